This is an optimization exercise on Yosys and OpenROAD, whose aim is small area, a short achievable clock period and few clock cycles per item, not a production implementation.
Where RTL was checked, it was by simulation tests only, not by an equivalence proof against the original.
The runs stand in the order in which they began. Some may have run side by side, so a run need not build on the results above it, and the first need not be the original design.
The series may have gaps, and a smaller design here may also do less where the tests do not look.
No functional check of the RTL was part of runs 1 to 3, 7 and 13.
No activity file was given, so power comes from the tool's default toggle rates.

==> design/flow/design.v <==
`timescale 1 ns / 1 ps
module sfa_5to1_mux
(
  output  reg              s1_tready  ,
  input   wire             s1_tvalid  ,
  input   wire  [31 : 0]   s1_tdata   ,
  output  reg              s2_tready  ,
  input   wire             s2_tvalid  ,
  input   wire  [31 : 0]   s2_tdata   ,
  output  reg              s3_tready  ,
  input   wire             s3_tvalid  ,
  input   wire  [31 : 0]   s3_tdata   ,
  output  reg              s4_tready  ,
  input   wire             s4_tvalid  ,
  input   wire  [31 : 0]   s4_tdata   ,
  output  reg              s5_tready  ,
  input   wire             s5_tvalid  ,
  input   wire  [31 : 0]   s5_tdata   ,
  input   wire             mO_tready ,
  output  reg              mO_tvalid ,
  output  reg   [31 : 0]   mO_tdata  ,
  input   wire  [ 3 : 0]   CONF
);
always @(*)
begin
  case (CONF)
    4'd0: begin
      mO_tvalid =  1'b0     ;
      mO_tdata  = 32'd0     ;
      s1_tready =  1'b0     ;
      s2_tready =  1'b0     ;
      s3_tready =  1'b0     ;
      s4_tready =  1'b0     ;
      s5_tready =  1'b0     ;
    end
    4'd1: begin
      mO_tvalid = s1_tvalid ;
      mO_tdata  = s1_tdata  ;
      s1_tready = mO_tready ;
      s2_tready = 1'b0      ;
      s3_tready = 1'b0      ;
      s4_tready = 1'b0      ;
      s5_tready = 1'b0      ;
    end
    4'd2: begin
      mO_tvalid = s2_tvalid ;
      mO_tdata  = s2_tdata  ;
      s1_tready = 1'b0      ;
      s2_tready = mO_tready ;
      s3_tready = 1'b0      ;
      s4_tready = 1'b0      ;
      s5_tready = 1'b0      ;
    end
    4'd3: begin
      mO_tvalid = s3_tvalid ;
      mO_tdata  = s3_tdata  ;
      s1_tready = 1'b0      ;
      s2_tready = 1'b0      ;
      s3_tready = mO_tready ;
      s4_tready = 1'b0      ;
      s5_tready = 1'b0      ;
    end
    4'd4: begin
      mO_tvalid = s4_tvalid ;
      mO_tdata  = s4_tdata  ;
      s1_tready = 1'b0      ;
      s2_tready = 1'b0      ;
      s3_tready = 1'b0      ;
      s4_tready = mO_tready ;
      s5_tready = 1'b0      ;
    end
    4'd5: begin
      mO_tvalid = s5_tvalid ;
      mO_tdata  = s5_tdata  ;
      s1_tready = 1'b0      ;
      s2_tready = 1'b0      ;
      s3_tready = 1'b0      ;
      s4_tready = 1'b0      ;
      s5_tready = mO_tready ;
    end
    default: begin
      mO_tvalid =  1'b0     ;
      mO_tdata  = 32'd0     ;
      s1_tready =  1'b0     ;
      s2_tready =  1'b0     ;
      s3_tready =  1'b0     ;
      s4_tready =  1'b0     ;
      s5_tready =  1'b0     ;
    end
  endcase
end
endmodule
`timescale 1 ns / 1 ps
module sfa_interconnect(
  output  wire            sn_tready     ,
  input   wire            sn_tvalid     ,
  input   wire  [31 : 0]  sn_tdata      ,
  output  wire            se_tready     ,
  input   wire            se_tvalid     ,
  input   wire  [31 : 0]  se_tdata      ,
  output  wire            ss_tready     ,
  input   wire            ss_tvalid     ,
  input   wire  [31 : 0]  ss_tdata      ,
  output  wire            sw_tready     ,
  input   wire            sw_tvalid     ,
  input   wire  [31 : 0]  sw_tdata      ,
  input   wire            mn_tready     ,
  output  wire            mn_tvalid     ,
  output  wire  [31 : 0]  mn_tdata      ,
  input   wire            me_tready     ,
  output  wire            me_tvalid     ,
  output  wire  [31 : 0]  me_tdata      ,
  input   wire            ms_tready     ,
  output  wire            ms_tvalid     ,
  output  wire  [31 : 0]  ms_tdata      ,
  input   wire            mw_tready     ,
  output  wire            mw_tvalid     ,
  output  wire  [31 : 0]  mw_tdata      ,
  input   wire            macc1_tready  ,
  output  wire            macc1_tvalid  ,
  output  wire  [31 : 0]  macc1_tdata   ,
  input   wire            macc2_tready  ,
  output  wire            macc2_tvalid  ,
  output  wire  [31 : 0]  macc2_tdata   ,
  output  wire            sacc_tready   ,
  input   wire            sacc_tvalid   ,
  input   wire  [31 : 0]  sacc_tdata    ,
  input   wire  [ 3 : 0]  IN1_CONF      ,
  input   wire  [ 3 : 0]  IN2_CONF      ,
  input   wire  [ 3 : 0]  N_CONF        ,
  input   wire  [ 3 : 0]  E_CONF        ,
  input   wire  [ 3 : 0]  S_CONF        ,
  input   wire  [ 3 : 0]  W_CONF        ,
  input   wire            ACLK          ,
  input   wire            ARESETN
);
wire en_tmp_tready;
wire sn_tmp_tready;
wire wn_tmp_tready;
wire ne_tmp_tready;
wire se_tmp_tready;
wire we_tmp_tready;
wire ns_tmp_tready;
wire es_tmp_tready;
wire ws_tmp_tready;
wire nw_tmp_tready;
wire ew_tmp_tready;
wire sw_tmp_tready;
wire nout_tmp_tready;
wire eout_tmp_tready;
wire sout_tmp_tready;
wire wout_tmp_tready;
wire nacc1_tmp_tready;
wire eacc1_tmp_tready;
wire sacc1_tmp_tready;
wire wacc1_tmp_tready;
wire nacc2_tmp_tready;
wire eacc2_tmp_tready;
wire sacc2_tmp_tready;
wire wacc2_tmp_tready;
assign sn_tready    = en_tmp_tready   | sn_tmp_tready   | wn_tmp_tready   | nacc1_tmp_tready | nacc2_tmp_tready;
assign se_tready    = ne_tmp_tready   | se_tmp_tready   | we_tmp_tready   | eacc1_tmp_tready | eacc2_tmp_tready;
assign ss_tready    = ns_tmp_tready   | es_tmp_tready   | ws_tmp_tready   | sacc1_tmp_tready | sacc2_tmp_tready;
assign sw_tready    = nw_tmp_tready   | ew_tmp_tready   | sw_tmp_tready   | wacc1_tmp_tready | wacc2_tmp_tready;
assign sacc_tready  = nout_tmp_tready | eout_tmp_tready | sout_tmp_tready | wout_tmp_tready;
sfa_5to1_mux N_OUT_MUX (
  .s1_tready () ,
  .s1_tvalid (1'b0 ) ,
  .s1_tdata  (32'b0) ,
  .s2_tready (ne_tmp_tready) ,
  .s2_tvalid (se_tvalid) ,
  .s2_tdata  (se_tdata ) ,
  .s3_tready (ns_tmp_tready) ,
  .s3_tvalid (ss_tvalid) ,
  .s3_tdata  (ss_tdata ) ,
  .s4_tready (nw_tmp_tready) ,
  .s4_tvalid (sw_tvalid) ,
  .s4_tdata  (sw_tdata ) ,
  .s5_tready (nout_tmp_tready) ,
  .s5_tvalid (sacc_tvalid) ,
  .s5_tdata  (sacc_tdata ) ,
  .mO_tready (mn_tready) ,
  .mO_tvalid (mn_tvalid) ,
  .mO_tdata  (mn_tdata ) ,
  .CONF      (N_CONF    )
);
sfa_5to1_mux E_OUT_MUX (
  .s1_tready (en_tmp_tready) ,
  .s1_tvalid (sn_tvalid) ,
  .s1_tdata  (sn_tdata ) ,
  .s2_tready () ,
  .s2_tvalid (1'b0 ) ,
  .s2_tdata  (32'b0) ,
  .s3_tready (es_tmp_tready) ,
  .s3_tvalid (ss_tvalid) ,
  .s3_tdata  (ss_tdata ) ,
  .s4_tready (ew_tmp_tready) ,
  .s4_tvalid (sw_tvalid) ,
  .s4_tdata  (sw_tdata ) ,
  .s5_tready (eout_tmp_tready) ,
  .s5_tvalid (sacc_tvalid) ,
  .s5_tdata  (sacc_tdata ) ,
  .mO_tready (me_tready) ,
  .mO_tvalid (me_tvalid) ,
  .mO_tdata  (me_tdata ) ,
  .CONF      (E_CONF    )
);
sfa_5to1_mux S_OUT_MUX (
  .s1_tready (sn_tmp_tready) ,
  .s1_tvalid (sn_tvalid) ,
  .s1_tdata  (sn_tdata ) ,
  .s2_tready (se_tmp_tready) ,
  .s2_tvalid (se_tvalid) ,
  .s2_tdata  (se_tdata ) ,
  .s3_tready () ,
  .s3_tvalid (1'b0 ) ,
  .s3_tdata  (32'b0) ,
  .s4_tready (sw_tmp_tready) ,
  .s4_tvalid (sw_tvalid) ,
  .s4_tdata  (sw_tdata ) ,
  .s5_tready (sout_tmp_tready) ,
  .s5_tvalid (sacc_tvalid) ,
  .s5_tdata  (sacc_tdata ) ,
  .mO_tready (ms_tready) ,
  .mO_tvalid (ms_tvalid) ,
  .mO_tdata  (ms_tdata ) ,
  .CONF      (S_CONF    )
);
sfa_5to1_mux W_OUT_MUX (
  .s1_tready (wn_tmp_tready) ,
  .s1_tvalid (sn_tvalid) ,
  .s1_tdata  (sn_tdata ) ,
  .s2_tready (we_tmp_tready) ,
  .s2_tvalid (se_tvalid) ,
  .s2_tdata  (se_tdata ) ,
  .s3_tready (ws_tmp_tready) ,
  .s3_tvalid (ss_tvalid) ,
  .s3_tdata  (ss_tdata ) ,
  .s4_tready () ,
  .s4_tvalid (1'b0 ) ,
  .s4_tdata  (32'b0) ,
  .s5_tready (wout_tmp_tready) ,
  .s5_tvalid (sacc_tvalid) ,
  .s5_tdata  (sacc_tdata ) ,
  .mO_tready (mw_tready) ,
  .mO_tvalid (mw_tvalid) ,
  .mO_tdata  (mw_tdata ) ,
  .CONF      (W_CONF    )
);
sfa_5to1_mux ACC_IN1_MUX (
  .s1_tready (nacc1_tmp_tready) ,
  .s1_tvalid (sn_tvalid) ,
  .s1_tdata  (sn_tdata ) ,
  .s2_tready (eacc1_tmp_tready) ,
  .s2_tvalid (se_tvalid) ,
  .s2_tdata  (se_tdata ) ,
  .s3_tready (sacc1_tmp_tready) ,
  .s3_tvalid (ss_tvalid) ,
  .s3_tdata  (ss_tdata ) ,
  .s4_tready (wacc1_tmp_tready) ,
  .s4_tvalid (sw_tvalid) ,
  .s4_tdata  (sw_tdata ) ,
  .s5_tready () ,
  .s5_tvalid (1'b0 ) ,
  .s5_tdata  (32'b0) ,
  .mO_tready (macc1_tready) ,
  .mO_tvalid (macc1_tvalid) ,
  .mO_tdata  (macc1_tdata ) ,
  .CONF      (IN1_CONF )
);
sfa_5to1_mux ACC_IN2_MUX (
  .s1_tready (nacc2_tmp_tready) ,
  .s1_tvalid (sn_tvalid) ,
  .s1_tdata  (sn_tdata ) ,
  .s2_tready (eacc2_tmp_tready) ,
  .s2_tvalid (se_tvalid) ,
  .s2_tdata  (se_tdata ) ,
  .s3_tready (sacc2_tmp_tready) ,
  .s3_tvalid (ss_tvalid) ,
  .s3_tdata  (ss_tdata ) ,
  .s4_tready (wacc2_tmp_tready) ,
  .s4_tvalid (sw_tvalid) ,
  .s4_tdata  (sw_tdata ) ,
  .s5_tready () ,
  .s5_tvalid (1'b0 ) ,
  .s5_tdata  (32'b0) ,
  .mO_tready (macc2_tready) ,
  .mO_tvalid (macc2_tvalid) ,
  .mO_tdata  (macc2_tdata ) ,
  .CONF      (IN2_CONF )
);
endmodule
`timescale 1ns / 1ps
module sfa_control (
  output  wire             sCMD_tready   ,
  input   wire             sCMD_tvalid   ,
  input   wire  [31 : 0]   sCMD_tdata    ,
  input   wire             mRet_tready   ,
  output  wire             mRet_tvalid   ,
  output  wire  [31 : 0]   mRet_tdata    ,
  output  wire             BC1_ap_start  ,
  input   wire             BC1_ap_done   ,
  input   wire             BC1_ap_idle   ,
  input   wire             BC1_ap_ready  ,
  output  wire             BC1_MODE      ,
  output  wire  [23 : 0]   BC1_INDEX     ,
  output  wire  [23 : 0]   BC1_SIZE      ,
  output  wire  [23 : 0]   BC1_STRIDE    ,
  output  wire             BC2_ap_start  ,
  input   wire             BC2_ap_done   ,
  input   wire             BC2_ap_idle   ,
  input   wire             BC2_ap_ready  ,
  output  wire             BC2_MODE      ,
  output  wire  [23 : 0]   BC2_INDEX     ,
  output  wire  [23 : 0]   BC2_SIZE      ,
  output  wire  [23 : 0]   BC2_STRIDE    ,
  output  wire  [ 3 : 0]   IN1_CONF      ,
  output  wire  [ 3 : 0]   IN2_CONF      ,
  output  wire  [ 3 : 0]   N_CONF        ,
  output  wire  [ 3 : 0]   E_CONF        ,
  output  wire  [ 3 : 0]   S_CONF        ,
  output  wire  [ 3 : 0]   W_CONF        ,
  input   wire             ACLK          ,
  input   wire             ARESETN
);
  localparam Fetch           = 6'd1;
  localparam Decode          = 6'd2;
  localparam VAMSET          = 6'd3;
  localparam VAMSTART        = 6'd4;
  localparam VAMDONE         = 6'd5;
  localparam VAMDONE_PLUS    = 6'd6;
  localparam WRITE_BACK      = 6'd7;
  localparam VSET          = 8'h1;
  localparam VSTART        = 8'hA;
  localparam VBC1_MODE     = 8'h11;
  localparam VBC1_INDEX    = 8'h12;
  localparam VBC1_SIZE     = 8'h13;
  localparam VBC1_STRIDE   = 8'h14;
  localparam VBC2_MODE     = 8'h21;
  localparam VBC2_INDEX    = 8'h22;
  localparam VBC2_SIZE     = 8'h23;
  localparam VBC2_STRIDE   = 8'h24;
  wire       condition_done;
  reg [ 5:0] state       ;
  reg [31:0] instruction ;
  reg [31:0] ret         ;
  reg [31:0] rPRSTART    ;
  reg [31:0] rPRDONE     ;
  reg        rDone1      ;
  reg        rDone2      ;
  wire       wDone1      ;
  wire       wDone2      ;
  assign sCMD_tready   = (state == Fetch);
  assign mRet_tvalid   = (state == WRITE_BACK);
  assign mRet_tdata   = ret;
  reg        rBC1_ap_start;
  reg        rBC2_ap_start;
  reg [3:0]  rIN1_CONF;
  reg [3:0]  rIN2_CONF;
  reg [3:0]  rN_CONF;
  reg [3:0]  rE_CONF;
  reg [3:0]  rS_CONF;
  reg [3:0]  rW_CONF;
  reg [23:0] rBC1_INDEX  ;
  reg [23:0] rBC1_SIZE   ;
  reg [23:0] rBC1_STRIDE ;
  reg        rBC1_MODE   ;
  reg [23:0] rBC2_INDEX  ;
  reg [23:0] rBC2_SIZE   ;
  reg [23:0] rBC2_STRIDE ;
  reg        rBC2_MODE   ;
  assign condition_done = BC1_ap_done & BC2_ap_done;
  assign wDone1 = rDone1 | BC1_ap_done;
  assign wDone2 = rDone2 | BC2_ap_done;
  assign IN1_CONF    = rIN1_CONF ;
  assign IN2_CONF    = rIN2_CONF ;
  assign N_CONF     = rN_CONF  ;
  assign E_CONF     = rE_CONF  ;
  assign S_CONF     = rS_CONF  ;
  assign W_CONF     = rW_CONF  ;
  assign BC1_ap_start = rBC1_ap_start ;
  assign BC1_INDEX    = rBC1_INDEX    ;
  assign BC1_SIZE     = rBC1_SIZE     ;
  assign BC1_STRIDE   = rBC1_STRIDE   ;
  assign BC1_MODE     = rBC1_MODE     ;
  assign BC2_ap_start = rBC2_ap_start ;
  assign BC2_INDEX    = rBC2_INDEX    ;
  assign BC2_SIZE     = rBC2_SIZE     ;
  assign BC2_STRIDE   = rBC2_STRIDE   ;
  assign BC2_MODE     = rBC2_MODE     ;
  always @(posedge ACLK)
  begin
    if(!ARESETN) begin
      state <= Fetch;
      rBC1_ap_start <= 1'd0;
      rBC2_ap_start <= 1'd0;
      rBC1_MODE    <=  1'd0;
      rBC1_INDEX   <= 24'd0;
      rBC1_SIZE    <= 24'd0;
      rBC1_STRIDE  <= 24'd0;
      rBC2_MODE    <=  1'd0;
      rBC2_INDEX   <= 24'd0;
      rBC2_SIZE    <= 24'd0;
      rBC2_STRIDE  <= 24'd0;
      instruction  <= 32'd0;
      ret          <= 32'd0;
      rDone1       <= 1'd0;
      rDone2       <= 1'd0;
    end
    else begin
      case (state)
        Fetch: begin
          if (sCMD_tvalid == 1) begin
            instruction  <= sCMD_tdata;
            state        <= Decode;
          end
          else begin
            state        <= Fetch;
          end
        end
        Decode: begin
          case (instruction[31 : 24])
            VSET        : state <= VAMSET;
            VSTART      : begin
              state <= VAMSTART;
            end
            VBC1_INDEX  : begin
              rBC1_INDEX  <= instruction[23 : 0];
              state       <= Fetch;
            end
            VBC1_SIZE   : begin
              rBC1_SIZE   <= instruction[23 : 0];
              state       <= Fetch;
            end
            VBC1_STRIDE : begin
              rBC1_STRIDE <= instruction[23 : 0];
              state       <= Fetch;
            end
            VBC1_MODE : begin
              rBC1_MODE   <= instruction[0];
              state       <= Fetch;
            end
            VBC2_INDEX  : begin
              rBC2_INDEX  <= instruction[23 : 0];
              state       <= Fetch;
            end
            VBC2_SIZE   : begin
              rBC2_SIZE   <= instruction[23 : 0];
              state       <= Fetch;
            end
            VBC2_STRIDE : begin
              rBC2_STRIDE <= instruction[23 : 0];
              state       <= Fetch;
            end
            VBC2_MODE : begin
              rBC2_MODE   <= instruction[0];
              state       <= Fetch;
            end
            default: begin
              state       <= Fetch;
            end
          endcase
        end
        VAMSET: begin
          rIN1_CONF  <= instruction[23 : 20];
          rIN2_CONF  <= instruction[19 : 16];
          rN_CONF   <= instruction[15 : 12];
          rE_CONF   <= instruction[11 :  8];
          rS_CONF   <= instruction[ 7 :  4];
          rW_CONF   <= instruction[ 3 :  0];
          state <=  Fetch;
        end
        VAMSTART: begin
          if (BC1_ap_idle == 1 & BC2_ap_idle == 1) begin
            rBC1_ap_start <= 1;
            rBC2_ap_start <= 1;
            rDone1 <= 0;
            rDone2 <= 0;
            state <= VAMDONE;
          end
          else begin
            state <= VAMSTART;
          end
        end
        VAMDONE: begin
          rBC1_ap_start <= 0;
          rBC2_ap_start <= 0;
          rDone1 <= wDone1;
          rDone2 <= wDone2;
          if (wDone1 == 1 & wDone2 == 1) begin
            ret   <= 32'hFFFF   ;
            state <= WRITE_BACK ;
          end
          else begin
            state <= VAMDONE;
          end
        end
        WRITE_BACK: begin
          if (mRet_tready == 1) begin
            state        <= Fetch;
          end
          else begin
            state        <= WRITE_BACK;
          end
        end
      endcase
    end
  end
endmodule
`timescale 1 ns / 1 ps
module sfa_bif(
  output reg              bram_en       ,
  output reg   [ 3 : 0]   bram_we       ,
  output wire  [31 : 0]   bram_addr     ,
  output wire  [31 : 0]   bram_din      ,
  input  wire  [31 : 0]   bram_dout     ,
  output wire             sBIF_tready   ,
  input  wire             sBIF_tvalid   ,
  input  wire  [31 : 0]   sBIF_tdata    ,
  input  wire             mBIF_tready   ,
  output wire             mBIF_tvalid   ,
  output wire  [31 : 0]   mBIF_tdata    ,
  input  wire             ap_start      ,
  output reg              ap_done       ,
  output reg              ap_idle       ,
  input  wire             MODE          ,
  input  wire  [23 : 0]   INDEX         ,
  input  wire  [23 : 0]   SIZE          ,
  input  wire  [23 : 0]   STRIDE        ,
  input  wire             ACLK          ,
  input  wire             ARESETN
);
localparam IDEL            = 5'b10000;  
localparam BRAM_READ       = 5'b01000;  
localparam AXIs_SEND       = 5'b00100;  
localparam BRAM_WRITE      = 5'b00010;  
localparam AXIs_Receive    = 5'b00001;  
reg   [ 4 : 0]   state          ;
reg   [15 : 0]   i_reg          ;
wire             condition      ;
wire   [23 : 0]  wINDEX         ;
wire   [23 : 0]  wSIZE          ;
wire   [23 : 0]  wbound         ;
assign wINDEX = $signed(INDEX);
assign wSIZE  = $signed(SIZE);
assign wbound = wINDEX + wSIZE;
assign condition = (i_reg == wbound ? 1'b1 : 1'b0);
assign bram_din            = sBIF_tdata ;
assign mBIF_tdata          = bram_dout  ;
assign bram_addr           = i_reg << 32'd2;
assign mBIF_tvalid         = (state == AXIs_SEND) ;
assign sBIF_tready         = (state == AXIs_Receive);
always @(posedge ACLK) begin
  if ((state == IDEL) & (ap_start == 0)) begin
    i_reg <= wINDEX;
  end
  else if ((state == BRAM_READ | state == BRAM_WRITE) & (condition != 1)) begin
    i_reg <= i_reg + 1;
  end
end
always @(*) begin
  if ((ap_start != 1) & (state == IDEL)) begin
    ap_idle = 1;
  end
  else begin
    ap_idle = 0;
  end
end
always @(*) begin
  if (ap_start == 1 & SIZE == 24'd0) begin
    ap_done  = 1;
  end
  else if ((state == BRAM_READ | state == AXIs_Receive) & (condition == 1)) begin
    ap_done = 1;
  end
  else begin
    ap_done = 0;
  end
end
always @(*) begin
  if ((state == BRAM_READ | state == AXIs_Receive) & (ap_done != 1)) begin
    bram_en = 1;
  end
  else begin
    bram_en = 0;
  end
end
always @(*) begin
  if (state == AXIs_Receive & ap_done != 1) begin
    bram_we = 4'hF;
  end
  else begin
    bram_we = 4'h0;
  end
end
always @(posedge ACLK) begin
  if (!ARESETN) begin
    state <= IDEL;
  end
  else begin
    case (state)
      IDEL: begin
        if (ap_start) begin
          if (!MODE) begin
            state <= BRAM_READ;
          end
          else begin
            state <= AXIs_Receive;
          end
        end
      end
      BRAM_READ: begin
        if (condition != 1) begin
          state <= AXIs_SEND;
        end
        else begin
          state <= IDEL;
        end
      end
      AXIs_SEND: begin
        if (mBIF_tready == 1) begin
          state <= BRAM_READ;
        end
        else begin
          state <= AXIs_SEND;
        end
      end
      AXIs_Receive: begin
        if (condition != 1) begin
          if (sBIF_tvalid == 1) begin
            state     <= BRAM_WRITE;
          end
          else begin
            state <= AXIs_Receive;
          end
        end
        else begin
          state <= IDEL;
        end
      end
      BRAM_WRITE: begin
        state <= AXIs_Receive;
      end
    endcase
  end
end
endmodule
`timescale 1 ns / 1 ps
module sfa_switch(
  output  wire            sn_tready     ,
  input   wire            sn_tvalid     ,
  input   wire  [31 : 0]  sn_tdata      ,
  output  wire            se_tready     ,
  input   wire            se_tvalid     ,
  input   wire  [31 : 0]  se_tdata      ,
  output  wire            ss_tready     ,
  input   wire            ss_tvalid     ,
  input   wire  [31 : 0]  ss_tdata      ,
  output  wire            sw_tready     ,
  input   wire            sw_tvalid     ,
  input   wire  [31 : 0]  sw_tdata      ,
  input   wire            mn_tready     ,
  output  wire            mn_tvalid     ,
  output  wire  [31 : 0]  mn_tdata      ,
  input   wire            me_tready     ,
  output  wire            me_tvalid     ,
  output  wire  [31 : 0]  me_tdata      ,
  input   wire            ms_tready     ,
  output  wire            ms_tvalid     ,
  output  wire  [31 : 0]  ms_tdata      ,
  input   wire            mw_tready     ,
  output  wire            mw_tvalid     ,
  output  wire  [31 : 0]  mw_tdata      ,
  input   wire            macc1_tready  ,
  output  wire            macc1_tvalid  ,
  output  wire  [31 : 0]  macc1_tdata   ,
  input   wire            macc2_tready  ,
  output  wire            macc2_tvalid  ,
  output  wire  [31 : 0]  macc2_tdata   ,
  output  wire            sacc_tready   ,
  input   wire            sacc_tvalid   ,
  input   wire  [31 : 0]  sacc_tdata    ,
  output  wire            sCMD_tready   ,
  input   wire            sCMD_tvalid   ,
  input   wire  [31 : 0]  sCMD_tdata    ,
  input   wire            mRet_tready   ,
  output  wire            mRet_tvalid   ,
  output  wire  [31 : 0]  mRet_tdata    ,
  output  wire            BC1_ap_start  ,
  input   wire            BC1_ap_done   ,
  input   wire            BC1_ap_idle   ,
  input   wire            BC1_ap_ready  ,
  output  wire            BC1_MODE      ,
  output  wire  [23 : 0]  BC1_INDEX     ,
  output  wire  [23 : 0]  BC1_SIZE      ,
  output  wire  [23 : 0]  BC1_STRIDE    ,
  output  wire            BC2_ap_start  ,
  input   wire            BC2_ap_done   ,
  input   wire            BC2_ap_idle   ,
  input   wire            BC2_ap_ready  ,
  output  wire            BC2_MODE      ,
  output  wire  [23 : 0]  BC2_INDEX     ,
  output  wire  [23 : 0]  BC2_SIZE      ,
  output  wire  [23 : 0]  BC2_STRIDE    ,
  input   wire            ACLK          ,
  input   wire            ARESETN
);
wire  [ 3 : 0]  IN1_CONF;
wire  [ 3 : 0]  IN2_CONF;
wire  [ 3 : 0]  N_CONF  ;
wire  [ 3 : 0]  E_CONF  ;
wire  [ 3 : 0]  S_CONF  ;
wire  [ 3 : 0]  W_CONF  ;
sfa_interconnect u_interconnect(
  .sn_tready      (sn_tready      ) ,
  .sn_tvalid      (sn_tvalid      ) ,
  .sn_tdata       (sn_tdata       ) ,
  .se_tready      (se_tready      ) ,
  .se_tvalid      (se_tvalid      ) ,
  .se_tdata       (se_tdata       ) ,
  .ss_tready      (ss_tready      ) ,
  .ss_tvalid      (ss_tvalid      ) ,
  .ss_tdata       (ss_tdata       ) ,
  .sw_tready      (sw_tready      ) ,
  .sw_tvalid      (sw_tvalid      ) ,
  .sw_tdata       (sw_tdata       ) ,
  .mn_tready      (mn_tready      ) ,
  .mn_tvalid      (mn_tvalid      ) ,
  .mn_tdata       (mn_tdata       ) ,
  .me_tready      (me_tready      ) ,
  .me_tvalid      (me_tvalid      ) ,
  .me_tdata       (me_tdata       ) ,
  .ms_tready      (ms_tready      ) ,
  .ms_tvalid      (ms_tvalid      ) ,
  .ms_tdata       (ms_tdata       ) ,
  .mw_tready      (mw_tready      ) ,
  .mw_tvalid      (mw_tvalid      ) ,
  .mw_tdata       (mw_tdata       ) ,
  .macc1_tready   (macc1_tready   ) ,
  .macc1_tvalid   (macc1_tvalid   ) ,
  .macc1_tdata    (macc1_tdata    ) ,
  .macc2_tready   (macc2_tready   ) ,
  .macc2_tvalid   (macc2_tvalid   ) ,
  .macc2_tdata    (macc2_tdata    ) ,
  .sacc_tready    (sacc_tready    ) ,
  .sacc_tvalid    (sacc_tvalid    ) ,
  .sacc_tdata     (sacc_tdata     ) ,
  .N_CONF         (N_CONF         ) ,
  .E_CONF         (E_CONF         ) ,
  .S_CONF         (S_CONF         ) ,
  .W_CONF         (W_CONF         ) ,
  .IN1_CONF       (IN1_CONF       ) ,
  .IN2_CONF       (IN2_CONF       ) ,
  .ACLK           (ACLK           ) ,
  .ARESETN        (ARESETN        )
);
sfa_control u_control(
  .sCMD_tready    (sCMD_tready    ) ,
  .sCMD_tvalid    (sCMD_tvalid    ) ,
  .sCMD_tdata     (sCMD_tdata     ) ,
  .mRet_tready    (mRet_tready    ) ,
  .mRet_tvalid    (mRet_tvalid    ) ,
  .mRet_tdata     (mRet_tdata     ) ,
  .BC1_ap_start   (BC1_ap_start   ) ,
  .BC1_ap_done    (BC1_ap_done    ) ,
  .BC1_ap_idle    (BC1_ap_idle    ) ,
  .BC1_ap_ready   (BC1_ap_ready   ) ,
  .BC1_MODE       (BC1_MODE       ) ,
  .BC1_INDEX      (BC1_INDEX      ) ,
  .BC1_SIZE       (BC1_SIZE       ) ,
  .BC1_STRIDE     (BC1_STRIDE     ) ,
  .BC2_ap_start   (BC2_ap_start   ) ,
  .BC2_ap_done    (BC2_ap_done    ) ,
  .BC2_ap_idle    (BC2_ap_idle    ) ,
  .BC2_ap_ready   (BC2_ap_ready   ) ,
  .BC2_MODE       (BC2_MODE       ) ,
  .BC2_INDEX      (BC2_INDEX      ) ,
  .BC2_SIZE       (BC2_SIZE       ) ,
  .BC2_STRIDE     (BC2_STRIDE     ) ,
  .IN1_CONF       (IN1_CONF       ) ,
  .IN2_CONF       (IN2_CONF       ) ,
  .N_CONF         (N_CONF         ) ,
  .E_CONF         (E_CONF         ) ,
  .S_CONF         (S_CONF         ) ,
  .W_CONF         (W_CONF         ) ,
  .ACLK           (ACLK           ) ,
  .ARESETN        (ARESETN        )
);
endmodule
`timescale 1 ns / 1 ps
module sfa_link(
  output  wire            s_tready      ,
  input   wire            s_tvalid      ,
  input   wire  [31 : 0]  s_tdata       ,
  input   wire            m_tready      ,
  output  wire            m_tvalid      ,
  output  wire  [31 : 0]  m_tdata       ,
  input   wire            ACLK          ,
  input   wire            ARESETN
);
reg             out_valid ;
reg   [31 : 0]  out_data  ;
reg             skid_valid;
reg   [31 : 0]  skid_data ;
assign s_tready = ~skid_valid;
assign m_tvalid = out_valid;
assign m_tdata  = out_data;
always @(posedge ACLK) begin
  if (!ARESETN) begin
    out_valid  <= 1'b0;
    skid_valid <= 1'b0;
  end
  else begin
    if (~out_valid | m_tready) begin
      if (skid_valid) begin
        out_valid  <= 1'b1;
        out_data   <= skid_data;
        skid_valid <= 1'b0;
      end
      else begin
        out_valid  <= s_tvalid;
        out_data   <= s_tdata;
      end
    end
    else if (s_tvalid & ~skid_valid) begin
      skid_valid <= 1'b1;
      skid_data  <= s_tdata;
    end
  end
end
endmodule
`timescale 1 ns / 1 ps
module sfa_2x2(
  input   wire            u_switch_00_macc1_tready,
  output  wire            u_switch_00_macc1_tvalid,
  output  wire  [31 : 0]  u_switch_00_macc1_tdata ,
  input   wire            u_switch_00_macc2_tready,
  output  wire            u_switch_00_macc2_tvalid,
  output  wire  [31 : 0]  u_switch_00_macc2_tdata ,
  output  wire            u_switch_00_sacc_tready ,
  input   wire            u_switch_00_sacc_tvalid ,
  input   wire  [31 : 0]  u_switch_00_sacc_tdata  ,
  output  wire            u_switch_00_sCMD_tready ,
  input   wire            u_switch_00_sCMD_tvalid ,
  input   wire  [31 : 0]  u_switch_00_sCMD_tdata  ,
  input   wire            u_switch_00_mRet_tready ,
  output  wire            u_switch_00_mRet_tvalid ,
  output  wire  [31 : 0]  u_switch_00_mRet_tdata  ,
  input   wire            u_switch_01_macc1_tready,
  output  wire            u_switch_01_macc1_tvalid,
  output  wire  [31 : 0]  u_switch_01_macc1_tdata ,
  input   wire            u_switch_01_macc2_tready,
  output  wire            u_switch_01_macc2_tvalid,
  output  wire  [31 : 0]  u_switch_01_macc2_tdata ,
  output  wire            u_switch_01_sacc_tready ,
  input   wire            u_switch_01_sacc_tvalid ,
  input   wire  [31 : 0]  u_switch_01_sacc_tdata  ,
  output  wire            u_switch_01_sCMD_tready ,
  input   wire            u_switch_01_sCMD_tvalid ,
  input   wire  [31 : 0]  u_switch_01_sCMD_tdata  ,
  input   wire            u_switch_01_mRet_tready ,
  output  wire            u_switch_01_mRet_tvalid ,
  output  wire  [31 : 0]  u_switch_01_mRet_tdata  ,
  input   wire            u_switch_10_macc1_tready,
  output  wire            u_switch_10_macc1_tvalid,
  output  wire  [31 : 0]  u_switch_10_macc1_tdata ,
  input   wire            u_switch_10_macc2_tready,
  output  wire            u_switch_10_macc2_tvalid,
  output  wire  [31 : 0]  u_switch_10_macc2_tdata ,
  output  wire            u_switch_10_sacc_tready ,
  input   wire            u_switch_10_sacc_tvalid ,
  input   wire  [31 : 0]  u_switch_10_sacc_tdata  ,
  output  wire            u_switch_10_sCMD_tready ,
  input   wire            u_switch_10_sCMD_tvalid ,
  input   wire  [31 : 0]  u_switch_10_sCMD_tdata  ,
  input   wire            u_switch_10_mRet_tready ,
  output  wire            u_switch_10_mRet_tvalid ,
  output  wire  [31 : 0]  u_switch_10_mRet_tdata  ,
  input   wire            u_switch_11_macc1_tready,
  output  wire            u_switch_11_macc1_tvalid,
  output  wire  [31 : 0]  u_switch_11_macc1_tdata ,
  input   wire            u_switch_11_macc2_tready,
  output  wire            u_switch_11_macc2_tvalid,
  output  wire  [31 : 0]  u_switch_11_macc2_tdata ,
  output  wire            u_switch_11_sacc_tready ,
  input   wire            u_switch_11_sacc_tvalid ,
  input   wire  [31 : 0]  u_switch_11_sacc_tdata  ,
  output  wire            u_switch_11_sCMD_tready ,
  input   wire            u_switch_11_sCMD_tvalid ,
  input   wire  [31 : 0]  u_switch_11_sCMD_tdata  ,
  input   wire            u_switch_11_mRet_tready ,
  output  wire            u_switch_11_mRet_tvalid ,
  output  wire  [31 : 0]  u_switch_11_mRet_tdata  ,
  output  wire            u_bif_00_1_bram_en     ,
  output  wire  [ 3 : 0]  u_bif_00_1_bram_we     ,
  output  wire  [31 : 0]  u_bif_00_1_bram_addr   ,
  output  wire  [31 : 0]  u_bif_00_1_bram_din    ,
  input   wire  [31 : 0]  u_bif_00_1_bram_dout   ,
  output  wire            u_bif_00_2_bram_en     ,
  output  wire  [ 3 : 0]  u_bif_00_2_bram_we     ,
  output  wire  [31 : 0]  u_bif_00_2_bram_addr   ,
  output  wire  [31 : 0]  u_bif_00_2_bram_din    ,
  input   wire  [31 : 0]  u_bif_00_2_bram_dout   ,
  output  wire            u_bif_01_1_bram_en     ,
  output  wire  [ 3 : 0]  u_bif_01_1_bram_we     ,
  output  wire  [31 : 0]  u_bif_01_1_bram_addr   ,
  output  wire  [31 : 0]  u_bif_01_1_bram_din    ,
  input   wire  [31 : 0]  u_bif_01_1_bram_dout   ,
  output  wire            u_bif_01_2_bram_en     ,
  output  wire  [ 3 : 0]  u_bif_01_2_bram_we     ,
  output  wire  [31 : 0]  u_bif_01_2_bram_addr   ,
  output  wire  [31 : 0]  u_bif_01_2_bram_din    ,
  input   wire  [31 : 0]  u_bif_01_2_bram_dout   ,
  output  wire            u_bif_10_1_bram_en     ,
  output  wire  [ 3 : 0]  u_bif_10_1_bram_we     ,
  output  wire  [31 : 0]  u_bif_10_1_bram_addr   ,
  output  wire  [31 : 0]  u_bif_10_1_bram_din    ,
  input   wire  [31 : 0]  u_bif_10_1_bram_dout   ,
  output  wire            u_bif_10_2_bram_en     ,
  output  wire  [ 3 : 0]  u_bif_10_2_bram_we     ,
  output  wire  [31 : 0]  u_bif_10_2_bram_addr   ,
  output  wire  [31 : 0]  u_bif_10_2_bram_din    ,
  input   wire  [31 : 0]  u_bif_10_2_bram_dout   ,
  output  wire            u_bif_11_1_bram_en     ,
  output  wire  [ 3 : 0]  u_bif_11_1_bram_we     ,
  output  wire  [31 : 0]  u_bif_11_1_bram_addr   ,
  output  wire  [31 : 0]  u_bif_11_1_bram_din    ,
  input   wire  [31 : 0]  u_bif_11_1_bram_dout   ,
  output  wire            u_bif_11_2_bram_en     ,
  output  wire  [ 3 : 0]  u_bif_11_2_bram_we     ,
  output  wire  [31 : 0]  u_bif_11_2_bram_addr   ,
  output  wire  [31 : 0]  u_bif_11_2_bram_din    ,
  input   wire  [31 : 0]  u_bif_11_2_bram_dout   ,
  input   wire            ACLK,
  input   wire            ARESETN
);
  wire            mn_u_bif_00_1_tready;
  wire            mn_u_bif_00_1_tvalid;
  wire  [31 : 0]  mn_u_bif_00_1_tdata;
  wire            me_00_sw_01_tready;
  wire            me_00_sw_01_tvalid;
  wire  [31 : 0]  me_00_sw_01_tdata;
  wire            ms_00_sn_10_tready;
  wire            ms_00_sn_10_tvalid;
  wire  [31 : 0]  ms_00_sn_10_tdata;
  wire            mw_u_bif_00_2_tready;
  wire            mw_u_bif_00_2_tvalid;
  wire  [31 : 0]  mw_u_bif_00_2_tdata;
  wire            BC1_u_bif_00_1_ap_start;
  wire            BC1_u_bif_00_1_ap_done ;
  wire            BC1_u_bif_00_1_ap_idle ;
  wire            BC1_u_bif_00_1_ap_ready;
  wire            BC1_u_bif_00_1_MODE    ;
  wire  [23 : 0]  BC1_u_bif_00_1_INDEX   ;
  wire  [23 : 0]  BC1_u_bif_00_1_SIZE    ;
  wire  [23 : 0]  BC1_u_bif_00_1_STRIDE  ;
  wire            BC2_u_bif_00_2_ap_start;
  wire            BC2_u_bif_00_2_ap_done ;
  wire            BC2_u_bif_00_2_ap_idle ;
  wire            BC2_u_bif_00_2_ap_ready;
  wire            BC2_u_bif_00_2_MODE    ;
  wire  [23 : 0]  BC2_u_bif_00_2_INDEX   ;
  wire  [23 : 0]  BC2_u_bif_00_2_SIZE    ;
  wire  [23 : 0]  BC2_u_bif_00_2_STRIDE  ;
  wire            mn_u_bif_01_1_tready;
  wire            mn_u_bif_01_1_tvalid;
  wire  [31 : 0]  mn_u_bif_01_1_tdata;
  wire            me_u_bif_01_2_tready;
  wire            me_u_bif_01_2_tvalid;
  wire  [31 : 0]  me_u_bif_01_2_tdata;
  wire            ms_01_sn_11_tready;
  wire            ms_01_sn_11_tvalid;
  wire  [31 : 0]  ms_01_sn_11_tdata;
  wire            mw_01_se_00_tready;
  wire            mw_01_se_00_tvalid;
  wire  [31 : 0]  mw_01_se_00_tdata;
  wire            BC1_u_bif_01_1_ap_start;
  wire            BC1_u_bif_01_1_ap_done ;
  wire            BC1_u_bif_01_1_ap_idle ;
  wire            BC1_u_bif_01_1_ap_ready;
  wire            BC1_u_bif_01_1_MODE    ;
  wire  [23 : 0]  BC1_u_bif_01_1_INDEX   ;
  wire  [23 : 0]  BC1_u_bif_01_1_SIZE    ;
  wire  [23 : 0]  BC1_u_bif_01_1_STRIDE  ;
  wire            BC2_u_bif_01_2_ap_start;
  wire            BC2_u_bif_01_2_ap_done ;
  wire            BC2_u_bif_01_2_ap_idle ;
  wire            BC2_u_bif_01_2_ap_ready;
  wire            BC2_u_bif_01_2_MODE    ;
  wire  [23 : 0]  BC2_u_bif_01_2_INDEX   ;
  wire  [23 : 0]  BC2_u_bif_01_2_SIZE    ;
  wire  [23 : 0]  BC2_u_bif_01_2_STRIDE  ;
  wire            mn_10_ss_00_tready;
  wire            mn_10_ss_00_tvalid;
  wire  [31 : 0]  mn_10_ss_00_tdata;
  wire            me_10_sw_11_tready;
  wire            me_10_sw_11_tvalid;
  wire  [31 : 0]  me_10_sw_11_tdata;
  wire            ms_u_bif_10_1_tready;
  wire            ms_u_bif_10_1_tvalid;
  wire  [31 : 0]  ms_u_bif_10_1_tdata;
  wire            mw_u_bif_10_2_tready;
  wire            mw_u_bif_10_2_tvalid;
  wire  [31 : 0]  mw_u_bif_10_2_tdata;
  wire            BC1_u_bif_10_1_ap_start;
  wire            BC1_u_bif_10_1_ap_done ;
  wire            BC1_u_bif_10_1_ap_idle ;
  wire            BC1_u_bif_10_1_ap_ready;
  wire            BC1_u_bif_10_1_MODE    ;
  wire  [23 : 0]  BC1_u_bif_10_1_INDEX   ;
  wire  [23 : 0]  BC1_u_bif_10_1_SIZE    ;
  wire  [23 : 0]  BC1_u_bif_10_1_STRIDE  ;
  wire            BC2_u_bif_10_2_ap_start;
  wire            BC2_u_bif_10_2_ap_done ;
  wire            BC2_u_bif_10_2_ap_idle ;
  wire            BC2_u_bif_10_2_ap_ready;
  wire            BC2_u_bif_10_2_MODE    ;
  wire  [23 : 0]  BC2_u_bif_10_2_INDEX   ;
  wire  [23 : 0]  BC2_u_bif_10_2_SIZE    ;
  wire  [23 : 0]  BC2_u_bif_10_2_STRIDE  ;
  wire            mn_11_ss_01_tready;
  wire            mn_11_ss_01_tvalid;
  wire  [31 : 0]  mn_11_ss_01_tdata;
  wire            me_u_bif_11_2_tready;
  wire            me_u_bif_11_2_tvalid;
  wire  [31 : 0]  me_u_bif_11_2_tdata;
  wire            ms_u_bif_11_1_tready;
  wire            ms_u_bif_11_1_tvalid;
  wire  [31 : 0]  ms_u_bif_11_1_tdata;
  wire            mw_11_se_10_tready;
  wire            mw_11_se_10_tvalid;
  wire  [31 : 0]  mw_11_se_10_tdata;
  wire            BC1_u_bif_11_1_ap_start;
  wire            BC1_u_bif_11_1_ap_done ;
  wire            BC1_u_bif_11_1_ap_idle ;
  wire            BC1_u_bif_11_1_ap_ready;
  wire            BC1_u_bif_11_1_MODE    ;
  wire  [23 : 0]  BC1_u_bif_11_1_INDEX   ;
  wire  [23 : 0]  BC1_u_bif_11_1_SIZE    ;
  wire  [23 : 0]  BC1_u_bif_11_1_STRIDE  ;
  wire            BC2_u_bif_11_2_ap_start;
  wire            BC2_u_bif_11_2_ap_done ;
  wire            BC2_u_bif_11_2_ap_idle ;
  wire            BC2_u_bif_11_2_ap_ready;
  wire            BC2_u_bif_11_2_MODE    ;
  wire  [23 : 0]  BC2_u_bif_11_2_INDEX   ;
  wire  [23 : 0]  BC2_u_bif_11_2_SIZE    ;
  wire  [23 : 0]  BC2_u_bif_11_2_STRIDE  ;
  wire            sn_u_bif_00_1_tready     ;
  wire            sn_u_bif_00_1_tvalid     ;
  wire  [31 : 0]  sn_u_bif_00_1_tdata      ;
  wire            sw_u_bif_00_2_tready     ;
  wire            sw_u_bif_00_2_tvalid     ;
  wire  [31 : 0]  sw_u_bif_00_2_tdata      ;
  wire            sn_u_bif_01_1_tready     ;
  wire            sn_u_bif_01_1_tvalid     ;
  wire  [31 : 0]  sn_u_bif_01_1_tdata      ;
  wire            se_u_bif_01_2_tready     ;
  wire            se_u_bif_01_2_tvalid     ;
  wire  [31 : 0]  se_u_bif_01_2_tdata      ;
  wire            ss_u_bif_10_1_tready     ;
  wire            ss_u_bif_10_1_tvalid     ;
  wire  [31 : 0]  ss_u_bif_10_1_tdata      ;
  wire            sw_u_bif_10_2_tready     ;
  wire            sw_u_bif_10_2_tvalid     ;
  wire  [31 : 0]  sw_u_bif_10_2_tdata      ;
  wire            ss_u_bif_11_1_tready     ;
  wire            ss_u_bif_11_1_tvalid     ;
  wire  [31 : 0]  ss_u_bif_11_1_tdata      ;
  wire            se_u_bif_11_2_tready     ;
  wire            se_u_bif_11_2_tvalid     ;
  wire  [31 : 0]  se_u_bif_11_2_tdata      ;
  wire            me_00_sw_01_q_tready;
  wire            me_00_sw_01_q_tvalid;
  wire  [31 : 0]  me_00_sw_01_q_tdata;
  wire            mw_01_se_00_q_tready;
  wire            mw_01_se_00_q_tvalid;
  wire  [31 : 0]  mw_01_se_00_q_tdata;
  wire            ms_00_sn_10_q_tready;
  wire            ms_00_sn_10_q_tvalid;
  wire  [31 : 0]  ms_00_sn_10_q_tdata;
  wire            mn_10_ss_00_q_tready;
  wire            mn_10_ss_00_q_tvalid;
  wire  [31 : 0]  mn_10_ss_00_q_tdata;
  wire            ms_01_sn_11_q_tready;
  wire            ms_01_sn_11_q_tvalid;
  wire  [31 : 0]  ms_01_sn_11_q_tdata;
  wire            mn_11_ss_01_q_tready;
  wire            mn_11_ss_01_q_tvalid;
  wire  [31 : 0]  mn_11_ss_01_q_tdata;
  wire            me_10_sw_11_q_tready;
  wire            me_10_sw_11_q_tvalid;
  wire  [31 : 0]  me_10_sw_11_q_tdata;
  wire            mw_11_se_10_q_tready;
  wire            mw_11_se_10_q_tvalid;
  wire  [31 : 0]  mw_11_se_10_q_tdata;
sfa_link u_link_me_00_sw_01(
  .s_tready      (me_00_sw_01_tready),
  .s_tvalid      (me_00_sw_01_tvalid),
  .s_tdata       (me_00_sw_01_tdata ),
  .m_tready      (me_00_sw_01_q_tready),
  .m_tvalid      (me_00_sw_01_q_tvalid),
  .m_tdata       (me_00_sw_01_q_tdata ),
  .ACLK          (ACLK),
  .ARESETN       (ARESETN)
);
sfa_link u_link_mw_01_se_00(
  .s_tready      (mw_01_se_00_tready),
  .s_tvalid      (mw_01_se_00_tvalid),
  .s_tdata       (mw_01_se_00_tdata ),
  .m_tready      (mw_01_se_00_q_tready),
  .m_tvalid      (mw_01_se_00_q_tvalid),
  .m_tdata       (mw_01_se_00_q_tdata ),
  .ACLK          (ACLK),
  .ARESETN       (ARESETN)
);
sfa_link u_link_ms_00_sn_10(
  .s_tready      (ms_00_sn_10_tready),
  .s_tvalid      (ms_00_sn_10_tvalid),
  .s_tdata       (ms_00_sn_10_tdata ),
  .m_tready      (ms_00_sn_10_q_tready),
  .m_tvalid      (ms_00_sn_10_q_tvalid),
  .m_tdata       (ms_00_sn_10_q_tdata ),
  .ACLK          (ACLK),
  .ARESETN       (ARESETN)
);
sfa_link u_link_mn_10_ss_00(
  .s_tready      (mn_10_ss_00_tready),
  .s_tvalid      (mn_10_ss_00_tvalid),
  .s_tdata       (mn_10_ss_00_tdata ),
  .m_tready      (mn_10_ss_00_q_tready),
  .m_tvalid      (mn_10_ss_00_q_tvalid),
  .m_tdata       (mn_10_ss_00_q_tdata ),
  .ACLK          (ACLK),
  .ARESETN       (ARESETN)
);
sfa_link u_link_ms_01_sn_11(
  .s_tready      (ms_01_sn_11_tready),
  .s_tvalid      (ms_01_sn_11_tvalid),
  .s_tdata       (ms_01_sn_11_tdata ),
  .m_tready      (ms_01_sn_11_q_tready),
  .m_tvalid      (ms_01_sn_11_q_tvalid),
  .m_tdata       (ms_01_sn_11_q_tdata ),
  .ACLK          (ACLK),
  .ARESETN       (ARESETN)
);
sfa_link u_link_mn_11_ss_01(
  .s_tready      (mn_11_ss_01_tready),
  .s_tvalid      (mn_11_ss_01_tvalid),
  .s_tdata       (mn_11_ss_01_tdata ),
  .m_tready      (mn_11_ss_01_q_tready),
  .m_tvalid      (mn_11_ss_01_q_tvalid),
  .m_tdata       (mn_11_ss_01_q_tdata ),
  .ACLK          (ACLK),
  .ARESETN       (ARESETN)
);
sfa_link u_link_me_10_sw_11(
  .s_tready      (me_10_sw_11_tready),
  .s_tvalid      (me_10_sw_11_tvalid),
  .s_tdata       (me_10_sw_11_tdata ),
  .m_tready      (me_10_sw_11_q_tready),
  .m_tvalid      (me_10_sw_11_q_tvalid),
  .m_tdata       (me_10_sw_11_q_tdata ),
  .ACLK          (ACLK),
  .ARESETN       (ARESETN)
);
sfa_link u_link_mw_11_se_10(
  .s_tready      (mw_11_se_10_tready),
  .s_tvalid      (mw_11_se_10_tvalid),
  .s_tdata       (mw_11_se_10_tdata ),
  .m_tready      (mw_11_se_10_q_tready),
  .m_tvalid      (mw_11_se_10_q_tvalid),
  .m_tdata       (mw_11_se_10_q_tdata ),
  .ACLK          (ACLK),
  .ARESETN       (ARESETN)
);
sfa_switch u_switch_00(
  .sn_tready     (sn_u_bif_00_1_tready),
  .sn_tvalid     (sn_u_bif_00_1_tvalid),
  .sn_tdata      (sn_u_bif_00_1_tdata),
  .mn_tready     (mn_u_bif_00_1_tready),
  .mn_tvalid     (mn_u_bif_00_1_tvalid),
  .mn_tdata      (mn_u_bif_00_1_tdata),
  .se_tready     (mw_01_se_00_q_tready),
  .se_tvalid     (mw_01_se_00_q_tvalid),
  .se_tdata      (mw_01_se_00_q_tdata),
  .me_tready     (me_00_sw_01_tready),
  .me_tvalid     (me_00_sw_01_tvalid),
  .me_tdata      (me_00_sw_01_tdata),
  .ss_tready     (mn_10_ss_00_q_tready),
  .ss_tvalid     (mn_10_ss_00_q_tvalid),
  .ss_tdata      (mn_10_ss_00_q_tdata),
  .ms_tready     (ms_00_sn_10_tready),
  .ms_tvalid     (ms_00_sn_10_tvalid),
  .ms_tdata      (ms_00_sn_10_tdata),
  .sw_tready     (sw_u_bif_00_2_tready),
  .sw_tvalid     (sw_u_bif_00_2_tvalid),
  .sw_tdata      (sw_u_bif_00_2_tdata),
  .mw_tready     (mw_u_bif_00_2_tready),
  .mw_tvalid     (mw_u_bif_00_2_tvalid),
  .mw_tdata      (mw_u_bif_00_2_tdata),
  .macc1_tready  (u_switch_00_macc1_tready),
  .macc1_tvalid  (u_switch_00_macc1_tvalid),
  .macc1_tdata   (u_switch_00_macc1_tdata ),
  .macc2_tready  (u_switch_00_macc2_tready),
  .macc2_tvalid  (u_switch_00_macc2_tvalid),
  .macc2_tdata   (u_switch_00_macc2_tdata),
  .sacc_tready   (u_switch_00_sacc_tready),
  .sacc_tvalid   (u_switch_00_sacc_tvalid),
  .sacc_tdata    (u_switch_00_sacc_tdata ),
  .sCMD_tready   (u_switch_00_sCMD_tready),
  .sCMD_tvalid   (u_switch_00_sCMD_tvalid),
  .sCMD_tdata    (u_switch_00_sCMD_tdata ),
  .mRet_tready   (u_switch_00_mRet_tready),
  .mRet_tvalid   (u_switch_00_mRet_tvalid),
  .mRet_tdata    (u_switch_00_mRet_tdata ),
  .BC1_ap_start  (BC1_u_bif_00_1_ap_start),
  .BC1_ap_done   (BC1_u_bif_00_1_ap_done ),
  .BC1_ap_idle   (BC1_u_bif_00_1_ap_idle ),
  .BC1_ap_ready  (BC1_u_bif_00_1_ap_ready),
  .BC1_MODE      (BC1_u_bif_00_1_MODE    ),
  .BC1_INDEX     (BC1_u_bif_00_1_INDEX   ),
  .BC1_SIZE      (BC1_u_bif_00_1_SIZE    ),
  .BC1_STRIDE    (BC1_u_bif_00_1_STRIDE  ),
  .BC2_ap_start  (BC2_u_bif_00_2_ap_start),
  .BC2_ap_done   (BC2_u_bif_00_2_ap_done ),
  .BC2_ap_idle   (BC2_u_bif_00_2_ap_idle ),
  .BC2_ap_ready  (BC2_u_bif_00_2_ap_ready),
  .BC2_MODE      (BC2_u_bif_00_2_MODE    ),
  .BC2_INDEX     (BC2_u_bif_00_2_INDEX   ),
  .BC2_SIZE      (BC2_u_bif_00_2_SIZE    ),
  .BC2_STRIDE    (BC2_u_bif_00_2_STRIDE  ),
  .ACLK          (ACLK),
  .ARESETN       (ARESETN)
);
sfa_switch u_switch_01(
  .sn_tready     (sn_u_bif_01_1_tready),
  .sn_tvalid     (sn_u_bif_01_1_tvalid),
  .sn_tdata      (sn_u_bif_01_1_tdata),
  .mn_tready     (mn_u_bif_01_1_tready),
  .mn_tvalid     (mn_u_bif_01_1_tvalid),
  .mn_tdata      (mn_u_bif_01_1_tdata),
  .se_tready     (se_u_bif_01_2_tready),
  .se_tvalid     (se_u_bif_01_2_tvalid),
  .se_tdata      (se_u_bif_01_2_tdata),
  .me_tready     (me_u_bif_01_2_tready),
  .me_tvalid     (me_u_bif_01_2_tvalid),
  .me_tdata      (me_u_bif_01_2_tdata),
  .ss_tready     (mn_11_ss_01_q_tready),
  .ss_tvalid     (mn_11_ss_01_q_tvalid),
  .ss_tdata      (mn_11_ss_01_q_tdata),
  .ms_tready     (ms_01_sn_11_tready),
  .ms_tvalid     (ms_01_sn_11_tvalid),
  .ms_tdata      (ms_01_sn_11_tdata),
  .sw_tready     (me_00_sw_01_q_tready),
  .sw_tvalid     (me_00_sw_01_q_tvalid),
  .sw_tdata      (me_00_sw_01_q_tdata),
  .mw_tready     (mw_01_se_00_tready),
  .mw_tvalid     (mw_01_se_00_tvalid),
  .mw_tdata      (mw_01_se_00_tdata),
  .macc1_tready  (u_switch_01_macc1_tready),
  .macc1_tvalid  (u_switch_01_macc1_tvalid),
  .macc1_tdata   (u_switch_01_macc1_tdata ),
  .macc2_tready  (u_switch_01_macc2_tready),
  .macc2_tvalid  (u_switch_01_macc2_tvalid),
  .macc2_tdata   (u_switch_01_macc2_tdata),
  .sacc_tready   (u_switch_01_sacc_tready),
  .sacc_tvalid   (u_switch_01_sacc_tvalid),
  .sacc_tdata    (u_switch_01_sacc_tdata ),
  .sCMD_tready   (u_switch_01_sCMD_tready),
  .sCMD_tvalid   (u_switch_01_sCMD_tvalid),
  .sCMD_tdata    (u_switch_01_sCMD_tdata ),
  .mRet_tready   (u_switch_01_mRet_tready),
  .mRet_tvalid   (u_switch_01_mRet_tvalid),
  .mRet_tdata    (u_switch_01_mRet_tdata ),
  .BC1_ap_start  (BC1_u_bif_01_1_ap_start),
  .BC1_ap_done   (BC1_u_bif_01_1_ap_done ),
  .BC1_ap_idle   (BC1_u_bif_01_1_ap_idle ),
  .BC1_ap_ready  (BC1_u_bif_01_1_ap_ready),
  .BC1_MODE      (BC1_u_bif_01_1_MODE    ),
  .BC1_INDEX     (BC1_u_bif_01_1_INDEX   ),
  .BC1_SIZE      (BC1_u_bif_01_1_SIZE    ),
  .BC1_STRIDE    (BC1_u_bif_01_1_STRIDE  ),
  .BC2_ap_start  (BC2_u_bif_01_2_ap_start),
  .BC2_ap_done   (BC2_u_bif_01_2_ap_done ),
  .BC2_ap_idle   (BC2_u_bif_01_2_ap_idle ),
  .BC2_ap_ready  (BC2_u_bif_01_2_ap_ready),
  .BC2_MODE      (BC2_u_bif_01_2_MODE    ),
  .BC2_INDEX     (BC2_u_bif_01_2_INDEX   ),
  .BC2_SIZE      (BC2_u_bif_01_2_SIZE    ),
  .BC2_STRIDE    (BC2_u_bif_01_2_STRIDE  ),
  .ACLK          (ACLK),
  .ARESETN       (ARESETN)
);
sfa_switch u_switch_10(
  .sn_tready     (ms_00_sn_10_q_tready),
  .sn_tvalid     (ms_00_sn_10_q_tvalid),
  .sn_tdata      (ms_00_sn_10_q_tdata),
  .mn_tready     (mn_10_ss_00_tready),
  .mn_tvalid     (mn_10_ss_00_tvalid),
  .mn_tdata      (mn_10_ss_00_tdata),
  .se_tready     (mw_11_se_10_q_tready),
  .se_tvalid     (mw_11_se_10_q_tvalid),
  .se_tdata      (mw_11_se_10_q_tdata),
  .me_tready     (me_10_sw_11_tready),
  .me_tvalid     (me_10_sw_11_tvalid),
  .me_tdata      (me_10_sw_11_tdata),
  .ss_tready     (ss_u_bif_10_1_tready),
  .ss_tvalid     (ss_u_bif_10_1_tvalid),
  .ss_tdata      (ss_u_bif_10_1_tdata),
  .ms_tready     (ms_u_bif_10_1_tready),
  .ms_tvalid     (ms_u_bif_10_1_tvalid),
  .ms_tdata      (ms_u_bif_10_1_tdata),
  .sw_tready     (sw_u_bif_10_2_tready),
  .sw_tvalid     (sw_u_bif_10_2_tvalid),
  .sw_tdata      (sw_u_bif_10_2_tdata),
  .mw_tready     (mw_u_bif_10_2_tready),
  .mw_tvalid     (mw_u_bif_10_2_tvalid),
  .mw_tdata      (mw_u_bif_10_2_tdata),
  .macc1_tready  (u_switch_10_macc1_tready),
  .macc1_tvalid  (u_switch_10_macc1_tvalid),
  .macc1_tdata   (u_switch_10_macc1_tdata ),
  .macc2_tready  (u_switch_10_macc2_tready),
  .macc2_tvalid  (u_switch_10_macc2_tvalid),
  .macc2_tdata   (u_switch_10_macc2_tdata),
  .sacc_tready   (u_switch_10_sacc_tready),
  .sacc_tvalid   (u_switch_10_sacc_tvalid),
  .sacc_tdata    (u_switch_10_sacc_tdata ),
  .sCMD_tready   (u_switch_10_sCMD_tready),
  .sCMD_tvalid   (u_switch_10_sCMD_tvalid),
  .sCMD_tdata    (u_switch_10_sCMD_tdata ),
  .mRet_tready   (u_switch_10_mRet_tready),
  .mRet_tvalid   (u_switch_10_mRet_tvalid),
  .mRet_tdata    (u_switch_10_mRet_tdata ),
  .BC1_ap_start  (BC1_u_bif_10_1_ap_start),
  .BC1_ap_done   (BC1_u_bif_10_1_ap_done ),
  .BC1_ap_idle   (BC1_u_bif_10_1_ap_idle ),
  .BC1_ap_ready  (BC1_u_bif_10_1_ap_ready),
  .BC1_MODE      (BC1_u_bif_10_1_MODE    ),
  .BC1_INDEX     (BC1_u_bif_10_1_INDEX   ),
  .BC1_SIZE      (BC1_u_bif_10_1_SIZE    ),
  .BC1_STRIDE    (BC1_u_bif_10_1_STRIDE  ),
  .BC2_ap_start  (BC2_u_bif_10_2_ap_start),
  .BC2_ap_done   (BC2_u_bif_10_2_ap_done ),
  .BC2_ap_idle   (BC2_u_bif_10_2_ap_idle ),
  .BC2_ap_ready  (BC2_u_bif_10_2_ap_ready),
  .BC2_MODE      (BC2_u_bif_10_2_MODE    ),
  .BC2_INDEX     (BC2_u_bif_10_2_INDEX   ),
  .BC2_SIZE      (BC2_u_bif_10_2_SIZE    ),
  .BC2_STRIDE    (BC2_u_bif_10_2_STRIDE  ),
  .ACLK          (ACLK),
  .ARESETN       (ARESETN)
);
sfa_switch u_switch_11(
  .sn_tready     (ms_01_sn_11_q_tready),
  .sn_tvalid     (ms_01_sn_11_q_tvalid),
  .sn_tdata      (ms_01_sn_11_q_tdata),
  .mn_tready     (mn_11_ss_01_tready),
  .mn_tvalid     (mn_11_ss_01_tvalid),
  .mn_tdata      (mn_11_ss_01_tdata),
  .se_tready     (se_u_bif_11_2_tready),
  .se_tvalid     (se_u_bif_11_2_tvalid),
  .se_tdata      (se_u_bif_11_2_tdata),
  .me_tready     (me_u_bif_11_2_tready),
  .me_tvalid     (me_u_bif_11_2_tvalid),
  .me_tdata      (me_u_bif_11_2_tdata),
  .ss_tready     (ss_u_bif_11_1_tready),
  .ss_tvalid     (ss_u_bif_11_1_tvalid),
  .ss_tdata      (ss_u_bif_11_1_tdata),
  .ms_tready     (ms_u_bif_11_1_tready),
  .ms_tvalid     (ms_u_bif_11_1_tvalid),
  .ms_tdata      (ms_u_bif_11_1_tdata),
  .sw_tready     (me_10_sw_11_q_tready),
  .sw_tvalid     (me_10_sw_11_q_tvalid),
  .sw_tdata      (me_10_sw_11_q_tdata),
  .mw_tready     (mw_11_se_10_tready),
  .mw_tvalid     (mw_11_se_10_tvalid),
  .mw_tdata      (mw_11_se_10_tdata),
  .macc1_tready  (u_switch_11_macc1_tready),
  .macc1_tvalid  (u_switch_11_macc1_tvalid),
  .macc1_tdata   (u_switch_11_macc1_tdata ),
  .macc2_tready  (u_switch_11_macc2_tready),
  .macc2_tvalid  (u_switch_11_macc2_tvalid),
  .macc2_tdata   (u_switch_11_macc2_tdata),
  .sacc_tready   (u_switch_11_sacc_tready),
  .sacc_tvalid   (u_switch_11_sacc_tvalid),
  .sacc_tdata    (u_switch_11_sacc_tdata ),
  .sCMD_tready   (u_switch_11_sCMD_tready),
  .sCMD_tvalid   (u_switch_11_sCMD_tvalid),
  .sCMD_tdata    (u_switch_11_sCMD_tdata ),
  .mRet_tready   (u_switch_11_mRet_tready),
  .mRet_tvalid   (u_switch_11_mRet_tvalid),
  .mRet_tdata    (u_switch_11_mRet_tdata ),
  .BC1_ap_start  (BC1_u_bif_11_1_ap_start),
  .BC1_ap_done   (BC1_u_bif_11_1_ap_done ),
  .BC1_ap_idle   (BC1_u_bif_11_1_ap_idle ),
  .BC1_ap_ready  (BC1_u_bif_11_1_ap_ready),
  .BC1_MODE      (BC1_u_bif_11_1_MODE    ),
  .BC1_INDEX     (BC1_u_bif_11_1_INDEX   ),
  .BC1_SIZE      (BC1_u_bif_11_1_SIZE    ),
  .BC1_STRIDE    (BC1_u_bif_11_1_STRIDE  ),
  .BC2_ap_start  (BC2_u_bif_11_2_ap_start),
  .BC2_ap_done   (BC2_u_bif_11_2_ap_done ),
  .BC2_ap_idle   (BC2_u_bif_11_2_ap_idle ),
  .BC2_ap_ready  (BC2_u_bif_11_2_ap_ready),
  .BC2_MODE      (BC2_u_bif_11_2_MODE    ),
  .BC2_INDEX     (BC2_u_bif_11_2_INDEX   ),
  .BC2_SIZE      (BC2_u_bif_11_2_SIZE    ),
  .BC2_STRIDE    (BC2_u_bif_11_2_STRIDE  ),
  .ACLK          (ACLK),
  .ARESETN       (ARESETN)
);
sfa_bif u_bif_00_1(
  .sBIF_tready   (mn_u_bif_00_1_tready),
  .sBIF_tvalid   (mn_u_bif_00_1_tvalid),
  .sBIF_tdata    (mn_u_bif_00_1_tdata ),
  .mBIF_tready   (sn_u_bif_00_1_tready),
  .mBIF_tvalid   (sn_u_bif_00_1_tvalid),
  .mBIF_tdata    (sn_u_bif_00_1_tdata ),
  .bram_en       (u_bif_00_1_bram_en  ),
  .bram_we       (u_bif_00_1_bram_we  ),
  .bram_addr     (u_bif_00_1_bram_addr),
  .bram_din      (u_bif_00_1_bram_din ),
  .bram_dout     (u_bif_00_1_bram_dout),
  .ap_start      (BC1_u_bif_00_1_ap_start),
  .ap_done       (BC1_u_bif_00_1_ap_done ),
  .ap_idle       (BC1_u_bif_00_1_ap_idle ),
  .MODE          (BC1_u_bif_00_1_MODE  ),
  .INDEX         (BC1_u_bif_00_1_INDEX ),
  .SIZE          (BC1_u_bif_00_1_SIZE  ),
  .STRIDE        (BC1_u_bif_00_1_STRIDE),
  .ACLK          (ACLK),
  .ARESETN       (ARESETN)
);
sfa_bif u_bif_00_2(
  .sBIF_tready   (mw_u_bif_00_2_tready),
  .sBIF_tvalid   (mw_u_bif_00_2_tvalid),
  .sBIF_tdata    (mw_u_bif_00_2_tdata ),
  .mBIF_tready   (sw_u_bif_00_2_tready),
  .mBIF_tvalid   (sw_u_bif_00_2_tvalid),
  .mBIF_tdata    (sw_u_bif_00_2_tdata ),
  .bram_en       (u_bif_00_2_bram_en  ),
  .bram_we       (u_bif_00_2_bram_we  ),
  .bram_addr     (u_bif_00_2_bram_addr),
  .bram_din      (u_bif_00_2_bram_din ),
  .bram_dout     (u_bif_00_2_bram_dout),
  .ap_start      (BC2_u_bif_00_2_ap_start),
  .ap_done       (BC2_u_bif_00_2_ap_done ),
  .ap_idle       (BC2_u_bif_00_2_ap_idle ),
  .MODE          (BC2_u_bif_00_2_MODE  ),
  .INDEX         (BC2_u_bif_00_2_INDEX ),
  .SIZE          (BC2_u_bif_00_2_SIZE  ),
  .STRIDE        (BC2_u_bif_00_2_STRIDE),
  .ACLK          (ACLK),
  .ARESETN       (ARESETN)
);
sfa_bif u_bif_01_1(
  .sBIF_tready   (mn_u_bif_01_1_tready),
  .sBIF_tvalid   (mn_u_bif_01_1_tvalid),
  .sBIF_tdata    (mn_u_bif_01_1_tdata ),
  .mBIF_tready   (sn_u_bif_01_1_tready),
  .mBIF_tvalid   (sn_u_bif_01_1_tvalid),
  .mBIF_tdata    (sn_u_bif_01_1_tdata ),
  .bram_en       (u_bif_01_1_bram_en  ),
  .bram_we       (u_bif_01_1_bram_we  ),
  .bram_addr     (u_bif_01_1_bram_addr),
  .bram_din      (u_bif_01_1_bram_din ),
  .bram_dout     (u_bif_01_1_bram_dout),
  .ap_start      (BC1_u_bif_01_1_ap_start),
  .ap_done       (BC1_u_bif_01_1_ap_done ),
  .ap_idle       (BC1_u_bif_01_1_ap_idle ),
  .MODE          (BC1_u_bif_01_1_MODE  ),
  .INDEX         (BC1_u_bif_01_1_INDEX ),
  .SIZE          (BC1_u_bif_01_1_SIZE  ),
  .STRIDE        (BC1_u_bif_01_1_STRIDE),
  .ACLK          (ACLK),
  .ARESETN       (ARESETN)
);
sfa_bif u_bif_01_2(
  .sBIF_tready   (me_u_bif_01_2_tready),
  .sBIF_tvalid   (me_u_bif_01_2_tvalid),
  .sBIF_tdata    (me_u_bif_01_2_tdata ),
  .mBIF_tready   (se_u_bif_01_2_tready),
  .mBIF_tvalid   (se_u_bif_01_2_tvalid),
  .mBIF_tdata    (se_u_bif_01_2_tdata ),
  .bram_en       (u_bif_01_2_bram_en  ),
  .bram_we       (u_bif_01_2_bram_we  ),
  .bram_addr     (u_bif_01_2_bram_addr),
  .bram_din      (u_bif_01_2_bram_din ),
  .bram_dout     (u_bif_01_2_bram_dout),
  .ap_start      (BC2_u_bif_01_2_ap_start),
  .ap_done       (BC2_u_bif_01_2_ap_done ),
  .ap_idle       (BC2_u_bif_01_2_ap_idle ),
  .MODE          (BC2_u_bif_01_2_MODE  ),
  .INDEX         (BC2_u_bif_01_2_INDEX ),
  .SIZE          (BC2_u_bif_01_2_SIZE  ),
  .STRIDE        (BC2_u_bif_01_2_STRIDE),
  .ACLK          (ACLK),
  .ARESETN       (ARESETN)
);
sfa_bif u_bif_10_1(
  .sBIF_tready   (ms_u_bif_10_1_tready),
  .sBIF_tvalid   (ms_u_bif_10_1_tvalid),
  .sBIF_tdata    (ms_u_bif_10_1_tdata ),
  .mBIF_tready   (ss_u_bif_10_1_tready),
  .mBIF_tvalid   (ss_u_bif_10_1_tvalid),
  .mBIF_tdata    (ss_u_bif_10_1_tdata ),
  .bram_en       (u_bif_10_1_bram_en  ),
  .bram_we       (u_bif_10_1_bram_we  ),
  .bram_addr     (u_bif_10_1_bram_addr),
  .bram_din      (u_bif_10_1_bram_din ),
  .bram_dout     (u_bif_10_1_bram_dout),
  .ap_start      (BC1_u_bif_10_1_ap_start),
  .ap_done       (BC1_u_bif_10_1_ap_done ),
  .ap_idle       (BC1_u_bif_10_1_ap_idle ),
  .MODE          (BC1_u_bif_10_1_MODE  ),
  .INDEX         (BC1_u_bif_10_1_INDEX ),
  .SIZE          (BC1_u_bif_10_1_SIZE  ),
  .STRIDE        (BC1_u_bif_10_1_STRIDE),
  .ACLK          (ACLK),
  .ARESETN       (ARESETN)
);
sfa_bif u_bif_10_2(
  .sBIF_tready   (mw_u_bif_10_2_tready),
  .sBIF_tvalid   (mw_u_bif_10_2_tvalid),
  .sBIF_tdata    (mw_u_bif_10_2_tdata ),
  .mBIF_tready   (sw_u_bif_10_2_tready),
  .mBIF_tvalid   (sw_u_bif_10_2_tvalid),
  .mBIF_tdata    (sw_u_bif_10_2_tdata ),
  .bram_en       (u_bif_10_2_bram_en  ),
  .bram_we       (u_bif_10_2_bram_we  ),
  .bram_addr     (u_bif_10_2_bram_addr),
  .bram_din      (u_bif_10_2_bram_din ),
  .bram_dout     (u_bif_10_2_bram_dout),
  .ap_start      (BC2_u_bif_10_2_ap_start),
  .ap_done       (BC2_u_bif_10_2_ap_done ),
  .ap_idle       (BC2_u_bif_10_2_ap_idle ),
  .MODE          (BC2_u_bif_10_2_MODE  ),
  .INDEX         (BC2_u_bif_10_2_INDEX ),
  .SIZE          (BC2_u_bif_10_2_SIZE  ),
  .STRIDE        (BC2_u_bif_10_2_STRIDE),
  .ACLK          (ACLK),
  .ARESETN       (ARESETN)
);
sfa_bif u_bif_11_1(
  .sBIF_tready   (ms_u_bif_11_1_tready),
  .sBIF_tvalid   (ms_u_bif_11_1_tvalid),
  .sBIF_tdata    (ms_u_bif_11_1_tdata ),
  .mBIF_tready   (ss_u_bif_11_1_tready),
  .mBIF_tvalid   (ss_u_bif_11_1_tvalid),
  .mBIF_tdata    (ss_u_bif_11_1_tdata ),
  .bram_en       (u_bif_11_1_bram_en  ),
  .bram_we       (u_bif_11_1_bram_we  ),
  .bram_addr     (u_bif_11_1_bram_addr),
  .bram_din      (u_bif_11_1_bram_din ),
  .bram_dout     (u_bif_11_1_bram_dout),
  .ap_start      (BC1_u_bif_11_1_ap_start),
  .ap_done       (BC1_u_bif_11_1_ap_done ),
  .ap_idle       (BC1_u_bif_11_1_ap_idle ),
  .MODE          (BC1_u_bif_11_1_MODE  ),
  .INDEX         (BC1_u_bif_11_1_INDEX ),
  .SIZE          (BC1_u_bif_11_1_SIZE  ),
  .STRIDE        (BC1_u_bif_11_1_STRIDE),
  .ACLK          (ACLK),
  .ARESETN       (ARESETN)
);
sfa_bif u_bif_11_2(
  .sBIF_tready   (me_u_bif_11_2_tready),
  .sBIF_tvalid   (me_u_bif_11_2_tvalid),
  .sBIF_tdata    (me_u_bif_11_2_tdata ),
  .mBIF_tready   (se_u_bif_11_2_tready),
  .mBIF_tvalid   (se_u_bif_11_2_tvalid),
  .mBIF_tdata    (se_u_bif_11_2_tdata ),
  .bram_en       (u_bif_11_2_bram_en  ),
  .bram_we       (u_bif_11_2_bram_we  ),
  .bram_addr     (u_bif_11_2_bram_addr),
  .bram_din      (u_bif_11_2_bram_din ),
  .bram_dout     (u_bif_11_2_bram_dout),
  .ap_start      (BC2_u_bif_11_2_ap_start),
  .ap_done       (BC2_u_bif_11_2_ap_done ),
  .ap_idle       (BC2_u_bif_11_2_ap_idle ),
  .MODE          (BC2_u_bif_11_2_MODE  ),
  .INDEX         (BC2_u_bif_11_2_INDEX ),
  .SIZE          (BC2_u_bif_11_2_SIZE  ),
  .STRIDE        (BC2_u_bif_11_2_STRIDE),
  .ACLK          (ACLK),
  .ARESETN       (ARESETN)
);
endmodule
==> design/flow/run.sh <==
#!/bin/bash
# synth_recipe.tcl (not shown) runs the flow's synth.tcl, then flattens the netlist and writes it again
# the make line also repeats each setting of config.mk as NAME=value (left out here)
make -C /OpenROAD-flow-scripts/flow DESIGN_CONFIG=/design/flow/config.mk WORK_HOME=/design/flow/orfs CLKGATE_MAP_FILE= SYNTH_SCRIPT=/design/flow/synth_recipe.tcl finish
==> design/flow/config.mk <==
export PLATFORM = sky130hd
export DESIGN_NAME = sfa_2x2
export DESIGN_NICKNAME = sfa_2x2
export VERILOG_FILES = /design/flow/design.v
export SDC_FILE = /design/flow/constraint.sdc
export NUM_CORES = 8
export LEC_CHECK = 0
export CAP_MARGIN = 20
export CORE_MARGIN = 2
export CORE_UTILIZATION = 25
export PLACE_DENSITY = 0.5
export SLEW_MARGIN = 20
==> design/flow/constraint.sdc <==
create_clock -name core_clock -period 8.0 [get_ports {ACLK}]
set_input_delay 1.6000 -clock core_clock [delete_from_list [all_inputs] [get_ports {ACLK}]]
set_output_delay 1.6000 -clock core_clock [all_outputs]
set_load 0.01 [all_outputs]
==> results of run 1 <==
==> cell families (layout without fill, tap and decap cells) <==
| logic type | after synthesis | after routing | synth area share |
|---|---|---|---|
| simple gates | 4004 | 4004 | 0.206 |
| compound gates | 2455 | 2455 | 0.217 |
| flops | 1340 | 1340 | 0.411 |
| buf+inv | 1013 | 1869 | 0.0589 |
| xor+xnor | 342 | 342 | 0.0363 |
| mux | 294 | 294 | 0.0396 |
| fa+ha+maj | 200 | 200 | 0.0308 |
| other cells | 1 | 292 | 0.0000451 |
==> worst max-delay path: cells and delay by family, from the launching register on <==
family	cells	cell delay (ps)
DFF	1	330
muxes	1	270
AOI/OAI and AO/OA	7	2590
buffers and inverters	1	570
and+or+nand+nor	1	300
adders and majority gates	2	650
==> layout by cell type, fill, tap and decap left out, types with 157 or more instances in the layout <==
cell type | synthesis | final
nand2_1 | 2751 | 2748
clkdlybuf4s50_1 | 0 | 1296
a21oi_1 | 835 | 835
edfxtp_1 | 736 | 736
a222oi_1 | 656 | 656
dfxtp_1 | 604 | 604
nor2_1 | 474 | 435
mux2_2 | 266 | 266
xnor2_1 | 213 | 213
o21ai_0 | 209 | 208
ha_1 | 192 | 192
conb_1 | 1 | 192
clkbuf_16 | 0 | 187
a22oi_1 | 157 | 157
==> report_power, final <==
group          leakage (µW)  switching (µW)  total, µW  internal [µW]
sequential           0.0124             392       7800           7410
combinational        0.0246            1140       1800            658
clock               0.00287            3400       8230           4830
==> worst min path at each step <==
stage                                               from                              endpoint  slack [ps]  cells after the start
CTS                         u_switch_10.u_control.rDone1          u_switch_10.u_control.rDone1         460                      2
floorplan                   u_switch_01.u_control.rDone1          u_switch_01.u_control.rDone1         430                      2
global route        u_switch_01.u_control.rBC2_INDEX[21]  u_switch_01.u_control.rBC2_INDEX[21]         470                      2
detailed placement          u_switch_10.u_control.rDone1          u_switch_10.u_control.rDone1         450                      2
global placement            u_switch_10.u_control.rDone1          u_switch_10.u_control.rDone1         440                      2
finish                      u_switch_10.u_control.rDone1          u_switch_10.u_control.rDone1         460                      2
==> area by class of cell <==
cell class	count	area, µm²
Fill cell	34600	224000
Multi-Input combinational cell	7487	45700
Sequential cell	1340	34200
Timing Repair Buffer	1460	14300
Tap cell	4366	5460
Clock buffer	238	5050
Clock inverter	73	803
Inverter	98	375
Antenna cell	100	250
==> metal layers <==
metal	global-route usage	vias to the layer above
met5	0.000283	-
met2	0.427	5649
li1	-	37500
met3	0.101	1195
met1	0.370	42200
met4	0.189	58
==> cell usage after synthesis, types with 21 or more instances <==
library cell	count	area [µm²]
nor2_1	474	1780
and3_1	95	594
a21oi_1	835	4180
nand3_1	122	611
buf_4	278	2090
nand4_1	64	400
nor3b_1	24	180
a21o_1	61	458
nand2b_1	50	313
inv_1	90	338
ha_1	192	2400
or3_1	27	169
a211oi_1	44	330
clkbuf_1	619	2320
dfxtp_1	604	12100
xnor2_1	213	1870
or2_2	22	138
nor4_1	62	388
xor2_1	127	1110
mux2i_1	27	270
edfxtp_1	736	22100
a31oi_1	28	175
mux2_2	266	3000
nor3_1	122	611
o21a_1	21	158
a22o_1	75	657
nor4b_1	50	438
nand2_1	2751	10300
nor2b_1	28	175
a22oi_1	157	1180
a221o_1	80	801
a222oi_1	656	6570
o211ai_1	37	278
o21ai_0	209	1050
==> stage by stage <==
step                 util  setup WS, ps  instances  power [µW]  hold WS, ps
floorplan               -          2920       9840        8360          427
global placement    0.302          2010      14700        9660          440
detailed placement  0.302          1850      14700        9660          448
CTS                 0.320           881      15100       17900          456
global route        0.321           537      15100       18300          472
finish              0.321           831      15200       17800          456
==> run notes, run 1 <==
- Async set-or-reset flop fraction in the synthesized netlist: 0
- Final instance area: 0.106 mm²
- Area after DPL: 0.0999 mm²
- Seq/Total Area, Yosys: 0.411
- Cells after Synth: between 9k and 10k
- Clock sinks: 1,340
- Antenna violations before repair: 183
- RSZ-0062 raised after global routing: false
- PD cells: around 170 mW/mm²
- R2R depth: 13
- Slowest-stage cell, CP: a2111oi_0
- Initial core utilization: 0.251
- Worst-margin pin slew: 1230 ps
- #FFs+latches synth: 1,340
- First-pass GRT wire length: 697,000 µm
- TritonCTS clock tree: done
- Slew headroom: 0.175
- Antenna Violating Nets Remaining: 0
- Total Routing Usage GR: 0.294
- Post-Route WL: 523,000 µm
- Met3 wire length: 61,000 µm
- Synth Flop Type: edfxtp_1
- Clock Tree Root: clkbuf_16
- Final net count: around 11k
- CTS Buf Count: 173
- Tmin final: 7170 ps
- Row cnt: 211
- Clock Path Buffers: 4
- Initial DRC Count: 16.3k
- Hold/Removal Path Class: flip-flop to flip-flop
- Mapped Avg Cell Area: 8.61 µm²
- WL met1: 205,000 µm
- Area growth from synthesis to layout: 27.7%
- Flop2flop setup slack: 3210 ps
- Worst Skew: 73.8 ps
- Via/cell ratio: 5.71
- DP HPWL: 397,000 µm
- Router iterations before antenna repair: 17
- Post-synth EDFFs: approximately 740
- Placer Congestion: around 1
- Core Box Area: between 0.3 and 0.4 mm²
- Final Cycle Share: 0.896
- Via Count: 86.6k
- Worst Path Required: around 6400 ps
- Nature of the critical path endpoint: output pin
- Largest net degree at the start of global routing: 182
- I/O pin total: between 1k and 1.5k
- Count of final max-slew check failures: 0
- R2r startpoint: u_switch_01.u_control.rBC1_INDEX[0]
- Leakage: approximately 0.04 µW
- Synthesized cell area: 0.0831 mm²
- Max layer used: met5
- Worst setup path endpoint: u_bif_01_1_bram_we[0]
- Post-synth cell types: 114
- Worst setup SP type: flip-flop
- # resized after CTS: 0
- Share of cells above drive strength 1: 0.0864
- WL per Instance: around 34 µm
- FMAX: 139 MHz
- Maxcap violations: 0
- CP Max Fanout: 4
- DR DRC count: 0
- Setup Viol. Count Final: 0
- Vias in the first global route: just under 80k
- Setup tns final: 0 ps
- Synth warn: 4
- CTS Hold Bufs: 0
- Die W: 581 µm
- Clk slew on worst S/H paths: 60 ps
- Status: no timing/DRC/antenna violations
- Routed length on met2: 216,000 µm
- Critical R2R Capture: u_switch_01.u_control.state[1]
- CP cell instances: ha_1 -> fa_1 -> a21oi_1 -> o21ai_0 -> a2111oi_0 -> o311ai_0 -> a31oi_1 -> mux2i_1 -> a211oi_1 -> a41oi_1 -> and2_1 -> clkdlybuf4s50_1
- Port Buf Inserts: 1,297
- # Post-CTS Setup Buffers: 0
- Total gr overflow: 0
- Die area: around 0.34 mm²
- Critical setup path kind: flip-flop to output pin
- CP startpoint: u_switch_01.u_control.rBC1_INDEX[0]
- Largest stage delay on the critical path: 860 ps
- Worst-Skew Late Latency: 870 ps
- Crit path arrival time: 5570 ps
- Htree depth: 4
- Die H: 581 µm
- Final hold violation count: 0
- Worst vdd ir: 0.170 mV
==> inputs of run 2 (changes only) <==
==> design/flow/design.v (replaced) <==
`timescale 1 ns / 1 ps
module sfa_mux4(
  input   wire  [ 3 : 0]   sel       ,
  input   wire  [ 3 : 0]   s_tvalid  ,
  input   wire  [31 : 0]   s0_tdata  ,
  input   wire  [31 : 0]   s1_tdata  ,
  input   wire  [31 : 0]   s2_tdata  ,
  input   wire  [31 : 0]   s3_tdata  ,
  output  wire  [ 3 : 0]   s_tready  ,
  input   wire             m_tready  ,
  output  wire             m_tvalid  ,
  output  wire  [31 : 0]   m_tdata
);
assign m_tvalid = |(sel & s_tvalid);
assign m_tdata  = ({32{sel[0]}} & s0_tdata) | ({32{sel[1]}} & s1_tdata) |
                  ({32{sel[2]}} & s2_tdata) | ({32{sel[3]}} & s3_tdata);
assign s_tready = sel & {4{m_tready}};
endmodule
`timescale 1 ns / 1 ps
module sfa_interconnect(
  output  wire            sn_tready     ,
  input   wire            sn_tvalid     ,
  input   wire  [31 : 0]  sn_tdata      ,
  output  wire            se_tready     ,
  input   wire            se_tvalid     ,
  input   wire  [31 : 0]  se_tdata      ,
  output  wire            ss_tready     ,
  input   wire            ss_tvalid     ,
  input   wire  [31 : 0]  ss_tdata      ,
  output  wire            sw_tready     ,
  input   wire            sw_tvalid     ,
  input   wire  [31 : 0]  sw_tdata      ,
  input   wire            mn_tready     ,
  output  wire            mn_tvalid     ,
  output  wire  [31 : 0]  mn_tdata      ,
  input   wire            me_tready     ,
  output  wire            me_tvalid     ,
  output  wire  [31 : 0]  me_tdata      ,
  input   wire            ms_tready     ,
  output  wire            ms_tvalid     ,
  output  wire  [31 : 0]  ms_tdata      ,
  input   wire            mw_tready     ,
  output  wire            mw_tvalid     ,
  output  wire  [31 : 0]  mw_tdata      ,
  input   wire            macc1_tready  ,
  output  wire            macc1_tvalid  ,
  output  wire  [31 : 0]  macc1_tdata   ,
  input   wire            macc2_tready  ,
  output  wire            macc2_tvalid  ,
  output  wire  [31 : 0]  macc2_tdata   ,
  output  wire            sacc_tready   ,
  input   wire            sacc_tvalid   ,
  input   wire  [31 : 0]  sacc_tdata    ,
  input   wire  [ 3 : 0]  selN          ,
  input   wire  [ 3 : 0]  selE          ,
  input   wire  [ 3 : 0]  selS          ,
  input   wire  [ 3 : 0]  selW          ,
  input   wire  [ 3 : 0]  selA1         ,
  input   wire  [ 3 : 0]  selA2
);
wire [3:0] rN, rE, rS, rW, rA1, rA2;
sfa_mux4 N_OUT_MUX (
  .sel(selN), .s_tvalid({sacc_tvalid, sw_tvalid, ss_tvalid, se_tvalid}),
  .s0_tdata(se_tdata), .s1_tdata(ss_tdata), .s2_tdata(sw_tdata), .s3_tdata(sacc_tdata),
  .s_tready(rN), .m_tready(mn_tready), .m_tvalid(mn_tvalid), .m_tdata(mn_tdata));
sfa_mux4 E_OUT_MUX (
  .sel(selE), .s_tvalid({sacc_tvalid, sw_tvalid, ss_tvalid, sn_tvalid}),
  .s0_tdata(sn_tdata), .s1_tdata(ss_tdata), .s2_tdata(sw_tdata), .s3_tdata(sacc_tdata),
  .s_tready(rE), .m_tready(me_tready), .m_tvalid(me_tvalid), .m_tdata(me_tdata));
sfa_mux4 S_OUT_MUX (
  .sel(selS), .s_tvalid({sacc_tvalid, sw_tvalid, se_tvalid, sn_tvalid}),
  .s0_tdata(sn_tdata), .s1_tdata(se_tdata), .s2_tdata(sw_tdata), .s3_tdata(sacc_tdata),
  .s_tready(rS), .m_tready(ms_tready), .m_tvalid(ms_tvalid), .m_tdata(ms_tdata));
sfa_mux4 W_OUT_MUX (
  .sel(selW), .s_tvalid({sacc_tvalid, ss_tvalid, se_tvalid, sn_tvalid}),
  .s0_tdata(sn_tdata), .s1_tdata(se_tdata), .s2_tdata(ss_tdata), .s3_tdata(sacc_tdata),
  .s_tready(rW), .m_tready(mw_tready), .m_tvalid(mw_tvalid), .m_tdata(mw_tdata));
sfa_mux4 ACC_IN1_MUX (
  .sel(selA1), .s_tvalid({sw_tvalid, ss_tvalid, se_tvalid, sn_tvalid}),
  .s0_tdata(sn_tdata), .s1_tdata(se_tdata), .s2_tdata(ss_tdata), .s3_tdata(sw_tdata),
  .s_tready(rA1), .m_tready(macc1_tready), .m_tvalid(macc1_tvalid), .m_tdata(macc1_tdata));
sfa_mux4 ACC_IN2_MUX (
  .sel(selA2), .s_tvalid({sw_tvalid, ss_tvalid, se_tvalid, sn_tvalid}),
  .s0_tdata(sn_tdata), .s1_tdata(se_tdata), .s2_tdata(ss_tdata), .s3_tdata(sw_tdata),
  .s_tready(rA2), .m_tready(macc2_tready), .m_tvalid(macc2_tvalid), .m_tdata(macc2_tdata));
assign sn_tready   = rE[0] | rS[0] | rW[0] | rA1[0] | rA2[0];
assign se_tready   = rN[0] | rS[1] | rW[1] | rA1[1] | rA2[1];
assign ss_tready   = rN[1] | rE[1] | rW[2] | rA1[2] | rA2[2];
assign sw_tready   = rN[2] | rE[2] | rS[2] | rA1[3] | rA2[3];
assign sacc_tready = rN[3] | rE[3] | rS[3] | rW[3];
endmodule
`timescale 1ns / 1ps
module sfa_control (
  output  wire             sCMD_tready   ,
  input   wire             sCMD_tvalid   ,
  input   wire  [31 : 0]   sCMD_tdata    ,
  input   wire             mRet_tready   ,
  output  wire             mRet_tvalid   ,
  output  wire  [31 : 0]   mRet_tdata    ,
  output  wire             run           ,
  input   wire             done1         ,
  input   wire             done2         ,
  output  wire             ld1_mode      ,
  output  wire             ld1_index     ,
  output  wire             ld1_size      ,
  output  wire             ld2_mode      ,
  output  wire             ld2_index     ,
  output  wire             ld2_size      ,
  output  reg   [ 3 : 0]   selN          ,   
  output  reg   [ 3 : 0]   selE          ,   
  output  reg   [ 3 : 0]   selS          ,   
  output  reg   [ 3 : 0]   selW          ,   
  output  reg   [ 3 : 0]   selA1         ,   
  output  reg   [ 3 : 0]   selA2         ,   
  input   wire             ACLK          ,
  input   wire             ARESETN
);
  reg        busy;
  wire       take = sCMD_tvalid & ~busy;
  wire [7:0] op   = sCMD_tdata[31:24];
  assign sCMD_tready = ~busy;
  assign run         = busy;
  assign mRet_tvalid = busy & done1 & done2;
  assign mRet_tdata  = 32'h0000FFFF;
  assign ld1_mode  = take & (op == 8'h11);
  assign ld1_index = take & (op == 8'h12);
  assign ld1_size  = take & (op == 8'h13);
  assign ld2_mode  = take & (op == 8'h21);
  assign ld2_index = take & (op == 8'h22);
  assign ld2_size  = take & (op == 8'h23);
  function [3:0] onehot;
    input [3:0] code;
    input [3:0] c0, c1, c2, c3;
    onehot = {code == c3, code == c2, code == c1, code == c0};
  endfunction
  always @(posedge ACLK) begin
    if (take & (op == 8'h01)) begin
      selA1 <= onehot(sCMD_tdata[23:20], 4'd1, 4'd2, 4'd3, 4'd4);
      selA2 <= onehot(sCMD_tdata[19:16], 4'd1, 4'd2, 4'd3, 4'd4);
      selN  <= onehot(sCMD_tdata[15:12], 4'd2, 4'd3, 4'd4, 4'd5);
      selE  <= onehot(sCMD_tdata[11: 8], 4'd1, 4'd3, 4'd4, 4'd5);
      selS  <= onehot(sCMD_tdata[ 7: 4], 4'd1, 4'd2, 4'd4, 4'd5);
      selW  <= onehot(sCMD_tdata[ 3: 0], 4'd1, 4'd2, 4'd3, 4'd5);
    end
  end
  always @(posedge ACLK) begin
    if (!ARESETN)
      busy <= 1'b0;
    else if (take & (op == 8'h0A))
      busy <= 1'b1;
    else if (mRet_tvalid & mRet_tready)
      busy <= 1'b0;
  end
endmodule
`timescale 1 ns / 1 ps
module sfa_bif(
  output wire             bram_en       ,
  output wire  [ 3 : 0]   bram_we       ,
  output wire  [31 : 0]   bram_addr     ,
  output wire  [31 : 0]   bram_din      ,
  input  wire  [31 : 0]   bram_dout     ,
  output wire             sBIF_tready   ,
  input  wire             sBIF_tvalid   ,
  input  wire  [31 : 0]   sBIF_tdata    ,
  input  wire             mBIF_tready   ,
  output wire             mBIF_tvalid   ,
  output wire  [31 : 0]   mBIF_tdata    ,
  input  wire             run           ,
  output wire             done          ,
  input  wire             ld_mode       ,
  input  wire             ld_index      ,
  input  wire             ld_size       ,
  input  wire  [23 : 0]   cfg           ,
  input  wire             ACLK          ,
  input  wire             ARESETN
);
reg             mode ;
reg   [11 : 0]  addr ;
reg   [12 : 0]  cnt  ;
reg             nz   ;
reg             v    ;
wire rd   = run & ~mode & nz & (~v | mBIF_tready);
wire wr   = run &  mode & nz & sBIF_tvalid;
wire step = rd | wr;
assign sBIF_tready = run & mode & nz;
assign mBIF_tvalid = v;
assign mBIF_tdata  = bram_dout;
assign bram_en     = step;
assign bram_we     = {4{wr}};
assign bram_addr   = {18'd0, addr, 2'd0};
assign bram_din    = sBIF_tdata;
assign done        = ~nz & ~v;
always @(posedge ACLK) begin
  if (ld_mode)
    mode <= cfg[0];
  if (ld_index)
    addr <= cfg[11:0];
  else if (step)
    addr <= addr + 12'd1;
  if (ld_size) begin
    cnt <= cfg[12:0];
    nz  <= |cfg[12:0];
  end
  else if (step) begin
    cnt <= cnt - 13'd1;
    nz  <= (cnt != 13'd1);
  end
end
always @(posedge ACLK) begin
  if (!ARESETN)
    v <= 1'b0;
  else
    v <= rd | (v & ~mBIF_tready);
end
endmodule
`timescale 1 ns / 1 ps
module sfa_switch #(
  parameter ROW = 0,
  parameter COL = 0
)(
  output  wire            sv_tready     ,
  input   wire            sv_tvalid     ,
  input   wire  [31 : 0]  sv_tdata      ,
  input   wire            mv_tready     ,
  output  wire            mv_tvalid     ,
  output  wire  [31 : 0]  mv_tdata      ,
  output  wire            sh_tready     ,
  input   wire            sh_tvalid     ,
  input   wire  [31 : 0]  sh_tdata      ,
  input   wire            mh_tready     ,
  output  wire            mh_tvalid     ,
  output  wire  [31 : 0]  mh_tdata      ,
  input   wire            macc1_tready  ,
  output  wire            macc1_tvalid  ,
  output  wire  [31 : 0]  macc1_tdata   ,
  input   wire            macc2_tready  ,
  output  wire            macc2_tvalid  ,
  output  wire  [31 : 0]  macc2_tdata   ,
  output  wire            sacc_tready   ,
  input   wire            sacc_tvalid   ,
  input   wire  [31 : 0]  sacc_tdata    ,
  output  wire            sCMD_tready   ,
  input   wire            sCMD_tvalid   ,
  input   wire  [31 : 0]  sCMD_tdata    ,
  input   wire            mRet_tready   ,
  output  wire            mRet_tvalid   ,
  output  wire  [31 : 0]  mRet_tdata    ,
  output  wire            bram1_en      ,
  output  wire  [ 3 : 0]  bram1_we      ,
  output  wire  [31 : 0]  bram1_addr    ,
  output  wire  [31 : 0]  bram1_din     ,
  input   wire  [31 : 0]  bram1_dout    ,
  output  wire            bram2_en      ,
  output  wire  [ 3 : 0]  bram2_we      ,
  output  wire  [31 : 0]  bram2_addr    ,
  output  wire  [31 : 0]  bram2_din     ,
  input   wire  [31 : 0]  bram2_dout    ,
  input   wire            ACLK          ,
  input   wire            ARESETN
);
wire [3:0] selN, selE, selS, selW, selA1, selA2;
wire       run, done1, done2;
wire       ld1_mode, ld1_index, ld1_size, ld2_mode, ld2_index, ld2_size;
wire        b1r_tready, b1r_tvalid;  wire [31:0] b1r_tdata;
wire        b1w_tready, b1w_tvalid;  wire [31:0] b1w_tdata;
wire        b2r_tready, b2r_tvalid;  wire [31:0] b2r_tdata;
wire        b2w_tready, b2w_tvalid;  wire [31:0] b2w_tdata;
wire        sn_tready, sn_tvalid;  wire [31:0] sn_tdata;
wire        se_tready, se_tvalid;  wire [31:0] se_tdata;
wire        ss_tready, ss_tvalid;  wire [31:0] ss_tdata;
wire        sw_tready, sw_tvalid;  wire [31:0] sw_tdata;
wire        mn_tready, mn_tvalid;  wire [31:0] mn_tdata;
wire        me_tready, me_tvalid;  wire [31:0] me_tdata;
wire        ms_tready, ms_tvalid;  wire [31:0] ms_tdata;
wire        mw_tready, mw_tvalid;  wire [31:0] mw_tdata;
generate
if (ROW == 0) begin : g_row0
  assign sn_tvalid = b1r_tvalid;  assign sn_tdata = b1r_tdata;  assign b1r_tready = sn_tready;
  assign b1w_tvalid = mn_tvalid;  assign b1w_tdata = mn_tdata;  assign mn_tready = b1w_tready;
  assign ss_tvalid = sv_tvalid;   assign ss_tdata = sv_tdata;   assign sv_tready = ss_tready;
  assign mv_tvalid = ms_tvalid;   assign mv_tdata = ms_tdata;   assign ms_tready = mv_tready;
end
else begin : g_row1
  assign ss_tvalid = b1r_tvalid;  assign ss_tdata = b1r_tdata;  assign b1r_tready = ss_tready;
  assign b1w_tvalid = ms_tvalid;  assign b1w_tdata = ms_tdata;  assign ms_tready = b1w_tready;
  assign sn_tvalid = sv_tvalid;   assign sn_tdata = sv_tdata;   assign sv_tready = sn_tready;
  assign mv_tvalid = mn_tvalid;   assign mv_tdata = mn_tdata;   assign mn_tready = mv_tready;
end
if (COL == 0) begin : g_col0
  assign sw_tvalid = b2r_tvalid;  assign sw_tdata = b2r_tdata;  assign b2r_tready = sw_tready;
  assign b2w_tvalid = mw_tvalid;  assign b2w_tdata = mw_tdata;  assign mw_tready = b2w_tready;
  assign se_tvalid = sh_tvalid;   assign se_tdata = sh_tdata;   assign sh_tready = se_tready;
  assign mh_tvalid = me_tvalid;   assign mh_tdata = me_tdata;   assign me_tready = mh_tready;
end
else begin : g_col1
  assign se_tvalid = b2r_tvalid;  assign se_tdata = b2r_tdata;  assign b2r_tready = se_tready;
  assign b2w_tvalid = me_tvalid;  assign b2w_tdata = me_tdata;  assign me_tready = b2w_tready;
  assign sw_tvalid = sh_tvalid;   assign sw_tdata = sh_tdata;   assign sh_tready = sw_tready;
  assign mh_tvalid = mw_tvalid;   assign mh_tdata = mw_tdata;   assign mw_tready = mh_tready;
end
endgenerate
sfa_interconnect u_interconnect(
  .sn_tready(sn_tready), .sn_tvalid(sn_tvalid), .sn_tdata(sn_tdata),
  .se_tready(se_tready), .se_tvalid(se_tvalid), .se_tdata(se_tdata),
  .ss_tready(ss_tready), .ss_tvalid(ss_tvalid), .ss_tdata(ss_tdata),
  .sw_tready(sw_tready), .sw_tvalid(sw_tvalid), .sw_tdata(sw_tdata),
  .mn_tready(mn_tready), .mn_tvalid(mn_tvalid), .mn_tdata(mn_tdata),
  .me_tready(me_tready), .me_tvalid(me_tvalid), .me_tdata(me_tdata),
  .ms_tready(ms_tready), .ms_tvalid(ms_tvalid), .ms_tdata(ms_tdata),
  .mw_tready(mw_tready), .mw_tvalid(mw_tvalid), .mw_tdata(mw_tdata),
  .macc1_tready(macc1_tready), .macc1_tvalid(macc1_tvalid), .macc1_tdata(macc1_tdata),
  .macc2_tready(macc2_tready), .macc2_tvalid(macc2_tvalid), .macc2_tdata(macc2_tdata),
  .sacc_tready(sacc_tready), .sacc_tvalid(sacc_tvalid), .sacc_tdata(sacc_tdata),
  .selN(selN), .selE(selE), .selS(selS), .selW(selW), .selA1(selA1), .selA2(selA2)
);
sfa_control u_control(
  .sCMD_tready(sCMD_tready), .sCMD_tvalid(sCMD_tvalid), .sCMD_tdata(sCMD_tdata),
  .mRet_tready(mRet_tready), .mRet_tvalid(mRet_tvalid), .mRet_tdata(mRet_tdata),
  .run(run), .done1(done1), .done2(done2),
  .ld1_mode(ld1_mode), .ld1_index(ld1_index), .ld1_size(ld1_size),
  .ld2_mode(ld2_mode), .ld2_index(ld2_index), .ld2_size(ld2_size),
  .selN(selN), .selE(selE), .selS(selS), .selW(selW), .selA1(selA1), .selA2(selA2),
  .ACLK(ACLK), .ARESETN(ARESETN)
);
sfa_bif u_bif1(
  .bram_en(bram1_en), .bram_we(bram1_we), .bram_addr(bram1_addr),
  .bram_din(bram1_din), .bram_dout(bram1_dout),
  .sBIF_tready(b1w_tready), .sBIF_tvalid(b1w_tvalid), .sBIF_tdata(b1w_tdata),
  .mBIF_tready(b1r_tready), .mBIF_tvalid(b1r_tvalid), .mBIF_tdata(b1r_tdata),
  .run(run), .done(done1),
  .ld_mode(ld1_mode), .ld_index(ld1_index), .ld_size(ld1_size), .cfg(sCMD_tdata[23:0]),
  .ACLK(ACLK), .ARESETN(ARESETN)
);
sfa_bif u_bif2(
  .bram_en(bram2_en), .bram_we(bram2_we), .bram_addr(bram2_addr),
  .bram_din(bram2_din), .bram_dout(bram2_dout),
  .sBIF_tready(b2w_tready), .sBIF_tvalid(b2w_tvalid), .sBIF_tdata(b2w_tdata),
  .mBIF_tready(b2r_tready), .mBIF_tvalid(b2r_tvalid), .mBIF_tdata(b2r_tdata),
  .run(run), .done(done2),
  .ld_mode(ld2_mode), .ld_index(ld2_index), .ld_size(ld2_size), .cfg(sCMD_tdata[23:0]),
  .ACLK(ACLK), .ARESETN(ARESETN)
);
endmodule
`timescale 1 ns / 1 ps
module sfa_link #(
  parameter KIND = 3
)(
  output  wire            s_tready      ,
  input   wire            s_tvalid      ,
  input   wire  [31 : 0]  s_tdata       ,
  input   wire            m_tready      ,
  output  wire            m_tvalid      ,
  output  wire  [31 : 0]  m_tdata       ,
  input   wire            ACLK          ,
  input   wire            ARESETN
);
generate
if (KIND == 0) begin : g_wire
  assign s_tready = m_tready;
  assign m_tvalid = s_tvalid;
  assign m_tdata  = s_tdata;
end
else if (KIND == 1) begin : g_fwd
  reg             out_valid;
  reg   [31 : 0]  out_data;
  assign s_tready = ~out_valid | m_tready;
  assign m_tvalid = out_valid;
  assign m_tdata  = out_data;
  always @(posedge ACLK) begin
    if (!ARESETN)
      out_valid <= 1'b0;
    else if (s_tready)
      out_valid <= s_tvalid;
  end
  always @(posedge ACLK) begin
    if (s_tready)
      out_data <= s_tdata;
  end
end
else if (KIND == 2) begin : g_rdy
  reg             skid_valid;
  reg   [31 : 0]  skid_data;
  assign s_tready = ~skid_valid;
  assign m_tvalid = skid_valid | s_tvalid;
  assign m_tdata  = skid_valid ? skid_data : s_tdata;
  always @(posedge ACLK) begin
    if (!ARESETN)
      skid_valid <= 1'b0;
    else if (skid_valid)
      skid_valid <= ~m_tready;
    else
      skid_valid <= s_tvalid & ~m_tready;
  end
  always @(posedge ACLK) begin
    if (~skid_valid)
      skid_data <= s_tdata;
  end
end
else begin : g_slice
  reg             out_valid ;
  reg   [31 : 0]  out_data  ;
  reg             skid_valid;
  reg   [31 : 0]  skid_data ;
  assign s_tready = ~skid_valid;
  assign m_tvalid = out_valid;
  assign m_tdata  = out_data;
  always @(posedge ACLK) begin
    if (!ARESETN) begin
      out_valid  <= 1'b0;
      skid_valid <= 1'b0;
    end
    else begin
      if (~out_valid | m_tready) begin
        if (skid_valid) begin
          out_valid  <= 1'b1;
          out_data   <= skid_data;
          skid_valid <= 1'b0;
        end
        else begin
          out_valid  <= s_tvalid;
          out_data   <= s_tdata;
        end
      end
      else if (s_tvalid & ~skid_valid) begin
        skid_valid <= 1'b1;
        skid_data  <= s_tdata;
      end
    end
  end
end
endgenerate
endmodule
`timescale 1 ns / 1 ps
module sfa_2x2(
  input   wire            u_switch_00_macc1_tready,
  output  wire            u_switch_00_macc1_tvalid,
  output  wire  [31 : 0]  u_switch_00_macc1_tdata ,
  input   wire            u_switch_00_macc2_tready,
  output  wire            u_switch_00_macc2_tvalid,
  output  wire  [31 : 0]  u_switch_00_macc2_tdata ,
  output  wire            u_switch_00_sacc_tready ,
  input   wire            u_switch_00_sacc_tvalid ,
  input   wire  [31 : 0]  u_switch_00_sacc_tdata  ,
  output  wire            u_switch_00_sCMD_tready ,
  input   wire            u_switch_00_sCMD_tvalid ,
  input   wire  [31 : 0]  u_switch_00_sCMD_tdata  ,
  input   wire            u_switch_00_mRet_tready ,
  output  wire            u_switch_00_mRet_tvalid ,
  output  wire  [31 : 0]  u_switch_00_mRet_tdata  ,
  input   wire            u_switch_01_macc1_tready,
  output  wire            u_switch_01_macc1_tvalid,
  output  wire  [31 : 0]  u_switch_01_macc1_tdata ,
  input   wire            u_switch_01_macc2_tready,
  output  wire            u_switch_01_macc2_tvalid,
  output  wire  [31 : 0]  u_switch_01_macc2_tdata ,
  output  wire            u_switch_01_sacc_tready ,
  input   wire            u_switch_01_sacc_tvalid ,
  input   wire  [31 : 0]  u_switch_01_sacc_tdata  ,
  output  wire            u_switch_01_sCMD_tready ,
  input   wire            u_switch_01_sCMD_tvalid ,
  input   wire  [31 : 0]  u_switch_01_sCMD_tdata  ,
  input   wire            u_switch_01_mRet_tready ,
  output  wire            u_switch_01_mRet_tvalid ,
  output  wire  [31 : 0]  u_switch_01_mRet_tdata  ,
  input   wire            u_switch_10_macc1_tready,
  output  wire            u_switch_10_macc1_tvalid,
  output  wire  [31 : 0]  u_switch_10_macc1_tdata ,
  input   wire            u_switch_10_macc2_tready,
  output  wire            u_switch_10_macc2_tvalid,
  output  wire  [31 : 0]  u_switch_10_macc2_tdata ,
  output  wire            u_switch_10_sacc_tready ,
  input   wire            u_switch_10_sacc_tvalid ,
  input   wire  [31 : 0]  u_switch_10_sacc_tdata  ,
  output  wire            u_switch_10_sCMD_tready ,
  input   wire            u_switch_10_sCMD_tvalid ,
  input   wire  [31 : 0]  u_switch_10_sCMD_tdata  ,
  input   wire            u_switch_10_mRet_tready ,
  output  wire            u_switch_10_mRet_tvalid ,
  output  wire  [31 : 0]  u_switch_10_mRet_tdata  ,
  input   wire            u_switch_11_macc1_tready,
  output  wire            u_switch_11_macc1_tvalid,
  output  wire  [31 : 0]  u_switch_11_macc1_tdata ,
  input   wire            u_switch_11_macc2_tready,
  output  wire            u_switch_11_macc2_tvalid,
  output  wire  [31 : 0]  u_switch_11_macc2_tdata ,
  output  wire            u_switch_11_sacc_tready ,
  input   wire            u_switch_11_sacc_tvalid ,
  input   wire  [31 : 0]  u_switch_11_sacc_tdata  ,
  output  wire            u_switch_11_sCMD_tready ,
  input   wire            u_switch_11_sCMD_tvalid ,
  input   wire  [31 : 0]  u_switch_11_sCMD_tdata  ,
  input   wire            u_switch_11_mRet_tready ,
  output  wire            u_switch_11_mRet_tvalid ,
  output  wire  [31 : 0]  u_switch_11_mRet_tdata  ,
  output  wire            u_bif_00_1_bram_en     ,
  output  wire  [ 3 : 0]  u_bif_00_1_bram_we     ,
  output  wire  [31 : 0]  u_bif_00_1_bram_addr   ,
  output  wire  [31 : 0]  u_bif_00_1_bram_din    ,
  input   wire  [31 : 0]  u_bif_00_1_bram_dout   ,
  output  wire            u_bif_00_2_bram_en     ,
  output  wire  [ 3 : 0]  u_bif_00_2_bram_we     ,
  output  wire  [31 : 0]  u_bif_00_2_bram_addr   ,
  output  wire  [31 : 0]  u_bif_00_2_bram_din    ,
  input   wire  [31 : 0]  u_bif_00_2_bram_dout   ,
  output  wire            u_bif_01_1_bram_en     ,
  output  wire  [ 3 : 0]  u_bif_01_1_bram_we     ,
  output  wire  [31 : 0]  u_bif_01_1_bram_addr   ,
  output  wire  [31 : 0]  u_bif_01_1_bram_din    ,
  input   wire  [31 : 0]  u_bif_01_1_bram_dout   ,
  output  wire            u_bif_01_2_bram_en     ,
  output  wire  [ 3 : 0]  u_bif_01_2_bram_we     ,
  output  wire  [31 : 0]  u_bif_01_2_bram_addr   ,
  output  wire  [31 : 0]  u_bif_01_2_bram_din    ,
  input   wire  [31 : 0]  u_bif_01_2_bram_dout   ,
  output  wire            u_bif_10_1_bram_en     ,
  output  wire  [ 3 : 0]  u_bif_10_1_bram_we     ,
  output  wire  [31 : 0]  u_bif_10_1_bram_addr   ,
  output  wire  [31 : 0]  u_bif_10_1_bram_din    ,
  input   wire  [31 : 0]  u_bif_10_1_bram_dout   ,
  output  wire            u_bif_10_2_bram_en     ,
  output  wire  [ 3 : 0]  u_bif_10_2_bram_we     ,
  output  wire  [31 : 0]  u_bif_10_2_bram_addr   ,
  output  wire  [31 : 0]  u_bif_10_2_bram_din    ,
  input   wire  [31 : 0]  u_bif_10_2_bram_dout   ,
  output  wire            u_bif_11_1_bram_en     ,
  output  wire  [ 3 : 0]  u_bif_11_1_bram_we     ,
  output  wire  [31 : 0]  u_bif_11_1_bram_addr   ,
  output  wire  [31 : 0]  u_bif_11_1_bram_din    ,
  input   wire  [31 : 0]  u_bif_11_1_bram_dout   ,
  output  wire            u_bif_11_2_bram_en     ,
  output  wire  [ 3 : 0]  u_bif_11_2_bram_we     ,
  output  wire  [31 : 0]  u_bif_11_2_bram_addr   ,
  output  wire  [31 : 0]  u_bif_11_2_bram_din    ,
  input   wire  [31 : 0]  u_bif_11_2_bram_dout   ,
  input   wire            ACLK,
  input   wire            ARESETN
);
  localparam K_00_01 = 3;
  localparam K_01_00 = 3;
  localparam K_10_11 = 3;
  localparam K_11_10 = 3;
  localparam K_00_10 = 3;
  localparam K_10_00 = 3;
  localparam K_01_11 = 3;
  localparam K_11_01 = 3;
  wire            l00_01_s_tready;
  wire            l00_01_s_tvalid;
  wire  [31 : 0]  l00_01_s_tdata;
  wire            l00_01_m_tready;
  wire            l00_01_m_tvalid;
  wire  [31 : 0]  l00_01_m_tdata;
  wire            l01_00_s_tready;
  wire            l01_00_s_tvalid;
  wire  [31 : 0]  l01_00_s_tdata;
  wire            l01_00_m_tready;
  wire            l01_00_m_tvalid;
  wire  [31 : 0]  l01_00_m_tdata;
  wire            l10_11_s_tready;
  wire            l10_11_s_tvalid;
  wire  [31 : 0]  l10_11_s_tdata;
  wire            l10_11_m_tready;
  wire            l10_11_m_tvalid;
  wire  [31 : 0]  l10_11_m_tdata;
  wire            l11_10_s_tready;
  wire            l11_10_s_tvalid;
  wire  [31 : 0]  l11_10_s_tdata;
  wire            l11_10_m_tready;
  wire            l11_10_m_tvalid;
  wire  [31 : 0]  l11_10_m_tdata;
  wire            l00_10_s_tready;
  wire            l00_10_s_tvalid;
  wire  [31 : 0]  l00_10_s_tdata;
  wire            l00_10_m_tready;
  wire            l00_10_m_tvalid;
  wire  [31 : 0]  l00_10_m_tdata;
  wire            l10_00_s_tready;
  wire            l10_00_s_tvalid;
  wire  [31 : 0]  l10_00_s_tdata;
  wire            l10_00_m_tready;
  wire            l10_00_m_tvalid;
  wire  [31 : 0]  l10_00_m_tdata;
  wire            l01_11_s_tready;
  wire            l01_11_s_tvalid;
  wire  [31 : 0]  l01_11_s_tdata;
  wire            l01_11_m_tready;
  wire            l01_11_m_tvalid;
  wire  [31 : 0]  l01_11_m_tdata;
  wire            l11_01_s_tready;
  wire            l11_01_s_tvalid;
  wire  [31 : 0]  l11_01_s_tdata;
  wire            l11_01_m_tready;
  wire            l11_01_m_tvalid;
  wire  [31 : 0]  l11_01_m_tdata;
  sfa_link #(.KIND(K_00_01)) u_link_00_01 (
    .s_tready(l00_01_s_tready), .s_tvalid(l00_01_s_tvalid), .s_tdata(l00_01_s_tdata),
    .m_tready(l00_01_m_tready), .m_tvalid(l00_01_m_tvalid), .m_tdata(l00_01_m_tdata),
    .ACLK(ACLK), .ARESETN(ARESETN));
  sfa_link #(.KIND(K_01_00)) u_link_01_00 (
    .s_tready(l01_00_s_tready), .s_tvalid(l01_00_s_tvalid), .s_tdata(l01_00_s_tdata),
    .m_tready(l01_00_m_tready), .m_tvalid(l01_00_m_tvalid), .m_tdata(l01_00_m_tdata),
    .ACLK(ACLK), .ARESETN(ARESETN));
  sfa_link #(.KIND(K_10_11)) u_link_10_11 (
    .s_tready(l10_11_s_tready), .s_tvalid(l10_11_s_tvalid), .s_tdata(l10_11_s_tdata),
    .m_tready(l10_11_m_tready), .m_tvalid(l10_11_m_tvalid), .m_tdata(l10_11_m_tdata),
    .ACLK(ACLK), .ARESETN(ARESETN));
  sfa_link #(.KIND(K_11_10)) u_link_11_10 (
    .s_tready(l11_10_s_tready), .s_tvalid(l11_10_s_tvalid), .s_tdata(l11_10_s_tdata),
    .m_tready(l11_10_m_tready), .m_tvalid(l11_10_m_tvalid), .m_tdata(l11_10_m_tdata),
    .ACLK(ACLK), .ARESETN(ARESETN));
  sfa_link #(.KIND(K_00_10)) u_link_00_10 (
    .s_tready(l00_10_s_tready), .s_tvalid(l00_10_s_tvalid), .s_tdata(l00_10_s_tdata),
    .m_tready(l00_10_m_tready), .m_tvalid(l00_10_m_tvalid), .m_tdata(l00_10_m_tdata),
    .ACLK(ACLK), .ARESETN(ARESETN));
  sfa_link #(.KIND(K_10_00)) u_link_10_00 (
    .s_tready(l10_00_s_tready), .s_tvalid(l10_00_s_tvalid), .s_tdata(l10_00_s_tdata),
    .m_tready(l10_00_m_tready), .m_tvalid(l10_00_m_tvalid), .m_tdata(l10_00_m_tdata),
    .ACLK(ACLK), .ARESETN(ARESETN));
  sfa_link #(.KIND(K_01_11)) u_link_01_11 (
    .s_tready(l01_11_s_tready), .s_tvalid(l01_11_s_tvalid), .s_tdata(l01_11_s_tdata),
    .m_tready(l01_11_m_tready), .m_tvalid(l01_11_m_tvalid), .m_tdata(l01_11_m_tdata),
    .ACLK(ACLK), .ARESETN(ARESETN));
  sfa_link #(.KIND(K_11_01)) u_link_11_01 (
    .s_tready(l11_01_s_tready), .s_tvalid(l11_01_s_tvalid), .s_tdata(l11_01_s_tdata),
    .m_tready(l11_01_m_tready), .m_tvalid(l11_01_m_tvalid), .m_tdata(l11_01_m_tdata),
    .ACLK(ACLK), .ARESETN(ARESETN));
  sfa_switch #(.ROW(0), .COL(0)) u_switch_00 (
    .sv_tready(l10_00_m_tready), .sv_tvalid(l10_00_m_tvalid), .sv_tdata(l10_00_m_tdata),
    .mv_tready(l00_10_s_tready), .mv_tvalid(l00_10_s_tvalid), .mv_tdata(l00_10_s_tdata),
    .sh_tready(l01_00_m_tready), .sh_tvalid(l01_00_m_tvalid), .sh_tdata(l01_00_m_tdata),
    .mh_tready(l00_01_s_tready), .mh_tvalid(l00_01_s_tvalid), .mh_tdata(l00_01_s_tdata),
    .macc1_tready(u_switch_00_macc1_tready), .macc1_tvalid(u_switch_00_macc1_tvalid), .macc1_tdata(u_switch_00_macc1_tdata),
    .macc2_tready(u_switch_00_macc2_tready), .macc2_tvalid(u_switch_00_macc2_tvalid), .macc2_tdata(u_switch_00_macc2_tdata),
    .sacc_tready(u_switch_00_sacc_tready), .sacc_tvalid(u_switch_00_sacc_tvalid), .sacc_tdata(u_switch_00_sacc_tdata),
    .sCMD_tready(u_switch_00_sCMD_tready), .sCMD_tvalid(u_switch_00_sCMD_tvalid), .sCMD_tdata(u_switch_00_sCMD_tdata),
    .mRet_tready(u_switch_00_mRet_tready), .mRet_tvalid(u_switch_00_mRet_tvalid), .mRet_tdata(u_switch_00_mRet_tdata),
    .bram1_en(u_bif_00_1_bram_en), .bram1_we(u_bif_00_1_bram_we), .bram1_addr(u_bif_00_1_bram_addr),
    .bram1_din(u_bif_00_1_bram_din), .bram1_dout(u_bif_00_1_bram_dout),
    .bram2_en(u_bif_00_2_bram_en), .bram2_we(u_bif_00_2_bram_we), .bram2_addr(u_bif_00_2_bram_addr),
    .bram2_din(u_bif_00_2_bram_din), .bram2_dout(u_bif_00_2_bram_dout),
    .ACLK(ACLK), .ARESETN(ARESETN));
  sfa_switch #(.ROW(0), .COL(1)) u_switch_01 (
    .sv_tready(l11_01_m_tready), .sv_tvalid(l11_01_m_tvalid), .sv_tdata(l11_01_m_tdata),
    .mv_tready(l01_11_s_tready), .mv_tvalid(l01_11_s_tvalid), .mv_tdata(l01_11_s_tdata),
    .sh_tready(l00_01_m_tready), .sh_tvalid(l00_01_m_tvalid), .sh_tdata(l00_01_m_tdata),
    .mh_tready(l01_00_s_tready), .mh_tvalid(l01_00_s_tvalid), .mh_tdata(l01_00_s_tdata),
    .macc1_tready(u_switch_01_macc1_tready), .macc1_tvalid(u_switch_01_macc1_tvalid), .macc1_tdata(u_switch_01_macc1_tdata),
    .macc2_tready(u_switch_01_macc2_tready), .macc2_tvalid(u_switch_01_macc2_tvalid), .macc2_tdata(u_switch_01_macc2_tdata),
    .sacc_tready(u_switch_01_sacc_tready), .sacc_tvalid(u_switch_01_sacc_tvalid), .sacc_tdata(u_switch_01_sacc_tdata),
    .sCMD_tready(u_switch_01_sCMD_tready), .sCMD_tvalid(u_switch_01_sCMD_tvalid), .sCMD_tdata(u_switch_01_sCMD_tdata),
    .mRet_tready(u_switch_01_mRet_tready), .mRet_tvalid(u_switch_01_mRet_tvalid), .mRet_tdata(u_switch_01_mRet_tdata),
    .bram1_en(u_bif_01_1_bram_en), .bram1_we(u_bif_01_1_bram_we), .bram1_addr(u_bif_01_1_bram_addr),
    .bram1_din(u_bif_01_1_bram_din), .bram1_dout(u_bif_01_1_bram_dout),
    .bram2_en(u_bif_01_2_bram_en), .bram2_we(u_bif_01_2_bram_we), .bram2_addr(u_bif_01_2_bram_addr),
    .bram2_din(u_bif_01_2_bram_din), .bram2_dout(u_bif_01_2_bram_dout),
    .ACLK(ACLK), .ARESETN(ARESETN));
  sfa_switch #(.ROW(1), .COL(0)) u_switch_10 (
    .sv_tready(l00_10_m_tready), .sv_tvalid(l00_10_m_tvalid), .sv_tdata(l00_10_m_tdata),
    .mv_tready(l10_00_s_tready), .mv_tvalid(l10_00_s_tvalid), .mv_tdata(l10_00_s_tdata),
    .sh_tready(l11_10_m_tready), .sh_tvalid(l11_10_m_tvalid), .sh_tdata(l11_10_m_tdata),
    .mh_tready(l10_11_s_tready), .mh_tvalid(l10_11_s_tvalid), .mh_tdata(l10_11_s_tdata),
    .macc1_tready(u_switch_10_macc1_tready), .macc1_tvalid(u_switch_10_macc1_tvalid), .macc1_tdata(u_switch_10_macc1_tdata),
    .macc2_tready(u_switch_10_macc2_tready), .macc2_tvalid(u_switch_10_macc2_tvalid), .macc2_tdata(u_switch_10_macc2_tdata),
    .sacc_tready(u_switch_10_sacc_tready), .sacc_tvalid(u_switch_10_sacc_tvalid), .sacc_tdata(u_switch_10_sacc_tdata),
    .sCMD_tready(u_switch_10_sCMD_tready), .sCMD_tvalid(u_switch_10_sCMD_tvalid), .sCMD_tdata(u_switch_10_sCMD_tdata),
    .mRet_tready(u_switch_10_mRet_tready), .mRet_tvalid(u_switch_10_mRet_tvalid), .mRet_tdata(u_switch_10_mRet_tdata),
    .bram1_en(u_bif_10_1_bram_en), .bram1_we(u_bif_10_1_bram_we), .bram1_addr(u_bif_10_1_bram_addr),
    .bram1_din(u_bif_10_1_bram_din), .bram1_dout(u_bif_10_1_bram_dout),
    .bram2_en(u_bif_10_2_bram_en), .bram2_we(u_bif_10_2_bram_we), .bram2_addr(u_bif_10_2_bram_addr),
    .bram2_din(u_bif_10_2_bram_din), .bram2_dout(u_bif_10_2_bram_dout),
    .ACLK(ACLK), .ARESETN(ARESETN));
  sfa_switch #(.ROW(1), .COL(1)) u_switch_11 (
    .sv_tready(l01_11_m_tready), .sv_tvalid(l01_11_m_tvalid), .sv_tdata(l01_11_m_tdata),
    .mv_tready(l11_01_s_tready), .mv_tvalid(l11_01_s_tvalid), .mv_tdata(l11_01_s_tdata),
    .sh_tready(l10_11_m_tready), .sh_tvalid(l10_11_m_tvalid), .sh_tdata(l10_11_m_tdata),
    .mh_tready(l11_10_s_tready), .mh_tvalid(l11_10_s_tvalid), .mh_tdata(l11_10_s_tdata),
    .macc1_tready(u_switch_11_macc1_tready), .macc1_tvalid(u_switch_11_macc1_tvalid), .macc1_tdata(u_switch_11_macc1_tdata),
    .macc2_tready(u_switch_11_macc2_tready), .macc2_tvalid(u_switch_11_macc2_tvalid), .macc2_tdata(u_switch_11_macc2_tdata),
    .sacc_tready(u_switch_11_sacc_tready), .sacc_tvalid(u_switch_11_sacc_tvalid), .sacc_tdata(u_switch_11_sacc_tdata),
    .sCMD_tready(u_switch_11_sCMD_tready), .sCMD_tvalid(u_switch_11_sCMD_tvalid), .sCMD_tdata(u_switch_11_sCMD_tdata),
    .mRet_tready(u_switch_11_mRet_tready), .mRet_tvalid(u_switch_11_mRet_tvalid), .mRet_tdata(u_switch_11_mRet_tdata),
    .bram1_en(u_bif_11_1_bram_en), .bram1_we(u_bif_11_1_bram_we), .bram1_addr(u_bif_11_1_bram_addr),
    .bram1_din(u_bif_11_1_bram_din), .bram1_dout(u_bif_11_1_bram_dout),
    .bram2_en(u_bif_11_2_bram_en), .bram2_we(u_bif_11_2_bram_we), .bram2_addr(u_bif_11_2_bram_addr),
    .bram2_din(u_bif_11_2_bram_din), .bram2_dout(u_bif_11_2_bram_dout),
    .ACLK(ACLK), .ARESETN(ARESETN));
endmodule
==> run notes, run 2 <==
- PD cells: 161 mW/mm²
- DR DRC count: 0
- Top-count cell post-synth: a22oi_1
- Worst setup SP type: input pin
- Antenna Violating Nets Remaining: 0
- Setup tns final: 0 ps
- Met3 wire length: 49,200 µm
- Crit path arrival time: 4560 ps
- Commonest non-fill, non-tap cell in the layout: a22oi_1
- Clk slew on worst S/H paths: roughly 60 ps
- Most frequent cells in the layout: a22oi_1, clkdlybuf4s50_1, nand2_1, edfxtp_1, conb_1
- Synth area leader: edfxtp_1
- Worst Path Required: 6400 ps
- Synth warn: 3
- Worst-Skew Late Latency: around 800 ps
- Int Power: 8500 µW
- Worst-margin pin slew: 1240 ps
- Tmin final: 6160 ps
- Hold/Removal Path Class: flip-flop to flip-flop
- DP HPWL: 310,000 µm
- I/O pin total: ~1.5k
- Count of final max-slew check failures: 0
- Share of cells above drive strength 1: 0.0966
- Final Cycle Share: 0.770
- FMAX: 162 MHz
- Row cnt: 172
- Async set-or-reset flop fraction in the synthesized netlist: 0
- # Post-CTS Setup Buffers: 0
- Critical R2R Capture: u_switch_01.u_bif2.cnt[2]
- R2R depth: 5
- Total gr overflow: 0
- Routed length on met2: 176,000 µm
- Die H: 475 µm
- Initial DRC Count: 9,752
- Clock Tree Root: clkbuf_16
- CP Max Fanout: 4
- Largest net degree at the start of global routing: 40
- Via/cell ratio: ~6.0
- Mapped Avg Cell Area: a little under 10 µm²
- RSZ-0062 raised after global routing: false
- Worst setup path endpoint: u_bif_01_2_bram_en
- Nature of the critical path endpoint: output pin
- Maxcap violations: 0
- Sw power: 3270 µW
- Clock share of power: 0.442
- Vias in the first global route: 51.9k
- Critical setup path kind: input pin to output pin
- R2r startpoint: u_switch_01.u_control.selA2[1]
- Post-synth cell types: 58
- Router iterations before antenna repair: 10
- Core Box Area: 0.220 mm²
- Worst Skew: 50.5 ps
- Clock sinks: 852
- Worst vdd ir: about 0.17 mV
- Combinational Power Share: 0.122
- WL per Instance: 41.8 µm
- Cells after Synth: around 5.6k
- Top cells by area, synth: edfxtp_1, a22oi_1, nand2_1
- Status: no timing/DRC/antenna violations
- CTS Hold Bufs: 0
- First-pass GRT wire length: 517,000 µm
- Placer Congestion: 0.957
- Seq/Total Area, Yosys: 0.456
- # resized after CTS: 0
- Antenna violations before repair: roughly 160
- Die area: 0.226 mm²
- Post-Route WL: 406,000 µm
- Via Count: around 58k
- CP startpoint: u_switch_01_macc1_tready
- Top cell type's share of synthesized area: 0.446
- Area after DPL: ~0.069 mm²
- Initial core utilization: 0.252
- Leakage: between 0.02 and 0.03 µW
- Total Routing Usage GR: 0.341
- WL met1: ~150,000 µm
- Final instance area: ~0.073 mm²
- TritonCTS clock tree: done
- Max layer used: met5
- Post-synth top cells: a22oi_1, nand2_1, edfxtp_1
- Die W: 475 µm
- Final hold violation count: 0
- Synth Flop Type: edfxtp_1
- Htree depth: 3
- Synthesized cell area: 0.0555 mm²
- Final net count: 7,131
- Switching share of power: 0.278
- Setup Viol. Count Final: 0
- #FFs+latches synth: 852
- Area growth from synthesis to layout: 31.8%
- CTS Buf Count: 107
- Slew headroom: 0.172
- Flop2flop setup slack: approximately 4500 ps
- Clock Path Buffers: 3
- Post-synth EDFFs: ~820
- Port Buf Inserts: 1,201
- Share of total power in sequential cells: 0.436
-- run 2: cell count changes in the layout (fill, tap and decap cells not counted), sizes merged, moves of 168 or more --
cell    delta
a222oi   -656
o21ai    -171
a21oi    -686
nor2     -215
dfxtp    -576
ha       -168
a22oi   +1443
nand2   -1852
-- run 2: layer usage --
layer  global-route usage  up-vias
met2                0.514     4758
li1                     -    23100
met4                0.225       80
met5                    0        -
met3                0.118     1054
met1                0.412    28800
-- run 2: how the worst min path moves through the flow --
stage | from | to | slack, ps | depth (start not counted)
2_1_floorplan | u_link_00_01.genblk1.genblk1.g_slice.skid_data[0] | u_link_00_01.genblk1.genblk1.g_slice.out_data[0] | 520 | 1
3_3_place_gp | u_link_01_11.genblk1.genblk1.g_slice.skid_data[23] | u_link_01_11.genblk1.genblk1.g_slice.out_data[23] | 530 | 1
3_5_place_dp | u_link_10_11.genblk1.genblk1.g_slice.skid_data[12] | u_link_10_11.genblk1.genblk1.g_slice.out_data[12] | 530 | 1
4_1_cts | u_link_00_01.genblk1.genblk1.g_slice.skid_data[5] | u_link_00_01.genblk1.genblk1.g_slice.out_data[5] | 540 | 1
5_1_grt | u_link_11_01.genblk1.genblk1.g_slice.skid_data[25] | u_link_11_01.genblk1.genblk1.g_slice.out_data[25] | 560 | 1
6_report | u_link_00_01.genblk1.genblk1.g_slice.skid_data[5] | u_link_00_01.genblk1.genblk1.g_slice.out_data[5] | 540 | 1
-- run 2: logic make-up after synthesis --
group,count (synthesis),synth area share
other cells,2,0.000135
flops,852,0.456
buf+inv,862,0.0805
simple gates,1589,0.133
xor+xnor,159,0.0251
mux,265,0.0538
compound gates,1883,0.246
fa+ha+maj,24,0.00541
-- run 2: power groups by stage --
stage               registers, µW  clock network (µW)  logic (µW)
floorplan                    5100                   0         584
global placement             5210                   0        1390
detailed placement           5210                   0        1400
CTS                          5120                5280        1410
global route                 5120                5420        1490
finish                       5130                5210        1440
-- run 2: critical path: stages --
cell and delay, ps:
clkdlybuf4s50_1 560, a22oi_1 430, nand4_1 340, o21ai_0 910, nand2b_1 170, clkdlybuf4s50_1 530
-- run 2: cell type report --
| type | instances | area [µm²] |
|---|---|---|
| Fill cell | 22600 | 147000 |
| Multi-Input combinational cell | 4208 | 26900 |
| Sequential cell | 852 | 25300 |
| Timing Repair Buffer | 1356 | 13200 |
| Tap cell | 2958 | 3700 |
| Clock buffer | 133 | 2840 |
| Clock inverter | 68 | 823 |
| Antenna cell | 78 | 195 |
| Inverter | 48 | 180 |
-- run 2: through the flow --
| stage | hold WS, ps | setup WS [ps] | util | power [µW] | std cells |
|---|---|---|---|---|---|
| floorplan | 523 | 2890 | - | 5680 | 5922 |
| global placement | 529 | 1980 | 0.315 | 6610 | 9421 |
| detailed placement | 531 | 1990 | 0.315 | 6610 | 9422 |
| CTS | 541 | 1970 | 0.331 | 11800 | 9623 |
| global route | 556 | 1940 | 0.332 | 12000 | 9672 |
| finish | 540 | 1840 | 0.332 | 11800 | 9701 |
==> inputs of run 3 (changes only) <==
--- a/design/flow/design.v
+++ b/design/flow/design.v
@@ -537,10 +537,10 @@
 );
   localparam K_00_01 = 3;
-  localparam K_01_00 = 3;
-  localparam K_10_11 = 3;
+  localparam K_01_00 = 0;
+  localparam K_10_11 = 0;
   localparam K_11_10 = 3;
   localparam K_00_10 = 3;
-  localparam K_10_00 = 3;
-  localparam K_01_11 = 3;
+  localparam K_10_00 = 0;
+  localparam K_01_11 = 0;
   localparam K_11_01 = 3;
   wire            l00_01_s_tready;
==> run notes, run 3 <==
- Clock sinks: 588
- Area growth from synthesis to layout: 34.5%
- Die H: 429 µm
- CP Max Fanout: 5
- Share of cells above drive strength 1: 0.0728
- Worst Skew: 57.7 ps
- Proportion of synthesized area in mux cells: 0.0341
- Critical setup path kind: input pin to output pin
- Global Route met2 Usage: 0.543
- Antenna violations before repair: 94
- FMAX: between 150 and 200 MHz
- Async set-or-reset flop fraction in the synthesized netlist: 0
- Inst Count DP: 8,343
- Top cells by area, synth: edfxtp_1, a22oi_1, nand2_1
- Post-synth EDFFs: ~570
- TritonCTS clock tree: done
- Setup Viol. Count Final: 0
- Worst-Skew Late Latency: 730 ps
- Top cell type's share of synthesized area: 0.377
- Largest net degree at the start of global routing: 38
- Core Box Area: 0.180 mm²
- CTS Buf Count: 77
- Via Count: between 50k and 60k
- DR DRC count: 0
- Simple-Gate Fraction of Synth Area: 0.186
- Leakage: between 0.02 and 0.025 µW
- Maxcap violations: 0
- GR Util met1: 0.389
- Cells after Synth: 5,147
- Status: no timing/DRC/antenna violations
- Post-synth cell types: 61
- #FFs+latches synth: around 590
- Commonest non-fill, non-tap cell in the layout: nand2_1
- Hold Slack: 529 ps
- Post-Synth XOR/XNOR Area: 0.0318
- Antenna Violating Nets Remaining: 0
- Setup tns final: 0 ps
- Port Buf Inserts: roughly 1.2k
- # Post-CTS Setup Buffers: 0
- Crit path arrival time: 4970 ps
- Final net count: 6,610
- Htree depth: 3
- Initial DRC Count: 9,825
- RSZ-0062 raised after global routing: false
- Clock Tree Root: clkbuf_16
- Die W: 429 µm
- Count of final max-slew check failures: 0
- Worst-margin pin slew: 1180 ps
- # resized after CTS: 0
- PD cells: 129 mW/mm²
- Router iterations before antenna repair: 14
- Slew headroom: 0.210
- Met3 Resource Use GR: 0.120
- Top-count cell post-synth: nand2_1
- Largest family of logic cells by synthesized area: compound AO/OA/AOI/OAI gates
- Post-synth top cells: nand2_1, a22oi_1, edfxtp_1
- Synth area leader: edfxtp_1
- Row cnt: 156
- Mapped Avg Cell Area: 8.78 µm²
- Final non-filler cell total: 8,538
- Synth Area in Compound Gates: 0.257
- Total gr overflow: 0
- Seq/Total Area, Yosys: 0.386
- CTS Hold Bufs: 0
- Clock Path Buffers: 3
- Worst vdd ir: 0.145 mV
- Synth warn: 3
- Final hold violation count: 0
- Clk slew on worst S/H paths: 60 ps
- WL per Instance: 38.5 µm
- Synthesized cell area: 0.0452 mm²
- Worst setup SP type: input pin
- Vias in the first global route: around 47k
- Nature of the critical path endpoint: output pin
- Die area: approximately 0.18 mm²
- Placer Congestion: between 0.9 and 1
- Synth Flop Type: edfxtp_1
- Post-synthesis adder-cell area fraction: 0.00664
- Post-Route WL: 328,000 µm
- Initial core utilization: 0.251
- Total Routing Usage GR: 0.338
- Gr busiest metal: met2
- DP HPWL: 251,000 µm
- First-pass GRT wire length: 431,000 µm
- Final Cycle Share: 0.822
- Hold/Removal Path Class: flip-flop to flip-flop
- Most frequent cells in the layout: nand2_1, clkdlybuf4s50_1, a22oi_1, edfxtp_1, a222oi_1
- Tmin final: 6570 ps
- Worst Path Required: 6400 ps
- I/O pin total: 1,490
- Via/cell ratio: 5.99
-- run 3: cell count changes after synthesis, moves of 22 or more --
cell and change:
a21oi_1 +46, a222oi_1 +404, a22oi_1 -799, clkbuf_1 -23, edfxtp_1 -256, mux2_2 -128
nand2_1 +368, nand2b_1 -37, nor2_1 +40, nor4_1 -22, o21ai_0 -33, xnor2_1 -35
xor2_1 +40
-- run 3: cell type report --
class / instances / area (µm²)
flip-flops and latches: 588 / 17500
repair buffers: 1340 / 13100
clock inverters: 45 / 537
clock buffers: 97 / 2030
diodes: 53 / 133
multi-input cells: 4009 / 24500
well taps: 2370 / 2970
inverters: 36 / 135
fillers: 18600 / 119000
-- run 3: critical path, stage by stage --
cell and delay [ps]:
clkdlybuf4s50_1 800, a22o_1 500, o21ai_0 210, a31oi_1 860, a21oi_1 170, inv_1 240, clkdlybuf4s50_1 580
-- run 3: power breakdown --
part | leakage (µW) | total, µW | internal, µW | switching (µW)
Clock | 0.00125 | 3620 | 2060 | 1570
Sequential | 0.00450 | 3370 | 3350 | 16.0
Combinational | 0.0154 | 826 | 351 | 475
-- run 3: metrics by stage --
step	utilization	setup WS, ps	area (µm²)	total power (µW)
2_1_floorplan	-	2980	46300	3780
3_3_place_gp	0.322	1620	58100	4220
3_5_place_dp	0.322	1590	58100	4230
4_1_cts	0.337	1580	60700	7870
5_1_grt	0.337	1490	60700	8020
6_report	0.337	1430	60800	7810
-- run 3: cells by family after synthesis --
| logic type | count (synthesis) |
|---|---|
| other cells | 2 |
| xor+xnor | 164 |
| simple gates | 1917 |
| buf+inv | 836 |
| flops | 588 |
| compound gates | 1479 |
| mux | 137 |
| fa+ha+maj | 24 |
-- run 3: path summary, 6_finish.rpt --
kind	cells past startpoint	slack, ps	end	from
setup / recovery	7	1430	u_bif_00_2_bram_en	u_switch_01_sacc_tvalid
hold / removal	1	530	u_link_00_10.genblk1.genblk1.g_slice.out_data[27]	u_link_00_10.genblk1.genblk1.g_slice.skid_data[27]
setup reg to reg	5	3920	u_link_11_01.genblk1.genblk1.g_slice.skid_data[10]	u_switch_00.u_control.selA1[1]
hold reg to reg	1	530	u_link_00_10.genblk1.genblk1.g_slice.out_data[27]	u_link_00_10.genblk1.genblk1.g_slice.skid_data[27]
-- run 3: routing by layer --
layer / up-vias / wire length [µm]
li1: 21100 / -
met1: 25200 / 117000
met2: 4006 / 149000
met3: 765 / 39700
met4: 52 / 22500
met5: - / 365
==> inputs of run 4 (changes only) <==
--- a/design/flow/design.v
+++ b/design/flow/design.v
@@ -98,7 +98,8 @@
   output  wire             mRet_tvalid   ,
   output  wire  [31 : 0]   mRet_tdata    ,
+  output  wire             start         ,
   output  wire             run           ,
-  input   wire             done1         ,
-  input   wire             done2         ,
+  input   wire             fin1          ,
+  input   wire             fin2          ,
   output  wire             ld1_mode      ,
   output  wire             ld1_index     ,
@@ -120,6 +121,7 @@
   wire [7:0] op   = sCMD_tdata[31:24];
   assign sCMD_tready = ~busy;
+  assign start       = take & (op == 8'h0A);
   assign run         = busy;
-  assign mRet_tvalid = busy & done1 & done2;
+  assign mRet_tvalid = busy & fin1 & fin2;
   assign mRet_tdata  = 32'h0000FFFF;
   assign ld1_mode  = take & (op == 8'h11);
@@ -147,5 +149,5 @@
     if (!ARESETN)
       busy <= 1'b0;
-    else if (take & (op == 8'h0A))
+    else if (start)
       busy <= 1'b1;
     else if (mRet_tvalid & mRet_tready)
@@ -166,6 +168,7 @@
   output wire             mBIF_tvalid   ,
   output wire  [31 : 0]   mBIF_tdata    ,
+  input  wire             start         ,
   input  wire             run           ,
-  output wire             done          ,
+  output wire             fin           ,
   input  wire             ld_mode       ,
   input  wire             ld_index      ,
@@ -178,17 +181,18 @@
 reg   [11 : 0]  addr ;
 reg   [12 : 0]  cnt  ;
-reg             nz   ;
+reg             nz   ;    
+reg             last ;    
 reg             v    ;
-wire rd   = run & ~mode & nz & (~v | mBIF_tready);
-wire wr   = run &  mode & nz & sBIF_tvalid;
+wire rd   = (run | start) & ~mode & nz & (~v | mBIF_tready);
+wire wr   = run & mode & nz & sBIF_tvalid;
 wire step = rd | wr;
 assign sBIF_tready = run & mode & nz;
 assign mBIF_tvalid = v;
 assign mBIF_tdata  = bram_dout;
-assign bram_en     = step;
+assign bram_en     = ~run | rd | wr;
 assign bram_we     = {4{wr}};
 assign bram_addr   = {18'd0, addr, 2'd0};
 assign bram_din    = sBIF_tdata;
-assign done        = ~nz & ~v;
+assign fin         = (~nz & ~v) | (wr & last);
 always @(posedge ACLK) begin
   if (ld_mode)
@@ -199,10 +203,12 @@
     addr <= addr + 12'd1;
   if (ld_size) begin
-    cnt <= cfg[12:0];
-    nz  <= |cfg[12:0];
+    cnt  <= cfg[12:0];
+    nz   <= |cfg[12:0];
+    last <= (cfg[12:0] == 13'd1);
   end
   else if (step) begin
-    cnt <= cnt - 13'd1;
-    nz  <= (cnt != 13'd1);
+    cnt  <= cnt - 13'd1;
+    nz   <= ~last;
+    last <= (cnt == 13'd2);
   end
 end
@@ -260,5 +266,5 @@
 );
 wire [3:0] selN, selE, selS, selW, selA1, selA2;
-wire       run, done1, done2;
+wire       start, run, fin1, fin2;
 wire       ld1_mode, ld1_index, ld1_size, ld2_mode, ld2_index, ld2_size;
 wire        b1r_tready, b1r_tvalid;  wire [31:0] b1r_tdata;
@@ -317,5 +323,5 @@
   .sCMD_tready(sCMD_tready), .sCMD_tvalid(sCMD_tvalid), .sCMD_tdata(sCMD_tdata),
   .mRet_tready(mRet_tready), .mRet_tvalid(mRet_tvalid), .mRet_tdata(mRet_tdata),
-  .run(run), .done1(done1), .done2(done2),
+  .start(start), .run(run), .fin1(fin1), .fin2(fin2),
   .ld1_mode(ld1_mode), .ld1_index(ld1_index), .ld1_size(ld1_size),
   .ld2_mode(ld2_mode), .ld2_index(ld2_index), .ld2_size(ld2_size),
@@ -328,5 +334,5 @@
   .sBIF_tready(b1w_tready), .sBIF_tvalid(b1w_tvalid), .sBIF_tdata(b1w_tdata),
   .mBIF_tready(b1r_tready), .mBIF_tvalid(b1r_tvalid), .mBIF_tdata(b1r_tdata),
-  .run(run), .done(done1),
+  .start(start), .run(run), .fin(fin1),
   .ld_mode(ld1_mode), .ld_index(ld1_index), .ld_size(ld1_size), .cfg(sCMD_tdata[23:0]),
   .ACLK(ACLK), .ARESETN(ARESETN)
@@ -337,5 +343,5 @@
   .sBIF_tready(b2w_tready), .sBIF_tvalid(b2w_tvalid), .sBIF_tdata(b2w_tdata),
   .mBIF_tready(b2r_tready), .mBIF_tvalid(b2r_tvalid), .mBIF_tdata(b2r_tdata),
-  .run(run), .done(done2),
+  .start(start), .run(run), .fin(fin2),
   .ld_mode(ld2_mode), .ld_index(ld2_index), .ld_size(ld2_size), .cfg(sCMD_tdata[23:0]),
   .ACLK(ACLK), .ARESETN(ARESETN)
==> design/flow/flow/run.sh (new file) <==
#!/bin/bash
# Standard layout, with plain buf_1 cells as the port buffers.
set -o pipefail
export BUFFER_PORTS_ARGS="-buffer_cell sky130_fd_sc_hd__buf_1"
cp standard.sh standard.sh.txt 2>/dev/null
bash standard.sh > standard.log 2>&1
==> design/flow/standard.sh (new file) <==
#!/bin/bash
# synth_recipe.tcl (not shown) runs the flow's synth.tcl, then flattens the netlist and writes it again
# the make line also repeats each setting of config.mk as NAME=value (left out here)
make -C /OpenROAD-flow-scripts/flow DESIGN_CONFIG=/design/flow/config.mk WORK_HOME=/design/flow/orfs CLKGATE_MAP_FILE= SYNTH_SCRIPT=/design/flow/synth_recipe.tcl "${@:-finish}"
--- a/design/flow/config.mk
+++ b/design/flow/config.mk
@@ -8,5 +8,6 @@
 export CAP_MARGIN = 20
 export CORE_MARGIN = 2
-export CORE_UTILIZATION = 25
-export PLACE_DENSITY = 0.5
+export CORE_UTILIZATION = 60
+export PLACE_DENSITY = 0.7
+export SETUP_SLACK_MARGIN = 4.0
 export SLEW_MARGIN = 20
removed: design/flow/run.sh
==> run notes, run 4 <==
- Top cells by area, synth: edfxtp_1, a22oi_1, nand2_1
- Synth Flop Type: edfxtp_1
- Synth area leader: edfxtp_1
- Post-synth top cells: nand2_1, a22oi_1, edfxtp_1
- Mapped Avg Cell Area: ~8.8 µm²
- Top-count cell post-synth: nand2_1
- Stop stage: I/O pin placement (3_2_place_iop)
- Status: did not finish
- Die H: between 200 and 300 µm
- First Err: [ERROR PPL-0024] Number of IO pins (1490) exceeds maximum number of available positions (1010). Increase the die perimeter from 1121.54um to 2026.40um.
- Post-synth EDFFs: 576
- Synthesized cell area: 0.0458 mm²
- #FFs+latches synth: 596
- Initial core utilization: 0.604
- Seq/Total Area, Yosys: 0.386
- Row cnt: ~100
- Post-synth cell types: 75
- Async set-or-reset flop fraction in the synthesized netlist: 0
- Top cell type's share of synthesized area: 0.377
- Cells after Synth: 5,229
- Die W: 280 µm
- Synth warn: 3
==> run 4: cell types whose count changed after synthesis, sizes merged, moves of 23 or more <==
cell	change
o21ai	+36
xor2	-30
nor2	-30
a21oi	-30
nor3	+23
nand2	+59
==> run 4: cell families after synthesis <==
logic type | Yosys count | share of synthesized area
simple gates | 1982 | 0.190
compound gates | 1498 | 0.257
buf+inv | 836 | 0.0968
flops | 596 | 0.386
xor+xnor | 155 | 0.0296
mux | 136 | 0.0334
fa+ha+maj | 24 | 0.00655
other cells | 2 | 0.000164
Testbench counts for the RTL of run 4, summed over its fixed seeds: cycles 75,526, words 73,380.
==> inputs of run 5 (changes only) <==
--- a/design/flow/config.mk
+++ b/design/flow/config.mk
@@ -7,7 +7,7 @@
 export LEC_CHECK = 0
 export CAP_MARGIN = 20
-export CORE_MARGIN = 2
-export CORE_UTILIZATION = 60
-export PLACE_DENSITY = 0.7
+export CORE_AREA = 5 5 505 505
+export DIE_AREA = 0 0 510 510
+export PLACE_DENSITY = 0.6
 export SETUP_SLACK_MARGIN = 4.0
 export SLEW_MARGIN = 20
==> run notes, run 5 <==
- Initial core utilization: 0.184
- Initial DRC Count: 12.4k
- Synth Flop Type: edfxtp_1
- Area growth from synthesis to layout: 35.5%
- Core Box Area: 0.249 mm²
- Setup tns final: 0 ps
- Combinational Power Share: 0.107
- Int Power: around 5800 µW
- Commonest non-fill, non-tap cell in the layout: nand2_1
- Worst Skew: ~73 ps
- Final net count: 6,887
- Post-synth cell types: between 70 and 80
- WL per Instance: 37.9 µm
- Synthesized cell area: ~0.046 mm²
- First-pass GRT wire length: 473,000 µm
- Vias in the first global route: 49.4k
- Async set-or-reset flop fraction in the synthesized netlist: 0
- Cells after Synth: 5,229
- RSZ-0062 raised after global routing: true
- FMAX: 211 MHz
- Worst setup SP type: input pin
- Clock Path Buffers: 3
- DP HPWL: 293,000 µm
- Slew headroom: 0.287
- Leakage: 0.0219 µW
- Top-count cell post-synth: nand2_1
- Largest net degree at the start of global routing: 37
- Via/cell ratio: 5.58
- Synth area leader: edfxtp_1
- TritonCTS clock tree: done
- Via Count: 54.7k
- Sw power: 2230 µW
- Worst-margin pin slew: 1070 ps
- DR DRC count: 0
- Synth warn: 3
- Post-synth EDFFs: roughly 580
- Crit path arrival time: 3130 ps
- Share of cells above drive strength 1: 0.232
- Nature of the critical path endpoint: output pin
- Port Buf Inserts: 1,201
- Flop2flop setup slack: 4200 ps
- Switching share of power: 0.276
- Total Routing Usage GR: 0.268
- Critical setup path kind: input pin to output pin
- Inst Count DP: 9,387
- Htree depth: 3
- PD cells: 130 mW/mm²
- Count of final max-slew check failures: 0
- Share of total power in sequential cells: 0.423
- Seq/Total Area, Yosys: 0.386
- Worst-Skew Late Latency: 750 ps
- Setup Viol. Count Final: 0
- Final non-filler cell total: 9,806
- I/O pin total: 1,490
- CP Max Fanout: 3
- Post-Route WL: roughly 370,000 µm
- CTS Buf Count: 82
- Final Power: 8060 µW
- Router iterations before antenna repair: 15
- Row cnt: 183
- Tmin final: 4730 ps
- Final hold violation count: 0
- Antenna Violating Nets Remaining: 0
- Post-synth top cells: nand2_1, a22oi_1, edfxtp_1
- Mapped Avg Cell Area: approximately 8.8 µm²
- #FFs+latches synth: 596
- Top cells by area, synth: edfxtp_1, a22oi_1, nand2_1
- Clock sinks: 596
- Clock share of power: 0.470
- Die W: roughly 510 µm
- Die area: roughly 0.26 mm²
- Final Cycle Share: 0.592
- Total gr overflow: 0
- Maxcap violations: 0
- Top cell type's share of synthesized area: 0.377
- Most frequent cells in the layout: nand2_1, buf_1, a22oi_1, edfxtp_1, a222oi_1
- Die H: 510 µm
- Hold/Removal Path Class: flip-flop to flip-flop
- Status: no timing/DRC/antenna violations
- Worst Path Required: 6400 ps
- Placer Congestion: 0.996
- Worst vdd ir: 0.139 mV
- CTS Hold Bufs: 0
- Antenna violations before repair: about 100
- Clock Tree Root: clkbuf_16
- Clk slew on worst S/H paths: 90 ps
run 5: cell counts after synthesis:
No cell type changed its count.
run 5: cells by family (layout without fill, tap and decap cells):
group	count (synthesis)	in the layout	synth area share
multiplexers	136	136	0.0334
AO/OA/AOI/OAI	1498	1498	0.257
adder cells (fa/ha/maj)	24	24	0.00655
flip-flops	596	596	0.386
XOR/XNOR	155	155	0.0296
buffers and inverters	836	1715	0.0968
other	2	370	0.000164
AND/OR/NAND/NOR	1982	1982	0.190
run 5: path summary, 6_finish.rpt:
path,start,end,cells past startpoint
min,u_link_00_10.genblk1.genblk1.g_slice.skid_data[23],u_link_00_10.genblk1.genblk1.g_slice.out_data[23],1
min reg2reg,u_link_00_10.genblk1.genblk1.g_slice.skid_data[23],u_link_00_10.genblk1.genblk1.g_slice.out_data[23],1
max reg2reg,u_switch_00.u_control.selS[1],u_link_11_01.genblk1.genblk1.g_slice.skid_data[12],8
max,u_switch_00_macc1_tready,u_switch_10_sacc_tready,8
run 5: critical path, cell delays in order:
cell and delay, ps:
buf_8 100, a22o_4 260, a211oi_4 200, buf_12 180, nand2_4 60, a222oi_1 320
nand2_1 200, buf_2 190
run 5: what timing repair did:
action,4_1_cts,5_1_grt
resized for setup,1407,220
setup endpoints to repair,464,342
pin swaps,509,202
setup buffers,146,41
run 5: power groups by stage:
stage                     clock network (µW)  registers (µW)  logic [µW]
after detailed placement                   0            3480         643
after CTS                               3870            3410         803
final                                   3790            3410         859
after global placement                     0            3480         638
after floorplan                            0            3470         371
after global routing                    3970            3410         888
run 5: per-stage QoR:
step           hold WS [ps]  worst slack, ps  utilization  cell area (µm²)
5_1_grt                 554             3260        0.249            62000
3_3_place_gp            529             2330        0.212            52600
2_1_floorplan           508             3830            -            47200
4_1_cts                 529             3200        0.245            61000
3_5_place_dp            534             2340        0.212            52600
6_report                529             3270        0.250            62100
run 5: per-layer routing:
metal  global-route usage  share of wire  vias to the layer above
met5              0.00365         0.0014                        -
met4                0.182          0.087                       60
met3                0.127           0.15                     1251
met2                0.396           0.42                     5203
met1                0.306           0.35                    26400
li1                     -              -                    21800
run 5: area by class of cell:
type	count	area (µm²)
fill	27200	187000
antenna	82	205
multi-input combinational	4083	27300
inverter	42	170
sequential	596	17700
clock inverter	60	632
timing repair buffer	1524	9820
clock buffer	89	2080
tap	3330	4170
==> inputs of run 6 (changes only) <==
==> design/flow/flow/run.sh (replaced) <==
#!/bin/bash
# Standard layout, with plain buf_1 cells as the port buffers.
set -o pipefail
export BUFFER_PORTS_ARGS="-buffer_cell sky130_fd_sc_hd__buf_1"

bash standard.sh > standard.log 2>&1
==> run notes, run 6 <==
- Status: no timing/DRC/antenna violations
- Placer Congestion: approximately 1.0
- FMAX: 211 MHz
- Vias in the first global route: 49.4k
- PnR worst setup slack: roughly 3300 ps
- #FFs+latches synth: 596
- Synth area leader: edfxtp_1
- CP Max Fanout: 3
- RSZ-0062 raised after global routing: true
- Largest stage delay on the critical path: 320 ps
- Worst Skew: 73.0 ps
- Worst-Skew Late Latency: 750 ps
- Largest net degree at the start of global routing: 37
- Final net count: around 6.9k
- Worst setup SP type: input pin
- Area after DPL: 0.0526 mm²
- I/O pin total: 1,490
- Clock sinks: a little under 600
- Final Cycle Share: 0.592
- Top cell type's share of synthesized area: 0.377
- CP startpoint: u_switch_00_macc1_tready
- Clock Path Buffers: 3
- Via Count: 54.7k
- Share of cells above drive strength 1: 0.232
- Clock Tree Root: clkbuf_16
- Post-Route WL: 372,000 µm
- CTS Buf Count: 82
- Nature of the critical path endpoint: output pin
- Antenna violations before repair: about 100
- Top cells by area, synth: edfxtp_1, a22oi_1, nand2_1
- Synth warn: 3
- Slew headroom: 0.287
- Hold/Removal Path Class: flip-flop to flip-flop
- Router iterations before antenna repair: 15
- Top-count cell post-synth: nand2_1
- Initial core utilization: 0.184
- Final instance area: 0.0621 mm²
- Final hold violation count: 0
- Initial DRC Count: 12.4k
- PD cells: 130 mW/mm²
- TritonCTS clock tree: done
- DP HPWL: 293,000 µm
- Total gr overflow: 0
- Via/cell ratio: 5.58
- Slowest-stage cell, CP: a222oi_1
- Count of final max-slew check failures: 0
- Setup Viol. Count Final: 0
- Htree depth: 3
- Worst vdd ir: 0.139 mV
- Setup tns final: 0 ps
- First-pass GRT wire length: 473,000 µm
- Tmin final: about 4700 ps
- Crit path arrival time: 3130 ps
- Port Buf Inserts: 1,201
- Fillers: 27.2k
- Post-synth cell types: 75
- Critical setup path kind: input pin to output pin
- Cells after Synth: 5,229
- Worst Path Required: between 6000 and 7000 ps
- Row cnt: 183
- Clk slew on worst S/H paths: 90 ps
- Post-place setup slack: roughly 2300 ps
- Synth Flop Type: edfxtp_1
- Post-synth EDFFs: 576
- Die area: 0.260 mm²
- DR DRC count: 0
- Synthesized cell area: 0.0458 mm²
- CP cell instances: buf_8 -> a22o_4 -> a211oi_4 -> buf_12 -> nand2_4 -> a222oi_1 -> nand2_1 -> buf_2
- WL per Instance: ~38 µm
- Hold wc startpoint: u_link_00_10.genblk1.genblk1.g_slice.skid_data[23]
- Core Box Area: 0.249 mm²
- Total Routing Usage GR: 0.268
- Area growth from synthesis to layout: 35.5%
- R2r startpoint: u_switch_00.u_control.selS[1]
- Die W: between 500 and 600 µm
- Die H: 510 µm
- Worst-margin pin slew: roughly 1100 ps
- Leakage: 0.0219 µW
- Async set-or-reset flop fraction in the synthesized netlist: 0
- CTS Hold Bufs: 0
- Seq/Total Area, Yosys: 0.386
- Mapped Avg Cell Area: 8.77 µm²
- Maxcap violations: 0
- Antenna Violating Nets Remaining: 0
- Commonest non-fill, non-tap cell in the layout: nand2_1
- Most frequent cells in the layout: nand2_1, buf_1, a22oi_1, edfxtp_1, a222oi_1
- Post-synth top cells: nand2_1, a22oi_1, edfxtp_1
-- run 6: cell counts in the layout (fill, tap and decap cells not counted) --
No cell type changed its count.
-- run 6: kinds of logic (layout without fill, tap and decap cells) --
kind of cell | count (synthesis) | in the layout | share of synthesized area
adders and majority gates | 24 | 24 | 0.00655
DFF | 596 | 596 | 0.386
and+or+nand+nor | 1982 | 1982 | 0.190
AOI/OAI and AO/OA | 1498 | 1498 | 0.257
other | 2 | 370 | 0.000164
muxes | 136 | 136 | 0.0334
xor gates and xnor gates | 155 | 155 | 0.0296
buffers and inverters | 836 | 1715 | 0.0968
-- run 6: metrics by stage --
| stage | utilization | total power (µW) | hold WS [ps] | std cells |
|---|---|---|---|---|
| 6_report | 0.250 | 8060 | 529 | 9806 |
| 5_1_grt | 0.249 | 8270 | 554 | 9774 |
| 4_1_cts | 0.245 | 8080 | 529 | 9682 |
| 3_5_place_dp | 0.212 | 4120 | 534 | 9387 |
| 3_3_place_gp | 0.212 | 4110 | 529 | 9387 |
| 2_1_floorplan | - | 3840 | 508 | 5515 |
-- run 6: repair_timing --
action / in CTS / in global routing
buffers inserted: 146 / 41
setup endpoints to repair: 464 / 342
gates resized for setup: 1407 / 220
pin swaps: 509 / 202
-- run 6: cell type report --
type                            instances  area [µm²]  area share
Sequential cell                       596       17700       0.285
Antenna cell                           82         205     0.00330
Multi-Input combinational cell       4083       27300       0.440
Clock inverter                         60         632      0.0102
Inverter                               42         170     0.00274
Clock buffer                           89        2080      0.0335
Timing Repair Buffer                 1524        9820       0.158
Tap cell                             3330        4170      0.0671
-- run 6: path summary, 6_finish.rpt --
kind / endpoint / cells past startpoint / slack (ps)
max: u_switch_10_sacc_tready / 8 / 3270
min: u_link_00_10.genblk1.genblk1.g_slice.out_data[23] / 1 / 530
max reg2reg: u_link_11_01.genblk1.genblk1.g_slice.skid_data[12] / 8 / 4200
min reg2reg: u_link_00_10.genblk1.genblk1.g_slice.out_data[23] / 1 / 530
-- run 6: power breakdown --
group	total, µW	switching (µW)	internal [µW]
clock	3790	1660	2130
sequential	3410	15.6	3390
combinational	859	551	308
total	8060	2230	5830
-- run 6: worst max-delay path: cells and delay by family --
family / cells / cell delay, ps
simple gates: 2 / 260
buf+inv: 3 / 470
compound gates: 3 / 780
-- run 6: routing by layer --
| metal | vias up | part of all wire | GRT usage |
|---|---|---|---|
| met5 | - | 0.0014 | 0.00365 |
| met4 | 60 | 0.087 | 0.182 |
| met3 | 1251 | 0.15 | 0.127 |
| met2 | 5203 | 0.42 | 0.396 |
| met1 | 26400 | 0.35 | 0.306 |
| li1 | 21800 | - | - |
==> inputs of run 7 (changes only) <==
--- a/design/flow/design.v
+++ b/design/flow/design.v
@@ -165,7 +165,11 @@
   input  wire             sBIF_tvalid   ,
   input  wire  [31 : 0]   sBIF_tdata    ,
+  input  wire  [ 3 : 0]   sBIF_sel      ,
+  input  wire  [ 3 : 0]   sBIF_srcv     ,
   input  wire             mBIF_tready   ,
   output wire             mBIF_tvalid   ,
   output wire  [31 : 0]   mBIF_tdata    ,
+  input  wire  [ 4 : 0]   mBIF_sel      ,
+  input  wire  [ 4 : 0]   mBIF_rdy      ,
   input  wire             start         ,
   input  wire             run           ,
@@ -181,18 +185,22 @@
 reg   [11 : 0]  addr ;
 reg   [12 : 0]  cnt  ;
-reg             nz   ;    
-reg             last ;    
+wire            nz   = |cnt;              
+wire            last = (cnt == 13'd1);    
 reg             v    ;
-wire rd   = (run | start) & ~mode & nz & (~v | mBIF_tready);
-wire wr   = run & mode & nz & sBIF_tvalid;
+wire rarm = run & ~mode & nz;
+wire warm = run &  mode & nz;
+wire en   = ~(run & ~mode & v) | (|(mBIF_sel & mBIF_rdy));
+wire rd0  = start & ~mode & nz;      
+wire rd   = (rarm & en) | rd0;
+wire wr   = warm & sBIF_tvalid;
 wire step = rd | wr;
-assign sBIF_tready = run & mode & nz;
+assign sBIF_tready = warm;
 assign mBIF_tvalid = v;
 assign mBIF_tdata  = bram_dout;
-assign bram_en     = ~run | rd | wr;
-assign bram_we     = {4{wr}};
+assign bram_en     = en;
+assign bram_we     = {4{warm}};
 assign bram_addr   = {18'd0, addr, 2'd0};
 assign bram_din    = sBIF_tdata;
-assign fin         = (~nz & ~v) | (wr & last);
+assign fin         = (~nz & ~v) | (warm & last & sBIF_tvalid);
 always @(posedge ACLK) begin
   if (ld_mode)
@@ -202,14 +210,8 @@
   else if (step)
     addr <= addr + 12'd1;
-  if (ld_size) begin
-    cnt  <= cfg[12:0];
-    nz   <= |cfg[12:0];
-    last <= (cfg[12:0] == 13'd1);
-  end
-  else if (step) begin
-    cnt  <= cnt - 13'd1;
-    nz   <= ~last;
-    last <= (cnt == 13'd2);
-  end
+  if (ld_size)
+    cnt <= cfg[12:0];
+  else if (step)
+    cnt <= cnt - 13'd1;
 end
 always @(posedge ACLK) begin
@@ -217,5 +219,5 @@
     v <= 1'b0;
   else
-    v <= rd | (v & ~mBIF_tready);
+    v <= en ? rd : v;
 end
 endmodule
@@ -306,4 +308,32 @@
 end
 endgenerate
+wire [3:0] b1w_sel, b1w_srcv, b2w_sel, b2w_srcv;
+wire [4:0] b1r_sel, b1r_rdy, b2r_sel, b2r_rdy;
+generate
+if (ROW == 0) begin : g_t1n
+  assign b1w_sel  = selN;
+  assign b1w_srcv = {sacc_tvalid, sw_tvalid, ss_tvalid, se_tvalid};
+  assign b1r_sel  = {selA2[0], selA1[0], selW[0], selS[0], selE[0]};
+  assign b1r_rdy  = {macc2_tready, macc1_tready, mw_tready, ms_tready, me_tready};
+end
+else begin : g_t1s
+  assign b1w_sel  = selS;
+  assign b1w_srcv = {sacc_tvalid, sw_tvalid, se_tvalid, sn_tvalid};
+  assign b1r_sel  = {selA2[2], selA1[2], selW[2], selE[1], selN[1]};
+  assign b1r_rdy  = {macc2_tready, macc1_tready, mw_tready, me_tready, mn_tready};
+end
+if (COL == 0) begin : g_t2w
+  assign b2w_sel  = selW;
+  assign b2w_srcv = {sacc_tvalid, ss_tvalid, se_tvalid, sn_tvalid};
+  assign b2r_sel  = {selA2[3], selA1[3], selS[2], selE[2], selN[2]};
+  assign b2r_rdy  = {macc2_tready, macc1_tready, ms_tready, me_tready, mn_tready};
+end
+else begin : g_t2e
+  assign b2w_sel  = selE;
+  assign b2w_srcv = {sacc_tvalid, sw_tvalid, ss_tvalid, sn_tvalid};
+  assign b2r_sel  = {selA2[1], selA1[1], selW[1], selS[1], selN[0]};
+  assign b2r_rdy  = {macc2_tready, macc1_tready, mw_tready, ms_tready, mn_tready};
+end
+endgenerate
 sfa_interconnect u_interconnect(
   .sn_tready(sn_tready), .sn_tvalid(sn_tvalid), .sn_tdata(sn_tdata),
@@ -333,5 +363,7 @@
   .bram_din(bram1_din), .bram_dout(bram1_dout),
   .sBIF_tready(b1w_tready), .sBIF_tvalid(b1w_tvalid), .sBIF_tdata(b1w_tdata),
+  .sBIF_sel(b1w_sel), .sBIF_srcv(b1w_srcv),
   .mBIF_tready(b1r_tready), .mBIF_tvalid(b1r_tvalid), .mBIF_tdata(b1r_tdata),
+  .mBIF_sel(b1r_sel), .mBIF_rdy(b1r_rdy),
   .start(start), .run(run), .fin(fin1),
   .ld_mode(ld1_mode), .ld_index(ld1_index), .ld_size(ld1_size), .cfg(sCMD_tdata[23:0]),
@@ -342,5 +374,7 @@
   .bram_din(bram2_din), .bram_dout(bram2_dout),
   .sBIF_tready(b2w_tready), .sBIF_tvalid(b2w_tvalid), .sBIF_tdata(b2w_tdata),
+  .sBIF_sel(b2w_sel), .sBIF_srcv(b2w_srcv),
   .mBIF_tready(b2r_tready), .mBIF_tvalid(b2r_tvalid), .mBIF_tdata(b2r_tdata),
+  .mBIF_sel(b2r_sel), .mBIF_rdy(b2r_rdy),
   .start(start), .run(run), .fin(fin2),
   .ld_mode(ld2_mode), .ld_index(ld2_index), .ld_size(ld2_size), .cfg(sCMD_tdata[23:0]),
==> design/flow/flow/run.sh (replaced) <==
#!/bin/bash
# Standard layout, with plain buf_1 cells as the port buffers.
set -o pipefail
export BUFFER_PORTS_ARGS="-buffer_cell sky130_fd_sc_hd__buf_1"
export PLACE_PINS_ARGS="-min_distance 1 -min_distance_in_tracks"
bash standard.sh > standard.log 2>&1
--- a/design/flow/config.mk
+++ b/design/flow/config.mk
@@ -7,7 +7,7 @@
 export LEC_CHECK = 0
 export CAP_MARGIN = 20
-export CORE_AREA = 5 5 505 505
-export DIE_AREA = 0 0 510 510
+export CORE_AREA = 5 5 395 395
+export DIE_AREA = 0 0 400 400
 export PLACE_DENSITY = 0.6
-export SETUP_SLACK_MARGIN = 4.0
+export SETUP_SLACK_MARGIN = 3.4
 export SLEW_MARGIN = 20
==> run notes, run 7 <==
- Status: no timing/DRC/antenna violations
- Total gr overflow: 0
- Worst setup path endpoint: u_switch_01_sacc_tready
- Clock Tree Root: clkbuf_16
- R2R depth: 10
- CP cell instances: or4_4 -> o41ai_4 -> bufinv_8 -> a221o_2 -> a222oi_1 -> nand2_1 -> buf_2
- CTS Hold Bufs: 0
- Area growth from synthesis to layout: 19.8%
- Stages on worst setup path: 7
- CTS Buf Count: 75
- Count of final max-slew check failures: 0
- Clk slew on worst S/H paths: 60 ps
- Largest stage delay on the critical path: approximately 580 ps
- Synth area leader: edfxtp_1
- Leakage: about 0.018 µW
- Post-Route WL: 293,000 µm
- Share of total power in sequential cells: 0.436
- Setup tns final: 0 ps
- Antenna Violating Nets Remaining: 0
- Vias in the first global route: 46.9k
- Async set-or-reset flop fraction in the synthesized netlist: 0
- Via Count: approximately 52k
- Synthesized cell area: ~0.045 mm²
- DR DRC count: 0
- Tmin final: between 5000 and 6000 ps
- Port Buf Inserts: about 1.2k
- Die W: 400 µm
- Via/cell ratio: 6.33
- Switching share of power: 0.264
- PD cells: around 140 mW/mm²
- Post-synth cell types: ~70
- Crit path arrival time: ~3400 ps
- WL per Instance: 35.5 µm
- Top cell type's share of synthesized area: 0.375
- R2r startpoint: u_switch_10.u_bif2.cnt[0]
- Fillers: 15.9k
- Clock sinks: 580
- DP HPWL: between 200,000 and 250,000 µm
- Slowest-stage cell, CP: or4_4
- Combinational Power Share: 0.089
- Hold/Removal Path Class: flip-flop to flip-flop
- Int Power: about 5600 µW
- Die H: 400 µm
- Placer Congestion: 1.06
- Core Box Area: between 0.15 and 0.2 mm²
- Top-count cell post-synth: nand2_1
- Final net count: 6,652
- Seq/Total Area, Yosys: 0.384
- CP startpoint: u_switch_00.u_bif2.cnt[9]
- Worst-Skew Late Latency: 690 ps
- CP bufs+invs: 2
- Post-synth top cells: nand2_1, a22oi_1, edfxtp_1
- Cells after Synth: 5,122
- RSZ-0062 raised after global routing: true
- Share of cells above drive strength 1: 0.0963
- Mapped Avg Cell Area: 8.75 µm²
- Worst-margin pin slew: 1110 ps
- FMAX: roughly 200 MHz
- I/O pin total: 1,490
- Initial core utilization: 0.296
- Critical R2R Capture: u_link_00_10.genblk1.genblk1.g_slice.skid_data[10]
- Final core occ: 0.354
- Worst Path Required: 6400 ps
- Worst Skew: 41.0 ps
- Clock Path Buffers: 3
- Total Routing Usage GR: 0.341
- Flop2flop setup slack: 3630 ps
- Worst setup SP type: flip-flop
- Sw power: 2010 µW
- CP Max Fanout: 4
- Nature of the critical path endpoint: output pin
- Row cnt: 143
- Critical setup path kind: flip-flop to output pin
- Post-synth EDFFs: 560
- Slew headroom: 0.251
- Final non-filler cell total: 8,276
- Synth Flop Type: edfxtp_1
- Commonest non-fill, non-tap cell in the layout: nand2_1
- Htree depth: 3
- Router iterations before antenna repair: 27
- Setup Viol. Count Final: 0
- TritonCTS clock tree: done
- Worst vdd ir: 0.152 mV
- #FFs+latches synth: 580
- Top delay family on crit path: compound AO/OA/AOI/OAI gates
- Initial DRC Count: 11.3k
- Die area: between 0.15 and 0.2 mm²
- Top cells by area, synth: edfxtp_1, a22oi_1, nand2_1
- Clock share of power: 0.475
- Maxcap violations: 0
- Inst Count DP: 7,985
- Final hold violation count: 0
- Most frequent cells in the layout: nand2_1, buf_1, a22oi_1, edfxtp_1, a222oi_1
- Synth warn: 3
- Largest net degree at the start of global routing: 39
- Final Cycle Share: 0.626
- Antenna violations before repair: 104
- First-pass GRT wire length: just under 400,000 µm
-- run 7: power groups by stage --
stage	clock network [µW]	logic (µW)	registers (µW)
3_3_place_gp	0	618	3390
6_report	3630	677	3330
4_1_cts	3680	634	3330
3_5_place_dp	0	626	3390
5_1_grt	3790	710	3330
2_1_floorplan	0	367	3380
-- run 7: worst min path at each step --
stage                     cells after the start                                                end                                                from
after floorplan                               1   u_link_00_01.genblk1.genblk1.g_slice.out_data[0]   u_link_00_01.genblk1.genblk1.g_slice.skid_data[0]
after global placement                        1  u_link_00_01.genblk1.genblk1.g_slice.out_data[14]  u_link_00_01.genblk1.genblk1.g_slice.skid_data[14]
after detailed placement                      1  u_link_00_01.genblk1.genblk1.g_slice.out_data[18]  u_link_00_01.genblk1.genblk1.g_slice.skid_data[18]
after CTS                                     1   u_link_00_01.genblk1.genblk1.g_slice.out_data[2]   u_link_00_01.genblk1.genblk1.g_slice.skid_data[2]
after global routing                          1   u_link_00_01.genblk1.genblk1.g_slice.out_data[4]   u_link_00_01.genblk1.genblk1.g_slice.skid_data[4]
final                                         1   u_link_00_01.genblk1.genblk1.g_slice.out_data[2]   u_link_00_01.genblk1.genblk1.g_slice.skid_data[2]
-- run 7: area by class of cell --
cell class	count	area, µm²	share of cell area
Multi-Input combinational cell	4001	25000	0.465
Sequential cell	580	17200	0.321
Timing Repair Buffer	1382	5970	0.111
Tap cell	2030	2540	0.0473
Clock buffer	90	1960	0.0366
Clock inverter	48	581	0.0108
Antenna cell	91	228	0.00424
Inverter	54	216	0.00403
-- run 7: through the flow --
| stage | setup slack [ps] | hold WS [ps] | cell area, µm² | total power, µW |
|---|---|---|---|---|
| CTS | 3000 | 519 | 53000 | 7640 |
| finish | 2990 | 521 | 53700 | 7630 |
| global route | 2940 | 545 | 53600 | 7820 |
| detailed placement | 2640 | 533 | 49800 | 4020 |
| global placement | 2570 | 528 | 49800 | 4010 |
| floorplan | 3790 | 523 | 46000 | 3750 |
-- run 7: per-layer routing --
metal	part of all wire	wire length, µm	vias to the layer above	GRT usage
li1	-	-	21200	-
met1	0.35	103000	25100	0.411
met2	0.41	120000	4922	0.488
met3	0.13	39600	1150	0.113
met4	0.11	30900	14	0.283
met5	0.00055	161	-	0.0135
-- run 7: what timing repair did --
action,4_1_cts,5_1_grt
setup buffers,40,19
endpoints found under the setup margin,189,134
pin swaps,33,43
gates resized for setup,96,82
-- run 7: cell families after synthesis --
logic type | share of synthesized area
DFF | 0.384
AOI/OAI and AO/OA | 0.264
buffers and inverters | 0.0963
xor gates and xnor gates | 0.0299
other | 0.000168
adders and majority gates | 0.00670
muxes | 0.0349
and+or+nand+nor | 0.183
==> inputs of run 8 (changes only) <==
--- a/design/flow/design.v
+++ b/design/flow/design.v
@@ -185,6 +185,6 @@
 reg   [11 : 0]  addr ;
 reg   [12 : 0]  cnt  ;
-wire            nz   = |cnt;              
-wire            last = (cnt == 13'd1);    
+reg             nz   ;    
+reg             last ;    
 reg             v    ;
 wire rarm = run & ~mode & nz;
@@ -210,8 +210,14 @@
   else if (step)
     addr <= addr + 12'd1;
-  if (ld_size)
-    cnt <= cfg[12:0];
-  else if (step)
-    cnt <= cnt - 13'd1;
+  if (ld_size) begin
+    cnt  <= cfg[12:0];
+    nz   <= |cfg[12:0];
+    last <= (cfg[12:0] == 13'd1);
+  end
+  else if (step) begin
+    cnt  <= cnt - 13'd1;
+    nz   <= ~last;
+    last <= (cnt == 13'd2);
+  end
 end
 always @(posedge ACLK) begin
--- a/design/flow/config.mk
+++ b/design/flow/config.mk
@@ -11,3 +11,3 @@
 export PLACE_DENSITY = 0.6
 export SETUP_SLACK_MARGIN = 3.4
-export SLEW_MARGIN = 20
+export SLEW_MARGIN = 60
==> run notes, run 8 <==
- PD cells: 139 mW/mm²
- Top cells by area, synth: edfxtp_1, a22oi_1, nand2_1
- Antenna Violating Nets Remaining: 0
- Top-count cell post-synth: nand2_1
- Flop2flop setup slack: 4890 ps
- Clock sinks: 596
- Final Cycle Share: 0.586
- TritonCTS clock tree: done
- Die area: between 0.15 and 0.2 mm²
- Initial core utilization: 0.301
- Switching share of power: 0.263
- Share of cells above drive strength 1: 0.104
- Post-synth EDFFs: around 580
- Register Area: roughly 0.018 mm²
- RSZ-0062 raised after global routing: true
- Htree depth: 3
- Sw power: 2010 µW
- Port Buf Inserts: 1,201
- Clk slew on worst S/H paths: ~60 ps
- Leakage: around 0.019 µW
- CP cell instances: buf_6 -> a22oi_2 -> nand2_4 -> a221o_1 -> and3_4 -> o221a_4 -> buf_6
- Post-place setup slack: 2790 ps
- Most used cell, CP: buf_6
- Final core occ: 0.362
- Status: no timing/DRC/antenna violations
- Slowest-stage cell, CP: a221o_1
- R2r startpoint: u_switch_00.u_control.busy
- R2R depth: 6
- Hold/Removal Path Class: flip-flop to flip-flop
- CTS Hold Bufs: 0
- FMAX: around 210 MHz
- Top cell type's share of synthesized area: 0.380
- Seq/Total Area, Yosys: 0.388
- Cells on Worst Hold Path: 1
- Async set-or-reset flop fraction in the synthesized netlist: 0
- Worst-Skew Late Latency: 680 ps
- Multi-input logic area: 0.0252 mm²
- Row cnt: 143
- Mapped Avg Cell Area: 8.77 µm²
- CP Max Fanout: 4
- Hold worst-path end: u_link_00_01.genblk1.genblk1.g_slice.out_data[15]
- Synthesized cell area: 0.0456 mm²
- Setup tns final: 0 ps
- DR DRC count: 0
- Nature of the critical path endpoint: output pin
- Most frequent cells in the layout: nand2_1, buf_1, a22oi_1, edfxtp_1, a222oi_1
- Final net count: 6,736
- Combinational Power Share: 0.085
- Largest stage delay on the critical path: 400 ps
- Setup Viol. Count Final: 0
- Critical R2R Capture: u_link_11_10.genblk1.genblk1.g_slice.skid_data[4]
- Crit path arrival time: just over 3000 ps
- PnR worst setup slack: 3310 ps
- Critical setup path kind: input pin to output pin
- Clock Tree Root: clkbuf_16
- Worst Path Required: 6400 ps
- Commonest non-fill, non-tap cell in the layout: nand2_1
- DP HPWL: 207,000 µm
- Area growth from synthesis to layout: 20.3%
- Clock share of power: 0.469
- Maxcap violations: 0
- Int Power: 5630 µW
- Worst-margin pin slew: 673 ps
- Worst Skew: a little under 40 ps
- #FFs+latches synth: 596
- Synth warn: 3
- Post-synth cell types: 67
- Die W: ~400 µm
- Router iterations before antenna repair: 17
- Share of total power in sequential cells: 0.446
- CTS Buf Count: 79
- WL per Instance: 34.1 µm
- Post-synth top cells: nand2_1, a22oi_1, edfxtp_1
- Hold wc startpoint: u_link_00_01.genblk1.genblk1.g_slice.skid_data[15]
- Clock Path Buffers: 3
- Worst setup SP type: input pin
- Core Box Area: 0.152 mm²
- Total Routing Usage GR: 0.332
- Via Count: between 50k and 60k
- Tmin final: between 4000 and 5000 ps
- Initial DRC Count: 10.6k
- Post-Route WL: 285,000 µm
- Synth area leader: edfxtp_1
- Vias in the first global route: approximately 47k
- Via/cell ratio: about 6.3
- Final hold violation count: 0
- Antenna violations before repair: 99
- Placer Congestion: 1.03
- Slew headroom: 0.551
- Largest net degree at the start of global routing: 39
- I/O pin total: 1,490
- Cells after Synth: 5,198
- Worst vdd ir: roughly 0.15 mV
- Count of final max-slew check failures: 0
- Die H: 400 µm
- First-pass GRT wire length: 379,000 µm
- Synth Flop Type: edfxtp_1
- Fillers: between 15k and 20k
- Total gr overflow: 0
run 8: metal layers:
layer  share of wire  track usage  vias to the layer above
li1                -            -                    21500
met1            0.35        0.400                    25300
met2            0.42        0.491                     4651
met3            0.14        0.116                     1079
met4           0.090        0.236                       28
met5          0.0022       0.0219                        -
run 8: worst max path at each step:
| stage | start | to | slack [ps] | cells after the start |
|---|---|---|---|---|
| after floorplan | u_switch_10_macc1_tready | u_bif_10_1_bram_en | 3680 | 4 |
| after global placement | u_switch_00_macc1_tready | u_bif_10_1_bram_en | 2730 | 6 |
| after detailed placement | u_switch_00_macc1_tready | u_bif_01_1_bram_en | 2790 | 6 |
| after CTS | u_switch_00_macc1_tready | u_switch_01_sacc_tready | 3290 | 7 |
| after global routing | u_switch_00_macc1_tready | u_switch_01_sacc_tready | 3260 | 8 |
| final | u_switch_01_sacc_tvalid | u_switch_00_mRet_tvalid | 3310 | 7 |
run 8: repair_timing:
item,CTS,global route
gates resized for setup,44,59
buffers inserted,13,4
endpoints found under the setup margin,27,75
pin swaps,17,29
run 8: power groups by stage:
stage | logic, µW | registers, µW | clock network, µW
6_report | 653 | 3410 | 3580
5_1_grt | 689 | 3410 | 3780
4_1_cts | 615 | 3410 | 3660
3_5_place_dp | 607 | 3470 | 0
3_3_place_gp | 586 | 3470 | 0
2_1_floorplan | 362 | 3470 | 0
run 8: cell families after synthesis:
group | Yosys count | share of synthesized area
AO/OA/AOI/OAI | 1505 | 0.259
multiplexers | 137 | 0.0339
AND/OR/NAND/NOR | 1939 | 0.185
flip-flops | 596 | 0.388
XOR/XNOR | 160 | 0.0308
other | 2 | 0.000165
adder cells (fa/ha/maj) | 24 | 0.00659
buffers and inverters | 835 | 0.0959
run 8: final cells by class:
cell class	count	share of cell area
flip-flops and latches	596	0.323
inverters	31	0.00212
clock buffers	93	0.0374
repair buffers	1417	0.117
well taps	2030	0.0463
clock inverters	49	0.00893
multi-input cells	4053	0.460
diodes	100	0.00457
run 8: worst max-delay path: cells and delay by family:
| family | cells | cell delay [ps] |
|---|---|---|
| AOI/OAI and AO/OA | 3 | 880 |
| buffers and inverters | 2 | 240 |
| and+or+nand+nor | 2 | 350 |
run 8: through the flow:
step	area, µm²	total power [µW]	std cells	hold slack [ps]
after floorplan	46700	3830	5484	495
after global placement	50600	4060	8049	519
after detailed placement	51300	4080	8101	518
after CTS	54100	7680	8256	531
after global routing	54700	7870	8335	547
final	54800	7640	8369	533
Testbench counts for the RTL of run 8, summed over its fixed seeds: cycles 75,526, words 73,380.
==> inputs of run 9 (changes only) <==
==> design/flow/flow/run.sh (replaced) <==
#!/bin/bash
# Standard layout (standard.sh), with plain buf_1 cells as the port buffers
# and pins placed one track apart so that a smaller die holds them.
set -o pipefail
export BUFFER_PORTS_ARGS="-buffer_cell sky130_fd_sc_hd__buf_1"
export PLACE_PINS_ARGS="-min_distance 1 -min_distance_in_tracks"
bash standard.sh > standard.log 2>&1
--- a/design/flow/config.mk
+++ b/design/flow/config.mk
@@ -9,5 +9,5 @@
 export CORE_AREA = 5 5 395 395
 export DIE_AREA = 0 0 400 400
-export PLACE_DENSITY = 0.6
+export PLACE_DENSITY = 0.75
 export SETUP_SLACK_MARGIN = 3.4
 export SLEW_MARGIN = 60
==> run notes, run 9 <==
- Status: no timing/DRC/antenna violations
- Share of cells above drive strength 1: 0.103
- Worst Skew: 35.5 ps
- Stages on worst setup path: 7
- Final net count: 6,720
- Port Buf Inserts: 1,201
- Post-synth EDFFs: 576
- Antenna Violating Nets Remaining: 0
- Die H: 400 µm
- Die area: 0.160 mm²
- I/O pin total: roughly 1.5k
- Total Routing Usage GR: 0.337
- Flop2flop setup slack: 4650 ps
- Top delay family on crit path: compound AO/OA/AOI/OAI gates
- CP cell instances: buf_6 -> a22oi_2 -> nand2_4 -> a221o_1 -> and3_4 -> o221a_4 -> buf_6
- FMAX: 213 MHz
- Vias in the first global route: between 40k and 50k
- Max layer used: met5
- Clk slew on worst S/H paths: 60 ps
- Largest stage delay on the critical path: approximately 400 ps
- Row cnt: 143
- Final Cycle Share: 0.586
- First-pass GRT wire length: 383,000 µm
- Crit path arrival time: 3090 ps
- Post-Route WL: 291,000 µm
- Routed length on met2: between 100,000 and 150,000 µm
- #FFs+latches synth: 596
- Critical setup path kind: input pin to output pin
- Most frequent cells in the layout: nand2_1, buf_1, a22oi_1, edfxtp_1, a222oi_1
- CP startpoint: u_switch_01_sacc_tvalid
- Post-synth top cells: nand2_1, a22oi_1, edfxtp_1
- Total gr overflow: 0
- Synthesized cell area: 0.0456 mm²
- Final instance area: between 0.05 and 0.06 mm²
- Count of final max-slew check failures: 0
- Worst setup SP type: input pin
- Tmin final: around 4700 ps
- Cells after Synth: 5,198
- Setup Viol. Count Final: 0
- Initial DRC Count: ~12k
- Critical R2R Capture: u_link_11_10.genblk1.genblk1.g_slice.skid_data[7]
- Synth warn: 3
- Hold Slack: around 540 ps
- Die W: about 400 µm
- R2r startpoint: u_switch_00.u_control.busy
- Slowest-stage cell, CP: a221o_1
- R2R depth: 8
- Initial core utilization: 0.301
- Slew headroom: 0.537
- TritonCTS clock tree: done
- WL per Instance: 34.8 µm
- Seq/Total Area, Yosys: 0.388
- Via Count: 54.1k
- Clock Tree Root: clkbuf_16
- Leakage: between 0.015 and 0.02 µW
- Maxcap violations: 0
- Mapped Avg Cell Area: 8.77 µm²
- Most used cell, CP: buf_6
- Worst setup path endpoint: u_switch_00_mRet_tvalid
- RSZ-0062 raised after global routing: true
- Worst-margin pin slew: 695 ps
- Largest net degree at the start of global routing: 39
- Via/cell ratio: 6.47
- Placer Congestion: just over 1
- CP bufs+invs: 2
- Hold wc startpoint: u_link_11_01.genblk1.genblk1.g_slice.skid_data[27]
- Final hold violation count: 0
- CTS Hold Bufs: 0
- Post-synth cell types: 67
- Nature of the critical path endpoint: output pin
- Commonest non-fill, non-tap cell in the layout: nand2_1
- PD cells: around 140 mW/mm²
- Antenna violations before repair: 121
- Clock sinks: 596
- Area growth from synthesis to layout: 19.8%
- Hold/Removal Path Class: flip-flop to flip-flop
- DR DRC count: 0
- Worst Path Required: 6400 ps
- CP Max Fanout: 4
- Worst vdd ir: 0.165 mV
- Top cells by area, synth: edfxtp_1, a22oi_1, nand2_1
- CTS Buf Count: 74
- Router iterations before antenna repair: 30
- Synth Flop Type: edfxtp_1
- Top-count cell post-synth: nand2_1
- Worst-Skew Late Latency: 690 ps
- Synth area leader: edfxtp_1
- Clock Path Buffers: 3
- Area after DPL: 0.0510 mm²
- Async set-or-reset flop fraction in the synthesized netlist: 0
- Top cell type's share of synthesized area: 0.380
- Setup tns final: 0 ps
- Htree depth: 3
- Core Box Area: 0.152 mm²
- WL met1: 98,300 µm
- DP HPWL: 209,000 µm
- Met3 wire length: 42,600 µm
[run 9: repair_timing]
item                       4_1_cts  5_1_grt
setup endpoints to repair       25       89
buffers inserted                13       14
pin swaps                       17       48
resized for setup               37       89
[run 9: cell families (layout without fill, tap and decap cells)]
group	count (synthesis)	count (layout)	synth area share
simple gates	1939	1939	0.185
compound gates	1505	1505	0.259
buf+inv	835	1574	0.0959
flops	596	596	0.388
xor+xnor	160	160	0.0308
mux	137	137	0.0339
fa+ha+maj	24	24	0.00659
other cells	2	387	0.000165
[run 9: metrics by stage]
stage	total power [µW]	instances	setup slack (ps)	utilization
3_5_place_dp	4070	8081	2890	0.337
2_1_floorplan	3830	5484	3680	-
6_report	7550	8352	3310	0.360
3_3_place_gp	4050	8047	2860	0.334
4_1_cts	7530	8231	3320	0.355
5_1_grt	7730	8312	3310	0.360
[run 9: report_power, final]
part / internal, µW / total, µW / switching (µW)
logic: 190 / 654 / 464
registers: 3390 / 3400 / 11.2
clock network: 1990 / 3490 / 1500
total: 5570 / 7550 / 1970
[run 9: how the worst min path moves through the flow]
| stage | cells after the start | to | slack [ps] |
|---|---|---|---|
| 6_report | 1 | u_link_11_01.genblk1.genblk1.g_slice.out_data[27] | 540 |
| 5_1_grt | 1 | u_link_11_01.genblk1.genblk1.g_slice.out_data[27] | 550 |
| 2_1_floorplan | 1 | u_link_00_01.genblk1.genblk1.g_slice.out_valid | 490 |
| 3_3_place_gp | 1 | u_link_00_01.genblk1.genblk1.g_slice.out_valid | 510 |
| 4_1_cts | 1 | u_link_00_01.genblk1.genblk1.g_slice.out_valid | 540 |
| 3_5_place_dp | 1 | u_link_00_01.genblk1.genblk1.g_slice.out_valid | 520 |
[run 9: final cells by class]
cell class | count | area (µm²)
Sequential cell | 596 | 17700
Clock inverter | 45 | 528
Antenna cell | 99 | 248
Clock buffer | 92 | 1920
Inverter | 31 | 119
Fill cell | 15500 | 96900
Timing Repair Buffer | 1406 | 6290
Multi-Input combinational cell | 4053 | 25300
Tap cell | 2030 | 2540
[run 9: metal layers]
metal | global-route usage | vias up
met5 | 0.0200 | -
met4 | 0.288 | 40
met3 | 0.135 | 1464
met2 | 0.479 | 5411
met1 | 0.393 | 25700
li1 | - | 21500
==> inputs of run 10 (changes only) <==
--- a/design/flow/config.mk
+++ b/design/flow/config.mk
@@ -9,5 +9,5 @@
 export CORE_AREA = 5 5 395 395
 export DIE_AREA = 0 0 400 400
-export PLACE_DENSITY = 0.75
-export SETUP_SLACK_MARGIN = 3.4
+export PLACE_DENSITY = 0.6
+export SETUP_SLACK_MARGIN = 3.6
 export SLEW_MARGIN = 60
==> run notes, run 10 <==
- Inst Count DP: around 8.1k
- Count of final max-slew check failures: 0
- Proportion of synthesized area in mux cells: 0.0339
- FMAX: 214 MHz
- Share of cells above drive strength 1: 0.158
- Crit path arrival time: 3070 ps
- Hold/Removal Path Class: flip-flop to flip-flop
- CTS Buf Count: 79
- Worst vdd ir: 0.151 mV
- Post-Route WL: 287,000 µm
- Core Box Area: 0.152 mm²
- Fillers: 15.7k
- PD cells: approximately 140 mW/mm²
- Worst Path Required: ~6400 ps
- Port Buf Inserts: between 1k and 1.5k
- Top cell type's share of synthesized area: 0.380
- Synth Flop Type: edfxtp_1
- Initial core utilization: 0.301
- First-pass GRT wire length: between 300,000 and 400,000 µm
- Clock Path Buffers: 3
- Maxcap violations: 0
- Largest family of logic cells by synthesized area: compound AO/OA/AOI/OAI gates
- Setup tns final: 0 ps
- Status: no timing/DRC/antenna violations
- Router iterations before antenna repair: 17
- Final non-filler cell total: ~8.4k
- Post-synth top cells: nand2_1, a22oi_1, edfxtp_1
- Die area: 0.160 mm²
- Final hold violation count: 0
- Initial DRC Count: 10.6k
- Worst-margin pin slew: ~670 ps
- Commonest non-fill, non-tap cell in the layout: nand2_1
- Synth warn: 3
- I/O pin total: 1,490
- Die H: 400 µm
- Clock Tree Root: clkbuf_16
- #FFs+latches synth: between 500 and 600
- Largest stage delay on the critical path: 390 ps
- WL per Instance: 34.1 µm
- Post-synth cell types: 67
- Worst Skew: just under 40 ps
- Async set-or-reset flop fraction in the synthesized netlist: 0
- Htree depth: 3
- Largest net degree at the start of global routing: 39
- Slew headroom: 0.550
- RSZ-0062 raised after global routing: true
- Antenna Violating Nets Remaining: 0
- Seq/Total Area, Yosys: 0.388
- Area after DPL: 0.0513 mm²
- Post-synth EDFFs: 576
- Via/cell ratio: 6.28
- Worst-Skew Late Latency: roughly 700 ps
- Worst setup SP type: input pin
- TritonCTS clock tree: done
- DP HPWL: 207,000 µm
- Total gr overflow: 0
- Cells after Synth: 5,198
- Placer Congestion: a little over 1
- Mapped Avg Cell Area: between 8 and 9 µm²
- Vias in the first global route: around 48k
- Total Routing Usage GR: 0.334
- Most used cell, CP: buf_6
- CP cell instances: buf_6 -> a22oi_2 -> nand2_4 -> a221o_1 -> and3_4 -> o221a_4 -> buf_6
- Final net count: 6,795
- Most frequent cells in the layout: nand2_1, buf_1, a22oi_1, edfxtp_1, a222oi_1
- Leakage: 0.0198 µW
- Post-Synth XOR/XNOR Area: 0.0308
- Tmin final: 4670 ps
- Simple-Gate Fraction of Synth Area: 0.185
- Clk slew on worst S/H paths: roughly 60 ps
- Antenna violations before repair: 87
- Final instance area: about 0.057 mm²
- Synth Area in Compound Gates: 0.259
- Area growth from synthesis to layout: 24.4%
- Final Cycle Share: 0.584
- Critical setup path kind: input pin to output pin
- Top-count cell post-synth: nand2_1
- DR DRC count: 0
- Post-synthesis adder-cell area fraction: 0.00659
- Synthesized cell area: 0.0456 mm²
- Top cells by area, synth: edfxtp_1, a22oi_1, nand2_1
- Setup Viol. Count Final: 0
- Clock sinks: 596
- Synth area leader: edfxtp_1
- Nature of the critical path endpoint: output pin
- Via Count: 52.9k
- CP Max Fanout: 4
- CTS Hold Bufs: 0
- Row cnt: ~140
- Slowest-stage cell, CP: a221o_1
- Die W: 400 µm
run 10: cell types whose count changed in the layout (fill, tap and decap cells not counted), moves of 9 or more:
cell,previous run,this run
buf_1,1169,1045
a22oi_1,779,685
a22oi_2,21,115
buf_4,156,215
buf_2,21,72
nand2_1,1200,1149
buf_6,31,74
nand2_4,14,56
clkbuf_2,20,39
buf_8,0,16
diode_2,99,85
nand2_2,68,77
run 10: report_power, final:
group          switching, µW  internal [µW]
registers               12.6           3390
logic                    479            224
clock network           1550           2040
total                   2040           5660
run 10: worst paths after layout:
path / startpoint / endpoint / slack, ps / cells after the start
worst max-delay path: u_switch_01_sacc_tvalid / u_switch_00_mRet_tvalid / 3330 / 7
worst min-delay path: u_link_00_01.genblk1.genblk1.g_slice.skid_data[15] / u_link_00_01.genblk1.genblk1.g_slice.out_data[15] / 530 / 1
worst max register to register: u_switch_00.u_control.selA1[0] / u_switch_00.u_bif1.v / 3990 / 25
worst min register to register: u_link_00_01.genblk1.genblk1.g_slice.skid_data[15] / u_link_00_01.genblk1.genblk1.g_slice.out_data[15] / 530 / 1
run 10: cells by family (layout without fill, tap and decap cells):
logic type               count (synthesis)  count (layout)
AND/OR/NAND/NOR                       1939            1939
flip-flops                             596             596
adder cells (fa/ha/maj)                 24              24
other                                    2             373
multiplexers                           137             137
XOR/XNOR                               160             160
AO/OA/AOI/OAI                         1505            1505
buffers and inverters                  835            1649
run 10: routing by layer:
layer  share of wire  vias to the layer above  GRT usage  wire length (µm)
li1                -                    21600          -                 -
met3            0.14                     1119      0.118             39100
met1            0.35                    25400      0.403            101000
met2            0.42                     4689      0.487            120000
met4           0.092                       32      0.248             26400
met5          0.0023                        -     0.0219               650
run 10: layout make-up:
class	instances	area [µm²]	share of cell area
inverter	31	119	0.00210
antenna	85	213	0.00375
tap	2030	2540	0.0448
clock inverter	49	489	0.00863
sequential	596	17700	0.312
clock buffer	93	2050	0.0361
multi-input combinational	4053	26100	0.461
timing repair buffer	1476	7450	0.131
run 10: repair_timing:
| item | 4_1_cts | 5_1_grt |
|---|---|---|
| hold endpoints to repair | 0 | 0 |
| endpoints found under the setup margin | 217 | 225 |
| gates resized for setup | 227 | 426 |
| buffers inserted | 46 | 31 |
| pin swaps | 118 | 230 |
run 10: worst max-delay path: cells and delay by family:
kind	cells	cell delay [ps]
AO/OA/AOI/OAI	3	870
AND/OR/NAND/NOR	2	350
buffers and inverters	2	230
run 10: metrics by stage:
| stage | total power, µW | setup slack, ps | hold WS [ps] | util |
|---|---|---|---|---|
| floorplan | 3830 | 3680 | 495 | - |
| global placement | 4060 | 2730 | 519 | 0.334 |
| detailed placement | 4080 | 2790 | 518 | 0.338 |
| CTS | 7700 | 3300 | 531 | 0.363 |
| global route | 7920 | 3280 | 555 | 0.374 |
| finish | 7700 | 3330 | 529 | 0.374 |
==> inputs of run 11 (changes only) <==
--- a/design/flow/design.v
+++ b/design/flow/design.v
@@ -202,5 +202,5 @@
 assign bram_addr   = {18'd0, addr, 2'd0};
 assign bram_din    = sBIF_tdata;
-assign fin         = (~nz & ~v) | (warm & last & sBIF_tvalid);
+assign fin         = (~nz & ~v) | (warm & last & (|(sBIF_sel & sBIF_srcv)));
 always @(posedge ACLK) begin
   if (ld_mode)
@@ -231,5 +231,7 @@
 module sfa_switch #(
   parameter ROW = 0,
-  parameter COL = 0
+  parameter COL = 0,
+  parameter VWIRE = 0,
+  parameter HWIRE = 0
 )(
   output  wire            sv_tready     ,
@@ -315,4 +317,9 @@
 endgenerate
 wire [3:0] b1w_sel, b1w_srcv, b2w_sel, b2w_srcv;
+wire slowN = (ROW == 1) && (VWIRE != 0);
+wire slowS = (ROW == 0) && (VWIRE != 0);
+wire slowE = (COL == 0) && (HWIRE != 0);
+wire slowW = (COL == 1) && (HWIRE != 0);
+wire [3:0] b1w_slow, b2w_slow;
 wire [4:0] b1r_sel, b1r_rdy, b2r_sel, b2r_rdy;
 generate
@@ -320,4 +327,5 @@
   assign b1w_sel  = selN;
   assign b1w_srcv = {sacc_tvalid, sw_tvalid, ss_tvalid, se_tvalid};
+  assign b1w_slow = {1'b0, slowW, slowS, slowE};
   assign b1r_sel  = {selA2[0], selA1[0], selW[0], selS[0], selE[0]};
   assign b1r_rdy  = {macc2_tready, macc1_tready, mw_tready, ms_tready, me_tready};
@@ -326,4 +334,5 @@
   assign b1w_sel  = selS;
   assign b1w_srcv = {sacc_tvalid, sw_tvalid, se_tvalid, sn_tvalid};
+  assign b1w_slow = {1'b0, slowW, slowE, slowN};
   assign b1r_sel  = {selA2[2], selA1[2], selW[2], selE[1], selN[1]};
   assign b1r_rdy  = {macc2_tready, macc1_tready, mw_tready, me_tready, mn_tready};
@@ -332,4 +341,5 @@
   assign b2w_sel  = selW;
   assign b2w_srcv = {sacc_tvalid, ss_tvalid, se_tvalid, sn_tvalid};
+  assign b2w_slow = {1'b0, slowS, slowE, slowN};
   assign b2r_sel  = {selA2[3], selA1[3], selS[2], selE[2], selN[2]};
   assign b2r_rdy  = {macc2_tready, macc1_tready, ms_tready, me_tready, mn_tready};
@@ -338,4 +348,5 @@
   assign b2w_sel  = selE;
   assign b2w_srcv = {sacc_tvalid, sw_tvalid, ss_tvalid, sn_tvalid};
+  assign b2w_slow = {1'b0, slowW, slowS, slowN};
   assign b2r_sel  = {selA2[1], selA1[1], selW[1], selS[1], selN[0]};
   assign b2r_rdy  = {macc2_tready, macc1_tready, mw_tready, ms_tready, mn_tready};
@@ -369,5 +380,5 @@
   .bram_din(bram1_din), .bram_dout(bram1_dout),
   .sBIF_tready(b1w_tready), .sBIF_tvalid(b1w_tvalid), .sBIF_tdata(b1w_tdata),
-  .sBIF_sel(b1w_sel), .sBIF_srcv(b1w_srcv),
+  .sBIF_sel(b1w_sel), .sBIF_srcv(b1w_srcv & ~b1w_slow),
   .mBIF_tready(b1r_tready), .mBIF_tvalid(b1r_tvalid), .mBIF_tdata(b1r_tdata),
   .mBIF_sel(b1r_sel), .mBIF_rdy(b1r_rdy),
@@ -380,5 +391,5 @@
   .bram_din(bram2_din), .bram_dout(bram2_dout),
   .sBIF_tready(b2w_tready), .sBIF_tvalid(b2w_tvalid), .sBIF_tdata(b2w_tdata),
-  .sBIF_sel(b2w_sel), .sBIF_srcv(b2w_srcv),
+  .sBIF_sel(b2w_sel), .sBIF_srcv(b2w_srcv & ~b2w_slow),
   .mBIF_tready(b2r_tready), .mBIF_tvalid(b2r_tvalid), .mBIF_tdata(b2r_tdata),
   .mBIF_sel(b2r_sel), .mBIF_rdy(b2r_rdy),
@@ -670,5 +681,5 @@
     .m_tready(l11_01_m_tready), .m_tvalid(l11_01_m_tvalid), .m_tdata(l11_01_m_tdata),
     .ACLK(ACLK), .ARESETN(ARESETN));
-  sfa_switch #(.ROW(0), .COL(0)) u_switch_00 (
+  sfa_switch #(.ROW(0), .COL(0), .VWIRE(1), .HWIRE(1)) u_switch_00 (
     .sv_tready(l10_00_m_tready), .sv_tvalid(l10_00_m_tvalid), .sv_tdata(l10_00_m_tdata),
     .mv_tready(l00_10_s_tready), .mv_tvalid(l00_10_s_tvalid), .mv_tdata(l00_10_s_tdata),
@@ -685,5 +696,5 @@
     .bram2_din(u_bif_00_2_bram_din), .bram2_dout(u_bif_00_2_bram_dout),
     .ACLK(ACLK), .ARESETN(ARESETN));
-  sfa_switch #(.ROW(0), .COL(1)) u_switch_01 (
+  sfa_switch #(.ROW(0), .COL(1), .VWIRE(0), .HWIRE(0)) u_switch_01 (
     .sv_tready(l11_01_m_tready), .sv_tvalid(l11_01_m_tvalid), .sv_tdata(l11_01_m_tdata),
     .mv_tready(l01_11_s_tready), .mv_tvalid(l01_11_s_tvalid), .mv_tdata(l01_11_s_tdata),
@@ -700,5 +711,5 @@
     .bram2_din(u_bif_01_2_bram_din), .bram2_dout(u_bif_01_2_bram_dout),
     .ACLK(ACLK), .ARESETN(ARESETN));
-  sfa_switch #(.ROW(1), .COL(0)) u_switch_10 (
+  sfa_switch #(.ROW(1), .COL(0), .VWIRE(0), .HWIRE(0)) u_switch_10 (
     .sv_tready(l00_10_m_tready), .sv_tvalid(l00_10_m_tvalid), .sv_tdata(l00_10_m_tdata),
     .mv_tready(l10_00_s_tready), .mv_tvalid(l10_00_s_tvalid), .mv_tdata(l10_00_s_tdata),
@@ -715,5 +726,5 @@
     .bram2_din(u_bif_10_2_bram_din), .bram2_dout(u_bif_10_2_bram_dout),
     .ACLK(ACLK), .ARESETN(ARESETN));
-  sfa_switch #(.ROW(1), .COL(1)) u_switch_11 (
+  sfa_switch #(.ROW(1), .COL(1), .VWIRE(1), .HWIRE(1)) u_switch_11 (
     .sv_tready(l01_11_m_tready), .sv_tvalid(l01_11_m_tvalid), .sv_tdata(l01_11_m_tdata),
     .mv_tready(l11_01_s_tready), .mv_tvalid(l11_01_s_tvalid), .mv_tdata(l11_01_s_tdata),
--- a/design/flow/config.mk
+++ b/design/flow/config.mk
@@ -10,4 +10,4 @@
 export DIE_AREA = 0 0 400 400
 export PLACE_DENSITY = 0.6
-export SETUP_SLACK_MARGIN = 3.6
+export SETUP_SLACK_MARGIN = 3.4
 export SLEW_MARGIN = 60
==> run notes, run 11 <==
- Die area: 0.160 mm²
- Top cells by area, synth: edfxtp_1, a22oi_1, nand2_1
- FMAX: 216 MHz
- Area after DPL: about 0.051 mm²
- I/O pin total: 1,490
- Final instance area: 0.0548 mm²
- Antenna Violating Nets Remaining: 0
- Worst vdd ir: 0.164 mV
- Port Buf Inserts: between 1k and 1.5k
- Flop2flop setup slack: 4630 ps
- Clock Path Buffers: 3
- Tmin final: 4620 ps
- Synth area leader: edfxtp_1
- Placer Congestion: 1.02
- Hold/Removal Path Class: flip-flop to flip-flop
- Post-synth EDFFs: 576
- Vias in the first global route: 46.9k
- Top cell type's share of synthesized area: 0.380
- Slew headroom: 0.565
- Cells on Worst Hold Path: 1
- DP HPWL: 213,000 µm
- Commonest non-fill, non-tap cell in the layout: nand2_1
- Status: no timing/DRC/antenna violations
- Slowest-stage cell, CP: a222oi_1
- Row cnt: 143
- DR DRC count: 0
- Final Cycle Share: 0.578
- Synth Flop Type: edfxtp_1
- Htree depth: 3
- Via/cell ratio: 6.29
- Worst-Skew Late Latency: 720 ps
- Top delay family on crit path: compound AO/OA/AOI/OAI gates
- Worst-margin pin slew: 653 ps
- Leakage: slightly above 0.02 µW
- CP bufs+invs: 5
- R2R depth: 7
- Antenna violations before repair: ~120
- Total Routing Usage GR: 0.339
- Most used cell, CP: buf_8
- RSZ-0062 raised after global routing: true
- Worst Skew: 52.7 ps
- Clk slew on worst S/H paths: approximately 60 ps
- Hold worst-path end: u_link_00_01.genblk1.genblk1.g_slice.out_data[12]
- Seq/Total Area, Yosys: 0.389
- Fillers: 15.9k
- PD cells: 152 mW/mm²
- Clock Tree Root: clkbuf_16
- CTS Buf Count: between 70 and 80
- Mapped Avg Cell Area: 8.72 µm²
- Hold wc startpoint: u_link_00_01.genblk1.genblk1.g_slice.skid_data[12]
- Crit path arrival time: a little over 3000 ps
- Final net count: 6,753
- R2r startpoint: u_switch_11.u_control.selA1[3]
- CP cell instances: buf_8 -> a222oi_1 -> nand2_2 -> buf_8 -> buf_6 -> a221oi_4 -> inv_1 -> buf_2
- Via Count: 52.9k
- Area growth from synthesis to layout: 20.3%
- PnR worst setup slack: roughly 3400 ps
- Critical setup path kind: input pin to output pin
- #FFs+latches synth: 596
- Final Power: 8320 µW
- CP startpoint: u_switch_00_macc1_tready
- Post-synth cell types: 55
- Initial core utilization: 0.300
- Clock sinks: 596
- Share of cells above drive strength 1: 0.102
- Largest stage delay on the critical path: 330 ps
- Synth warn: 3
- Top-count cell post-synth: nand2_1
- Initial DRC Count: 12.3k
- CP Max Fanout: 4
- Async set-or-reset flop fraction in the synthesized netlist: 0
- Worst setup SP type: input pin
- Synthesized cell area: about 0.046 mm²
- Cells after Synth: 5,216
- Setup Viol. Count Final: 0
- Post-place setup slack: slightly above 3000 ps
- WL per Instance: between 30 and 40 µm
- Final hold violation count: 0
- Die H: 400 µm
- Die W: 400 µm
- First-pass GRT wire length: approximately 380,000 µm
- Post-Route WL: a little under 300,000 µm
- Count of final max-slew check failures: 0
- Router iterations before antenna repair: 16
- Core Box Area: 0.152 mm²
- Worst Path Required: 6400 ps
- Total gr overflow: 0
- Setup tns final: 0 ps
- Maxcap violations: 0
- CTS Hold Bufs: 0
- Post-synth top cells: nand2_1, a22oi_1, edfxtp_1
- Critical R2R Capture: u_link_00_10.genblk1.genblk1.g_slice.skid_data[20]
- Largest net degree at the start of global routing: 39
- TritonCTS clock tree: done
- Most frequent cells in the layout: nand2_1, buf_1, a22oi_1, edfxtp_1, a222oi_1
- Nature of the critical path endpoint: output pin
run 11: cell count changes in the layout (fill, tap and decap cells not counted), sizes merged, moves of 8 or more:
cell and change:
nor2 +8, clkbuf -32, nand2 +9, nand2b +13
buf -33, diode +31, nor2b -13, nand3 +23
a21boi -8
run 11: through the flow:
step / utilization / hold WS [ps] / cells
2_1_floorplan: - / 525 / 5502
3_3_place_gp: 0.334 / 531 / 8073
3_5_place_dp: 0.337 / 534 / 8117
4_1_cts: 0.356 / 518 / 8268
5_1_grt: 0.360 / 539 / 8353
6_report: 0.361 / 523 / 8406
run 11: cells by family after synthesis:
| logic type | count (synthesis) | share of synthesized area |
|---|---|---|
| compound gates | 1479 | 0.255 |
| xor+xnor | 158 | 0.0304 |
| buf+inv | 839 | 0.0963 |
| flops | 596 | 0.389 |
| other cells | 2 | 0.000165 |
| mux | 138 | 0.0342 |
| simple gates | 1980 | 0.188 |
| fa+ha+maj | 24 | 0.00660 |
run 11: timing repair:
action                     CTS  global route
hold endpoints to repair     0             0
pin swaps                    6            39
setup endpoints to repair   33           107
setup buffers                5            18
gates resized for setup     25            79
gates cloned                 0             0
run 11: power by group:
part | total (µW) | internal, µW | switching (µW)
Clock | 3810 | 2210 | 1610
Sequential | 3510 | 3440 | 69.7
Combinational | 1000 | 269 | 734
run 11: metal layers:
metal  wire length [µm]  GRT usage  part of all wire  up-vias
met5                294     0.0299            0.0010        -
met4              27700      0.252             0.095       14
met3              40900      0.127              0.14     1102
met2             122000      0.495              0.42     4904
met1             101000      0.402              0.35    25300
li1                   -          -                 -    21500
run 11: how the worst max path moves through the flow:
stage | end | slack (ps) | cells after the start
after floorplan | u_bif_01_2_bram_en | 3830 | 4
after global placement | u_bif_10_1_bram_en | 2730 | 6
after detailed placement | u_bif_10_1_bram_en | 3090 | 6
after CTS | u_bif_10_1_bram_en | 3300 | 7
after global routing | u_switch_10_sacc_tready | 3290 | 8
final | u_bif_10_1_bram_en | 3380 | 8
run 11: worst register-to-register path: stages, from the launching register on:
cell	delay, ps
edfxtp_1	360
buf_4	310
a222oi_1	540
nand2_2	210
a221oi_1	430
buf_4	250
and4_1	500
buf_4	430
run 11: cell type report:
cell class	instances	area [µm²]	share of cell area
multi-input combinational	4067	25100	0.458
timing repair buffer	1416	6280	0.115
antenna	116	290	0.00530
tap	2030	2540	0.0464
clock inverter	59	731	0.0133
sequential	596	17700	0.323
inverter	35	131	0.00240
clock buffer	87	2010	0.0367
Testbench counts for the RTL of run 11, summed over its fixed seeds: cycles 75,747, words 73,380.
==> inputs of run 12 (changes only) <==
--- a/design/flow/config.mk
+++ b/design/flow/config.mk
@@ -8,4 +8,6 @@
 export CAP_MARGIN = 20
 export CORE_AREA = 5 5 395 395
+export CTS_CLUSTER_DIAMETER = 80
+export CTS_CLUSTER_SIZE = 25
 export DIE_AREA = 0 0 400 400
 export PLACE_DENSITY = 0.6
==> run notes, run 12 <==
- Status: no timing/DRC/antenna violations
- Share of cells above drive strength 1: 0.0962
- Vias in the first global route: 46.4k
- Worst setup path endpoint: u_bif_10_1_bram_en
- CP startpoint: u_switch_00_macc1_tready
- Maxcap violations: 0
- CP cell instances: buf_6 -> a222oi_1 -> nand2_2 -> buf_6 -> buf_6 -> a221oi_4 -> inv_1 -> buf_2
- Critical setup path kind: input pin to output pin
- Initial DRC Count: 11.9k
- Crit path arrival time: ~3000 ps
- Flop2flop setup slack: between 4000 and 5000 ps
- Final core occ: 0.355
- Antenna violations before repair: 119
- Setup Viol. Count Final: 0
- Top cell type's share of synthesized area: 0.380
- RSZ-0062 raised after global routing: true
- DP HPWL: 213,000 µm
- Port Buf Inserts: approximately 1.2k
- Area growth from synthesis to layout: 18.3%
- First-pass GRT wire length: 382,000 µm
- Multi-input logic area: 0.0251 mm²
- Async set-or-reset flop fraction in the synthesized netlist: 0
- #FFs+latches synth: ~600
- Clock Tree Root: clkbuf_16
- Largest stage delay on the critical path: around 350 ps
- PD cells: between 100 and 150 mW/mm²
- Antenna Violating Nets Remaining: 0
- Setup tns final: 0 ps
- Final Cycle Share: 0.579
- Fillers: 16.0k
- Count of final max-slew check failures: 0
- Mapped Avg Cell Area: 8.72 µm²
- CP Max Fanout: 4
- Htree depth: 2
- Tmin final: 4630 ps
- R2r startpoint: u_switch_11.u_control.selA1[3]
- Die area: 0.160 mm²
- Post-synth EDFFs: roughly 580
- Top-count cell post-synth: nand2_1
- Worst-margin pin slew: 662 ps
- WL per Instance: around 35 µm
- Seq/Total Area, Yosys: 0.389
- Placer Congestion: 1.02
- FMAX: 216 MHz
- DR DRC count: 0
- Synth Flop Type: edfxtp_1
- Nature of the critical path endpoint: output pin
- Post-Route WL: between 200,000 and 300,000 µm
- CTS Buf Count: 51
- Worst setup SP type: input pin
- Clock sinks: 596
- Commonest non-fill, non-tap cell in the layout: nand2_1
- Slowest-stage cell, CP: a222oi_1
- Cells after Synth: ~5.2k
- Hold/Removal Path Class: flip-flop to flip-flop
- Register Area: ~0.018 mm²
- Critical R2R Capture: u_link_00_10.genblk1.genblk1.g_slice.skid_data[12]
- Most frequent cells in the layout: nand2_1, buf_1, a22oi_1, edfxtp_1, a222oi_1
- Synth warn: 3
- Largest net degree at the start of global routing: 39
- Top cells by area, synth: edfxtp_1, a22oi_1, nand2_1
- Clk slew on worst S/H paths: 90 ps
- Post-synth cell types: 55
- CTS Hold Bufs: 0
- Via Count: 52.6k
- Core Box Area: 0.152 mm²
- Die H: 400 µm
- Via/cell ratio: roughly 6.3
- I/O pin total: 1,490
- Worst Skew: 54.6 ps
- Worst vdd ir: 0.153 mV
- Row cnt: 143
- Worst-Skew Late Latency: 700 ps
- Hold Slack: around 520 ps
- Final net count: 6,721
- Most used cell, CP: buf_6
- Router iterations before antenna repair: 17
- Final hold violation count: 0
- Clock Path Buffers: 3
- Worst Path Required: between 6000 and 7000 ps
- Post-synth top cells: nand2_1, a22oi_1, edfxtp_1
- Slew headroom: 0.559
- Synth area leader: edfxtp_1
- Leakage: 0.0198 µW
- Total Routing Usage GR: 0.337
- Total gr overflow: 0
- Initial core utilization: 0.300
- R2R depth: 7
- Die W: 400 µm
- Synthesized cell area: 0.0455 mm²
- TritonCTS clock tree: done
- Final Power: 7410 µW
-- run 12: cell type report --
| type | count | area share |
|---|---|---|
| Sequential cell | 596 | 0.329 |
| Timing Repair Buffer | 1412 | 0.116 |
| Multi-Input combinational cell | 4067 | 0.466 |
| Antenna cell | 106 | 0.00493 |
| Inverter | 35 | 0.00244 |
| Tap cell | 2030 | 0.0472 |
| Clock inverter | 39 | 0.0107 |
| Clock buffer | 56 | 0.0244 |
-- run 12: layer usage --
layer	part of all wire	up-vias	track usage
li1	-	21500	-
met1	0.34	25200	0.399
met2	0.42	4847	0.500
met3	0.14	1072	0.126
met4	0.092	14	0.238
met5	0.00032	-	0.0219
-- run 12: worst min-delay path by stage --
stage	slack [ps]	endpoint	depth (start not counted)	start
finish	520	u_link_11_10.genblk1.genblk1.g_slice.out_data[16]	1	u_link_11_10.genblk1.genblk1.g_slice.skid_data[16]
global route	540	u_link_11_10.genblk1.genblk1.g_slice.out_data[16]	1	u_link_11_10.genblk1.genblk1.g_slice.skid_data[16]
CTS	530	u_link_11_10.genblk1.genblk1.g_slice.out_data[16]	1	u_link_11_10.genblk1.genblk1.g_slice.skid_data[16]
detailed placement	530	u_link_11_10.genblk1.genblk1.g_slice.out_data[11]	1	u_link_11_10.genblk1.genblk1.g_slice.skid_data[11]
global placement	530	u_link_11_01.genblk1.genblk1.g_slice.out_data[29]	1	u_link_11_01.genblk1.genblk1.g_slice.skid_data[29]
floorplan	520	u_link_00_01.genblk1.genblk1.g_slice.out_data[0]	1	u_link_00_01.genblk1.genblk1.g_slice.skid_data[0]
-- run 12: worst max-delay path, delay by kind of cell --
family | cells | cell delay (ps)
AOI/OAI and AO/OA | 2 | 690
buffers and inverters | 5 | 650
and+or+nand+nor | 1 | 90
-- run 12: logic make-up after synthesis --
family,Yosys count,synth area share
other,2,0.000165
buffers and inverters,839,0.0963
AO/OA/AOI/OAI,1479,0.255
multiplexers,138,0.0342
XOR/XNOR,158,0.0304
adder cells (fa/ha/maj),24,0.00660
flip-flops,596,0.389
AND/OR/NAND/NOR,1980,0.188
-- run 12: timing repair --
| action | 4_1_cts | 5_1_grt |
|---|---|---|
| setup buffers | 5 | 13 |
| endpoints found under the setup margin | 33 | 100 |
| pin swaps | 6 | 38 |
| resized for setup | 26 | 74 |
-- run 12: through the flow --
stage | area [µm²] | cells | worst slack [ps]
floorplan | 46600 | 5502 | 3830
global placement | 50600 | 8073 | 2730
detailed placement | 51100 | 8117 | 3090
CTS | 53100 | 8217 | 3300
global route | 53700 | 8294 | 3310
finish | 53800 | 8341 | 3370
-- run 12: where the power goes --
part / switching, µW / leakage (µW) / total [µW] / internal (µW)
combinational: 732 / 0.0133 / 1000 / 268
sequential: 69.7 / 0.00558 / 3500 / 3430
clock: 1510 / 0.000912 / 2910 / 1400
==> inputs of run 13 (changes only) <==
--- a/design/flow/design.v
+++ b/design/flow/design.v
@@ -594,10 +594,10 @@
 );
   localparam K_00_01 = 3;
-  localparam K_01_00 = 0;
-  localparam K_10_11 = 0;
+  localparam K_01_00 = 3;
+  localparam K_10_11 = 3;
   localparam K_11_10 = 3;
   localparam K_00_10 = 3;
-  localparam K_10_00 = 0;
-  localparam K_01_11 = 0;
+  localparam K_10_00 = 3;
+  localparam K_01_11 = 3;
   localparam K_11_01 = 3;
   wire            l00_01_s_tready;
@@ -681,5 +681,5 @@
     .m_tready(l11_01_m_tready), .m_tvalid(l11_01_m_tvalid), .m_tdata(l11_01_m_tdata),
     .ACLK(ACLK), .ARESETN(ARESETN));
-  sfa_switch #(.ROW(0), .COL(0), .VWIRE(1), .HWIRE(1)) u_switch_00 (
+  sfa_switch #(.ROW(0), .COL(0), .VWIRE(0), .HWIRE(0)) u_switch_00 (
     .sv_tready(l10_00_m_tready), .sv_tvalid(l10_00_m_tvalid), .sv_tdata(l10_00_m_tdata),
     .mv_tready(l00_10_s_tready), .mv_tvalid(l00_10_s_tvalid), .mv_tdata(l00_10_s_tdata),
@@ -726,5 +726,5 @@
     .bram2_din(u_bif_10_2_bram_din), .bram2_dout(u_bif_10_2_bram_dout),
     .ACLK(ACLK), .ARESETN(ARESETN));
-  sfa_switch #(.ROW(1), .COL(1), .VWIRE(1), .HWIRE(1)) u_switch_11 (
+  sfa_switch #(.ROW(1), .COL(1), .VWIRE(0), .HWIRE(0)) u_switch_11 (
     .sv_tready(l01_11_m_tready), .sv_tvalid(l01_11_m_tvalid), .sv_tdata(l01_11_m_tdata),
     .mv_tready(l11_01_s_tready), .mv_tvalid(l11_01_s_tvalid), .mv_tdata(l11_01_s_tdata),
--- a/design/flow/config.mk
+++ b/design/flow/config.mk
@@ -8,8 +8,6 @@
 export CAP_MARGIN = 20
 export CORE_AREA = 5 5 395 395
-export CTS_CLUSTER_DIAMETER = 80
-export CTS_CLUSTER_SIZE = 25
 export DIE_AREA = 0 0 400 400
 export PLACE_DENSITY = 0.6
-export SETUP_SLACK_MARGIN = 3.4
+export SETUP_SLACK_MARGIN = 4.0
 export SLEW_MARGIN = 60
==> run notes, run 13 <==
- Async set-or-reset flop fraction in the synthesized netlist: 0
- CTS Buf Count: ~100
- Top-count cell post-synth: a22oi_1
- Htree depth: 3
- PD cells: between 150 and 200 mW/mm²
- Clk slew on worst S/H paths: approximately 60 ps
- CP Max Fanout: 4
- Router iterations before antenna repair: 7
- Post-synth cell types: 62
- Post-synth top cells: a22oi_1, nand2_1, edfxtp_1
- Final net count: 7,261
- Worst-margin pin slew: 622 ps
- Die H: 400 µm
- Switching share of power: 0.251
- Antenna violations before repair: 42
- Synthesized cell area: 0.0561 mm²
- Nature of the critical path endpoint: output pin
- FMAX: 243 MHz
- Seq/Total Area, Yosys: 0.455
- Flop2flop setup slack: 4310 ps
- DP HPWL: 212,000 µm
- Top cell type's share of synthesized area: 0.445
- Setup tns final: 0 ps
- CP cell instances: buf_12 -> a22oi_2 -> a21boi_2 -> a31o_2 -> and2_4 -> buf_6
- Final Cycle Share: 0.513
- R2r startpoint: u_switch_01.u_control.selS[1]
- Post-Route WL: 297,000 µm
- Synth area leader: edfxtp_1
- Int Power: 7780 µW
- First-pass GRT wire length: around 400,000 µm
- Core Box Area: 0.152 mm²
- CP bufs+invs: 2
- I/O pin total: approximately 1.5k
- Port Buf Inserts: 1,201
- Maxcap violations: 0
- Die W: about 400 µm
- Clock share of power: 0.456
- R2R depth: 19
- Cells after Synth: 5,699
- Share of cells above drive strength 1: 0.144
- Register Area: 0.0256 mm²
- Cells on Worst Hold Path: 1
- Fillers: 14.7k
- Initial core utilization: 0.370
- Worst-Skew Late Latency: around 760 ps
- Placer Congestion: 1.03
- Synth Flop Type: edfxtp_1
- Via Count: roughly 57k
- RSZ-0062 raised after global routing: true
- Area growth from synthesis to layout: 18.9%
- Share of total power in sequential cells: 0.474
- Mapped Avg Cell Area: 9.85 µm²
- Row cnt: 143
- Area after DPL: 0.0619 mm²
- Via/cell ratio: between 6 and 7
- Total gr overflow: 0
- Clock sinks: 860
- Initial DRC Count: 8,165
- Top delay family on crit path: compound AO/OA/AOI/OAI gates
- #FFs+latches synth: 860
- Worst vdd ir: 0.181 mV
- Crit path arrival time: 2510 ps
- Count of final max-slew check failures: 0
- CTS Hold Bufs: 0
- Largest net degree at the start of global routing: 40
- Largest stage delay on the critical path: about 270 ps
- Setup Viol. Count Final: 0
- TritonCTS clock tree: done
- Die area: 0.160 mm²
- Clock Path Buffers: 3
- Combinational Power Share: 0.070
- Most frequent cells in the layout: a22oi_1, buf_1, edfxtp_1, nand2_1, nor2_1
- Tmin final: 4110 ps
- Antenna Violating Nets Remaining: 0
- Total Routing Usage GR: 0.348
- Commonest non-fill, non-tap cell in the layout: a22oi_1
- Multi-input logic area: 0.0281 mm²
- Final hold violation count: 0
- Hold worst-path end: u_link_01_00.genblk1.genblk1.g_slice.out_data[6]
- Worst Skew: 90.1 ps
- Sw power: 2610 µW
- Critical setup path kind: input pin to output pin
- Final instance area: 0.0667 mm²
- Hold/Removal Path Class: flip-flop to flip-flop
- Worst Path Required: 6400 ps
- Worst setup SP type: input pin
- Top cells by area, synth: edfxtp_1, a22oi_1, nand2_1
- Final core occ: 0.440
- Vias in the first global route: 51.8k
- WL per Instance: 33.5 µm
- Post-synth EDFFs: around 830
- Synth warn: 3
- Status: no timing/DRC/antenna violations
- Hold Slack: 522 ps
- Leakage: 0.0209 µW
- Hold wc startpoint: u_link_01_00.genblk1.genblk1.g_slice.skid_data[6]
- Slowest-stage cell, CP: a31o_2
- Critical R2R Capture: u_switch_01.u_bif2.cnt[6]
- Slew headroom: 0.580
- Clock Tree Root: clkbuf_16
- DR DRC count: 0
==> run 13: changes by cell type in the layout (fill, tap and decap cells not counted), sizes merged, moves of 109 or more <==
cell    before   now
edfxtp     576   832
a222oi     400     0
mux2       137   264
nand2     1291   872
a22oi      800  1592
clkbuf      66   175
==> run 13: logic make-up (layout without fill, tap and decap cells) <==
group	count (synthesis)	in the layout	synth area share
mux	264	264	0.0530
fa+ha+maj	24	24	0.00535
xor+xnor	163	163	0.0254
other cells	2	334	0.000134
compound gates	1891	1891	0.245
buf+inv	880	1685	0.0810
simple gates	1615	1615	0.135
flops	860	860	0.455
==> run 13: area by class of cell <==
type / count / area share
repair buffers: 1443 / 0.104
multi-input cells: 4245 / 0.420
well taps: 2030 / 0.0381
clock buffers: 115 / 0.0393
clock inverters: 76 / 0.0109
inverters: 51 / 0.00287
diodes: 46 / 0.00172
flip-flops and latches: 860 / 0.383
==> run 13: what timing repair did <==
item	CTS	global route
endpoints found under the setup margin	64	151
buffers inserted	46	11
gates resized for setup	141	127
pin swaps	25	32
==> run 13: per-stage QoR <==
step	total power, µW	setup WS (ps)	cells
detailed placement	5680	3640	8568
CTS	10400	3900	8805
global route	10700	3860	8845
global placement	5660	3510	8514
floorplan	5400	4080	5985
finish	10400	3890	8866
==> run 13: worst register-to-register path, stage by stage, from the launching register on <==
cell and delay (ps):
edfxtp_1 360, buf_4 300, nand2b_1 220, o2111ai_4 140, buf_4 160, buf_4 120, buf_4 120, buf_4 120
buf_4 120, buf_4 130, buf_4 120, buf_4 120, buf_4 120, buf_4 120, buf_4 120, buf_4 120
buf_4 120, buf_4 130, o31ai_4 310, nand3_4 290
==> run 13: worst max-delay path by stage <==
stage	cells after the start	endpoint	from	slack, ps
6_report	6	u_switch_11_mRet_tvalid	u_switch_11_sacc_tvalid	3890
3_5_place_dp	6	u_switch_11_mRet_tvalid	u_switch_11_sacc_tvalid	3640
3_3_place_gp	4	u_switch_11.u_bif2.cnt[10]	u_switch_11_sCMD_tdata[24]	3510
2_1_floorplan	3	u_link_00_01.genblk1.genblk1.g_slice.out_data[0]	ARESETN	4080
5_1_grt	6	u_switch_11_mRet_tvalid	u_switch_11_sacc_tvalid	3860
4_1_cts	6	u_switch_11_mRet_tvalid	u_switch_11_sacc_tvalid	3900
==> run 13: per-layer routing <==
layer,share of wire,vias up,track usage
li1,-,23500,-
met1,0.38,28100,0.455
met2,0.43,4646,0.517
met3,0.11,1005,0.0874
met4,0.079,10,0.215
met5,0.00018,-,0.000308
==> run 13: power groups by stage <==
stage	Combinational, µW	Sequential (µW)	Clock [µW]
global placement	640	5020	0
CTS	682	4920	4810
global route	763	4920	4980
finish	728	4920	4740
floorplan	392	5010	0
detailed placement	667	5020	0

-- separate check: timing with driven ports --
The results above use ideal ports. As a check the final layouts listed here were re-extracted and re-timed, cells and wires unchanged.
Step 1: set_driving_cell puts a clkbuf_16 on ACLK and a buf_2 on each other input, an assumption about the parent block.
Step 2, shift: input delay + t, output delay - t, t = (earliest + latest rising clock arrival at the registers) / 2. This alone moves slack from input paths to output paths.
Three values: ideal ports, drivers, drivers and shift; two values: the first two.
| run | t, ns | slack for setup (ns) | hold WS [ns] | clock arrival spread, ns | worst register clock-pin slew, ns |
|---|---|---|---|---|---|
| run 1 | 0.934 | 0.831 / 0.733 / 1.667 | 0.456 / 0.456 / 0.456 | 0.083 / 0.082 | 0.07 / 0.07 |
| run 2 | 0.877 | 1.838 / 1.718 / 1.718 | 0.540 / 0.540 / 0.540 | 0.052 / 0.053 | 0.07 / 0.07 |
| run 3 | 0.793 | 1.425 / 1.401 / 1.401 | 0.529 / 0.529 / 0.529 | 0.059 / 0.059 | 0.07 / 0.07 |
| run 5 | 0.806 | 3.266 / 3.206 / 3.206 | 0.529 / 0.529 / 0.529 | 0.077 / 0.077 | 0.09 / 0.09 |
| run 6 | 0.806 | 3.266 / 3.206 / 3.206 | 0.529 / 0.529 / 0.529 | 0.077 / 0.077 | 0.09 / 0.09 |
| run 7 | 0.744 | 2.992 / 2.916 / 3.167 | 0.521 / 0.521 / 0.521 | 0.042 / 0.042 | 0.07 / 0.07 |
| run 8 | 0.733 | 3.315 / 3.246 / 3.246 | 0.533 / 0.533 / 0.533 | 0.040 / 0.040 | 0.07 / 0.07 |
| run 9 | 0.742 | 3.313 / 3.243 / 3.243 | 0.541 / 0.541 / 0.541 | 0.035 / 0.036 | 0.07 / 0.07 |
| run 10 | 0.735 | 3.325 / 3.254 / 2.854 | 0.529 / 0.529 / 0.529 | 0.040 / 0.040 | 0.07 / 0.07 |
| run 11 | 0.768 | 3.377 / 3.281 / 3.281 | 0.523 / 0.523 / 0.523 | 0.053 / 0.053 | 0.07 / 0.07 |
| run 12 | 0.754 | 3.365 / 3.273 / 3.273 | 0.516 / 0.516 / 0.516 | 0.054 / 0.055 | 0.10 / 0.10 |
| run 13 | 0.792 | 3.893 / 3.801 / 3.408 | 0.522 / 0.522 / 0.522 | 0.093 / 0.092 | 0.07 / 0.07 |
After both steps setup and hold are still met in every run listed. For run 13, which loses most, drivers alone change the setup slack by -0.092 ns; drivers and shift together by -0.485 ns.
